This is an optimization exercise on Yosys and OpenROAD, whose aim is small area, not a production implementation. Where RTL was checked, it was by simulation tests only, not by an equivalence proof against the original. Order is by start time. A run may have started before the one above it ended, and the first run may already hold edits. Some runs may be left out. An edit can pass the tests and still lose a function that they never use. For runs 14, 17, 18 and 21, only the layout was checked, not whether the RTL still works.

File: run.sh
#!/bin/bash
# synth_recipe.tcl (not shown) runs the flow's synth.tcl, then flattens the netlist and writes it again
# the make line also repeats each setting of config.mk as NAME=value (left out here)
make -C /OpenROAD-flow-scripts/flow DESIGN_CONFIG=/design/flow/config.mk WORK_HOME=/design/flow/orfs CLKGATE_MAP_FILE= SYNTH_SCRIPT=/design/flow/synth_recipe.tcl finish
File: config.mk
export PLATFORM = sky130hd
export DESIGN_NAME = SYS_CTRL
export DESIGN_NICKNAME = SYS_CTRL
export VERILOG_FILES = /design/flow/design.v
export SDC_FILE = /design/flow/constraint.sdc
export NUM_CORES = 4
export LEC_CHECK = 0
export CAP_MARGIN = 20
export CORE_MARGIN = 2
export CORE_UTILIZATION = 40
export SLEW_MARGIN = 20
File: constraint.sdc
create_clock -name core_clock -period 40.0 [get_ports {clk}]
set_input_delay 8.0000 -clock core_clock [delete_from_list [all_inputs] [get_ports {clk}]]
set_output_delay 8.0000 -clock core_clock [all_outputs]
set_load 0.01 [all_outputs]
File: design.v
module RST_SYNC
#(
parameter NUM_STAGES = 2
)
(
input wire      RST,
input wire      CLK,
output wire     SYNC_RST
);
reg [NUM_STAGES-1:0] reset_synchronizer;
always @(posedge CLK, negedge RST ) begin
if(!RST)
begin
reset_synchronizer <= 0;
end 
else
begin 
reset_synchronizer <= {reset_synchronizer[NUM_STAGES-2:0],1'b1};
end 
end
assign SYNC_RST = reset_synchronizer[NUM_STAGES-1];
endmodule
module ALU(
input wire   [7:0] A,  
input wire   [7:0] B,  
input wire   [3:0] ALU_FUN,  
input wire CLK,
input wire RST,
input wire Enable,
input wire CLK_EN,  
output reg [15:0]ALU_OUT,  
output reg OUT_VALID
);
reg [15:0]ALU_OUT_COMB;
always @ (*)
begin 
ALU_OUT_COMB =0;
case (ALU_FUN)
4'b0000:    begin 
             ALU_OUT_COMB = A+B;
             end 
4'b0001: 	begin 
			ALU_OUT_COMB = A-B;
			end 
4'b0010: 	begin 
			ALU_OUT_COMB = A*B;
			end 
4'b0011: 	begin 
			ALU_OUT_COMB = (B == 8'd0) ? 16'd0 : A/B;
			end 
4'b0100: 	begin 
			ALU_OUT_COMB = A&B;
			end 
4'b0101: 	begin 
			ALU_OUT_COMB = A|B;
			end 
4'b0110: 	begin 
			ALU_OUT_COMB = ~(A&B);
			end 
4'b0111: 	begin 
			ALU_OUT_COMB = ~(A|B);
			end 
4'b1000: 	begin 
			ALU_OUT_COMB = A^B;
			end 
4'b1001:	begin 
			ALU_OUT_COMB = A~^B;
			end 
4'b1010: 	begin 
		if(A == B)
		begin
			ALU_OUT_COMB = 1;
		end
		else
		begin 
			ALU_OUT_COMB = 0;
		end 
			end 
4'b1011: 	begin 
		if(A > B)
        begin
            ALU_OUT_COMB = 2;
        end
        else
        begin 
			ALU_OUT_COMB = 0;
        end 
			end 
4'b1100: 	begin 
        if(A < B)
        begin
            ALU_OUT_COMB = 3;
        end
        else
        begin 
			ALU_OUT_COMB = 0;
        end 
			end 
4'b1101: 	begin 
			ALU_OUT_COMB = A >> 1;
			end 
4'b1110: 	begin 
			ALU_OUT_COMB = A << 1;
			end 
default : 
			begin
			ALU_OUT_COMB =0;
			end 
endcase 
end 
always @(posedge CLK )
begin
	if(!CLK_EN)
	begin
	ALU_OUT <= ALU_OUT;
	OUT_VALID <= OUT_VALID;
	end
	else if(!RST)
	begin
	ALU_OUT <= 0;
	OUT_VALID <= 0;
	end 
	else if (Enable)
	begin 
    ALU_OUT <= ALU_OUT_COMB;
    OUT_VALID <= 1'b1;
	end 
	else
	begin 
	OUT_VALID <= 0;
	end 
end
endmodule 
module register_file 
#(
parameter  WIDTH = 8,
parameter DEPTH = 16
)
(
input wire WrEn,
input wire CLK,
input wire RST,
input wire RdEn,
input wire [WIDTH-1:0]WrData,
input wire [3:0]Address,
output reg RdData_Valid,
output wire [WIDTH-1:0]REG0,
output wire [WIDTH-1:0]REG1,
output wire [WIDTH-1:0]REG2,
output wire [WIDTH-1:0]REG3,
output reg  [WIDTH-1:0]RdData
);
reg [WIDTH-1:0] rf_mem [DEPTH-1:0];
integer  i;
always @(posedge CLK, negedge RST ) begin
if(!RST)
begin
RdData_Valid <=0;
RdData <= 0;
for(i=0;i<DEPTH;i=i+1)
begin 
if(i == 2)
begin 
rf_mem[2] <= 8'b0010_0001;
end 
else if (i == 3)
begin 
rf_mem[3] <= 8'b0000_1000;
end 
else 
begin 
rf_mem[i] <= 0;
end 
end 
end 
else
begin
RdData_Valid <=0;
RdData <= 0;
if(WrEn)
begin
rf_mem[Address] <= WrData;
end 
else if(RdEn && !WrEn)
begin
RdData <= rf_mem[Address];
RdData_Valid <= 1'b1;
end
end
end 
assign REG0 = rf_mem[0];
assign REG1 = rf_mem[1];
assign REG2 = rf_mem[2];
assign REG3 = rf_mem[3];
endmodule
module CTRL_RX
#(
parameter ADDR_WIDTH = 4,
parameter OPERAND_WIDTH = 16
)
(
input wire RX_D_VLD,
input wire [7:0]RX_P_DATA,
input wire [OPERAND_WIDTH-1:0] ALU_OUT,
input wire ALU_OUT_valid,
input wire clk,
input wire rst, 
input wire [7:0]Rd_D,
input wire Rd_D_Vld,
output reg CLK_Gate_EN,
output reg [3:0]FUN,
output reg EN,
output reg [ADDR_WIDTH-1:0]ADDR,
output reg RdEn,
output reg WrEn,
output reg [7:0]Wr_Data,
output reg CLK_DIV_EN,
output reg [7:0] RF_SEND_TX,
output reg RF_SEND_TX_FLAG,
output reg [15:0] ALU_OUT_LATCHED,
output reg ALU_SEND_FLAG
);
localparam [3:0]IDLE = 4'b0000;
localparam [3:0]WRITE_CMD_RF_S = 4'b0001 ;
localparam [3:0]WRITE_ADDR_RF_S = 4'b0010 ;
localparam [3:0]WRITE_DATA_RF_S = 4'b0011;
localparam [3:0]READ_ADDR_RF_S = 4'b0101;
localparam [3:0]ALU_WNOP_CMD_S = 4'b0110;
localparam [3:0]ALU_WNOP_FUN_S = 4'b0111;
localparam [3:0]ALU_WOP_OPA_S = 4'b1001;
localparam [3:0]ALU_WOP_OPB_S = 4'b1010;
localparam [3:0]ALU_WOP_FUN_S= 4'b1011;
localparam [3:0]RF_WAIT_S =  4'b1110;
localparam [3:0]ALU_EXTRA_STATE = 4'b1111;
localparam [7:0] RF_WRITE_CMD = 8'hAA;
localparam [7:0] RF_READ_CMD = 8'hBB;
localparam [7:0] ALU_W_OP_CMD = 8'hCC;
localparam [7:0] ALU_WN_OP_CMD = 8'hDD;
reg [3:0] present_state, next_state;
always @(posedge clk , negedge rst ) begin
if(!rst)
    begin 
        present_state <= IDLE;
    end 
    else 
    begin 
        present_state <= next_state;
    end 
end
reg store_address_RF;
reg store_data_RF;
reg store_alu_data;
reg [7:0] RF_ADD_STORE;
reg [7:0] RF_DATA_STORE;
always @(posedge clk , negedge rst) begin
if(!rst)
begin 
RF_ADD_STORE <= 0;
end 
else if (store_address_RF)
begin 
RF_ADD_STORE <= RX_P_DATA;
end 
end
always @(posedge clk) begin
if (store_data_RF)
begin 
RF_SEND_TX <= Rd_D ;
end 
end
always @(posedge clk , negedge rst) begin
if(!rst)
begin 
ALU_OUT_LATCHED <=0; 
end 
else if (store_alu_data)
begin 
ALU_OUT_LATCHED <= ALU_OUT;
end 
end
always @(*) begin
case (present_state)
   IDLE : 
                    begin
                                if(!RX_D_VLD)
                                begin 
                                next_state = IDLE;
                                end 
                                else if(RX_P_DATA == RF_WRITE_CMD && RX_D_VLD )
                                begin 
                                next_state = WRITE_ADDR_RF_S;
                                end
                                else if(RX_P_DATA == RF_READ_CMD && RX_D_VLD )
                                begin 
                                next_state = READ_ADDR_RF_S;
                                end 
                                else if(RX_P_DATA == ALU_W_OP_CMD && RX_D_VLD)
                                begin 
                                next_state = ALU_WOP_OPA_S;
                                end
                                else if(RX_P_DATA == ALU_WN_OP_CMD && RX_D_VLD  )
                                begin 
                                next_state = ALU_WOP_FUN_S;
                                end
                                else 
                                begin 
                                next_state = IDLE;
                                end
                    end 
        WRITE_ADDR_RF_S:
                    begin 
                            if(RX_D_VLD)
                            begin 
                            next_state = WRITE_DATA_RF_S;
                            end 
                            else 
                            begin 
                            next_state =  WRITE_ADDR_RF_S;
                            end 
                    end
        WRITE_DATA_RF_S:
                    begin 
                            if(RX_D_VLD)
                                begin 
                                next_state = IDLE;
                                end 
                            else 
                                begin 
                                next_state =  WRITE_DATA_RF_S;  
                                end 
                    end
        READ_ADDR_RF_S:
                    begin
                            if(RX_D_VLD)
                                begin 
                                next_state = RF_WAIT_S;
                                end
                            else
                                begin 
                                next_state = READ_ADDR_RF_S;
                                end  
                    end 
      RF_WAIT_S:
                    begin 
                        if(Rd_D_Vld)
                                begin 
                                next_state = IDLE;
                                end
                        else
                                begin 
                                next_state = RF_WAIT_S;
                                end 
                    end
    ALU_WOP_OPA_S:
                    begin 
                        if(RX_D_VLD)
                                begin
                                next_state = ALU_WOP_OPB_S;
                                end 
                        else 
                                begin 
                                next_state = ALU_WOP_OPA_S;      
                                end 
                    end 
    ALU_WOP_OPB_S:
                    begin 
                        if(RX_D_VLD)
                            begin 
                            next_state = ALU_WOP_FUN_S;
                            end
                        else 
                            begin 
                            next_state = ALU_WOP_OPB_S;
                            end 
                    end 
ALU_WOP_FUN_S:
begin 
                            if(RX_D_VLD)
                                begin 
                                next_state = ALU_EXTRA_STATE;
                                end 
                            else 
                                begin 
                                next_state = ALU_WOP_FUN_S;
                                end
end 
ALU_EXTRA_STATE:
                        begin 
                            if(ALU_OUT_valid)
                                begin
                                next_state = IDLE;
                                end 
                                else 
                                begin 
                                next_state =  ALU_EXTRA_STATE;      
                                end  
                        end 
    default: 
    begin 
    next_state = IDLE; 
    end 
 endcase 
end
always @(*) begin
        CLK_Gate_EN = 0;
        FUN= 4'b0;
        EN= 0 ;
        ADDR=4'b0;
        RdEn= 0 ;
        WrEn= 0;
        Wr_Data= 0;
        CLK_DIV_EN= 1'b1;
        store_address_RF= 1'b0;
        store_data_RF = 1'b0;
        store_alu_data = 1'b0;
        ALU_SEND_FLAG = 1'b0;
        RF_SEND_TX_FLAG = 1'b0;
    case (present_state)
        IDLE:
        begin 
        CLK_Gate_EN = 0;
        FUN= 4'b0;
        EN= 0 ;
        ADDR=4'b0;
        RdEn= 0 ;
        WrEn= 0;
        Wr_Data= 0;
        CLK_DIV_EN= 1'b1;
        end 
        WRITE_ADDR_RF_S:
        begin
        if(RX_D_VLD) 
        begin 
        store_address_RF = 1'b1;
        end 
        else 
        begin 
        store_address_RF = 1'b0;
        end 
        end 
        READ_ADDR_RF_S:
        begin 
        if(RX_D_VLD) 
        begin 
        store_address_RF = 1'b1;
        end 
        else 
        begin 
        store_address_RF = 1'b0;
        end 
        end 
        WRITE_DATA_RF_S:
        begin 
        if(RX_D_VLD) 
        begin 
        Wr_Data = RX_P_DATA;
        ADDR = RF_ADD_STORE;
        WrEn = 1'b1;
        end 
        else 
        begin 
        Wr_Data = RX_P_DATA;
        ADDR = RF_ADD_STORE;
        WrEn = 1'b0;
        end 
        end 
        RF_WAIT_S:
        begin 
        RdEn = 1'b1;
        ADDR = RF_ADD_STORE;
        if(Rd_D_Vld) 
        begin 
        store_data_RF = 1'b1;
        RF_SEND_TX_FLAG = 1'b1;
        end 
        else 
        begin 
        store_data_RF = 1'b0;
        RF_SEND_TX_FLAG = 1'b0;
        end 
        end 
        ALU_WOP_OPA_S:
        begin 
        if(RX_D_VLD) 
        begin 
         WrEn = 1'b1;
         Wr_Data = RX_P_DATA;
         ADDR = 0000_0000;
        end 
        else 
        begin 
        WrEn = 1'b0;
        Wr_Data = RX_P_DATA;
        ADDR = 0000_0000;
        end 
        end 
        ALU_WOP_OPB_S:
        begin 
        if(RX_D_VLD) 
        begin 
         WrEn = 1'b1;
         Wr_Data = RX_P_DATA;
         ADDR = 0000_0001;
        end 
        else 
        begin 
        WrEn = 1'b0;
        Wr_Data = RX_P_DATA;
        ADDR = 0000_0001;
        end 
        end 
        ALU_WOP_FUN_S:
        begin 
        CLK_Gate_EN = 1'b1;
        if(RX_D_VLD) 
        begin 
        FUN = RX_P_DATA;
        EN = 1'b1;
        end 
        else 
        begin 
        FUN = RX_P_DATA;
        EN = 1'b0;
        end 
        end 
        ALU_EXTRA_STATE:
        begin 
        CLK_Gate_EN = 1'b1;
        if(ALU_OUT_valid) 
        begin 
        store_alu_data = 1'b1;
        ALU_SEND_FLAG = 1'b1;
        end 
        else 
        begin 
        store_alu_data = 1'b0;
        ALU_SEND_FLAG = 1'b1;
        end 
        end 
        default: begin
        CLK_Gate_EN = 0;
        FUN= 4'b0;
        EN= 0 ;
        ADDR=4'b0;
        RdEn= 0 ;
        WrEn= 0;
        Wr_Data= 0;
        CLK_DIV_EN= 1'b1;
        store_address_RF= 1'b0;
        store_data_RF = 1'b0;
        store_alu_data = 1'b0;
        ALU_SEND_FLAG = 1'b0;
        RF_SEND_TX_FLAG = 1'b0;
        end 
    endcase
end
endmodule
module CTRL_TX(
input wire clk, 
input wire rst,
input wire UART_TX_busy,
input wire RF_SEND_TX_FLAG,
input wire ALU_SEND_FLAG,
input wire [15:0]ALU_OUT_LATCHED,
input wire [7:0] RF_SEND_TX,
output reg [7:0] P_DATA,
output reg       UART_TX_VALID
);
localparam [2:0] IDLE = 3'b00; 
localparam [2:0] SEND_RD_RF = 3'b01; 
localparam [2:0] SEND_FST_BYTE = 3'b10;
localparam [2:0] SEND_2ND_BYTE = 3'b11;
localparam [2:0] half_alu_delay = 3'b111;
reg [2:0] present_state, next_state;
always @(posedge clk , negedge rst) begin
    if(!rst)
    begin 
    present_state <= 2'b00;
    end 
    else
    begin 
    present_state <= next_state;
    end 
end
always @(*) begin
    case (present_state)
        IDLE: begin 
         if(RF_SEND_TX_FLAG)
         begin 
        next_state = SEND_RD_RF;
         end
         else if(ALU_SEND_FLAG)
         begin 
        next_state = SEND_FST_BYTE;
         end 
         else
         begin 
        next_state = IDLE;
         end 
        end 
        SEND_RD_RF: begin 
        if(!UART_TX_busy)
        begin 
        next_state = SEND_RD_RF;
        end
        else
        begin 
        next_state = IDLE;
        end 
        end 
        SEND_FST_BYTE:begin 
        if(UART_TX_busy)
        begin 
        next_state = half_alu_delay;
        end
        else
        begin 
        next_state = SEND_FST_BYTE ;
        end 
        end 
        half_alu_delay:
        begin
         if(UART_TX_busy)
        begin 
        next_state = half_alu_delay;
        end
        else
        begin 
        next_state = SEND_2ND_BYTE ;
        end 
        end 
        SEND_2ND_BYTE:begin 
        if(UART_TX_busy)
        begin 
            next_state = IDLE;
        end
        else
        begin 
           next_state = SEND_2ND_BYTE ;
        end 
        end 
        default: begin
        next_state = IDLE;
        end
    endcase
end
always @(*) begin
    P_DATA = 8'b0000_0000;
    UART_TX_VALID = 1'b0;
    case (present_state)
        IDLE:begin 
    P_DATA = 8'b0;
    UART_TX_VALID = 1'b0;
        end 
        SEND_RD_RF:begin
    P_DATA = RF_SEND_TX;
    UART_TX_VALID = 1'b1;
        end 
        SEND_FST_BYTE:begin 
    P_DATA = ALU_OUT_LATCHED[7:0];
    UART_TX_VALID = 1'b1;
        end 
        half_alu_delay: begin
    P_DATA = 8'b0;
    UART_TX_VALID = 1'b0;
        end 
        SEND_2ND_BYTE:begin 
    P_DATA = ALU_OUT_LATCHED[15:8];
    UART_TX_VALID = 1'b1;
        end 
    endcase
end
endmodule
module CTRL_TOP 
 (
    input wire clk,
    input wire rst,
    input wire [7:0]Rd_D,
    input wire Rd_D_Vld,
    input wire [15:0]ALU_OUT,
    input wire ALU_OUT_valid,
    input wire UART_RX_VLD,
    input wire [7:0]UART_RX_DATA,
    input wire UART_TX_Busy,
    output wire WrEn,
    output wire RdEn,
    output wire [3:0]ADDR,
    output wire CLK_Gate_EN,
    output wire EN,
    output wire [7:0]WR_DATA,
    output wire CLK_DIV_EN,
    output wire [3:0]FUN,
    output wire [7:0]UART_TX_INPUT,
    output wire UART_TX_VALID
);
wire [7:0]RF_SEND_TX;
wire RF_SEND_TX_FLAG;
wire [15:0]ALU_OUT_LATCHED; 
wire ALU_SEND_FLAG;
CTRL_RX CTRL_RX_U0(
.RX_D_VLD(UART_RX_VLD),
.RX_P_DATA(UART_RX_DATA),
.ALU_OUT(ALU_OUT),
.ALU_OUT_valid(ALU_OUT_valid),
.clk(clk),
.rst(rst), 
.Rd_D(Rd_D),
.Rd_D_Vld(Rd_D_Vld),
.CLK_Gate_EN(CLK_Gate_EN),
.FUN(FUN),
.EN(EN),
.ADDR(ADDR),
.RdEn(RdEn),
.WrEn(WrEn),
.Wr_Data(WR_DATA),
.CLK_DIV_EN(CLK_DIV_EN),
.RF_SEND_TX(RF_SEND_TX),
.RF_SEND_TX_FLAG(RF_SEND_TX_FLAG),
.ALU_OUT_LATCHED(ALU_OUT_LATCHED),
.ALU_SEND_FLAG(ALU_SEND_FLAG)
);
CTRL_TX CTRL_TX_U1 (
.clk(clk), 
.rst(rst),
.UART_TX_busy(UART_TX_Busy),
.RF_SEND_TX_FLAG(RF_SEND_TX_FLAG),
.ALU_SEND_FLAG(ALU_SEND_FLAG),
.ALU_OUT_LATCHED(ALU_OUT_LATCHED),
.RF_SEND_TX(RF_SEND_TX),
.P_DATA(UART_TX_INPUT),
.UART_TX_VALID(UART_TX_VALID)
);
endmodule
module SYS_CTRL(
input wire clk,
input wire rst_n,
input wire [7:0]rx_data,
input wire rx_valid,
input wire tx_busy,
output wire [7:0]tx_data,
output wire tx_valid,
output wire [7:0]uart_config,
output wire [7:0]div_ratio
);
wire [7:0]Rd_D;
wire Rd_D_Vld;
wire [15:0]ALU_OUT;
wire ALU_OUT_valid;
wire WrEn;
wire RdEn;
wire [3:0]ADDR;
wire CLK_Gate_EN;
wire EN;
wire [7:0]wr_data;
wire CLK_DIV_EN;
wire [3:0]FUN;
wire SYNC_RST_CTRL_DOMAIN;
wire [7:0]OPA,OPB;
CTRL_TOP CTRL_TOP_U2(
.clk(clk),
.rst(SYNC_RST_CTRL_DOMAIN),
.Rd_D(Rd_D),
.Rd_D_Vld(Rd_D_Vld),
.ALU_OUT(ALU_OUT),
.ALU_OUT_valid(ALU_OUT_valid),
.UART_RX_VLD(rx_valid),
.UART_RX_DATA(rx_data),
.UART_TX_Busy(tx_busy),
.WrEn(WrEn),
.RdEn(RdEn),
.ADDR(ADDR),
.CLK_Gate_EN(CLK_Gate_EN),
.EN(EN),
.WR_DATA(wr_data),
.CLK_DIV_EN(CLK_DIV_EN),
.FUN(FUN),
.UART_TX_INPUT(tx_data),
.UART_TX_VALID(tx_valid)
);
register_file REGISTER_FILE_U1(
.WrEn(WrEn),
.CLK(clk),
.RST(SYNC_RST_CTRL_DOMAIN),
.RdEn(RdEn),
.WrData(wr_data),
.RdData(Rd_D),
.Address(ADDR),
.RdData_Valid(Rd_D_Vld),
.REG0(OPA),
.REG1(OPB),
.REG2(uart_config),
.REG3(div_ratio)
);
ALU ALU_MODULE_U2(
.A(OPA), 
.B(OPB), 
.ALU_FUN(FUN),
.CLK(clk),
.RST(SYNC_RST_CTRL_DOMAIN),
.Enable(EN),
.CLK_EN(CLK_Gate_EN),
.ALU_OUT(ALU_OUT),
.OUT_VALID(ALU_OUT_valid)
);
RST_SYNC RST_SYNC_REG_FILE(
 .RST(rst_n),
 .CLK(clk),
 .SYNC_RST(SYNC_RST_CTRL_DOMAIN)
);
endmodule
==> flow_metrics.tcl, run 1 <==
set metrics [dict create \
    slowest_stage "nor4_4" \
    cts_tree "yes" \
    yosys-top-cells-area "dfrtp_1 24%, ha_1 12%, mux2_2 9.7%" \
    cts_setup_buffers 0 \
    dpl.hpwl_um 36300 \
    synth_flop_cell "dfrtp_1" \
    drv_slew 0 \
    endpoint_kind "flop" \
    numCtsBuffers 17 \
    crit_top_cell "o21a_1" \
    final.setup_skew_ps 11.8 \
    synthSimpleGateAreaFrac_pct 16.0 \
    timing.final.crit_share_pct 78.4 \
    die_w_um 210 \
    worstMarginPinSlew_ps 965 \
    fin_crit_ps 31380 \
    gp_congestion 0.908 \
    multi_input_area_um2 11300 \
    fmax_mhz 31.9 \
    cp_max_fo 19 \
    clk_pin_slew_ps 70 \
    path_class "flop to flop" \
    synthXorXnorAreaFrac_pct 3.06 \
    synth_commonest_cells "167 x nand2_1, 163 x dfrtp_1, 162 x ha_1, 161 x nor2_1, 145 x mux2_2" \
    placed_area_um2 17800 \
    cts_resized 0 \
    cap_violations 0 \
    synth_top_family_by_area "compound AO/OA/AOI/OAI gates" \
    antenna_found_initial 0 \
    globalRouteOverflowTotal 0 \
    drive_gt1_share_pct 13.0 \
    syn-cell-area_um2 16900 \
    worstSetupStartpointType "flop" \
    syn-instance-count 1862 \
    finalSetupViolCount 0 \
    io_buffer_count 36 \
    postRouteWirelength_um 50200 \
    cp_slowest_stage_delay_ps 870 \
    grt_max_degree 145 \
    hold_viol_final 0 \
    grt_pass1_vias 14100 \
    rsz0062_at_grt "false" \
    outcome "complete, no violations" \
    avgViaCountPerCell 5.96 \
    nNetsFinal 2082 \
    initial_core_util_pct 40.4 \
    die_h_um 210 \
    synth_area_leader_cell "dfrtp_1" \
    dr.first_iter.drc_count 1218 \
    avgRoutedWirePerCell_um 20.7 \
    fillCellCount 4103 \
    h-tree-depth 4 \
    critical_path_arrival_ps 31570 \
    synth_warnings 6 \
    grt_pass1_wl_um 79300 \
    yosysMostFrequentCell "nand2_1" \
    die-area_um2 43900 \
    first_pass_iters 6 \
    syn_area_per_cell_um2 9.07 \
    via_count 14400 \
    drt.antenna.violating_nets 0 \
    area_delta_synth_final_pct 8.92 \
    coreArea_um2 41900 \
    worstPathRequired_ps 40190 \
    drcViolationCount 0 \
    synth_edf_count 25 \
    synth_compound_area_share_pct 19.4 \
    synth.area.mux_share_pct 11.7 \
    postCtsHoldBufs 0 \
    slew_headroom_pct 35.2 \
    yosysUniqueCellTypes 95 \
    synth_seq_area_share_pct 29.1 \
    tns_ps 0 \
    min_path_type "flop to asynchronous set/reset pin" \
    regArea_um2 4910 \
    fin_area_um2 18400 \
    clk_latency_ps 450 \
    antenna_cells 0 \
    async_flop_share_pct 86.9 \
    synth_top_cell_area_share_pct 24.1 \
    grtUsageTotal_pct 22.8 \
    cts_root_buffer "clkbuf_16" \
    rows 75 \
    cts.sinks 191 \
    critical-path-top-delay-family "compound AO/OA/AOI/OAI gates" \
    cts_max_path_buffers 2 \
    ys_ff_latch 191 \
    crit_buf_inv 2 \
    ios 37 \
    synth-adder-area-share_pct 16.5 \
]
==> metal layers <==
layer	part of all wire (%)	GRT usage [%]	routed length (µm)
met1	46	31.8	23000
met2	47	38.1	23700
met3	4.8	2.27	2420
met4	2.2	6.09	1090
met5	0	0	0
==> per-stage QoR <==
stage | util (%) | cells | hold slack (ps) | worst slack, ps
after floorplan | - | 1869 | 331 | 11970
after global placement | 42.6 | 2390 | 262 | 9800
after detailed placement | 42.6 | 2390 | 263 | 9060
after CTS | 44.0 | 2422 | 273 | 8930
after global routing | 44.0 | 2422 | 288 | 5970
final | 44.0 | 2422 | 259 | 8620
==> cell type report <==
| class | instances | area share [%] |
|---|---|---|
| clock buffer | 17 | 2.31 |
| timing repair buffer | 62 | 3.09 |
| inverter | 103 | 2.10 |
| tap | 539 | 3.67 |
| sequential | 191 | 26.7 |
| clock inverter | 15 | 0.687 |
| multi-input combinational | 1495 | 61.5 |
==> worst paths after layout <==
| path | slack [ps] | to | from | depth (start not counted) |
|---|---|---|---|---|
| max in group asynchronous | 32160 | RST_SYNC_REG_FILE.reset_synchronizer[1] | rst_n | 1 |
| min reg2reg | 260 | REGISTER_FILE_U1.rf_mem[5][7] | RST_SYNC_REG_FILE.reset_synchronizer[1] | 0 |
| max reg2reg | 8620 | ALU_MODULE_U2.ALU_OUT[0] | REGISTER_FILE_U1.rf_mem[1][2] | 123 |
| min in group core_clock | 350 | RST_SYNC_REG_FILE.reset_synchronizer[1] | RST_SYNC_REG_FILE.reset_synchronizer[0] | 0 |
| min | 260 | REGISTER_FILE_U1.rf_mem[5][7] | RST_SYNC_REG_FILE.reset_synchronizer[1] | 0 |
| max | 8620 | ALU_MODULE_U2.ALU_OUT[0] | REGISTER_FILE_U1.rf_mem[1][2] | 123 |
==> flip-flops by register name, summed over array words and instances (netlist names), 2 cells and up <==
signal                                  flops
CTRL_TOP_U2.CTRL_RX_U0.RF_SEND_TX           8
RST_SYNC_REG_FILE.reset_synchronizer        2
CTRL_TOP_U2.CTRL_RX_U0.ALU_OUT_LATCHED     16
CTRL_TOP_U2.CTRL_TX_U1.present_state        3
REGISTER_FILE_U1.rf_mem                   128
REGISTER_FILE_U1.RdData                     8
ALU_MODULE_U2.ALU_OUT                      16
CTRL_TOP_U2.CTRL_RX_U0.present_state        4
CTRL_TOP_U2.CTRL_RX_U0.RF_ADD_STORE         4
==> cells by family after synthesis <==
| kind of cell | count (synthesis) |
|---|---|
| and+or+nand+nor | 567 |
| AOI/OAI and AO/OA | 483 |
| adders and majority gates | 200 |
| DFF | 191 |
| buffers and inverters | 183 |
| muxes | 177 |
| xor gates and xnor gates | 59 |
| other | 2 |
==> layout by cell type (no fill, tap or decap), drive strengths merged, types with 15 or more instances in the layout <==
| master | netlist | routed |
|---|---|---|
| dfrtp | 163 | 163 |
| or2 | 15 | 15 |
| clkdlybuf4s50 | 0 | 36 |
| buf | 9 | 26 |
| ha | 162 | 162 |
| a21oi | 116 | 116 |
| a22oi | 33 | 33 |
| o21a | 41 | 41 |
| o31ai | 16 | 16 |
| edfxtp | 25 | 25 |
| mux2i | 25 | 25 |
| mux2 | 152 | 152 |
| nand2b | 17 | 17 |
| nor3 | 58 | 58 |
| a221oi | 26 | 26 |
| xnor2 | 34 | 34 |
| and2 | 16 | 16 |
| nor4 | 18 | 18 |
| fa | 38 | 38 |
| inv | 101 | 107 |
| o211ai | 19 | 19 |
| nand2 | 167 | 167 |
| xor2 | 25 | 25 |
| nor2 | 162 | 162 |
| a21o | 24 | 24 |
| nand3 | 36 | 36 |
| a31oi | 22 | 22 |
| and3 | 15 | 15 |
| a211oi | 16 | 16 |
| o21ai | 90 | 90 |
| clkbuf | 71 | 17 |
Power of run 1 is not shown: the default activity estimate is doubtful for this run.
==> inputs of run 2 (changes only) <==
==> design.v (replaced) <==
module SYS_CTRL(
input wire clk,
input wire rst_n,
input wire [7:0] rx_data,
input wire rx_valid,
input wire tx_busy,
output wire [7:0] tx_data,
output wire tx_valid,
output wire [7:0] uart_config,
output wire [7:0] div_ratio
);
localparam [3:0] S_CLR0 = 4'd0, S_CLR1 = 4'd1, S_CLR2 = 4'd2, S_IDLE = 4'd3,
                 S_WA = 4'd4, S_WD = 4'd5, S_RA = 4'd6, S_RD = 4'd7,
                 S_CA = 4'd8, S_CB = 4'd9, S_FN = 4'd10, S_EX = 4'd11,
                 S_SHA = 4'd12, S_SHB = 4'd13, S_OF1 = 4'd14, S_OF2 = 4'd15;
reg [3:0] state;
reg [3:0] areg;         
reg       rd;           
reg [6:0] cnt;          
reg       c;            
reg       fl;           
reg       dly;          
reg       pend;         
reg [1:0] ph3;          
reg [1:0] ph4;          
reg [15:0] s;
reg [7:0] r0, r1, r2, r3;
reg [95:0] ring;
wire clr = (state == S_CLR0) | (state == S_CLR1) | (state == S_CLR2);
wire rxv = rx_valid;
reg [1:0] m3;
always @(*) begin
  case (areg)
    4'd0, 4'd3, 4'd6, 4'd9, 4'd12, 4'd15: m3 = 2'd1;   
    4'd1, 4'd4, 4'd7, 4'd10, 4'd13:       m3 = 2'd0;
    default:                              m3 = 2'd2;
  endcase
end
wire [2:0] p3s = {1'b0, m3} + {1'b0, ph3};
wire [1:0] pos3 = (p3s >= 3'd3) ? p3s - 3'd3 : p3s[1:0];
wire [1:0] pos4 = areg[1:0] + ph4;
wire ring_addr = (areg[3:2] != 2'b00);
wire ip_hit = (pos3 == 2'd2);                   
wire tap_hit = (pos3 == 2'd0) & (pos4 == 2'd0);  
wire wd_now = (state == S_WD) & rxv;
wire wr_ring = ((wd_now & ring_addr) | pend) & ip_hit;
wire [7:0] wbyte = clr ? 8'd0 : (pend ? s[7:0] : rx_data);
wire ins0 = clr | (wr_ring & (pos4 == 2'd3));
wire ins3 = clr | (wr_ring & (pos4 == 2'd2));
wire ins6 = clr | (wr_ring & (pos4 == 2'd1));
wire ins9 = clr | (wr_ring & (pos4 == 2'd0));
always @(posedge clk) begin
  ring[7:0]   <= ins0 ? wbyte : ring[95:88];
  ring[15:8]  <= ring[7:0];
  ring[23:16] <= ring[15:8];
  ring[31:24] <= ins3 ? wbyte : ring[23:16];
  ring[39:32] <= ring[31:24];
  ring[47:40] <= ring[39:32];
  ring[55:48] <= ins6 ? wbyte : ring[47:40];
  ring[63:56] <= ring[55:48];
  ring[71:64] <= ring[63:56];
  ring[79:72] <= ins9 ? wbyte : ring[71:64];
  ring[87:80] <= ring[79:72];
  ring[95:88] <= ring[87:80];
end
always @(posedge clk or negedge rst_n) begin
  if (!rst_n) begin
    ph3 <= 2'd0;
    ph4 <= 2'd0;
    pend <= 1'b0;
  end else begin
    ph3 <= (ph3 == 2'd2) ? 2'd0 : ph3 + 2'd1;
    ph4 <= ph4 + 2'd1;
    if (wd_now & ring_addr & ~ip_hit)
      pend <= 1'b1;
    else if (pend & ip_hit)
      pend <= 1'b0;
  end
end
wire [7:0] rxd = rx_data & {8{~clr}};
always @(posedge clk) begin
  if (clr | (wd_now & (areg == 4'd0)) | ((state == S_CA) & rxv))
    r0 <= rxd;
  if (clr | (wd_now & (areg == 4'd1)) | ((state == S_CB) & rxv))
    r1 <= rxd;
end
always @(posedge clk or negedge rst_n) begin
  if (!rst_n) begin
    r2 <= 8'h21;
    r3 <= 8'h08;
  end else begin
    if (wd_now & (areg == 4'd2)) r2 <= rx_data;
    if (wd_now & (areg == 4'd3)) r3 <= rx_data;
  end
end
assign uart_config = r2;
assign div_ratio = r3;
wire [3:0] k = cnt[3:0];
wire [2:0] j = cnt[6:4];
wire lo = ~k[3];
wire f_add = ~rd & (areg == 4'd0);
wire f_sub = ~rd & (areg == 4'd1);
wire f_mul = ~rd & (areg == 4'd2);
wire f_div = ~rd & (areg == 4'd3);
wire f_cmp = ~rd & ((areg == 4'd10) | (areg == 4'd11) | (areg == 4'd12));
wire f_shr = ~rd & (areg == 4'd13);
wire f_shl = ~rd & (areg == 4'd14);
reg [4:0] off;
always @(*) begin
  if (f_mul)      off = {2'b00, j};
  else if (f_shl) off = 5'd1;
  else if (f_shr) off = 5'h1f;
  else            off = 5'd0;
end
wire [4:0] d = {1'b0, k} - off;
wire vd = (d[4:3] == 2'b00);
wire [2:0] ia = f_div ? ~j : d[2:0];
wire [2:0] ib = f_mul ? j : k[2:0];
wire [7:0] opa = (rd & areg[1]) ? r2 : r0;
wire [7:0] opb = (rd & areg[1]) ? r3 : r1;
wire a_bit = opa[ia];
wire b_bit = opb[ib];
wire av = a_bit & vd;
wire bv = b_bit & lo;
wire bz = (r1 == 8'd0);
wire first = (k == 4'd0);
reg x, y, cinit;
always @(*) begin
  x = av;
  y = bv;
  cinit = 1'b0;
  if (f_sub | f_cmp) begin
    y = ~bv;
    cinit = 1'b1;
  end
  if (f_mul) begin
    x = s[0] & (j != 3'd0);
    y = av & b_bit;
  end
  if (f_div) begin
    x = first ? a_bit : (dly & (j != 3'd0));
    y = bv ^ fl;
    cinit = fl;
  end
end
wire ce = first ? cinit : c;
wire sum = x ^ y ^ ce;
wire cout = (x & y) | (x & ce) | (y & ce);
wire q = (k == 4'd8) ? ~sum : fl;
reg sin;
always @(*) begin
  if (rd)
    sin = lo & (areg[0] ? b_bit : a_bit);
  else begin
    case (areg)
      4'd0, 4'd1, 4'd2: sin = sum;
      4'd3:  sin = lo ? sum : ((k == (4'd15 - {1'b0, j})) ? (q & ~bz) : s[0]);
      4'd4:  sin = lo & (av & bv);
      4'd5:  sin = lo & (av | bv);
      4'd6:  sin = ~(lo & av & bv);
      4'd7:  sin = ~(lo & (av | bv));
      4'd8:  sin = lo & (av ^ bv);
      4'd9:  sin = ~(lo & (av ^ bv));
      4'd10: sin = (j == 3'd1) & (k == 4'd0) & fl;
      4'd11: sin = (j == 3'd1) & (k == 4'd1) & c & ~fl;
      4'd12: sin = (j == 3'd1) & (k[3:1] == 3'd0) & ~c;
      4'd13, 4'd14: sin = av;
      default: sin = 1'b0;
    endcase
  end
end
wire ex = (state == S_EX);
wire last = (f_mul | f_div) ? (cnt == 7'd127) :
            f_cmp ? (cnt == 7'd31) : (cnt == 7'd15);
always @(posedge clk) begin
  if (ex) begin
    dly <= s[0];
    if (~(f_cmp & (j == 3'd1)))
      c <= cout;
    if (f_div & (k == 4'd8))
      fl <= ~sum;
    if (f_cmp & (j == 3'd0) & lo)
      fl <= fl & ~(av ^ bv);
  end else if (state == S_FN)
    fl <= 1'b1;
end
wire shift = ex | (state == S_SHA) | (state == S_SHB);
wire sbit = ex & sin;
wire ld = wd_now | ((state == S_RD) & tap_hit);
wire [7:0] pbus = (state == S_WD) ? rx_data : ring[7:0];
always @(posedge clk) begin
  if (shift)
    s <= {sbit, s[15:1]};
  else if (ld)
    s[7:0] <= pbus;
end
assign tx_data = s[7:0];
assign tx_valid = (state == S_OF1) | (state == S_OF2);
always @(posedge clk) begin
  if (state == S_FN | state == S_RA | state == S_OF1)
    cnt <= 7'd0;
  else
    cnt <= cnt + 7'd1;
  if ((state == S_WA | state == S_RA | state == S_FN) & rxv)
    areg <= rx_data[3:0];
  if (state == S_RA)
    rd <= 1'b1;
  else if (state == S_FN)
    rd <= 1'b0;
end
always @(posedge clk or negedge rst_n) begin
  if (!rst_n)
    state <= S_CLR0;
  else begin
    case (state)
      S_CLR0: state <= S_CLR1;
      S_CLR1: state <= S_CLR2;
      S_CLR2: state <= S_IDLE;
      S_IDLE: if (rxv) begin
                if (rx_data == 8'hAA) state <= S_WA;
                else if (rx_data == 8'hBB) state <= S_RA;
                else if (rx_data == 8'hCC) state <= S_CA;
                else if (rx_data == 8'hDD) state <= S_FN;
              end
      S_WA:   if (rxv) state <= S_WD;
      S_WD:   if (rxv) state <= S_IDLE;
      S_RA:   if (rxv) state <= (rx_data[3:2] == 2'b00) ? S_EX : S_RD;
      S_RD:   if (tap_hit) state <= S_OF1;
      S_CA:   if (rxv) state <= S_CB;
      S_CB:   if (rxv) state <= S_FN;
      S_FN:   if (rxv) state <= S_EX;
      S_EX:   if (last) state <= f_div ? S_SHA : S_OF1;
      S_SHA:  if (cnt[2:0] == 3'd7) state <= S_OF1;
      S_OF1:  if (~tx_busy) state <= rd ? S_IDLE : S_SHB;
      S_SHB:  if (cnt[2:0] == 3'd7) state <= S_OF2;
      S_OF2:  if (~tx_busy) state <= S_IDLE;
    endcase
  end
end
endmodule
==> flow_metrics.tcl, run 2 <==
set metrics [dict create \
    outcome "complete, no violations" \
    synth_edf_count 39 \
    coreArea_um2 17900 \
    synth_seq_area_share_pct 53.9 \
    cts_root_buffer "clkbuf_16" \
    final_cell_mix "106 x dfxtp_1, 74 x nor2_1, 49 x nand2_1" \
    hold_end "ring[89]" \
    syn-instance-count 692 \
    nNetsFinal 737 \
    cp_max_fo 9 \
    synth_top_cell_area_share_pct 29.2 \
    yosysMostFrequentCell "dfxtp_1" \
    antenna_found_initial 0 \
    r2r_start "areg[1]" \
    cap_violations 0 \
    cts_max_path_buffers 2 \
    initial_core_util_pct 40.6 \
    rows 49 \
    min_from "ring[81]" \
    fillCellCount 1634 \
    area_delta_synth_final_pct 14.8 \
    grtUsageTotal_pct 18.6 \
    postCtsHoldBufs 0 \
    path_class "primary input to flop" \
    drcViolationCount 0 \
    avgViaCountPerCell 5.63 \
    endpoint_kind "flop" \
    cts_setup_buffers 0 \
    synth_flop_cell "dfxtp_1" \
    antenna_cells 0 \
    numCtsBuffers 17 \
    clk_latency_ps 420 \
    rsz0062_at_grt "false" \
    postRouteWirelength_um 17700 \
    synth_area_leader_cell "dfxtp_1" \
    worstSetupStartpointType "primary input" \
    gp_congestion 0.950 \
    grt_pass1_wl_um 28400 \
    synth_commonest_cells "106 x dfxtp_1, 74 x nor2_1, 49 x nand2_1, 39 x edfxtp_1, 35 x a211oi_1" \
    drt.antenna.violating_nets 0 \
    ios 37 \
    yosys-top-cells-area "dfxtp_1 29%, edfxtp_1 16%, dfrtp_1 7.6%" \
    critical_path_arrival_ps 10490 \
    min_path_type "flop to flop" \
    die_h_um 139 \
    clk_pin_slew_ps 70 \
    reg_top3 "ring (96), s (16)" \
    r2r_cells 20 \
    final.setup_skew_ps 8.70 \
    grt_max_degree 41 \
    h-tree-depth 4 \
    grt_pass1_vias 5292 \
    fin_crit_ps 10190 \
    die-area_um2 19300 \
    worstPathRequired_ps 40300 \
    syn-cell-area_um2 7270 \
    top_register "ring" \
    via_count 5340 \
    synth_warnings 1 \
    drive_gt1_share_pct 11.0 \
    finalSetupViolCount 0 \
    cts_tree "yes" \
    largest_reg_flops 96 \
    yosysUniqueCellTypes 76 \
    async_flop_share_pct 14.7 \
    dr.first_iter.drc_count 439 \
    slew_headroom_pct 27.4 \
    globalRouteOverflowTotal 0 \
    hold_viol_final 0 \
    drv_slew 0 \
    first_pass_iters 5 \
    r2r_slack_ps 33630 \
    cts_resized 0 \
    avgRoutedWirePerCell_um 18.7 \
    syn_area_per_cell_um2 10.5 \
    r2r_end "s[15]" \
    cts.sinks 170 \
    tns_ps 0 \
    timing.final.crit_share_pct 25.5 \
    final_common_cell "dfxtp_1" \
    fmax_mhz 98.1 \
    min_path_cells 0 \
    io_buffer_count 36 \
    die_w_um 139 \
    dpl.hpwl_um 12600 \
    ys_ff_latch 170 \
    worstMarginPinSlew_ps 1080 \
]
[run 2: cell types whose count changed after synthesis, moves of 35 or more]
cell and change:
a21oi_1 -87, clkbuf_1 -41, dfrtp_1 -141, dfxtp_1 +106, fa_1 -35, ha_1 -147, inv_1 -73, mux2_2 -123
nand2_1 -118, nor2_1 -87, nor3_1 -42, o21a_1 -38, o21ai_0 -65
[run 2: how the worst max path moves through the flow]
stage,startpoint,depth (start not counted),to,slack [ps]
3_3_place_gp,rx_valid,7,ring[53],29650
3_5_place_dp,rx_data[1],7,state[2],29470
2_1_floorplan,rx_valid,7,m3[1],30290
6_report,rx_data[1],7,state[2],29810
5_1_grt,rx_valid,7,ring[55],29600
4_1_cts,rx_data[1],7,state[2],29870
[run 2: stage by stage]
stage	setup slack [ps]	hold WS, ps	util (%)	instances	cell area [µm²]
final	29810	325	46.6	949	8350
after global routing	29600	331	46.6	949	8350
after CTS	29870	322	46.6	949	8340
after detailed placement	29470	312	43.4	917	7770
after global placement	29650	310	43.4	917	7770
after floorplan	30290	310	-	692	7270
[run 2: cell families after synthesis]
family | synth area share, %
multiplexers | 7.19
XOR/XNOR | 1.45
AO/OA/AOI/OAI | 14.9
adder cells (fa/ha/maj) | 3.41
flip-flops | 53.9
AND/OR/NAND/NOR | 14.6
buffers and inverters | 4.44
[run 2: worst max-delay path, stage by stage]
cell	delay, ps
clkdlybuf4s50_1	700
nor4bb_1	430
o211a_1	250
a311oi_1	130
o31ai_1	440
o21ai_2	180
o41ai_1	360
[run 2: layout make-up]
class / count / area [µm²] / share of cell area, %
Sequential cell: 170 / 3920 / 47.0
Multi-Input combinational cell: 446 / 3040 / 36.5
Clock buffer: 19 / 443 / 5.31
Timing Repair Buffer: 43 / 413 / 4.95
Tap cell: 229 / 287 / 3.43
Clock inverter: 13 / 130 / 1.56
Inverter: 29 / 109 / 1.30
[run 2: metal layers]
layer | GRT usage, % | part of all wire, %
met4 | 8.24 | 3.5
met1 | 23.3 | 43
met2 | 31.3 | 49
met5 | 0 | 0
met3 | 3.83 | 4.4
Power of run 2 is not shown: the default activity estimate is doubtful for this run.
==> inputs of run 3 (changes only) <==
--- a/config.mk
+++ b/config.mk
@@ -7,2 +7,3 @@
 export LEC_CHECK = 0
+export ABC_AREA = 1
 export CAP_MARGIN = 20
@@ -10,2 +11,3 @@
 export CORE_UTILIZATION = 40
+export CTS_BUF_LIST = sky130_fd_sc_hd__clkbuf_8
 export SLEW_MARGIN = 20
==> flow_metrics.tcl, run 3 <==
set metrics [dict create \
    outcome "complete, no violations" \
    worstMarginPinSlew_ps 973 \
    fin_crit_ps 9880 \
    endpoint_kind "primary output" \
    drive_gt1_share_pct 8.16 \
    min_path_type "flop to flop" \
    cp_max_fo 6 \
    grt_pass1_vias 5277 \
    clk_latency_ps 460 \
    met3_usage_pct 3.50 \
    ys_ff_latch 170 \
    gp_congestion 0.935 \
    syn_area_per_cell_um2 8.82 \
    drt.antenna.violating_nets 0 \
    rows 49 \
    dp_slack_ps 29950 \
    numCtsBuffers 17 \
    critical_path_arrival_ps 1880 \
    via_count 5603 \
    grt_pass1_wl_um 28000 \
    synth_commonest_cells "151 x nand2_1, 106 x dfxtp_1, 90 x inv_1, 87 x o21ai_0, 73 x nor2_1" \
    cts_max_path_buffers 2 \
    slew_headroom_pct 35.2 \
    avgViaCountPerCell 5.15 \
    syn-instance-count 817 \
    final_cell_mix "151 x nand2_1, 106 x dfxtp_1, 90 x inv_1" \
    largest_reg_flops 96 \
    antenna_found_initial 0 \
    drv_slew 0 \
    worstPathRequired_ps 32000 \
    yosysMostFrequentCell "nand2_1" \
    synth_flop_cell "dfxtp_1" \
    postRouteWirelength_um 17400 \
    min_path_cells 0 \
    io_buffer_count 36 \
    antenna_cells 0 \
    gr-max-usage-layer "met2" \
    finalWorstSetupSlack_ps 30120 \
    nNetsFinal 875 \
    cts_setup_buffers 0 \
    final.setup_skew_ps 11.3 \
    worstSetupStartpointType "flop" \
    first_pass_iters 5 \
    dpl.hpwl_um 12600 \
    initial_core_util_pct 40.4 \
    die_w_um 138 \
    h-tree-depth 4 \
    ios 37 \
    syn-cell-area_um2 7200 \
    area_delta_synth_final_pct 12.2 \
    hold_viol_final 0 \
    grt_util_met2_pct 28.4 \
    clk_pin_slew_ps 100 \
    yosys-top-cells-area "dfxtp_1 29%, edfxtp_1 16%, nand2_1 7.9%" \
    cts_root_buffer "clkbuf_8" \
    cts_tree "yes" \
    r2r_cells 23 \
    rsz0062_at_grt "false" \
    synth_area_leader_cell "dfxtp_1" \
    postCtsHoldBufs 0 \
    coreArea_um2 17800 \
    timing.final.crit_share_pct 24.7 \
    avgRoutedWirePerCell_um 16.0 \
    final_common_cell "nand2_1" \
    dr.first_iter.drc_count 481 \
    yosysUniqueCellTypes 52 \
    fmax_mhz 101 \
    cts.sinks 170 \
    cap_violations 0 \
    globalRouteOverflowTotal 0 \
    grtUsageTotal_pct 18.6 \
    synth_top_cell_area_share_pct 29.5 \
    drcViolationCount 0 \
    top_register "ring" \
    synth_warnings 1 \
    synth_seq_area_share_pct 54.5 \
    die-area_um2 19100 \
    reg_top3 "ring (96), s (16)" \
    path_class "flop to primary output" \
    grt_max_degree 34 \
    synth_edf_count 39 \
    finalSetupViolCount 0 \
    cts_resized 0 \
    fin_util_pct 45.3 \
    tns_ps 0 \
    async_flop_share_pct 14.7 \
    die_h_um 138 \
    grtUsageMet1_pct 26.1 \
]
[run 3: cell types whose count changed after synthesis, moves of 22 or more]
cell	before	now
a211oi_1	35	2
clkbuf_1	30	8
inv_1	28	90
mux2_2	22	0
mux2i_1	23	1
nand2_1	49	151
nand3_1	12	62
o21ai_0	20	87
[run 3: area by class of cell]
type / count / area (µm²)
Sequential cell: 170 / 3920
Inverter: 99 / 372
Fill cell: 1747 / 9760
Clock inverter: 15 / 156
Timing Repair Buffer: 39 / 383
Multi-Input combinational cell: 518 / 2730
Clock buffer: 17 / 234
Tap cell: 229 / 287
[run 3: layer usage]
| metal | wire, µm | up-vias |
|---|---|---|
| met2 | 7700 | 169 |
| li1 | - | 2769 |
| met1 | 8340 | 2630 |
| met5 | 0 | - |
| met4 | 516 | 0 |
| met3 | 804 | 35 |
[run 3: worst paths after layout]
kind | from | to | slack [ps]
max | state[2] | tx_valid | 30120
min | ring[63] | ring[71] | 330
max reg2reg | areg[1] | s[15] | 35150
min reg2reg | ring[63] | ring[71] | 330
max in group asynchronous | rst_n | r3[3] | 31770
min in group asynchronous | rst_n | r2[1] | 7920
[run 3: stage by stage]
stage / instance area [µm²] / hold slack [ps] / cells
finish: 8080 / 326 / 1087
global route: 8080 / 330 / 1087
CTS: 8080 / 326 / 1087
detailed placement: 7690 / 312 / 1055
global placement: 7690 / 310 / 1055
floorplan: 7200 / 310 / 817
[run 3: kinds of logic after synthesis]
| logic type | after synthesis | share of synthesized area, % |
|---|---|---|
| AND/OR/NAND/NOR | 341 | 21.3 |
| flip-flops | 170 | 54.5 |
| AO/OA/AOI/OAI | 149 | 11.7 |
| buffers and inverters | 129 | 7.69 |
| adder cells (fa/ha/maj) | 18 | 3.44 |
| XOR/XNOR | 9 | 1.30 |
| multiplexers | 1 | 0.139 |
[run 3: critical path, stage by stage, from the launching register on]
cell             delay (ps)
dfrtp_1                 460
nand2_1                 190
nor2_1                  210
clkdlybuf4s50_1         570
Power of run 3 is not shown: the default activity estimate is doubtful for this run.
==> inputs of run 4 (changes only) <==
--- a/design.v
+++ b/design.v
@@ -11,6 +11,6 @@
 );
-localparam [3:0] S_CLR0 = 4'd0, S_CLR1 = 4'd1, S_CLR2 = 4'd2, S_IDLE = 4'd3,
-                 S_WA = 4'd4, S_WD = 4'd5, S_RA = 4'd6, S_RD = 4'd7,
-                 S_CA = 4'd8, S_CB = 4'd9, S_FN = 4'd10, S_EX = 4'd11,
-                 S_SHA = 4'd12, S_SHB = 4'd13, S_OF1 = 4'd14, S_OF2 = 4'd15;
+localparam [3:0] S_CLR = 4'd0, S_IDLE = 4'd1, S_WA = 4'd2, S_WD = 4'd3,
+                 S_RA = 4'd4, S_RD = 4'd5, S_CA = 4'd6, S_CB = 4'd7,
+                 S_EX = 4'd8, S_SHA = 4'd9, S_SHB = 4'd10, S_FN = 4'd11,
+                 S_OF1 = 4'd12, S_OF2 = 4'd13;
 reg [3:0] state;
@@ -28,3 +28,3 @@
 reg [95:0] ring;
-wire clr = (state == S_CLR0) | (state == S_CLR1) | (state == S_CLR2);
+wire clr = (state == S_CLR);
 wire rxv = rx_valid;
@@ -163,5 +163,5 @@
       4'd9:  sin = ~(lo & (av ^ bv));
-      4'd10: sin = (j == 3'd1) & (k == 4'd0) & fl;
-      4'd11: sin = (j == 3'd1) & (k == 4'd1) & c & ~fl;
-      4'd12: sin = (j == 3'd1) & (k[3:1] == 3'd0) & ~c;
+      4'd10: sin = (j != 3'd0) & (k == 4'd0) & fl;
+      4'd11: sin = (j != 3'd0) & (k == 4'd1) & c & ~fl;
+      4'd12: sin = (j != 3'd0) & (k[3:1] == 3'd0) & ~c;
       4'd13, 4'd14: sin = av;
@@ -172,4 +172,3 @@
 wire ex = (state == S_EX);
-wire last = (f_mul | f_div) ? (cnt == 7'd127) :
-            f_cmp ? (cnt == 7'd31) : (cnt == 7'd15);
+wire last = (cnt == 7'd127);
 always @(posedge clk) begin
@@ -177,3 +176,3 @@
     dly <= s[0];
-    if (~(f_cmp & (j == 3'd1)))
+    if (~(f_cmp & (j != 3'd0)))
       c <= cout;
@@ -188,3 +187,3 @@
 wire sbit = ex & sin;
-wire ld = wd_now | ((state == S_RD) & tap_hit);
+wire ld = (state == S_WD) | (state == S_RD);
 wire [7:0] pbus = (state == S_WD) ? rx_data : ring[7:0];
@@ -199,6 +198,3 @@
 always @(posedge clk) begin
-  if (state == S_FN | state == S_RA | state == S_OF1)
-    cnt <= 7'd0;
-  else
-    cnt <= cnt + 7'd1;
+  cnt <= shift ? cnt + 7'd1 : 7'd0;
   if ((state == S_WA | state == S_RA | state == S_FN) & rxv)
@@ -212,8 +208,6 @@
   if (!rst_n)
-    state <= S_CLR0;
+    state <= S_CLR;
   else begin
     case (state)
-      S_CLR0: state <= S_CLR1;
-      S_CLR1: state <= S_CLR2;
-      S_CLR2: state <= S_IDLE;
+      S_CLR:  if (ph3 == 2'd2) state <= S_IDLE;
       S_IDLE: if (rxv) begin
@@ -236,2 +230,3 @@
       S_OF2:  if (~tx_busy) state <= S_IDLE;
+      default: state <= S_IDLE;
     endcase
==> flow_metrics.tcl, run 4 <==
set metrics [dict create \
    postCtsHoldBufs 0 \
    die_h_um 138 \
    finalSetupViolCount 0 \
    async_flop_share_pct 14.7 \
    cts.sinks 170 \
    slew_headroom_pct 32.8 \
    cap_violations 0 \
    drive_gt1_share_pct 7.18 \
    cts_setup_buffers 0 \
    outcome "complete, no violations" \
    final.setup_skew_ps 11.8 \
    fin_crit_ps 9880 \
    rows 49 \
    finalWorstSetupSlack_ps 30120 \
    cts_root_buffer "clkbuf_8" \
    grtUsageTotal_pct 18.2 \
    synth_warnings 1 \
    dpl.hpwl_um 12900 \
    reg_top3 "ring (96), s (16)" \
    final_cell_mix "166 x nand2_1, 119 x inv_1, 106 x dfxtp_1" \
    syn-cell-area_um2 7180 \
    hold_viol_final 0 \
    clk_latency_ps 460 \
    synth_commonest_cells "166 x nand2_1, 119 x inv_1, 106 x dfxtp_1, 91 x o21ai_0, 76 x nor2_1" \
    top_register "ring" \
    yosysMostFrequentCell "nand2_1" \
    drt.antenna.violating_nets 0 \
    grt_pass1_vias 4946 \
    yosys-top-cells-area "dfxtp_1 30%, edfxtp_1 16%, nand2_1 8.7%" \
    drcViolationCount 0 \
    h-tree-depth 4 \
    largest_reg_flops 96 \
    worstSetupStartpointType "flop" \
    syn_area_per_cell_um2 8.76 \
    min_path_type "flop to flop" \
    worstMarginPinSlew_ps 1000 \
    avgRoutedWirePerCell_um 15.7 \
    area_delta_synth_final_pct 12.6 \
    hold_slack_ps 333 \
    antenna_cells 0 \
    coreArea_um2 17800 \
    postRouteWirelength_um 17100 \
    initial_core_util_pct 40.4 \
    synth_top_cell_area_share_pct 29.5 \
    worstPathRequired_ps 32000 \
    drv_slew 0 \
    min_from "ring[60]" \
    dp_slack_ps 29970 \
    cts_resized 0 \
    tns_ps 0 \
    timing.final.crit_share_pct 24.7 \
    startpoint "state[2]" \
    cp_max_fo 5 \
    crit_chain "nand2_1 > nor2_1 > clkdlybuf4s50_1" \
    grt_pass1_wl_um 27300 \
    fmax_mhz 101 \
    critical_path_arrival_ps 1880 \
    gp_congestion 0.898 \
    via_count 5514 \
    cts_max_path_buffers 2 \
    die_w_um 138 \
    io_buffer_count 36 \
    globalRouteOverflowTotal 0 \
    die-area_um2 19000 \
    dr.first_iter.drc_count 598 \
    crit_buf_inv 1 \
    syn-instance-count 820 \
    slowest_stage "clkdlybuf4s50_1" \
    r2r_start "areg[3]" \
    synth_flop_cell "dfxtp_1" \
    ios 37 \
    numCtsBuffers 17 \
    critical-path-top-delay-family "buffers and inverters" \
    cp_slowest_stage_delay_ps 600 \
    nNetsFinal 881 \
    fin_util_pct 45.5 \
    ys_ff_latch 170 \
    endpoint_kind "primary output" \
    path_class "flop to primary output" \
    grt_max_degree 32 \
    antenna_found_initial 0 \
    final_common_cell "nand2_1" \
    rsz0062_at_grt "false" \
    first_pass_iters 5 \
    clk_pin_slew_ps 90 \
    avgViaCountPerCell 5.04 \
    synth_area_leader_cell "dfxtp_1" \
    r2r_slack_ps 35190 \
    cts_tree "yes" \
    yosysUniqueCellTypes 42 \
    synth_edf_count 39 \
    synth_seq_area_share_pct 54.6 \
]
[run 4: worst paths after layout]
path                       depth (start not counted)  endpoint
min reg2reg                                        0  ring[68]
min                                                0  ring[68]
min in group asynchronous                          2      pend
max                                                3  tx_valid
max reg2reg                                       25     s[15]
max in group asynchronous                          2     r3[3]
[run 4: layer usage]
layer / share of wire [%] / track usage, % / routed length [µm] / vias up
met5: 0 / 0 / 0 / -
met2: 44 / 27.4 / 7630 / 187
met1: 48 / 26.2 / 8240 / 2571
met3: 5.6 / 3.81 / 968 / 28
met4: 1.8 / 6.39 / 309 / 0
li1: - / - / - / 2728
[run 4: through the flow]
| stage | std cells | instance area [µm²] |
|---|---|---|
| floorplan | 820 | 7180 |
| global placement | 1061 | 7680 |
| detailed placement | 1061 | 7680 |
| CTS | 1093 | 8090 |
| global route | 1093 | 8090 |
| finish | 1093 | 8090 |
[run 4: final cells by class]
cell class / instances / area, µm²
well taps: 229 / 287
flip-flops and latches: 170 / 3920
repair buffers: 37 / 368
clock inverters: 13 / 145
inverters: 123 / 462
clock buffers: 19 / 262
multi-input cells: 502 / 2650
fillers: 1756 / 9690
[run 4: kinds of logic after synthesis]
| family | count (synthesis) | synth area share, % |
|---|---|---|
| compound gates | 148 | 12.0 |
| xor+xnor | 8 | 0.975 |
| fa+ha+maj | 18 | 3.45 |
| buf+inv | 148 | 8.66 |
| flops | 170 | 54.6 |
| mux | 8 | 1.25 |
| simple gates | 320 | 19.1 |
Power of run 4 is not shown: the default activity estimate is doubtful for this run.
==> inputs of run 5 (changes only) <==
==> flow/run.sh (new file) <==
#!/bin/bash
# Layout flow: the standard flow, with an area-oriented ABC mapping script
# for synthesis (no buffering or upsizing in ABC), buf_1 port buffers and a
# clock tree built from clkbuf_8.
set -euo pipefail
W=$(pwd)
rm -rf "$W/scripts_area"
cp -r "$FLOW_HOME/scripts" "$W/scripts_area"
cp "$W/flow/abc_area.script" "$W/scripts_area/abc_area.script"
bash standard.sh SCRIPTS_DIR="$W/scripts_area" ABC_AREA=1 synth > "$W/synth.log" 2>&1
bash standard.sh "BUFFER_PORTS_ARGS=-buffer_cell sky130_fd_sc_hd__buf_1" finish > "$W/layout.log" 2>&1
==> flow/abc_area.script (new file) <==
strash
&get -n
&st
&dch
&nf -R 1000 -p -F 8 -A 4
&put
topo
==> standard.sh (new file) <==
#!/bin/bash
# synth_recipe.tcl (not shown) runs the flow's synth.tcl, then flattens the netlist and writes it again
# the make line also repeats each setting of config.mk as NAME=value (left out here)
make -C /OpenROAD-flow-scripts/flow DESIGN_CONFIG=/design/flow/config.mk WORK_HOME=/design/flow/orfs CLKGATE_MAP_FILE= SYNTH_SCRIPT=/design/flow/synth_recipe.tcl "${@:-finish}"
removed: run.sh
==> flow_metrics.tcl, run 5 <==
set metrics [dict create \
    dp.cells 873 \
    worstPathRequired_ps 40340 \
    outcome "complete, no violations" \
    fin_cells 906 \
    drt.antenna.violating_nets 0 \
    fin_util_pct 45.7 \
    worstSetupStartpointType "primary input" \
    rsz0062_at_grt "false" \
    final.setup_skew_ps 12.4 \
    cts.sinks 170 \
    r2r_cells 23 \
    nNetsFinal 703 \
    crit_top_cell "nor3_1" \
    fmax_mhz 102 \
    grtUsageTotal_pct 19.1 \
    min_from "ring[24]" \
    clk_latency_ps 450 \
    die-area_um2 17700 \
    r2r_end "s[15]" \
    cts_tree "yes" \
    hold_viol_final 0 \
    slew_headroom_pct 36.1 \
    drcViolationCount 0 \
    drive_gt1_share_pct 6.85 \
    syn-instance-count 616 \
    clk_pin_slew_ps 90 \
    critical_path_arrival_ps 10150 \
    h-tree-depth 4 \
    r2r_slack_ps 33120 \
    critical-path-top-delay-family "simple AND/OR/NAND/NOR gates" \
    cp_slowest_stage_delay_ps 450 \
    synth_area_leader_cell "dfxtp_1" \
    rows 47 \
    hold_end "ring[32]" \
    avgViaCountPerCell 5.41 \
    io_buffer_count 36 \
    globalRouteOverflowTotal 0 \
    endpoint_kind "flop" \
    cts_resized 0 \
    grt_max_degree 26 \
    yosysMostFrequentCell "dfxtp_1" \
    antenna_found_initial 0 \
    min_path_cells 0 \
    via_count 4901 \
    worstMarginPinSlew_ps 949 \
    cap_violations 0 \
    die_h_um 133 \
    initial_core_util_pct 40.5 \
    min_path_type "flop to flop" \
    dpl.hpwl_um 11600 \
    timing.final.crit_share_pct 24.5 \
    coreArea_um2 16400 \
    synth_edf_count 39 \
    final_cell_mix "106 x dfxtp_1, 93 x nand2_1, 50 x o21ai_0" \
    fin_crit_ps 9810 \
    synth_top_cell_area_share_pct 31.9 \
    r2r_start "areg[3]" \
    numCtsBuffers 17 \
    finalSetupViolCount 0 \
    synth_seq_area_share_pct 59.0 \
    postCtsHoldBufs 0 \
    synth_warnings 1 \
    first_pass_iters 5 \
    gp_congestion 0.900 \
    cts_max_path_buffers 2 \
    path_class "primary input to flop" \
    final_common_cell "dfxtp_1" \
    yosysUniqueCellTypes 44 \
    cts_setup_buffers 0 \
    yosys-top-cells-area "dfxtp_1 32%, edfxtp_1 18%, dfrtp_1 8.3%" \
    postRouteWirelength_um 16300 \
    reg_top3 "ring (96), s (16)" \
    top_register "ring" \
    drv_slew 0 \
    hold_slack_ps 332 \
    dr.first_iter.drc_count 336 \
    area_delta_synth_final_pct 12.8 \
    tns_ps 0 \
    slowest_stage "buf_1" \
    cp_max_fo 11 \
    grt_pass1_vias 4777 \
    antenna_cells 0 \
    ys_ff_latch 170 \
    crit_buf_inv 1 \
    synth_commonest_cells "106 x dfxtp_1, 93 x nand2_1, 50 x o21ai_0, 39 x edfxtp_1, 37 x nor2_1" \
    cts_root_buffer "clkbuf_8" \
    syn-cell-area_um2 6640 \
    grt_pass1_wl_um 25900 \
    avgRoutedWirePerCell_um 18.0 \
    largest_reg_flops 96 \
    synth_flop_cell "dfxtp_1" \
    die_w_um 133 \
    syn_area_per_cell_um2 10.8 \
    async_flop_share_pct 14.7 \
    ios 37 \
    crit_chain "buf_1 > nand2_1 > nor3_1 > nand3_1 > nor3_1 > nor3_1 > nand2_1 > a21oi_1 > nor3_1 > nand4_1 > mux2_1" \
]
run 5: per-layer routing:
metal | global-route usage (%) | wire length (µm) | up-vias
met5 | 0 | 0 | -
met4 | 7.95 | 420 | 0
met3 | 3.75 | 884 | 35
met2 | 31.5 | 7900 | 155
met1 | 24.5 | 7130 | 2391
li1 | - | - | 2320
run 5: logic make-up after synthesis:
logic type	share of synthesized area (%)
buffers and inverters	2.26
flip-flops	59.0
multiplexers	7.42
XOR/XNOR	1.45
adder cells (fa/ha/maj)	3.73
AND/OR/NAND/NOR	15.2
AO/OA/AOI/OAI	10.9
run 5: area by class of cell:
class | count | area (µm²)
Clock buffer | 18 | 248
Clock inverter | 14 | 166
Fill cell | 1590 | 8910
Inverter | 24 | 90.1
Multi-Input combinational cell | 414 | 2580
Sequential cell | 170 | 3920
Tap cell | 220 | 275
Timing Repair Buffer | 46 | 218
run 5: how the worst max path moves through the flow:
stage               cells past startpoint       end  startpoint
detailed placement                     11  state[1]  rx_data[3]
global placement                       11  state[1]  rx_data[3]
finish                                 11  state[1]  rx_data[3]
CTS                                    11  state[1]  rx_data[3]
floorplan                               9  state[1]  rx_data[6]
global route                           11  state[1]  rx_data[3]
run 5: stage by stage:
step | cell area [µm²] | setup WS [ps]
after floorplan | 6640 | 30530
after global placement | 7070 | 29850
after detailed placement | 7070 | 29750
after CTS | 7480 | 30230
after global routing | 7500 | 30050
final | 7500 | 30200
Power of run 5 is not shown: the default activity estimate is doubtful for this run.
==> inputs of run 6 (changes only) <==
==> flow/run.sh (replaced) <==
#!/bin/bash
# Layout flow: the standard flow (standard.sh) with these changes:
#  - synthesis maps with an area-oriented ABC script (flow/abc_area.script:
#    no buffering or upsizing inside ABC) and buffers pass-through wires
#    with buf_1 instead of buf_4; registers are mapped exactly as in the
#    standard synthesis;
#  - port buffers are buf_1;
#  - the clock tree is built from clkbuf_8 without dummy loads.
# Each tool's output goes to its own log file in this folder.
set -euo pipefail
W=$(pwd)
rm -rf "$W/scripts_area"
cp -r "$FLOW_HOME/scripts" "$W/scripts_area"
cp "$W/flow/abc_area.script" "$W/scripts_area/abc_area.script"
bash standard.sh SCRIPTS_DIR="$W/scripts_area" ABC_AREA=1 \
  "MIN_BUF_CELL_AND_PORTS=sky130_fd_sc_hd__buf_1 A X" synth > "$W/synth.log" 2>&1
bash standard.sh "BUFFER_PORTS_ARGS=-buffer_cell sky130_fd_sc_hd__buf_1" \
  "CTS_ARGS=-sink_clustering_enable -repair_clock_nets -buf_list sky130_fd_sc_hd__clkbuf_8 -dont_use_dummy_load" \
  finish > "$W/layout.log" 2>&1
==> flow_metrics.tcl, run 6 <==
set metrics [dict create \
    crit_buf_inv 1 \
    yosysMostFrequentCell "dfxtp_1" \
    timing.final.crit_share_pct 24.4 \
    avgViaCountPerCell 5.38 \
    synth_area_leader_cell "dfxtp_1" \
    drv_slew 0 \
    die-area_um2 17600 \
    tns_ps 0 \
    die_h_um 133 \
    cts.sinks 170 \
    reg_top3 "ring (96), s (16)" \
    numCtsBuffers 17 \
    cp_slowest_stage_delay_ps 420 \
    fmax_mhz 102 \
    synth_top_cell_area_share_pct 32.1 \
    cts_root_buffer "clkbuf_8" \
    rsz0062_at_grt "false" \
    worstPathRequired_ps 40310 \
    synth_flop_cell "dfxtp_1" \
    clk_latency_ps 450 \
    antenna_found_initial 0 \
    critical-path-top-delay-family "simple AND/OR/NAND/NOR gates" \
    final_common_cell "dfxtp_1" \
    via_count 4791 \
    dpl.hpwl_um 11500 \
    syn-instance-count 616 \
    endpoint_kind "flop" \
    crit_chain "buf_1 > nand2_1 > nor3_1 > nand3_1 > nor3_1 > nor3_1 > nand2_1 > a21oi_1 > nor3_1 > nand4_1 > mux2_1" \
    drive_gt1_share_pct 4.93 \
    outcome "complete, no violations" \
    synth_warnings 1 \
    top_register "ring" \
    slowest_stage "buf_1" \
    io_buffer_count 36 \
    antenna_cells 0 \
    final.setup_skew_ps 33.0 \
    cts_setup_buffers 0 \
    yosys-top-cells-area "dfxtp_1 32%, edfxtp_1 18%, dfrtp_1 8.3%" \
    postRouteWirelength_um 15800 \
    synth_seq_area_share_pct 59.3 \
    path_class "primary input to flop" \
    initial_core_util_pct 40.5 \
    clk_pin_slew_ps 90 \
    placed_area_um2 7070 \
    grtUsageTotal_pct 18.8 \
    fin_crit_ps 9770 \
    rows 47 \
    slew_headroom_pct 34.1 \
    final_cell_mix "106 x dfxtp_1, 93 x nand2_1, 50 x o21ai_0" \
    synth_edf_count 39 \
    worstMarginPinSlew_ps 979 \
    dr.first_iter.drc_count 403 \
    cap_violations 0 \
    crit_top_cell "nor3_1" \
    worstSetupStartpointType "primary input" \
    die_w_um 133 \
    finalSetupViolCount 0 \
    avgRoutedWirePerCell_um 17.8 \
    critical_path_arrival_ps 10080 \
    grt_max_degree 26 \
    async_flop_share_pct 14.7 \
    drt.antenna.violating_nets 0 \
    hold_viol_final 0 \
    postCtsHoldBufs 0 \
    grt_pass1_vias 4863 \
    ios 37 \
    cts_max_path_buffers 2 \
    largest_reg_flops 96 \
    cts_tree "yes" \
    fin_area_um2 7300 \
    coreArea_um2 16300 \
    min_path_type "flop to flop" \
    area_delta_synth_final_pct 10.4 \
    syn-cell-area_um2 6610 \
    h-tree-depth 4 \
    cp_max_fo 11 \
    first_pass_iters 6 \
    syn_area_per_cell_um2 10.7 \
    grt_pass1_wl_um 25800 \
    drcViolationCount 0 \
    globalRouteOverflowTotal 0 \
    nNetsFinal 702 \
    yosysUniqueCellTypes 44 \
    cts_resized 0 \
    ys_ff_latch 170 \
    gp_congestion 0.891 \
    synth_commonest_cells "106 x dfxtp_1, 93 x nand2_1, 50 x o21ai_0, 39 x edfxtp_1, 37 x nor2_1" \
]
[run 6: stage by stage]
stage | util, % | cells | setup slack [ps] | hold WS, ps
after floorplan | - | 616 | 30530 | 310
after global placement | 43.2 | 873 | 29840 | 310
after detailed placement | 43.2 | 873 | 29760 | 312
after CTS | 44.7 | 890 | 30220 | 318
after global routing | 44.7 | 890 | 30030 | 326
final | 44.7 | 890 | 30230 | 319
[run 6: path summary, 6_finish.rpt]
| kind | startpoint | to | slack (ps) | cells past startpoint |
|---|---|---|---|---|
| max | rx_data[3] | state[1] | 30230 | 11 |
| min | ring[8] | ring[16] | 320 | 0 |
| max reg2reg | areg[0] | s[15] | 33570 | 20 |
| min reg2reg | ring[8] | ring[16] | 320 | 0 |
| max in group asynchronous | rst_n | r3[3] | 32150 | 2 |
| min in group asynchronous | rst_n | ph3[1] | 7540 | 2 |
[run 6: final cells by class]
type | instances | area (µm²)
fillers | 1587 | 9050
flip-flops and latches | 170 | 3920
multi-input cells | 414 | 2580
well taps | 220 | 275
clock buffers | 17 | 234
repair buffers | 45 | 203
inverters | 24 | 90.1
[run 6: cells by family after synthesis]
group,synth area share [%]
flip-flops,59.3
XOR/XNOR,1.46
multiplexers,7.45
buffers and inverters,1.82
AND/OR/NAND/NOR,15.3
AO/OA/AOI/OAI,11.0
adder cells (fa/ha/maj),3.75
[run 6: layer usage]
layer | global-route usage (%) | wire, µm
met1 | 24.9 | 7320
met2 | 28.8 | 7210
met4 | 8.30 | 452
met3 | 5.21 | 840
met5 | 0 | 0
Power of run 6 is not shown: the default activity estimate is doubtful for this run.
==> inputs of run 7 (changes only) <==
--- a/design.v
+++ b/design.v
@@ -110,3 +110,2 @@
   if (f_mul)      off = {2'b00, j};
-  else if (f_shl) off = 5'd1;
   else if (f_shr) off = 5'h1f;
@@ -129,3 +128,3 @@
   x = av;
-  y = bv;
+  y = f_shl ? av : bv;
   cinit = 1'b0;
@@ -148,3 +147,2 @@
 wire cout = (x & y) | (x & ce) | (y & ce);
-wire q = (k == 4'd8) ? ~sum : fl;
 reg sin;
@@ -155,4 +153,4 @@
     case (areg)
-      4'd0, 4'd1, 4'd2: sin = sum;
-      4'd3:  sin = lo ? sum : ((k == (4'd15 - {1'b0, j})) ? (q & ~bz) : s[0]);
+      4'd0, 4'd1, 4'd2, 4'd14: sin = sum;
+      4'd3:  sin = lo ? sum : ((k == 4'd8) ? (~sum & ~bz) : dly);
       4'd4:  sin = lo & (av & bv);
@@ -166,3 +164,3 @@
       4'd12: sin = (j != 3'd0) & (k[3:1] == 3'd0) & ~c;
-      4'd13, 4'd14: sin = av;
+      4'd13: sin = av;
       default: sin = 1'b0;
--- a/flow/run.sh
+++ b/flow/run.sh
@@ -17,3 +17,3 @@
 bash standard.sh "BUFFER_PORTS_ARGS=-buffer_cell sky130_fd_sc_hd__buf_1" \
-  "CTS_ARGS=-sink_clustering_enable -repair_clock_nets -buf_list sky130_fd_sc_hd__clkbuf_8 -dont_use_dummy_load" \
+  "CTS_ARGS=-sink_clustering_enable -repair_clock_nets -buf_list sky130_fd_sc_hd__clkbuf_8 -dont_use_dummy_load -sink_clustering_size 30 -sink_clustering_max_diameter 100" \
   finish > "$W/layout.log" 2>&1
--- a/config.mk
+++ b/config.mk
@@ -10,4 +10,4 @@
 export CORE_MARGIN = 2
-export CORE_UTILIZATION = 40
-export CTS_BUF_LIST = sky130_fd_sc_hd__clkbuf_8
+export CORE_UTILIZATION = 60
+export PLACE_DENSITY = 0.75
 export SLEW_MARGIN = 20
==> flow_metrics.tcl, run 7 <==
set metrics [dict create \
    ys_ff_latch 170 \
    tns_ps 0 \
    cp_slowest_stage_delay_ps 740 \
    cap_violations 0 \
    avgViaCountPerCell 6.03 \
    final_common_cell "dfxtp_1" \
    clk_pin_slew_ps 80 \
    numCtsBuffers 17 \
    r2r_cells 23 \
    gp_congestion 0.961 \
    outcome "complete, no violations" \
    postCtsHoldBufs 0 \
    drcViolationCount 0 \
    synth_edf_count 39 \
    io_buffer_count 36 \
    first_pass_iters 5 \
    path_class "primary input to flop" \
    syn-cell-area_um2 6630 \
    syn-instance-count 611 \
    cts_setup_buffers 0 \
    grt_pass1_wl_um 23200 \
    die_h_um 109 \
    initial_core_util_pct 61.4 \
    finalSetupViolCount 0 \
    cts_tree "yes" \
    synth_area_leader_cell "dfxtp_1" \
    synth_flop_cell "dfxtp_1" \
    coreArea_um2 10800 \
    globalRouteOverflowTotal 0 \
    grtUsageTotal_pct 26.1 \
    largest_reg_flops 96 \
    hold_viol_final 0 \
    rsz0062_at_grt "false" \
    worstMarginPinSlew_ps 967 \
    rows 38 \
    area_delta_synth_final_pct 8.49 \
    dpl.hpwl_um 10300 \
    fin_crit_ps 9720 \
    worstPathRequired_ps 40280 \
    yosysUniqueCellTypes 52 \
    fmax_mhz 103 \
    antenna_found_initial 0 \
    min_path_cells 0 \
    nNetsFinal 692 \
    drv_slew 0 \
    yosysMostFrequentCell "dfxtp_1" \
    worstSetupStartpointType "primary input" \
    drive_gt1_share_pct 4.85 \
    slowest_stage "nor2_1" \
    crit_chain "buf_1 > and2_0 > a21oi_1 > nand2b_1 > nand2b_1 > nor2_1 > nor2_1 > o21ai_0" \
    cts.sinks 170 \
    dp_slack_ps 29850 \
    antenna_cells 0 \
    timing.final.crit_share_pct 24.3 \
    postRouteWirelength_um 14700 \
    async_flop_share_pct 14.7 \
    wl_met2_um 7110 \
    maxUsedRoutingLayer "met4" \
    reg_top3 "ring (96), s (16)" \
    syn_area_per_cell_um2 10.9 \
    die_w_um 109 \
    dr.first_iter.drc_count 346 \
    final.setup_skew_ps 26.1 \
    cts_root_buffer "clkbuf_8" \
    slew_headroom_pct 35.3 \
    synth_seq_area_share_pct 59.2 \
    finalWorstSetupSlack_ps 30280 \
    yosys-top-cells-area "dfxtp_1 32%, edfxtp_1 18%, dfrtp_1 8.3%" \
    top_register "ring" \
    h-tree-depth 4 \
    routed-wl-met3_um 902 \
    ios 37 \
    fillCellCount 831 \
    cts_resized 0 \
    critical_path_arrival_ps 9990 \
    endpoint_kind "flop" \
    grt_max_degree 26 \
    avgRoutedWirePerCell_um 18.3 \
    hold_slack_ps 316 \
    synth_top_cell_area_share_pct 32.0 \
    die-area_um2 11900 \
    wirelength_met1_um 6270 \
    final_cell_mix "106 x dfxtp_1, 93 x nand2_1, 55 x o21ai_0" \
    via_count 4825 \
    cp_max_fo 16 \
    clk_latency_ps 450 \
    min_path_type "flop to flop" \
    drt.antenna.violating_nets 0 \
    synth_commonest_cells "106 x dfxtp_1, 93 x nand2_1, 55 x o21ai_0, 43 x nor2_1, 39 x edfxtp_1" \
    grt_pass1_vias 4620 \
    cts_max_path_buffers 2 \
    synth_warnings 1 \
]
==> run 7: worst paths after layout <==
check | start | end | slack, ps
min in group asynchronous | rst_n | ph3[1] | 7520
min | ring[56] | ring[64] | 320
max in group asynchronous | rst_n | r2[5] | 32140
max | rx_valid | ring[49] | 30280
min reg2reg | ring[56] | ring[64] | 320
max reg2reg | areg[1] | s[15] | 33980
==> run 7: cell type report <==
cell class | instances | area (µm²) | area share [%]
inverters | 20 | 75.1 | 1.04
repair buffers | 40 | 165 | 2.30
well taps | 140 | 175 | 2.43
flip-flops and latches | 170 | 3920 | 54.5
clock buffers | 17 | 234 | 3.25
multi-input cells | 413 | 2620 | 36.5
==> run 7: per-layer routing <==
metal	up-vias	global-route usage, %
met5	-	0
li1	2264	-
met2	190	43.5
met1	2330	33.1
met4	0	10.1
met3	41	5.80
==> run 7: worst max-delay path: cells and delay by family <==
family | cells | cell delay, ps
simple gates | 5 | 1370
compound gates | 2 | 480
buf+inv | 1 | 130
==> run 7: cell families (layout without fill, tap and decap cells) <==
group,after synthesis,after routing,share of synthesized area [%]
buffers and inverters,28,77,1.58
xor gates and xnor gates,9,9,1.19
muxes,47,47,8.40
AOI/OAI and AO/OA,123,123,11.0
DFF,170,170,59.2
and+or+nand+nor,216,216,15.0
adders and majority gates,18,18,3.74
==> run 7: per-stage QoR <==
step	instances	util [%]	instance area [µm²]
2_1_floorplan	611	-	6630
3_3_place_gp	783	64.4	6950
3_5_place_dp	783	64.4	6950
4_1_cts	800	66.5	7180
5_1_grt	800	66.7	7190
6_report	800	66.7	7190
Power of run 7 is not shown: the default activity estimate is doubtful for this run.
==> inputs of run 8 (changes only) <==
--- a/flow/run.sh
+++ b/flow/run.sh
@@ -17,3 +17,3 @@
 bash standard.sh "BUFFER_PORTS_ARGS=-buffer_cell sky130_fd_sc_hd__buf_1" \
-  "CTS_ARGS=-sink_clustering_enable -repair_clock_nets -buf_list sky130_fd_sc_hd__clkbuf_8 -dont_use_dummy_load -sink_clustering_size 30 -sink_clustering_max_diameter 100" \
+  "CTS_ARGS=-sink_clustering_enable -repair_clock_nets -buf_list sky130_fd_sc_hd__clkbuf_8 -dont_use_dummy_load -sink_buffer_max_cap_derate 0.05" \
   finish > "$W/layout.log" 2>&1
==> flow_metrics.tcl, run 8 <==
set metrics [dict create \
    avgRoutedWirePerCell_um 18.3 \
    clk_pin_slew_ps 80 \
    finalSetupViolCount 0 \
    ys_ff_latch 170 \
    min_path_type "flop to flop" \
    async_flop_share_pct 14.7 \
    synth_commonest_cells "106 x dfxtp_1, 93 x nand2_1, 55 x o21ai_0, 43 x nor2_1, 39 x edfxtp_1" \
    initial_core_util_pct 61.4 \
    numCtsBuffers 17 \
    via_count 4825 \
    die-area_um2 11900 \
    rows 38 \
    min_path_cells 0 \
    die_h_um 109 \
    met3_usage_pct 5.80 \
    clk_latency_ps 450 \
    cts.sinks 170 \
    antenna_cells 0 \
    drv_slew 0 \
    drt.antenna.violating_nets 0 \
    hold_viol_final 0 \
    reg_top3 "ring (96), s (16)" \
    slew_headroom_pct 35.3 \
    antenna_found_initial 0 \
    ios 37 \
    critical_path_arrival_ps 9990 \
    drive_gt1_share_pct 4.85 \
    top_register "ring" \
    r2r_cells 23 \
    synth_area_leader_cell "dfxtp_1" \
    coreArea_um2 10800 \
    final_cell_mix "106 x dfxtp_1, 93 x nand2_1, 55 x o21ai_0" \
    synth_edf_count 39 \
    grt_util_met2_pct 43.5 \
    postCtsHoldBufs 0 \
    hold_end "ring[64]" \
    fin_crit_ps 9720 \
    die_w_um 109 \
    synth_seq_area_share_pct 59.2 \
    synth_flop_cell "dfxtp_1" \
    hold_slack_ps 316 \
    cts_setup_buffers 0 \
    endpoint_kind "flop" \
    worstSetupStartpointType "primary input" \
    final.setup_skew_ps 26.1 \
    min_from "ring[56]" \
    nNetsFinal 692 \
    dpl.hpwl_um 10300 \
    grt_max_degree 26 \
    gp_congestion 0.961 \
    grtUsageTotal_pct 26.1 \
    first_pass_iters 5 \
    yosys-top-cells-area "dfxtp_1 32%, edfxtp_1 18%, dfrtp_1 8.3%" \
    grt_pass1_wl_um 23200 \
    syn-instance-count 611 \
    worstPathRequired_ps 40280 \
    cts_root_buffer "clkbuf_8" \
    cts_max_path_buffers 2 \
    yosysMostFrequentCell "dfxtp_1" \
    cp_max_fo 16 \
    r2r_end "s[15]" \
    cap_violations 0 \
    area_delta_synth_final_pct 8.49 \
    fillCellCount 831 \
    r2r_start "areg[1]" \
    drcViolationCount 0 \
    synth_top_cell_area_share_pct 32.0 \
    rsz0062_at_grt "false" \
    syn-cell-area_um2 6630 \
    synth_warnings 1 \
    tns_ps 0 \
    largest_reg_flops 96 \
    r2r_slack_ps 33980 \
    grt_pass1_vias 4620 \
    grtUsageMet1_pct 33.1 \
    syn_area_per_cell_um2 10.9 \
    yosysUniqueCellTypes 52 \
    postRouteWirelength_um 14700 \
    timing.final.crit_share_pct 24.3 \
    avgViaCountPerCell 6.03 \
    io_buffer_count 36 \
    h-tree-depth 4 \
    cts_tree "yes" \
    outcome "complete, no violations" \
    dr.first_iter.drc_count 346 \
    globalRouteOverflowTotal 0 \
    fmax_mhz 103 \
    cts_resized 0 \
    gr-max-usage-layer "met2" \
    path_class "primary input to flop" \
    worstMarginPinSlew_ps 967 \
    final_common_cell "dfxtp_1" \
]
==> run 8: cell counts after synthesis <==
Identical to the previous run, type by type.
==> run 8: cells by family after synthesis <==
group	share of synthesized area, %
AO/OA/AOI/OAI	11.0
buffers and inverters	1.58
adder cells (fa/ha/maj)	3.74
XOR/XNOR	1.19
AND/OR/NAND/NOR	15.0
flip-flops	59.2
multiplexers	8.40
==> run 8: cell type report <==
class	instances	area [µm²]	share of cell area [%]
Timing Repair Buffer	40	165	2.30
Tap cell	140	175	2.43
Multi-Input combinational cell	413	2620	36.5
Inverter	20	75.1	1.04
Clock buffer	17	234	3.25
Sequential cell	170	3920	54.5
==> run 8: through the flow <==
step / utilization, % / instance area [µm²] / cells / worst slack (ps)
finish: 66.7 / 7190 / 800 / 30280
global placement: 64.4 / 6950 / 783 / 29920
CTS: 66.5 / 7180 / 800 / 30320
floorplan: - / 6630 / 611 / 30470
global route: 66.7 / 7190 / 800 / 30090
detailed placement: 64.4 / 6950 / 783 / 29850
==> run 8: worst max-delay path by stage <==
stage                from  endpoint  cells after the start
2_1_floorplan    rx_valid   ring[7]                      7
3_3_place_gp     rx_valid   ring[7]                      8
3_5_place_dp     rx_valid   ring[7]                      8
4_1_cts          rx_valid   ring[0]                      8
5_1_grt        rx_data[3]  state[0]                     11
6_report         rx_valid  ring[49]                      8
==> run 8: critical path: stages <==
cell and delay (ps):
buf_1 130, and2_0 220, a21oi_1 250, nand2b_1 200
nand2b_1 160, nor2_1 50, nor2_1 740, o21ai_0 230
==> run 8: per-layer routing <==
layer	part of all wire (%)	vias to the layer above
met1	43	2330
li1	-	2264
met4	2.6	0
met5	0	-
met2	49	190
met3	6.2	41
Power of run 8 is not shown: the default activity estimate is doubtful for this run.
==> inputs of run 9 (changes only) <==
--- a/flow/run.sh
+++ b/flow/run.sh
@@ -17,3 +17,3 @@
 bash standard.sh "BUFFER_PORTS_ARGS=-buffer_cell sky130_fd_sc_hd__buf_1" \
-  "CTS_ARGS=-sink_clustering_enable -repair_clock_nets -buf_list sky130_fd_sc_hd__clkbuf_8 -dont_use_dummy_load -sink_buffer_max_cap_derate 0.05" \
+  "CTS_ARGS=-sink_clustering_enable -repair_clock_nets -buf_list sky130_fd_sc_hd__clkbuf_8 -dont_use_dummy_load" \
   finish > "$W/layout.log" 2>&1
--- a/config.mk
+++ b/config.mk
@@ -10,4 +10,3 @@
 export CORE_MARGIN = 2
-export CORE_UTILIZATION = 60
-export PLACE_DENSITY = 0.75
+export CORE_UTILIZATION = 40
 export SLEW_MARGIN = 20
==> flow_metrics.tcl, run 9 <==
set metrics [dict create \
    cts_root_buffer "clkbuf_8" \
    final_cell_mix "106 x dfxtp_1, 93 x nand2_1, 55 x o21ai_0" \
    drcViolationCount 0 \
    antenna_cells 0 \
    cts_tree "yes" \
    syn-cell-area_um2 6630 \
    die-area_um2 17600 \
    yosysMostFrequentCell "dfxtp_1" \
    globalRouteOverflowTotal 0 \
    io_buffer_count 36 \
    yosys-top-cells-area "dfxtp_1 32%, edfxtp_1 18%, dfrtp_1 8.3%" \
    rows 47 \
    final.setup_skew_ps 23.6 \
    met3_usage_pct 3.68 \
    finalSetupViolCount 0 \
    synth_edf_count 39 \
    outcome "complete, no violations" \
    gr-max-usage-layer "met2" \
    synth_area_leader_cell "dfxtp_1" \
    die_w_um 133 \
    avgRoutedWirePerCell_um 17.0 \
    min_path_cells 0 \
    cap_violations 0 \
    tns_ps 0 \
    cts_resized 0 \
    r2r_slack_ps 33830 \
    worstSetupStartpointType "primary input" \
    synth_commonest_cells "106 x dfxtp_1, 93 x nand2_1, 55 x o21ai_0, 43 x nor2_1, 39 x edfxtp_1" \
    path_class "primary input to flop" \
    fmax_mhz 103 \
    slew_headroom_pct 31.6 \
    top_register "ring" \
    via_count 4635 \
    ys_ff_latch 170 \
    min_from "ring[85]" \
    fillCellCount 1522 \
    cts_setup_buffers 0 \
    h-tree-depth 4 \
    die_h_um 133 \
    worstPathRequired_ps 40270 \
    dp.cells 863 \
    yosysUniqueCellTypes 52 \
    cts.sinks 170 \
    grt_max_degree 26 \
    final_common_cell "dfxtp_1" \
    initial_core_util_pct 40.4 \
    synth_flop_cell "dfxtp_1" \
    synth_seq_area_share_pct 59.2 \
    numCtsBuffers 17 \
    drive_gt1_share_pct 4.70 \
    ios 37 \
    gp_congestion 0.916 \
    fin_cells 880 \
    grt_pass1_wl_um 24400 \
    crit_chain "buf_1 > and2_0 > a21oi_1 > nand2b_1 > nand2b_1 > clkinv_1 > a21oi_1 > o21ai_0" \
    reg_top3 "ring (96), s (16)" \
    first_pass_iters 4 \
    async_flop_share_pct 14.7 \
    cts_max_path_buffers 2 \
    grt_pass1_vias 4549 \
    avgViaCountPerCell 5.27 \
    hold_end "ring[93]" \
    antenna_found_initial 0 \
    endpoint_kind "flop" \
    timing.final.crit_share_pct 24.2 \
    grtUsageMet1_pct 24.0 \
    fin_crit_ps 9690 \
    postCtsHoldBufs 0 \
    grtUsageTotal_pct 17.8 \
    clk_latency_ps 440 \
    synth_warnings 1 \
    r2r_cells 23 \
    drt.antenna.violating_nets 0 \
    cp_max_fo 16 \
    syn-instance-count 611 \
    drv_slew 0 \
    postRouteWirelength_um 15000 \
    critical_path_arrival_ps 9960 \
    r2r_start "areg[1]" \
    rsz0062_at_grt "false" \
    syn_area_per_cell_um2 10.9 \
    synth_top_cell_area_share_pct 32.0 \
    nNetsFinal 692 \
    slowest_stage "a21oi_1" \
    grt_util_met2_pct 28.0 \
    cp_slowest_stage_delay_ps 800 \
    min_path_type "flop to flop" \
    hold_viol_final 0 \
    coreArea_um2 16400 \
    dpl.hpwl_um 10800 \
    worstMarginPinSlew_ps 1030 \
    clk_pin_slew_ps 80 \
    r2r_end "s[15]" \
    dr.first_iter.drc_count 314 \
    area_delta_synth_final_pct 9.94 \
    largest_reg_flops 96 \
]
run 9: cell counts after synthesis:
Identical to the previous run, type by type.
run 9: how the worst max path moves through the flow:
stage          startpoint       end  cells after the start
3_5_place_dp   rx_data[3]  state[3]                     11
4_1_cts          state[3]  tx_valid                      3
3_3_place_gp     rx_valid   ring[7]                      8
5_1_grt          rx_valid   ring[7]                      8
6_report         rx_valid   ring[1]                      8
2_1_floorplan    rx_valid   ring[7]                      7
run 9: cells by family after synthesis:
group	synth area share [%]
adders and majority gates	3.74
AOI/OAI and AO/OA	11.0
muxes	8.40
DFF	59.2
and+or+nand+nor	15.0
xor gates and xnor gates	1.19
buffers and inverters	1.58
run 9: layout make-up:
type | count | area (µm²) | area share [%]
clock buffer | 17 | 234 | 3.21
inverter | 20 | 75.1 | 1.03
multi-input combinational | 413 | 2620 | 35.9
sequential | 170 | 3920 | 53.8
tap | 220 | 275 | 3.78
timing repair buffer | 40 | 165 | 2.27
run 9: through the flow:
step	util, %	hold WS (ps)	area (µm²)	setup slack (ps)
final	44.4	321	7290	30310
after global routing	44.4	322	7290	30110
after CTS	44.4	324	7280	30370
after detailed placement	43.0	312	7050	29910
after global placement	43.0	310	7050	29980
after floorplan	-	310	6630	30470
run 9: critical path, delay by kind of cell:
| family | cells | cell delay, ps |
|---|---|---|
| compound gates | 3 | 1260 |
| buf+inv | 2 | 170 |
| simple gates | 3 | 530 |
run 9: routing by layer:
metal,vias to the layer above,part of all wire [%]
met4,0,2.2
met1,2244,47
met2,109,46
met3,20,5.0
li1,2262,-
met5,-,0
Power of run 9 is not shown: the default activity estimate is doubtful for this run.
==> inputs of run 10 (changes only) <==
--- a/design.v
+++ b/design.v
@@ -30,2 +30,3 @@
 wire rxv = rx_valid;
+wire [7:0] rxd = rx_data & {8{~clr}};
 reg [1:0] m3;
@@ -46,3 +47,3 @@
 wire wr_ring = ((wd_now & ring_addr) | pend) & ip_hit;
-wire [7:0] wbyte = clr ? 8'd0 : (pend ? s[7:0] : rx_data);
+wire [7:0] wbyte = pend ? s[7:0] : rxd;    
 wire ins0 = clr | (wr_ring & (pos4 == 2'd3));
@@ -79,3 +80,2 @@
 end
-wire [7:0] rxd = rx_data & {8{~clr}};
 always @(posedge clk) begin
@@ -100,9 +100,11 @@
 wire lo = ~k[3];
-wire f_add = ~rd & (areg == 4'd0);
-wire f_sub = ~rd & (areg == 4'd1);
-wire f_mul = ~rd & (areg == 4'd2);
-wire f_div = ~rd & (areg == 4'd3);
-wire f_cmp = ~rd & ((areg == 4'd10) | (areg == 4'd11) | (areg == 4'd12));
-wire f_shr = ~rd & (areg == 4'd13);
-wire f_shl = ~rd & (areg == 4'd14);
+wire [3:0] f = areg;
+wire f_sub = ~rd & (f == 4'd1);
+wire f_mul = ~rd & (f == 4'd2);
+wire f_div = ~rd & (f == 4'd3);
+wire f_log = ~rd & (f >= 4'd4) & (f <= 4'd9);
+wire f_cmp = ~rd & ((f == 4'd10) | (f == 4'd11) | (f == 4'd12));
+wire f_shr = ~rd & (f == 4'd13);
+wire f_shl = ~rd & (f == 4'd14);
+wire f_zero = ~rd & (f == 4'd15);
 reg [4:0] off;
@@ -125,22 +127,22 @@
 wire first = (k == 4'd0);
-reg x, y, cinit;
-always @(*) begin
-  x = av;
-  y = f_shl ? av : bv;
-  cinit = 1'b0;
-  if (f_sub | f_cmp) begin
-    y = ~bv;
-    cinit = 1'b1;
-  end
-  if (f_mul) begin
-    x = s[0] & (j != 3'd0);
-    y = av & b_bit;
-  end
-  if (f_div) begin
-    x = first ? a_bit : (dly & (j != 3'd0));
-    y = bv ^ fl;
-    cinit = fl;
-  end
-end
-wire ce = first ? cinit : c;
+reg x, y, cinit, cforce, cval, selc, inv;
+always @(*) begin
+  x = av; y = bv; cinit = 1'b0; cforce = 1'b0; cval = 1'b0; selc = 1'b0; inv = 1'b0;
+  if (rd) begin
+    x = areg[0] ? bv : av; y = 1'b0; cforce = 1'b1;
+  end
+  if (f_sub | f_cmp) begin y = ~bv; cinit = 1'b1; end
+  if (f_shl) y = av;
+  if (f_shr | f_zero) begin y = 1'b0; cforce = 1'b1; end
+  if (f_zero) x = 1'b0;
+  if (f_log) begin
+    cforce = 1'b1;
+    cval = f[0];                  
+    selc = ~f[3];                 
+    inv = f[2] & f[1];            
+  end
+  if (f_mul) begin x = s[0] & (j != 3'd0); y = av & b_bit; end
+  if (f_div) begin x = first ? a_bit : (dly & (j != 3'd0)); y = bv ^ fl; cinit = fl; end
+end
+wire ce = cforce ? cval : (first ? cinit : c);
 wire sum = x ^ y ^ ce;
@@ -149,21 +151,9 @@
 always @(*) begin
-  if (rd)
-    sin = lo & (areg[0] ? b_bit : a_bit);
-  else begin
-    case (areg)
-      4'd0, 4'd1, 4'd2, 4'd14: sin = sum;
-      4'd3:  sin = lo ? sum : ((k == 4'd8) ? (~sum & ~bz) : dly);
-      4'd4:  sin = lo & (av & bv);
-      4'd5:  sin = lo & (av | bv);
-      4'd6:  sin = ~(lo & av & bv);
-      4'd7:  sin = ~(lo & (av | bv));
-      4'd8:  sin = lo & (av ^ bv);
-      4'd9:  sin = ~(lo & (av ^ bv));
-      4'd10: sin = (j != 3'd0) & (k == 4'd0) & fl;
-      4'd11: sin = (j != 3'd0) & (k == 4'd1) & c & ~fl;
-      4'd12: sin = (j != 3'd0) & (k[3:1] == 3'd0) & ~c;
-      4'd13: sin = av;
-      default: sin = 1'b0;
-    endcase
-  end
+  if (f_div)
+    sin = lo ? sum : ((k == 4'd8) ? (~sum & ~bz) : dly);
+  else if (f_cmp & (j != 3'd0))
+    sin = (k == 4'd0) ? ((f[1:0] == 2'd2) & fl | f[2] & ~c) :
+          (k == 4'd1) ? ((f[1:0] == 2'd3) & c & ~fl | f[2] & ~c) : 1'b0;
+  else
+    sin = (selc ? cout : sum) ^ inv;
 end
==> flow_metrics.tcl, run 10 <==
set metrics [dict create \
    outcome "complete, no violations" \
    synth_area_leader_cell "dfxtp_1" \
    dpl.hpwl_um 11100 \
    synth_top_cell_area_share_pct 32.7 \
    initial_core_util_pct 40.9 \
    largest_reg_flops 96 \
    critical_path_arrival_ps 9860 \
    grt_pass1_wl_um 24900 \
    ys_ff_latch 170 \
    clk_latency_ps 440 \
    h-tree-depth 4 \
    path_class "primary input to flop" \
    reg_top3 "ring (96), s (16)" \
    endpoint_kind "flop" \
    drcViolationCount 0 \
    worstSetupStartpointType "primary input" \
    final.setup_skew_ps 32.7 \
    io_buffer_count 36 \
    die_w_um 131 \
    antenna_found_initial 0 \
    rows 46 \
    final_common_cell "dfxtp_1" \
    synth_warnings 1 \
    die_h_um 131 \
    synth_edf_count 39 \
    yosysUniqueCellTypes 47 \
    fmax_mhz 105 \
    nNetsFinal 670 \
    area_delta_synth_final_pct 10.7 \
    avgRoutedWirePerCell_um 17.8 \
    fillCellCount 1532 \
    syn_area_per_cell_um2 11.1 \
    cts_setup_buffers 0 \
    coreArea_um2 15900 \
    r2r_start "areg[1]" \
    cts_max_path_buffers 2 \
    postCtsHoldBufs 0 \
    ios 37 \
    yosysMostFrequentCell "dfxtp_1" \
    startpoint "rx_data[2]" \
    cp_max_fo 9 \
    worstPathRequired_ps 40310 \
    min_from "ring[30]" \
    synth_flop_cell "dfxtp_1" \
    clk_pin_slew_ps 80 \
    via_count 4559 \
    die-area_um2 17300 \
    finalSetupViolCount 0 \
    gp_congestion 0.893 \
    rsz0062_at_grt "false" \
    numCtsBuffers 17 \
    cts.sinks 170 \
    top_register "ring" \
    grt_max_degree 26 \
    drive_gt1_share_pct 5.16 \
    synth_seq_area_share_pct 60.4 \
    worstMarginPinSlew_ps 841 \
    tns_ps 0 \
    fin_crit_ps 9550 \
    dr.first_iter.drc_count 302 \
    grtUsageTotal_pct 18.5 \
    hold_viol_final 0 \
    yosys-top-cells-area "dfxtp_1 33%, edfxtp_1 18%, dfrtp_1 8.5%" \
    timing.final.crit_share_pct 23.9 \
    cap_violations 0 \
    cts_resized 0 \
    min_path_type "flop to flop" \
    final_cell_mix "106 x dfxtp_1, 67 x nand2_1, 63 x o21ai_0" \
    cts_tree "yes" \
    drt.antenna.violating_nets 0 \
    antenna_cells 0 \
    globalRouteOverflowTotal 0 \
    first_pass_iters 5 \
    avgViaCountPerCell 5.33 \
    syn-instance-count 585 \
    slew_headroom_pct 43.3 \
    synth_commonest_cells "106 x dfxtp_1, 67 x nand2_1, 63 x o21ai_0, 39 x edfxtp_1, 35 x nor2_1" \
    drv_slew 0 \
    postRouteWirelength_um 15200 \
    syn-cell-area_um2 6500 \
    cts_root_buffer "clkbuf_8" \
    grt_pass1_vias 4592 \
    async_flop_share_pct 14.7 \
]
==> run 10: changes by cell type after synthesis, moves of 5 or more <==
cell      delta
xor2_1       +5
a31oi_1      -5
nor2_1       -8
nand2_1     -26
mux2i_1     +10
a22oi_1      +6
mux2_1       -7
o21ai_0      +8
nand2b_1     -7
==> run 10: path summary, 6_finish.rpt <==
path	endpoint	slack [ps]	cells past startpoint
setup / recovery	state[2]	30450	8
hold / removal	ring[38]	310	0
setup reg to reg	s[15]	33980	20
hold reg to reg	ring[38]	310	0
max in group asynchronous	r2[5]	32120	2
min in group asynchronous	ph4[0]	7540	2
==> run 10: per-stage QoR <==
stage | utilization, % | cells | hold slack (ps) | setup slack [ps] | cell area [µm²]
final | 45.3 | 856 | 314 | 30450 | 7190
after detailed placement | 43.8 | 839 | 312 | 30000 | 6960
after global routing | 45.3 | 856 | 325 | 30230 | 7190
after floorplan | - | 585 | 310 | 30580 | 6500
after global placement | 43.8 | 839 | 310 | 30090 | 6960
after CTS | 45.3 | 856 | 315 | 30460 | 7190
==> run 10: metal layers <==
layer  global-route usage (%)  vias to the layer above  part of all wire [%]
li1                         -                     2209                     -
met3                     4.17                       24                   4.4
met1                     24.5                     2211                    46
met2                     29.6                      115                    47
met4                     7.07                        0                   2.3
met5                        0                        -                     0
==> run 10: worst max-delay path, stage by stage <==
cell	delay (ps)
buf_1	320
nor3_1	120
nand3_1	130
nor2_1	70
nor2_1	130
nand2_1	120
o21ai_0	580
mux2_1	380
==> run 10: layout make-up <==
type	count	area, µm²	area share, %
sequential	170	3920	54.5
multi-input combinational	389	2490	34.6
tap	216	270	3.76
clock buffer	17	234	3.25
timing repair buffer	46	210	2.92
inverter	18	67.6	0.939
==> run 10: logic make-up (layout without fill, tap and decap cells) <==
family,Yosys count,in the layout,share of synthesized area [%]
multiplexers,47,47,7.86
adder cells (fa/ha/maj),16,16,3.43
XOR/XNOR,12,12,1.62
flip-flops,170,170,60.4
AND/OR/NAND/NOR,178,178,12.9
buffers and inverters,26,81,1.50
AO/OA/AOI/OAI,136,136,12.3
Power of run 10 is not shown: the default activity estimate is doubtful for this run.
==> inputs of run 11 (changes only) <==
--- a/flow/run.sh
+++ b/flow/run.sh
@@ -17,3 +17,3 @@
 bash standard.sh "BUFFER_PORTS_ARGS=-buffer_cell sky130_fd_sc_hd__buf_1" \
-  "CTS_ARGS=-sink_clustering_enable -repair_clock_nets -buf_list sky130_fd_sc_hd__clkbuf_8 -dont_use_dummy_load" \
+  "CTS_ARGS=-repair_clock_nets -buf_list sky130_fd_sc_hd__clkbuf_16 -dont_use_dummy_load" \
   finish > "$W/layout.log" 2>&1
==> flow_metrics.tcl, run 11 <==
set metrics [dict create \
    outcome "complete, no violations" \
    top_register "ring" \
    ys_ff_latch 170 \
    cts_setup_buffers 0 \
    r2r_cells 20 \
    synth_flop_cell "dfxtp_1" \
    nNetsFinal 670 \
    dpl.hpwl_um 11100 \
    r2r_start "areg[1]" \
    via_count 4530 \
    syn-instance-count 585 \
    cts_max_path_buffers 2 \
    cts_root_buffer "clkbuf_16" \
    drive_gt1_share_pct 5.16 \
    final_common_cell "dfxtp_1" \
    fmax_mhz 105 \
    coreArea_um2 15900 \
    die-area_um2 17300 \
    io_buffer_count 36 \
    dr.first_iter.drc_count 324 \
    syn-cell-area_um2 6500 \
    cts_resized 0 \
    r2r_end "s[15]" \
    rsz0062_at_grt "false" \
    synth_area_leader_cell "dfxtp_1" \
    final.setup_skew_ps 20.4 \
    synth_top_cell_area_share_pct 32.7 \
    finalSetupViolCount 0 \
    r2r_slack_ps 34020 \
    synth_seq_area_share_pct 60.4 \
    drt.antenna.violating_nets 0 \
    critical_path_arrival_ps 9850 \
    placed_area_um2 6960 \
    avgViaCountPerCell 5.29 \
    hold_end "ring[38]" \
    async_flop_share_pct 14.7 \
    postRouteWirelength_um 15400 \
    syn_area_per_cell_um2 11.1 \
    endpoint_kind "flop" \
    yosysMostFrequentCell "dfxtp_1" \
    cp_max_fo 9 \
    hold_viol_final 0 \
    tns_ps 0 \
    synth_edf_count 39 \
    grt_pass1_vias 4580 \
    grtUsageTotal_pct 18.5 \
    rows 46 \
    slew_headroom_pct 43.4 \
    worstPathRequired_ps 40290 \
    reg_top3 "ring (96), s (16)" \
    area_delta_synth_final_pct 13.7 \
    yosysUniqueCellTypes 47 \
    yosys-top-cells-area "dfxtp_1 33%, edfxtp_1 18%, dfrtp_1 8.5%" \
    cts.sinks 170 \
    h-tree-depth 4 \
    fillCellCount 1513 \
    grt_pass1_wl_um 24900 \
    avgRoutedWirePerCell_um 18.0 \
    gp_congestion 0.893 \
    cts_tree "yes" \
    synth_commonest_cells "106 x dfxtp_1, 67 x nand2_1, 63 x o21ai_0, 39 x edfxtp_1, 35 x nor2_1" \
    die_h_um 131 \
    globalRouteOverflowTotal 0 \
    timing.final.crit_share_pct 23.9 \
    clk_latency_ps 410 \
    clk_pin_slew_ps 60 \
    grt_max_degree 26 \
    final_cell_mix "106 x dfxtp_1, 67 x nand2_1, 63 x o21ai_0" \
    min_path_type "flop to flop" \
    hold_slack_ps 317 \
    worstSetupStartpointType "primary input" \
    drv_slew 0 \
    path_class "primary input to flop" \
    first_pass_iters 6 \
    die_w_um 131 \
    largest_reg_flops 96 \
    ios 37 \
    postCtsHoldBufs 0 \
    min_from "ring[30]" \
    synth_warnings 1 \
    antenna_cells 0 \
    drcViolationCount 0 \
    worstMarginPinSlew_ps 841 \
    numCtsBuffers 17 \
    fin_crit_ps 9560 \
    min_path_cells 0 \
    cap_violations 0 \
    antenna_found_initial 0 \
    fin_area_um2 7380 \
    initial_core_util_pct 40.9 \
]
run 11: cell counts after synthesis:
No cell type changed its count.
run 11: how the worst max path moves through the flow:
| stage | from | endpoint | slack (ps) |
|---|---|---|---|
| 3_3_place_gp | rx_data[2] | state[2] | 30090 |
| 2_1_floorplan | rx_valid | m3[0] | 30580 |
| 4_1_cts | rx_data[2] | state[2] | 30420 |
| 3_5_place_dp | rx_data[2] | state[2] | 30000 |
| 6_report | rx_data[2] | state[2] | 30440 |
| 5_1_grt | rx_data[2] | state[2] | 30190 |
run 11: routing by layer:
metal	share of wire, %	wire length, µm	GRT usage (%)
met1	47	7220	24.4
met2	48	7360	30.1
met3	3.2	491	4.28
met4	1.9	293	5.92
met5	0	0	0
run 11: layout make-up:
type	count	area (µm²)	area share, %
Sequential cell	170	3920	53.1
Multi-Input combinational cell	389	2490	33.7
Clock buffer	17	425	5.76
Tap cell	216	270	3.66
Timing Repair Buffer	46	210	2.85
Inverter	18	67.6	0.915
run 11: kinds of logic after synthesis:
| kind of cell | after synthesis | synth area share, % |
|---|---|---|
| buffers and inverters | 26 | 1.50 |
| AO/OA/AOI/OAI | 136 | 12.3 |
| adder cells (fa/ha/maj) | 16 | 3.43 |
| AND/OR/NAND/NOR | 178 | 12.9 |
| XOR/XNOR | 12 | 1.62 |
| multiplexers | 47 | 7.86 |
| flip-flops | 170 | 60.4 |
run 11: stage by stage:
| step | cells | worst slack [ps] | util, % |
|---|---|---|---|
| floorplan | 585 | 30580 | - |
| finish | 856 | 30440 | 46.5 |
| global placement | 839 | 30090 | 43.8 |
| detailed placement | 839 | 30000 | 43.8 |
| CTS | 856 | 30420 | 46.5 |
| global route | 856 | 30190 | 46.5 |
run 11: worst max-delay path, cell delays in order:
cell	delay (ps)
buf_1	320
nor3_1	120
nand3_1	130
nor2_1	70
nor2_1	130
nand2_1	120
o21ai_0	570
mux2_1	380
Power of run 11 is not shown: the default activity estimate is doubtful for this run.
==> inputs of run 12 (changes only) <==
--- a/design.v
+++ b/design.v
@@ -170,6 +170,7 @@
       fl <= fl & ~(av ^ bv);
-  end else if (state == S_FN)
+  end else
     fl <= 1'b1;
 end
-wire shift = ex | (state == S_SHA) | (state == S_SHB);
+wire of1_go = (state == S_OF1) & ~tx_busy & ~rd;
+wire shift = ex | (state == S_SHA) | (state == S_SHB) | of1_go;
 wire sbit = ex & sin;
@@ -178,4 +179,5 @@
 always @(posedge clk) begin
+  s[15:8] <= {sbit, s[15:9]};
   if (shift)
-    s <= {sbit, s[15:1]};
+    s[7:0] <= s[8:1];
   else if (ld)
@@ -216,2 +218,3 @@
       S_OF1:  if (~tx_busy) state <= rd ? S_IDLE : S_SHB;
+              else if (~rd) state <= S_EX;
       S_SHB:  if (cnt[2:0] == 3'd7) state <= S_OF2;
--- a/flow/run.sh
+++ b/flow/run.sh
@@ -17,3 +17,3 @@
 bash standard.sh "BUFFER_PORTS_ARGS=-buffer_cell sky130_fd_sc_hd__buf_1" \
-  "CTS_ARGS=-repair_clock_nets -buf_list sky130_fd_sc_hd__clkbuf_16 -dont_use_dummy_load" \
+  "CTS_ARGS=-sink_clustering_enable -repair_clock_nets -buf_list sky130_fd_sc_hd__clkbuf_8 -dont_use_dummy_load" \
   finish > "$W/layout.log" 2>&1
==> flow_metrics.tcl, run 12 <==
set metrics [dict create \
    outcome "complete, no violations" \
    worstMarginPinSlew_ps 1100 \
    synth_seq_area_share_pct 59.4 \
    cts_root_buffer "clkbuf_8" \
    reg_top3 "ring (96), s (16)" \
    yosysUniqueCellTypes 47 \
    timing.final.crit_share_pct 24.0 \
    r2r_end "s[15]" \
    coreArea_um2 15800 \
    startpoint "tx_busy" \
    cp_max_fo 24 \
    final_common_cell "dfxtp_1" \
    grt_max_degree 26 \
    area_delta_synth_final_pct 10.7 \
    path_class "primary input to flop" \
    async_flop_share_pct 14.7 \
    largest_reg_flops 96 \
    worstPathRequired_ps 40040 \
    drive_gt1_share_pct 5.09 \
    postCtsHoldBufs 0 \
    grt_pass1_wl_um 24500 \
    synth_edf_count 30 \
    cts.sinks 170 \
    slew_headroom_pct 26.3 \
    numCtsBuffers 17 \
    syn-instance-count 594 \
    synth_commonest_cells "115 x dfxtp_1, 64 x nand2_1, 56 x o21ai_0, 48 x nor2_1, 34 x a21oi_1" \
    via_count 4598 \
    gp_congestion 0.880 \
    yosys-top-cells-area "dfxtp_1 36%, edfxtp_1 14%, dfrtp_1 8.5%" \
    fillCellCount 1537 \
    syn-cell-area_um2 6450 \
    globalRouteOverflowTotal 0 \
    initial_core_util_pct 40.8 \
    r2r_start "areg[0]" \
    hold_viol_final 0 \
    fmax_mhz 104 \
    drv_slew 0 \
    fin_area_um2 7140 \
    drcViolationCount 0 \
    regArea_um2 3830 \
    avgViaCountPerCell 5.32 \
    cts_resized 0 \
    syn_area_per_cell_um2 10.9 \
    grt_pass1_vias 4480 \
    r2r_slack_ps 33640 \
    nNetsFinal 678 \
    clk_pin_slew_ps 90 \
    yosysMostFrequentCell "dfxtp_1" \
    worstSetupStartpointType "primary input" \
    antenna_cells 0 \
    cap_violations 0 \
    ys_ff_latch 170 \
    rsz0062_at_grt "false" \
    cts_max_path_buffers 2 \
    clk_latency_ps 450 \
    finalSetupViolCount 0 \
    ios 37 \
    drt.antenna.violating_nets 0 \
    dr.first_iter.drc_count 328 \
    multi_input_area_um2 2530 \
    min_path_type "flop to flop" \
    io_buffer_count 36 \
    rows 46 \
    avgRoutedWirePerCell_um 18.1 \
    synth_area_leader_cell "dfxtp_1" \
    r2r_cells 25 \
    die_w_um 131 \
    die_h_um 131 \
    fin_crit_ps 9590 \
    dpl.hpwl_um 11500 \
    first_pass_iters 4 \
    synth_top_cell_area_share_pct 35.7 \
    cts_setup_buffers 0 \
    die-area_um2 17200 \
    postRouteWirelength_um 15600 \
    endpoint_kind "flop" \
    antenna_found_initial 0 \
    h-tree-depth 4 \
    placed_area_um2 6910 \
    tns_ps 0 \
    grtUsageTotal_pct 19.3 \
    min_from "ring[79]" \
    final.setup_skew_ps 34.1 \
    critical_path_arrival_ps 9630 \
    min_path_cells 0 \
    cts_tree "yes" \
    synth_flop_cell "dfxtp_1" \
    final_cell_mix "115 x dfxtp_1, 64 x nand2_1, 56 x o21ai_0" \
    top_register "ring" \
    hold_end "ring[87]" \
    synth_warnings 1 \
]
[run 12: cell types whose count changed after synthesis, sizes merged, moves of 4 or more]
cell and change:
a21oi +7, a22oi -6, dfxtp +9, edfxtp -9
mux2i +9, nand3 +4, nor2 +13, nor3 -4
o21ai -7
[run 12: cell type report]
class / instances / share of cell area (%)
flip-flops and latches: 170 / 53.7
inverters: 19 / 0.999
multi-input cells: 397 / 35.4
repair buffers: 45 / 2.84
well taps: 216 / 3.78
clock buffers: 17 / 3.28
[run 12: logic make-up after synthesis]
logic type / share of synthesized area (%)
buffers and inverters: 1.57
flip-flops: 59.4
AO/OA/AOI/OAI: 11.4
adder cells (fa/ha/maj): 3.45
AND/OR/NAND/NOR: 13.2
multiplexers: 8.96
XOR/XNOR: 1.90
[run 12: how the worst max path moves through the flow]
stage | to | slack [ps]
after floorplan | s[0] | 30240
after global placement | s[0] | 30120
after detailed placement | s[7] | 30020
after CTS | s[1] | 30460
after global routing | s[1] | 30340
final | s[1] | 30410
[run 12: worst max-delay path: stages]
cell and delay [ps]:
buf_1 160, nor3_1 110, a21oi_2 840, nand3b_1 500
[run 12: metal layers]
metal	global-route usage, %	share of wire, %	wire, µm	vias up
met5	0	0	0	-
met4	5.94	1.3	210	0
met3	4.76	4.3	670	17
met2	31.9	48	7530	107
met1	25.2	46	7210	2261
li1	-	-	-	2213
[run 12: metrics by stage]
step | setup slack [ps] | std cells | hold WS (ps) | util [%]
finish | 30410 | 864 | 317 | 45.1
global route | 30340 | 864 | 324 | 45.1
CTS | 30460 | 864 | 319 | 45.1
detailed placement | 30020 | 847 | 312 | 43.6
global placement | 30120 | 847 | 311 | 43.6
floorplan | 30240 | 594 | 310 | -
Power of run 12 is not shown: the default activity estimate is doubtful for this run.
==> inputs of run 13 (changes only) <==
--- a/flow/run.sh
+++ b/flow/run.sh
@@ -15,3 +15,3 @@
 bash standard.sh SCRIPTS_DIR="$W/scripts_area" ABC_AREA=1 \
-  "MIN_BUF_CELL_AND_PORTS=sky130_fd_sc_hd__buf_1 A X" synth > "$W/synth.log" 2>&1
+  SYNTH_INSBUF=0 synth > "$W/synth.log" 2>&1
 bash standard.sh "BUFFER_PORTS_ARGS=-buffer_cell sky130_fd_sc_hd__buf_1" \
==> flow_metrics.tcl, run 13 <==
set metrics [dict create \
    coreArea_um2 15800 \
    clk_latency_ps 440 \
    cts_setup_buffers 0 \
    numCtsBuffers 17 \
    via_count 4586 \
    fin_crit_ps 9510 \
    min_path_type "flop to flop" \
    postRouteWirelength_um 15200 \
    nNetsFinal 676 \
    drive_gt1_share_pct 5.26 \
    synth_area_leader_cell "dfxtp_1" \
    area_delta_synth_final_pct 11.2 \
    regArea_um2 3830 \
    grtUsageTotal_pct 19.0 \
    antenna_found_initial 0 \
    drcViolationCount 0 \
    synth_flop_cell "dfxtp_1" \
    syn-cell-area_um2 6420 \
    drt.antenna.violating_nets 0 \
    avgRoutedWirePerCell_um 17.6 \
    multi_input_area_um2 2540 \
    synth_top_cell_area_share_pct 35.9 \
    async_flop_share_pct 14.7 \
    yosys-top-cells-area "dfxtp_1 36%, edfxtp_1 14%, dfrtp_1 8.6%" \
    cts_root_buffer "clkbuf_8" \
    dp_slack_ps 30090 \
    cts_tree "yes" \
    top_register "ring" \
    dpl.hpwl_um 11200 \
    rsz0062_at_grt "false" \
    cts_resized 0 \
    worstPathRequired_ps 40050 \
    critical_path_arrival_ps 9560 \
    finalWorstSetupSlack_ps 30490 \
    ys_ff_latch 170 \
    final.setup_skew_ps 23.9 \
    worstSetupStartpointType "primary input" \
    io_buffer_count 36 \
    grt_pass1_vias 4495 \
    hold_viol_final 0 \
    h-tree-depth 4 \
    final_common_cell "dfxtp_1" \
    globalRouteOverflowTotal 0 \
    grt_max_degree 26 \
    dr.first_iter.drc_count 272 \
    cts.sinks 170 \
    grt_pass1_wl_um 23900 \
    cts_max_path_buffers 2 \
    reg_top3 "ring (96), s (16)" \
    antenna_cells 0 \
    outcome "complete, no violations" \
    initial_core_util_pct 40.7 \
    die_h_um 131 \
    path_class "primary input to flop" \
    synth_seq_area_share_pct 59.7 \
    yosysUniqueCellTypes 46 \
    avgViaCountPerCell 5.32 \
    hold_slack_ps 322 \
    syn_area_per_cell_um2 11.0 \
    first_pass_iters 5 \
    worstMarginPinSlew_ps 1070 \
    rows 46 \
    cap_violations 0 \
    synth_commonest_cells "115 x dfxtp_1, 64 x nand2_1, 56 x o21ai_0, 48 x nor2_1, 34 x a21oi_1" \
    synth_edf_count 30 \
    fmax_mhz 105 \
    finalSetupViolCount 0 \
    fillCellCount 1527 \
    timing.final.crit_share_pct 23.8 \
    cp_max_fo 24 \
    yosysMostFrequentCell "dfxtp_1" \
    syn-instance-count 586 \
    die-area_um2 17100 \
    slew_headroom_pct 28.7 \
    postCtsHoldBufs 0 \
    gp_congestion 0.860 \
    final_cell_mix "115 x dfxtp_1, 64 x nand2_1, 56 x o21ai_0" \
    clk_pin_slew_ps 70 \
    die_w_um 131 \
    tns_ps 0 \
    synth_warnings 1 \
    drv_slew 0 \
    largest_reg_flops 96 \
    ios 37 \
    endpoint_kind "flop" \
]
-- run 13: changes by cell type in the layout (fill, tap and decap cells not counted) --
cell | previous run | this run
a21oi_2 | 1 | 3
a31oi_1 | 8 | 7
a31oi_2 | 0 | 1
a21oi_1 | 33 | 31
buf_4 | 9 | 7
-- run 13: area by class of cell --
class / instances / area share (%)
flip-flops and latches: 170 / 53.7
well taps: 216 / 3.78
inverters: 19 / 0.999
clock buffers: 17 / 3.28
repair buffers: 43 / 2.63
multi-input cells: 397 / 35.6
-- run 13: critical path, stage by stage --
cell and delay, ps:
buf_1 150, nor3_1 100, a21oi_2 810, nand3b_1 480
-- run 13: per-stage QoR --
stage                     cell area [µm²]  utilization (%)  std cells
after floorplan                      6420                -        586
after global placement               6890             43.7        845
after detailed placement             6900             43.7        845
after CTS                            7130             45.2        862
after global routing                 7140             45.3        862
final                                7140             45.3        862
-- run 13: path summary, 6_finish.rpt --
| kind | to | start | cells after the start | slack [ps] |
|---|---|---|---|---|
| max in group asynchronous | r2[0] | rst_n | 2 | 32090 |
| worst min-delay path | s[10] | s[11] | 0 | 320 |
| worst max register to register | s[15] | areg[0] | 25 | 33610 |
| worst min register to register | s[10] | s[11] | 0 | 320 |
| worst max-delay path | s[7] | tx_busy | 4 | 30490 |
| min in group asynchronous | ph3[0] | rst_n | 2 | 7560 |
-- run 13: logic make-up (layout without fill, tap and decap cells) --
group / Yosys count / in the layout / synth area share [%]
DFF: 170 / 170 / 59.7
buffers and inverters: 19 / 79 / 1.11
and+or+nand+nor: 186 / 186 / 13.3
AOI/OAI and AO/OA: 127 / 127 / 11.5
xor gates and xnor gates: 14 / 14 / 1.91
muxes: 54 / 54 / 9.00
adders and majority gates: 16 / 16 / 3.47
-- run 13: routing by layer --
layer	GRT usage [%]	share of wire [%]	vias to the layer above
met5	0	0	-
met1	24.5	46	2225
met3	3.62	3.7	21
met4	7.13	2.0	0
li1	-	-	2217
met2	31.8	48	123
Power of run 13 is not shown: the default activity estimate is doubtful for this run.
==> inputs of run 14 (changes only) <==
--- a/design.v
+++ b/design.v
@@ -119,4 +119,4 @@
 wire [2:0] ib = f_mul ? j : k[2:0];
-wire [7:0] opa = (rd & areg[1]) ? r2 : r0;
-wire [7:0] opb = (rd & areg[1]) ? r3 : r1;
+wire [7:0] opa = r0;
+wire [7:0] opb = r1;
 wire a_bit = opa[ia];
@@ -177,3 +177,3 @@
 wire ld = (state == S_WD) | (state == S_RD);
-wire [7:0] pbus = (state == S_WD) ? rx_data : ring[7:0];
+wire [7:0] pbus = (state == S_WD) ? rx_data : ring_addr ? ring[7:0] : areg[0] ? r3 : r2;
 always @(posedge clk) begin
@@ -210,4 +210,4 @@
       S_WD:   if (rxv) state <= S_IDLE;
-      S_RA:   if (rxv) state <= (rx_data[3:2] == 2'b00) ? S_EX : S_RD;
-      S_RD:   if (tap_hit) state <= S_OF1;
+      S_RA:   if (rxv) state <= (rx_data[3:1] == 3'b000) ? S_EX : S_RD;
+      S_RD:   if (tap_hit | ~ring_addr) state <= S_OF1;
       S_CA:   if (rxv) state <= S_CB;
--- a/flow/run.sh
+++ b/flow/run.sh
@@ -15,3 +15,3 @@
 bash standard.sh SCRIPTS_DIR="$W/scripts_area" ABC_AREA=1 \
-  SYNTH_INSBUF=0 synth > "$W/synth.log" 2>&1
+  "MIN_BUF_CELL_AND_PORTS=sky130_fd_sc_hd__buf_1 A X" synth > "$W/synth.log" 2>&1
 bash standard.sh "BUFFER_PORTS_ARGS=-buffer_cell sky130_fd_sc_hd__buf_1" \
==> flow_metrics.tcl, run 14 <==
set metrics [dict create \
    min_path_type "flop to flop" \
    cts_root_buffer "clkbuf_8" \
    grt_pass1_vias 4761 \
    gr-max-usage-layer "met2" \
    coreArea_um2 15800 \
    worstPathRequired_ps 40310 \
    fillCellCount 1530 \
    syn_area_per_cell_um2 10.5 \
    cts.sinks 170 \
    antenna_found_initial 0 \
    grt_pass1_wl_um 24800 \
    fin_crit_ps 9760 \
    die-area_um2 17200 \
    yosys-top-cells-area "dfxtp_1 36%, edfxtp_1 14%, dfrtp_1 8.5%" \
    dr.first_iter.drc_count 422 \
    drv_slew 0 \
    final_cell_mix "115 x dfxtp_1, 85 x nand2_1, 64 x o21ai_0" \
    worstSetupStartpointType "primary input" \
    met3_usage_pct 4.40 \
    synth_edf_count 30 \
    yosysUniqueCellTypes 47 \
    outcome "complete, no violations" \
    cap_violations 0 \
    postCtsHoldBufs 0 \
    slew_headroom_pct 35.5 \
    critical_path_arrival_ps 10070 \
    initial_core_util_pct 40.8 \
    h-tree-depth 4 \
    final.setup_skew_ps 22.8 \
    grtUsageTotal_pct 18.4 \
    synth_flop_cell "dfxtp_1" \
    grtUsageMet1_pct 24.5 \
    yosysMostFrequentCell "dfxtp_1" \
    gp_congestion 0.888 \
    reg_top3 "ring (96), s (16)" \
    nNetsFinal 700 \
    globalRouteOverflowTotal 0 \
    grt_max_degree 28 \
    die_h_um 131 \
    fmax_mhz 102 \
    ios 37 \
    drive_gt1_share_pct 5.07 \
    path_class "primary input to flop" \
    final_common_cell "dfxtp_1" \
    top_register "ring" \
    synth_top_cell_area_share_pct 35.6 \
    startpoint "rx_data[3]" \
    numCtsBuffers 17 \
    synth_seq_area_share_pct 59.3 \
    cts_tree "yes" \
    min_from "ring[51]" \
    async_flop_share_pct 14.7 \
    die_w_um 131 \
    worstMarginPinSlew_ps 958 \
    finalSetupViolCount 0 \
    hold_viol_final 0 \
    cts_max_path_buffers 2 \
    largest_reg_flops 96 \
    syn-cell-area_um2 6460 \
    area_delta_synth_final_pct 11.0 \
    tns_ps 0 \
    endpoint_kind "flop" \
    antenna_cells 0 \
    clk_pin_slew_ps 90 \
    avgRoutedWirePerCell_um 17.4 \
    synth_commonest_cells "115 x dfxtp_1, 85 x nand2_1, 64 x o21ai_0, 37 x nor2_1, 30 x edfxtp_1" \
    first_pass_iters 5 \
    cts_resized 0 \
    drcViolationCount 0 \
    drt.antenna.violating_nets 0 \
    rsz0062_at_grt "false" \
    syn-instance-count 614 \
    timing.final.crit_share_pct 24.4 \
    ys_ff_latch 170 \
    cts_setup_buffers 0 \
    cp_max_fo 9 \
    via_count 4753 \
    clk_latency_ps 440 \
    synth_area_leader_cell "dfxtp_1" \
    postRouteWirelength_um 15400 \
    grt_util_met2_pct 30.3 \
    synth_warnings 1 \
    fin_util_pct 45.3 \
    io_buffer_count 36 \
    dpl.hpwl_um 11100 \
    r2r_start "areg[1]" \
    avgViaCountPerCell 5.36 \
    rows 46 \
]
run 14: changes by cell type in the layout (fill, tap and decap cells not counted), moves of 3 or more:
cell	before	now
nand2_1	64	85
mux2i_1	33	20
nor2_1	48	37
a21oi_1	31	22
a31oi_1	7	16
nand2b_1	7	15
o21ai_0	56	64
o211ai_1	5	10
buf_4	7	11
clkinv_1	19	23
nor2b_1	16	19
run 14: cells by family after synthesis:
| family | count (synthesis) | share of synthesized area, % |
|---|---|---|
| xor gates and xnor gates | 12 | 1.63 |
| DFF | 170 | 59.3 |
| muxes | 38 | 6.23 |
| and+or+nand+nor | 210 | 15.2 |
| buffers and inverters | 31 | 1.80 |
| adders and majority gates | 16 | 3.45 |
| AOI/OAI and AO/OA | 137 | 12.4 |
run 14: critical path, stage by stage:
cell and delay, ps:
buf_1 300, nand3_1 140, or4_1 500, nand3_1 110
nand2b_1 150, o21ai_0 80, a31oi_1 410, mux2_1 370
run 14: final cells by class:
| class | count | area, µm² | area share (%) |
|---|---|---|---|
| Sequential cell | 170 | 3830 | 53.4 |
| Timing Repair Buffer | 47 | 218 | 3.04 |
| Multi-Input combinational cell | 413 | 2530 | 35.3 |
| Inverter | 23 | 86.3 | 1.20 |
| Tap cell | 216 | 270 | 3.77 |
| Clock buffer | 17 | 234 | 3.26 |
run 14: path summary, 6_finish.rpt:
path,cells past startpoint,slack [ps],endpoint
setup / recovery,8,30240,state[2]
max in group asynchronous,2,32150,r2[5]
min in group asynchronous,2,7530,ph4[1]
hold / removal,0,320,ring[59]
setup reg to reg,19,34190,s[15]
hold reg to reg,0,320,ring[59]
run 14: per-stage QoR:
step | worst slack, ps | cell area (µm²) | hold slack [ps] | std cells
floorplan | 30260 | 6460 | 310 | 614
global placement | 29900 | 6940 | 310 | 869
detailed placement | 29830 | 6940 | 312 | 869
CTS | 30270 | 7170 | 316 | 886
global route | 30120 | 7170 | 316 | 886
finish | 30240 | 7170 | 318 | 886
run 14: routing by layer:
layer	wire, µm	up-vias
li1	-	2285
met1	7190	2291
met2	7170	157
met3	829	20
met4	193	0
met5	0	-
Power of run 14 is not shown: the default activity estimate is doubtful for this run.
==> inputs of run 15 (changes only) <==
--- a/design.v
+++ b/design.v
@@ -11,6 +11,3 @@
 );
-localparam [3:0] S_CLR = 4'd0, S_IDLE = 4'd1, S_WA = 4'd2, S_WD = 4'd3,
-                 S_RA = 4'd4, S_RD = 4'd5, S_CA = 4'd6, S_CB = 4'd7,
-                 S_EX = 4'd8, S_SHA = 4'd9, S_SHB = 4'd10, S_FN = 4'd11,
-                 S_OF1 = 4'd12, S_OF2 = 4'd13;
+localparam [3:0] S_CLR = 4'd9, S_IDLE = 4'd14, S_WA = 4'd13, S_WD = 4'd1, S_RA = 4'd0, S_RD = 4'd15, S_CA = 4'd4, S_CB = 4'd6, S_EX = 4'd8, S_SHA = 4'd10, S_SHB = 4'd2, S_FN = 4'd12, S_OF1 = 4'd7, S_OF2 = 4'd3;
 reg [3:0] state;
@@ -119,4 +116,4 @@
 wire [2:0] ib = f_mul ? j : k[2:0];
-wire [7:0] opa = r0;
-wire [7:0] opb = r1;
+wire [7:0] opa = (rd & areg[1]) ? r2 : r0;
+wire [7:0] opb = (rd & areg[1]) ? r3 : r1;
 wire a_bit = opa[ia];
@@ -177,3 +174,3 @@
 wire ld = (state == S_WD) | (state == S_RD);
-wire [7:0] pbus = (state == S_WD) ? rx_data : ring_addr ? ring[7:0] : areg[0] ? r3 : r2;
+wire [7:0] pbus = (state == S_WD) ? rx_data : ring[7:0];
 always @(posedge clk) begin
@@ -210,4 +207,4 @@
       S_WD:   if (rxv) state <= S_IDLE;
-      S_RA:   if (rxv) state <= (rx_data[3:1] == 3'b000) ? S_EX : S_RD;
-      S_RD:   if (tap_hit | ~ring_addr) state <= S_OF1;
+      S_RA:   if (rxv) state <= (rx_data[3:2] == 2'b00) ? S_EX : S_RD;
+      S_RD:   if (tap_hit) state <= S_OF1;
       S_CA:   if (rxv) state <= S_CB;
==> flow_metrics.tcl, run 15 <==
set metrics [dict create \
    globalRouteOverflowTotal 0 \
    yosysMostFrequentCell "dfxtp_1" \
    outcome "complete, no violations" \
    slew_headroom_pct 36.9 \
    gp_congestion 0.897 \
    fin_crit_ps 10080 \
    io_buffer_count 36 \
    synth_seq_area_share_pct 59.7 \
    grt_pass1_vias 4403 \
    critical_path_arrival_ps 10390 \
    synth_commonest_cells "115 x dfxtp_1, 58 x nand2_1, 56 x o21ai_0, 47 x nor2_1, 32 x a21oi_1" \
    hold_viol_final 0 \
    fillCellCount 1515 \
    r2r_slack_ps 34180 \
    synth_top_cell_area_share_pct 35.8 \
    hold_slack_ps 309 \
    worstPathRequired_ps 40310 \
    min_path_type "flop to flop" \
    reg_top3 "ring (96), s (16)" \
    antenna_found_initial 0 \
    cts_resized 0 \
    top_register "ring" \
    cts_setup_buffers 0 \
    worstSetupStartpointType "primary input" \
    clk_pin_slew_ps 70 \
    final_common_cell "dfxtp_1" \
    timing.final.crit_share_pct 25.2 \
    syn-cell-area_um2 6430 \
    die_h_um 131 \
    dr.first_iter.drc_count 276 \
    numCtsBuffers 17 \
    cts_root_buffer "clkbuf_8" \
    drive_gt1_share_pct 5.70 \
    final_cell_mix "115 x dfxtp_1, 58 x nand2_1, 56 x o21ai_0" \
    die-area_um2 17100 \
    dp_slack_ps 29480 \
    syn-instance-count 579 \
    yosysUniqueCellTypes 46 \
    cts_max_path_buffers 2 \
    grtUsageTotal_pct 18.7 \
    fin_util_pct 45.1 \
    dpl.hpwl_um 10600 \
    endpoint_kind "flop" \
    worstMarginPinSlew_ps 938 \
    antenna_cells 0 \
    r2r_cells 22 \
    synth_edf_count 30 \
    largest_reg_flops 96 \
    regArea_um2 3830 \
    area_delta_synth_final_pct 10.6 \
    initial_core_util_pct 40.8 \
    yosys-top-cells-area "dfxtp_1 36%, edfxtp_1 14%, dfrtp_1 7.8%" \
    rows 46 \
    ios 37 \
    ys_ff_latch 170 \
    finalSetupViolCount 0 \
    postRouteWirelength_um 14800 \
    finalWorstSetupSlack_ps 29920 \
    async_flop_share_pct 14.7 \
    min_path_cells 0 \
    synth_warnings 1 \
    nNetsFinal 662 \
    cp_max_fo 9 \
    drcViolationCount 0 \
    syn_area_per_cell_um2 11.1 \
    avgViaCountPerCell 5.21 \
    final.setup_skew_ps 34.8 \
    path_class "primary input to flop" \
    first_pass_iters 4 \
    grt_max_degree 26 \
    cts_tree "yes" \
    postCtsHoldBufs 0 \
    synth_area_leader_cell "dfxtp_1" \
    drv_slew 0 \
    grt_pass1_wl_um 23900 \
    coreArea_um2 15800 \
    rsz0062_at_grt "false" \
    clk_latency_ps 460 \
    avgRoutedWirePerCell_um 17.5 \
    drt.antenna.violating_nets 0 \
    cts.sinks 170 \
    via_count 4419 \
    synth_flop_cell "dfxtp_1" \
    tns_ps 0 \
    cap_violations 0 \
    die_w_um 131 \
    fmax_mhz 99.3 \
    multi_input_area_um2 2520 \
    h-tree-depth 4 \
]
## run 15: logic make-up after synthesis
family	count (synthesis)	share of synthesized area, %
flops	170	59.7
simple gates	180	13.2
mux	54	9.58
compound gates	120	10.6
xor+xnor	15	2.04
buf+inv	24	1.40
fa+ha+maj	16	3.47
## run 15: worst paths after layout
path	from	endpoint
setup reg to reg	areg[2]	s[15]
hold / removal	ring[58]	ring[66]
hold reg to reg	ring[58]	ring[66]
min in group asynchronous	rst_n	r2[7]
setup / recovery	rx_data[1]	state[2]
max in group asynchronous	rst_n	r3[3]
## run 15: layout make-up
cell class / instances / area share (%)
timing repair buffer: 44 / 2.75
clock buffer: 17 / 3.29
sequential: 170 / 53.9
inverter: 16 / 0.845
tap: 216 / 3.80
multi-input combinational: 385 / 35.4
## run 15: stage by stage
stage / std cells / area [µm²]
after floorplan: 579 / 6430
after global placement: 831 / 6870
after detailed placement: 831 / 6870
after CTS: 848 / 7100
after global routing: 848 / 7110
final: 848 / 7110
## run 15: worst max-delay path: stages
cell and delay, ps:
buf_1 350, nor4bb_1 280, nand3_1 140, o21a_1 230, o21ai_0 110, nor3_1 90
nor4_1 810, mux2_1 390
## run 15: layer usage
metal  global-route usage [%]  wire [µm]  up-vias
met2                     29.9       6830       89
met3                     4.68        499       12
met4                     4.69        129        0
met5                        0          0        -
met1                     25.6       7360     2162
li1                         -          -     2156
Power of run 15 is not shown: the default activity estimate is doubtful for this run.
==> inputs of run 16 (changes only) <==
--- a/flow/run.sh
+++ b/flow/run.sh
@@ -17,3 +17,3 @@
 bash standard.sh "BUFFER_PORTS_ARGS=-buffer_cell sky130_fd_sc_hd__buf_1" \
-  "CTS_ARGS=-sink_clustering_enable -repair_clock_nets -buf_list sky130_fd_sc_hd__clkbuf_8 -dont_use_dummy_load" \
+  "CTS_ARGS=-sink_clustering_enable -repair_clock_nets -buf_list sky130_fd_sc_hd__clkbuf_16 -dont_use_dummy_load -sink_clustering_size 40 -sink_clustering_max_diameter 150 -sink_clustering_levels 1" \
   finish > "$W/layout.log" 2>&1
==> flow_metrics.tcl, run 16 <==
set metrics [dict create \
    die_w_um 131 \
    finalWorstSetupSlack_ps 29940 \
    endpoint_kind "flop" \
    slew_headroom_pct 37.7 \
    cts_root_buffer "clkbuf_16" \
    initial_core_util_pct 40.8 \
    fillCellCount 1500 \
    via_count 4447 \
    synth_top_cell_area_share_pct 35.8 \
    dr.first_iter.drc_count 259 \
    final_common_cell "dfxtp_1" \
    rows 46 \
    hold_viol_final 0 \
    slowest_stage "nor4_1" \
    cap_violations 0 \
    io_buffer_count 36 \
    synth_area_leader_cell "dfxtp_1" \
    nNetsFinal 662 \
    met3_usage_pct 4.28 \
    rsz0062_at_grt "false" \
    min_path_type "flop to flop" \
    syn-instance-count 579 \
    postCtsHoldBufs 0 \
    globalRouteOverflowTotal 0 \
    drt.antenna.violating_nets 0 \
    final_cell_mix "115 x dfxtp_1, 58 x nand2_1, 56 x o21ai_0" \
    fin_crit_ps 10060 \
    syn-cell-area_um2 6430 \
    synth_flop_cell "dfxtp_1" \
    fmax_mhz 99.4 \
    r2r_end "s[15]" \
    timing.final.crit_share_pct 25.2 \
    final.setup_skew_ps 25.6 \
    path_class "primary input to flop" \
    dp_slack_ps 29480 \
    cp_max_fo 7 \
    outcome "complete, no violations" \
    regArea_um2 3830 \
    r2r_cells 22 \
    reg_top3 "ring (96), s (16)" \
    tns_ps 0 \
    cp_slowest_stage_delay_ps 800 \
    grt_pass1_vias 4372 \
    drv_slew 0 \
    drcViolationCount 0 \
    synth_commonest_cells "115 x dfxtp_1, 58 x nand2_1, 56 x o21ai_0, 47 x nor2_1, 32 x a21oi_1" \
    multi_input_area_um2 2520 \
    grtUsageMet1_pct 25.5 \
    synth_warnings 1 \
    syn_area_per_cell_um2 11.1 \
    cts.sinks 170 \
    min_from "ring[58]" \
    gr-max-usage-layer "met2" \
    cts_resized 0 \
    cts_tree "yes" \
    coreArea_um2 15800 \
    avgViaCountPerCell 5.24 \
    clk_latency_ps 430 \
    finalSetupViolCount 0 \
    yosys-top-cells-area "dfxtp_1 36%, edfxtp_1 14%, dfrtp_1 7.8%" \
    dp.cells 831 \
    crit_buf_inv 1 \
    crit_chain "buf_1 > nor4bb_1 > nand3_1 > o21a_1 > o21ai_0 > nor3_1 > nor4_1 > mux2_1" \
    critical-path-top-delay-family "simple AND/OR/NAND/NOR gates" \
    h-tree-depth 4 \
    critical_path_arrival_ps 10350 \
    min_path_cells 0 \
    antenna_cells 0 \
    grt_pass1_wl_um 23800 \
    postRouteWirelength_um 14800 \
    cts_setup_buffers 0 \
    drive_gt1_share_pct 5.70 \
    yosysUniqueCellTypes 46 \
    async_flop_share_pct 14.7 \
    grt_max_degree 26 \
    die_h_um 131 \
    r2r_start "areg[2]" \
    synth_edf_count 30 \
    numCtsBuffers 17 \
    largest_reg_flops 96 \
    hold_end "ring[66]" \
    r2r_slack_ps 34100 \
    area_delta_synth_final_pct 13.6 \
    ios 37 \
    ys_ff_latch 170 \
    worstMarginPinSlew_ps 926 \
    synth_seq_area_share_pct 59.7 \
    yosysMostFrequentCell "dfxtp_1" \
    clk_pin_slew_ps 60 \
    antenna_found_initial 0 \
    worstPathRequired_ps 40290 \
    first_pass_iters 4 \
    dpl.hpwl_um 10600 \
    grtUsageTotal_pct 18.7 \
    die-area_um2 17100 \
    fin_cells 848 \
    cts_max_path_buffers 2 \
    grt_util_met2_pct 29.7 \
    top_register "ring" \
    gp_congestion 0.897 \
    avgRoutedWirePerCell_um 17.5 \
    worstSetupStartpointType "primary input" \
]
run 16: cell counts after synthesis:
No cell type changed its count.
run 16: metrics by stage:
step	util [%]	area, µm²	hold slack [ps]
2_1_floorplan	-	6430	310
3_3_place_gp	43.5	6870	310
3_5_place_dp	43.5	6870	313
4_1_cts	46.2	7290	315
5_1_grt	46.3	7300	325
6_report	46.3	7300	311
run 16: logic make-up (layout without fill, tap and decap cells):
group	after synthesis	after routing	share of synthesized area, %
adder cells (fa/ha/maj)	16	16	3.47
flip-flops	170	170	59.7
AND/OR/NAND/NOR	180	180	13.2
buffers and inverters	24	77	1.40
AO/OA/AOI/OAI	120	120	10.6
XOR/XNOR	15	15	2.04
multiplexers	54	54	9.58
run 16: how the worst max path moves through the flow:
stage	from	to	slack, ps	cells past startpoint
floorplan	rx_data[0]	state[2]	30090	5
global placement	rx_data[5]	state[2]	29660	8
detailed placement	rx_data[1]	state[2]	29480	8
CTS	rx_data[1]	state[2]	29940	8
global route	rx_data[1]	state[2]	29690	8
finish	rx_data[5]	state[2]	29940	8
run 16: final cells by class:
cell class	count	share of cell area, %
Tap cell	216	3.70
Clock buffer	17	5.83
Sequential cell	170	52.5
Multi-Input combinational cell	385	34.5
Inverter	16	0.822
Timing Repair Buffer	44	2.67
run 16: routing by layer:
metal | wire [µm] | vias up
li1 | - | 2158
met3 | 642 | 18
met5 | 0 | -
met4 | 208 | 0
met1 | 7210 | 2167
met2 | 6790 | 104
Power of run 16 is not shown: the default activity estimate is doubtful for this run.
==> inputs of run 17 (changes only) <==
--- a/design.v
+++ b/design.v
@@ -11,3 +11,3 @@
 );
-localparam [3:0] S_CLR = 4'd9, S_IDLE = 4'd14, S_WA = 4'd13, S_WD = 4'd1, S_RA = 4'd0, S_RD = 4'd15, S_CA = 4'd4, S_CB = 4'd6, S_EX = 4'd8, S_SHA = 4'd10, S_SHB = 4'd2, S_FN = 4'd12, S_OF1 = 4'd7, S_OF2 = 4'd3;
+localparam [3:0] S_CLR = 4'd5, S_IDLE = 4'd8, S_WA = 4'd11, S_WD = 4'd15, S_RA = 4'd6, S_RD = 4'd7, S_CA = 4'd2, S_CB = 4'd9, S_EX = 4'd0, S_SHA = 4'd3, S_SHB = 4'd1, S_FN = 4'd10, S_OF1 = 4'd12, S_OF2 = 4'd4;
 reg [3:0] state;
--- a/flow/run.sh
+++ b/flow/run.sh
@@ -17,3 +17,3 @@
 bash standard.sh "BUFFER_PORTS_ARGS=-buffer_cell sky130_fd_sc_hd__buf_1" \
-  "CTS_ARGS=-sink_clustering_enable -repair_clock_nets -buf_list sky130_fd_sc_hd__clkbuf_16 -dont_use_dummy_load -sink_clustering_size 40 -sink_clustering_max_diameter 150 -sink_clustering_levels 1" \
+  "CTS_ARGS=-sink_clustering_enable -repair_clock_nets -buf_list sky130_fd_sc_hd__clkbuf_8 -dont_use_dummy_load" \
   finish > "$W/layout.log" 2>&1
==> flow_metrics.tcl, run 17 <==
set metrics [dict create \
    antenna_found_initial 0 \
    min_path_cells 0 \
    grt_pass1_wl_um 23800 \
    min_path_type "flop to flop" \
    rows 46 \
    r2r_cells 22 \
    postRouteWirelength_um 15300 \
    synth_warnings 1 \
    worstPathRequired_ps 32000 \
    numCtsBuffers 17 \
    drt.antenna.violating_nets 0 \
    ios 37 \
    cts_max_path_buffers 2 \
    slew_headroom_pct 37.6 \
    outcome "complete, no violations" \
    routed-wl-met3_um 768 \
    syn-cell-area_um2 6440 \
    via_count 4500 \
    r2r_end "s[15]" \
    grt_max_degree 26 \
    dr.first_iter.drc_count 360 \
    fin_crit_ps 9640 \
    fillCellCount 1458 \
    path_class "flop to primary output" \
    fmax_mhz 104 \
    hold_end "ring[86]" \
    final.setup_skew_ps 27.1 \
    globalRouteOverflowTotal 0 \
    avgViaCountPerCell 5.26 \
    largest_reg_flops 96 \
    synth_edf_count 30 \
    gp_congestion 0.875 \
    r2r_slack_ps 34210 \
    wl_met2_um 7400 \
    worstMarginPinSlew_ps 926 \
    cp_slowest_stage_delay_ps 530 \
    dpl.hpwl_um 11200 \
    coreArea_um2 15800 \
    cts_setup_buffers 0 \
    maxUsedRoutingLayer "met4" \
    cts_tree "yes" \
    crit_buf_inv 1 \
    antenna_cells 0 \
    final_common_cell "dfxtp_1" \
    die_w_um 131 \
    top_register "ring" \
    finalSetupViolCount 0 \
    cts_resized 0 \
    ys_ff_latch 170 \
    wirelength_met1_um 6980 \
    initial_core_util_pct 40.7 \
    synth_area_leader_cell "dfxtp_1" \
    rsz0062_at_grt "false" \
    clk_latency_ps 450 \
    yosysUniqueCellTypes 46 \
    first_pass_iters 5 \
    critical_path_arrival_ps 1640 \
    crit_chain "nor2_1 > and2_0 > buf_1" \
    postCtsHoldBufs 0 \
    tns_ps 0 \
    hold_viol_final 0 \
    r2r_start "areg[2]" \
    reg_top3 "ring (96), s (16)" \
    cts_root_buffer "clkbuf_8" \
    synth_seq_area_share_pct 59.5 \
    avgRoutedWirePerCell_um 17.9 \
    cts.sinks 170 \
    min_from "ring[78]" \
    syn-instance-count 585 \
    clk_pin_slew_ps 80 \
    worstSetupStartpointType "flop" \
    die-area_um2 17100 \
    cap_violations 0 \
    synth_top_cell_area_share_pct 35.7 \
    drv_slew 0 \
    yosysMostFrequentCell "dfxtp_1" \
    die_h_um 131 \
    timing.final.crit_share_pct 24.1 \
    synth_flop_cell "dfxtp_1" \
    endpoint_kind "primary output" \
    cp_max_fo 12 \
    h-tree-depth 4 \
    drcViolationCount 0 \
    io_buffer_count 36 \
    grtUsageTotal_pct 18.8 \
    async_flop_share_pct 14.7 \
    syn_area_per_cell_um2 11.0 \
    critical-path-top-delay-family "flip-flops" \
    final_cell_mix "115 x dfxtp_1, 64 x nand2_1, 54 x o21ai_0" \
    slowest_stage "dfrtp_1" \
    nNetsFinal 669 \
    grt_pass1_vias 4313 \
    area_delta_synth_final_pct 10.9 \
    drive_gt1_share_pct 5.63 \
    synth_commonest_cells "115 x dfxtp_1, 64 x nand2_1, 55 x o21ai_0, 41 x nor2_1, 34 x a21oi_1" \
    yosys-top-cells-area "dfxtp_1 36%, edfxtp_1 14%, dfrtp_1 7.8%" \
]
## run 17: cells by family (layout without fill, tap and decap cells)
| group | after synthesis | count (layout) | synth area share [%] |
|---|---|---|---|
| buffers and inverters | 29 | 83 | 1.69 |
| DFF | 170 | 170 | 59.5 |
| xor gates and xnor gates | 16 | 16 | 2.18 |
| and+or+nand+nor | 175 | 175 | 12.6 |
| muxes | 54 | 54 | 9.36 |
| adders and majority gates | 16 | 16 | 3.46 |
| AOI/OAI and AO/OA | 125 | 125 | 11.2 |
## run 17: through the flow
stage | utilization [%] | setup WS (ps) | std cells | instance area [µm²] | hold slack (ps)
after floorplan | - | 30140 | 585 | 6440 | 310
after global placement | 43.6 | 30020 | 838 | 6890 | 309
after detailed placement | 43.6 | 29980 | 838 | 6890 | 312
after CTS | 45.0 | 30370 | 855 | 7130 | 311
after global routing | 45.1 | 30240 | 855 | 7140 | 322
final | 45.1 | 30360 | 855 | 7140 | 314
## run 17: area by class of cell
cell class / instances / area [µm²] / area share, %
sequential: 170 / 3830 / 53.7
multi-input combinational: 386 / 2520 / 35.3
tap: 216 / 270 / 3.78
clock buffer: 17 / 234 / 3.28
timing repair buffer: 45 / 203 / 2.84
inverter: 21 / 78.8 / 1.10
## run 17: per-layer routing
metal / vias up / track usage (%)
met4: 0 / 5.57
met3: 17 / 4.85
met2: 130 / 30.8
met1: 2175 / 24.8
li1: 2178 / -
met5: - / 0
## run 17: worst max path at each step
| stage | startpoint | end | cells after the start |
|---|---|---|---|
| 6_report | state[1] | tx_valid | 3 |
| 5_1_grt | state[1] | tx_valid | 3 |
| 4_1_cts | state[1] | tx_valid | 3 |
| 3_5_place_dp | tx_busy | s[6] | 4 |
| 3_3_place_gp | tx_busy | s[4] | 4 |
| 2_1_floorplan | tx_busy | s[0] | 3 |
Power of run 17 is not shown: the default activity estimate is doubtful for this run.
==> inputs of run 18 (changes only) <==
--- a/design.v
+++ b/design.v
@@ -11,3 +11,3 @@
 );
-localparam [3:0] S_CLR = 4'd5, S_IDLE = 4'd8, S_WA = 4'd11, S_WD = 4'd15, S_RA = 4'd6, S_RD = 4'd7, S_CA = 4'd2, S_CB = 4'd9, S_EX = 4'd0, S_SHA = 4'd3, S_SHB = 4'd1, S_FN = 4'd10, S_OF1 = 4'd12, S_OF2 = 4'd4;
+localparam [3:0] S_CLR = 4'd6, S_IDLE = 4'd9, S_WA = 4'd1, S_WD = 4'd13, S_RA = 4'd12, S_RD = 4'd15, S_CA = 4'd0, S_CB = 4'd4, S_EX = 4'd8, S_SHA = 4'd10, S_SHB = 4'd7, S_FN = 4'd2, S_OF1 = 4'd14, S_OF2 = 4'd11;
 reg [3:0] state;
==> flow_metrics.tcl, run 18 <==
set metrics [dict create \
    outcome "complete, no violations" \
    critical_path_arrival_ps 2020 \
    clk_pin_slew_ps 90 \
    synth_area_leader_cell "dfxtp_1" \
    synth_edf_count 30 \
    worstMarginPinSlew_ps 904 \
    cp_max_fo 10 \
    grt_pass1_wl_um 23500 \
    grt_pass1_vias 4388 \
    avgViaCountPerCell 5.24 \
    nNetsFinal 665 \
    dr.first_iter.drc_count 289 \
    synth_warnings 1 \
    fillCellCount 1500 \
    ys_ff_latch 170 \
    fin_area_um2 7110 \
    globalRouteOverflowTotal 0 \
    cts_tree "yes" \
    syn-cell-area_um2 6450 \
    regArea_um2 3830 \
    top_register "ring" \
    finalSetupViolCount 0 \
    drcViolationCount 0 \
    syn-instance-count 584 \
    drv_slew 0 \
    fin_crit_ps 10020 \
    cap_violations 0 \
    timing.final.crit_share_pct 25.0 \
    largest_reg_flops 96 \
    cts_root_buffer "clkbuf_8" \
    rows 46 \
    placed_area_um2 6880 \
    initial_core_util_pct 40.8 \
    fmax_mhz 99.8 \
    slew_headroom_pct 39.5 \
    clk_latency_ps 450 \
    final.setup_skew_ps 35.4 \
    antenna_found_initial 0 \
    yosysUniqueCellTypes 44 \
    via_count 4456 \
    synth_commonest_cells "115 x dfxtp_1, 60 x nand2_1, 57 x o21ai_0, 42 x nor2_1, 35 x a21oi_1" \
    avgRoutedWirePerCell_um 17.7 \
    grt_max_degree 26 \
    die_w_um 131 \
    io_buffer_count 36 \
    tns_ps 0 \
    postRouteWirelength_um 15100 \
    ios 37 \
    antenna_cells 0 \
    synth_top_cell_area_share_pct 35.7 \
    h-tree-depth 4 \
    coreArea_um2 15800 \
    first_pass_iters 4 \
    final_common_cell "dfxtp_1" \
    die_h_um 131 \
    synth_seq_area_share_pct 59.4 \
    grtUsageTotal_pct 18.4 \
    drive_gt1_share_pct 5.20 \
    multi_input_area_um2 2530 \
    cts_setup_buffers 0 \
    finalWorstSetupSlack_ps 29980 \
    endpoint_kind "primary output" \
    numCtsBuffers 17 \
    dp_slack_ps 29570 \
    reg_top3 "ring (96), s (16)" \
    final_cell_mix "115 x dfxtp_1, 60 x nand2_1, 57 x o21ai_0" \
    die-area_um2 17200 \
    hold_viol_final 0 \
    synth_flop_cell "dfxtp_1" \
    yosysMostFrequentCell "dfxtp_1" \
    worstPathRequired_ps 32000 \
    syn_area_per_cell_um2 11.0 \
    yosys-top-cells-area "dfxtp_1 36%, edfxtp_1 14%, dfrtp_1 7.8%" \
    postCtsHoldBufs 0 \
    drt.antenna.violating_nets 0 \
    min_path_type "flop to flop" \
    dpl.hpwl_um 10900 \
    path_class "flop to primary output" \
    cts.sinks 170 \
    cts_max_path_buffers 2 \
    gp_congestion 0.948 \
    rsz0062_at_grt "false" \
    area_delta_synth_final_pct 10.3 \
    async_flop_share_pct 14.7 \
    worstSetupStartpointType "flop" \
    cts_resized 0 \
]
[run 18: cell count changes in the layout (fill, tap and decap cells not counted), moves of 4 or more]
cell and change:
nand2_1 -4, nor3_1 +6, a31oi_1 +4, a211oi_1 -5
clkinv_1 -5
[run 18: worst paths after layout]
check                          from        to  slack (ps)  cells past startpoint
max                        state[1]  tx_valid       29980                      4
min                        ring[78]  ring[86]         310                      0
max reg2reg                 areg[2]     s[15]       34400                     20
min reg2reg                ring[78]  ring[86]         310                      0
max in group asynchronous     rst_n  state[1]       32120                      2
min in group asynchronous     rst_n    ph3[1]        7540                      2
[run 18: cells by family (layout without fill, tap and decap cells)]
logic type | Yosys count | in the layout | synth area share, %
buffers and inverters | 24 | 75 | 1.40
AND/OR/NAND/NOR | 179 | 179 | 13.1
multiplexers | 59 | 59 | 10.2
XOR/XNOR | 14 | 14 | 1.90
adder cells (fa/ha/maj) | 16 | 16 | 3.45
AO/OA/AOI/OAI | 122 | 122 | 10.6
flip-flops | 170 | 170 | 59.4
[run 18: metal layers]
layer	track usage, %	share of wire, %	vias up	wire length, µm
met4	6.32	1.7	0	263
li1	-	-	2178	-
met3	4.48	3.9	21	589
met2	30.4	48	96	7200
met5	0	0	-	0
met1	23.7	47	2161	7010
[run 18: worst max-delay path, stage by stage, from the launching register on]
cell and delay (ps):
dfstp_2 630, nor2b_1 350, nand3_1 230, o21ai_0 190, buf_1 190
[run 18: cell type report]
| type | count | area share [%] |
|---|---|---|
| Clock buffer | 17 | 3.29 |
| Inverter | 16 | 0.844 |
| Multi-Input combinational cell | 390 | 35.6 |
| Sequential cell | 170 | 53.9 |
| Tap cell | 216 | 3.80 |
| Timing Repair Buffer | 42 | 2.53 |
[run 18: per-stage QoR]
step	utilization, %	cells	hold WS (ps)
4_1_cts	44.9	851	316
3_3_place_gp	43.4	834	310
5_1_grt	44.9	851	324
2_1_floorplan	-	584	310
3_5_place_dp	43.4	834	312
6_report	44.9	851	315
Power of run 18 is not shown: the default activity estimate is doubtful for this run.
==> inputs of run 19 (changes only) <==
--- a/design.v
+++ b/design.v
@@ -11,3 +11,3 @@
 );
-localparam [3:0] S_CLR = 4'd6, S_IDLE = 4'd9, S_WA = 4'd1, S_WD = 4'd13, S_RA = 4'd12, S_RD = 4'd15, S_CA = 4'd0, S_CB = 4'd4, S_EX = 4'd8, S_SHA = 4'd10, S_SHB = 4'd7, S_FN = 4'd2, S_OF1 = 4'd14, S_OF2 = 4'd11;
+localparam [3:0] S_CLR = 4'd9, S_IDLE = 4'd14, S_WA = 4'd13, S_WD = 4'd1, S_RA = 4'd0, S_RD = 4'd15, S_CA = 4'd4, S_CB = 4'd6, S_EX = 4'd8, S_SHA = 4'd10, S_SHB = 4'd2, S_FN = 4'd12, S_OF1 = 4'd7, S_OF2 = 4'd3;
 reg [3:0] state;
--- a/config.mk
+++ b/config.mk
@@ -11,2 +11,3 @@
 export CORE_UTILIZATION = 40
+export GPL_TIMING_DRIVEN = 0
 export SLEW_MARGIN = 20
==> flow_metrics.tcl, run 19 <==
set metrics [dict create \
    outcome "complete, no violations" \
    initial_core_util_pct 40.8 \
    cts_resized 0 \
    min_path_type "flop to flop" \
    cts_root_buffer "clkbuf_8" \
    worstSetupStartpointType "primary input" \
    endpoint_kind "flop" \
    grt_pass1_wl_um 23100 \
    postCtsHoldBufs 0 \
    final.setup_skew_ps 34.4 \
    coreArea_um2 15800 \
    timing.final.crit_share_pct 25.6 \
    gp_congestion 0.873 \
    final_cell_mix "115 x dfxtp_1, 58 x nand2_1, 56 x o21ai_0" \
    worstMarginPinSlew_ps 1060 \
    top_register "ring" \
    nNetsFinal 664 \
    ios 37 \
    postRouteWirelength_um 14700 \
    synth_area_leader_cell "dfxtp_1" \
    largest_reg_flops 96 \
    grt_pass1_vias 4224 \
    drt.antenna.violating_nets 0 \
    syn_area_per_cell_um2 11.1 \
    yosysMostFrequentCell "dfxtp_1" \
    clk_latency_ps 440 \
    cts_setup_buffers 0 \
    grtUsageTotal_pct 18.1 \
    h-tree-depth 4 \
    die_w_um 131 \
    ys_ff_latch 170 \
    fin_crit_ps 10250 \
    slew_headroom_pct 28.5 \
    hold_viol_final 0 \
    avgRoutedWirePerCell_um 17.3 \
    die-area_um2 17100 \
    avgViaCountPerCell 5.22 \
    async_flop_share_pct 14.7 \
    reg_top3 "ring (96), s (16)" \
    cp_max_fo 7 \
    grt_max_degree 26 \
    cap_violations 0 \
    antenna_found_initial 0 \
    globalRouteOverflowTotal 0 \
    die_h_um 131 \
    synth_seq_area_share_pct 59.7 \
    rows 46 \
    via_count 4436 \
    clk_pin_slew_ps 70 \
    drv_slew 0 \
    drive_gt1_share_pct 5.68 \
    rsz0062_at_grt "false" \
    syn-cell-area_um2 6430 \
    cts.sinks 170 \
    worstPathRequired_ps 40300 \
    io_buffer_count 36 \
    path_class "primary input to flop" \
    syn-instance-count 579 \
    first_pass_iters 6 \
    antenna_cells 0 \
    area_delta_synth_final_pct 10.8 \
    tns_ps 0 \
    numCtsBuffers 17 \
    dpl.hpwl_um 10600 \
    cts_max_path_buffers 2 \
    synth_flop_cell "dfxtp_1" \
    synth_edf_count 30 \
    synth_commonest_cells "115 x dfxtp_1, 58 x nand2_1, 56 x o21ai_0, 47 x nor2_1, 32 x a21oi_1" \
    finalSetupViolCount 0 \
    synth_top_cell_area_share_pct 35.8 \
    cts_tree "yes" \
    yosysUniqueCellTypes 46 \
    dr.first_iter.drc_count 364 \
    critical_path_arrival_ps 10540 \
    synth_warnings 1 \
    yosys-top-cells-area "dfxtp_1 36%, edfxtp_1 14%, dfrtp_1 7.8%" \
    drcViolationCount 0 \
    fmax_mhz 97.6 \
    final_common_cell "dfxtp_1" \
]
## run 19: stage by stage
step	util, %	cells	worst slack, ps	area, µm²	hold WS (ps)
after detailed placement	43.7	833	29350	6880	312
after CTS	45.1	850	29820	7120	305
after global routing	45.2	850	29750	7120	321
after global placement	43.3	831	29180	6830	310
final	45.2	850	29750	7120	305
after floorplan	-	579	30090	6430	310
## run 19: area by class of cell
type                    count  area, µm²
fillers                  1517       8650
flip-flops and latches    170       3830
plain buffers               8       30.0
multi-input cells         385       2530
inverters                  16       60.1
repair buffers             38        159
well taps                 216        270
clock buffers              17        234
## run 19: cell families after synthesis
| logic type | share of synthesized area, % |
|---|---|
| xor+xnor | 2.04 |
| fa+ha+maj | 3.47 |
| flops | 59.7 |
| mux | 9.58 |
| simple gates | 13.2 |
| buf+inv | 1.40 |
| compound gates | 10.6 |
## run 19: critical path, stage by stage
cell and delay, ps:
buf_1 330, nor4bb_1 320, nand3_1 140, o21a_1 230, o21ai_0 120, nor3_1 110
nor4_1 900, mux2_1 390
## run 19: per-layer routing
metal | global-route usage (%) | vias up | routed length [µm]
li1 | - | 2162 | -
met1 | 24.9 | 2145 | 6990
met2 | 27.8 | 117 | 6730
met3 | 5.09 | 12 | 770
met4 | 5.69 | 0 | 219
met5 | 0 | - | 0
## run 19: path summary, 6_finish.rpt
kind	start	endpoint	slack (ps)	cells past startpoint
max reg2reg	areg[1]	s[15]	33820	22
min reg2reg	s[13]	s[12]	310	0
min	s[13]	s[12]	310	0
max	rx_data[5]	state[2]	29750	8
max in group asynchronous	rst_n	r3[1]	31990	1
min in group asynchronous	rst_n	ph3[1]	7570	1
Power of run 19 is not shown: the default activity estimate is doubtful for this run.
==> inputs of run 20 (changes only) <==
--- a/config.mk
+++ b/config.mk
@@ -8,3 +8,3 @@
 export ABC_AREA = 1
-export CAP_MARGIN = 20
+export CAP_MARGIN = 0
 export CORE_MARGIN = 2
@@ -12,2 +12,2 @@
 export GPL_TIMING_DRIVEN = 0
-export SLEW_MARGIN = 20
+export SLEW_MARGIN = 0
==> flow_metrics.tcl, run 20 <==
set metrics [dict create \
    outcome "complete, no violations" \
    worstSetupStartpointType "primary input" \
    yosys-top-cells-area "dfxtp_1 36%, edfxtp_1 14%, dfrtp_1 7.8%" \
    globalRouteOverflowTotal 0 \
    critical_path_arrival_ps 10490 \
    gr-max-usage-layer "met2" \
    drv_slew 0 \
    final_cell_mix "115 x dfxtp_1, 58 x nand2_1, 56 x o21ai_0" \
    die-area_um2 17100 \
    synthXorXnorAreaFrac_pct 2.04 \
    avgViaCountPerCell 5.28 \
    critical-path-top-delay-family "simple AND/OR/NAND/NOR gates" \
    r2r_slack_ps 33900 \
    grt_pass1_wl_um 23400 \
    die_h_um 131 \
    antenna_found_initial 0 \
    worstMarginPinSlew_ps 1290 \
    dr.first_iter.drc_count 435 \
    timing.final.crit_share_pct 25.5 \
    synth_flop_cell "dfxtp_1" \
    cts_max_path_buffers 2 \
    met3_usage_pct 4.56 \
    final.setup_skew_ps 29.6 \
    initial_core_util_pct 40.8 \
    cts_root_buffer "clkbuf_8" \
    synth_compound_area_share_pct 10.6 \
    min_path_type "flop to flop" \
    synth_seq_area_share_pct 59.7 \
    cap_violations 0 \
    postCtsHoldBufs 0 \
    dpl.hpwl_um 10600 \
    synth_area_leader_cell "dfxtp_1" \
    top_register "ring" \
    grt_pass1_vias 4293 \
    grt_max_degree 26 \
    synth_commonest_cells "115 x dfxtp_1, 58 x nand2_1, 56 x o21ai_0, 47 x nor2_1, 32 x a21oi_1" \
    grt_util_met2_pct 28.5 \
    r2r_cells 22 \
    synth_top_cell_area_share_pct 35.8 \
    drt.antenna.violating_nets 0 \
    fin_crit_ps 10180 \
    cts_tree "yes" \
    syn-instance-count 579 \
    synth-adder-area-share_pct 3.47 \
    gp_congestion 0.873 \
    grtUsageMet1_pct 25.0 \
    endpoint_kind "flop" \
    postRouteWirelength_um 14700 \
    synth_warnings 1 \
    yosysMostFrequentCell "dfxtp_1" \
    fillCellCount 1498 \
    via_count 4488 \
    reg_top3 "ring (96), s (16)" \
    clk_pin_slew_ps 80 \
    endpoint "state[2]" \
    h-tree-depth 4 \
    fmax_mhz 98.2 \
    yosysUniqueCellTypes 46 \
    rsz0062_at_grt "false" \
    startpoint "rx_data[5]" \
    synth.area.mux_share_pct 9.58 \
    final_common_cell "dfxtp_1" \
    tns_ps 0 \
    cts_resized 0 \
    ios 37 \
    avgRoutedWirePerCell_um 17.3 \
    path_class "primary input to flop" \
    synth_edf_count 30 \
    r2r_start "areg[1]" \
    hold_viol_final 0 \
    numCtsBuffers 17 \
    finalSetupViolCount 0 \
    largest_reg_flops 96 \
    syn-cell-area_um2 6430 \
    drcViolationCount 0 \
    syn_area_per_cell_um2 11.1 \
    cts_setup_buffers 0 \
    grtUsageTotal_pct 18.2 \
    slowest_stage "nor4_1" \
    rows 46 \
    first_pass_iters 5 \
    worstPathRequired_ps 40310 \
    crit_buf_inv 1 \
    coreArea_um2 15800 \
    synthSimpleGateAreaFrac_pct 13.2 \
    slew_headroom_pct 13.9 \
    cp_max_fo 7 \
    cp_slowest_stage_delay_ps 870 \
    cp_num_cells 8 \
    nNetsFinal 664 \
    ys_ff_latch 170 \
    area_delta_synth_final_pct 10.7 \
    cts.sinks 170 \
    drive_gt1_share_pct 5.21 \
    async_flop_share_pct 14.7 \
    synth_top_family_by_area "simple AND/OR/NAND/NOR gates" \
    r2r_end "s[15]" \
    io_buffer_count 36 \
    clk_latency_ps 450 \
    die_w_um 131 \
    antenna_cells 0 \
    crit_chain "buf_1 > nor4bb_1 > nand3_1 > o21a_1 > o21ai_0 > nor3_1 > nor4_1 > mux2_1" \
]
-- run 20: cell counts after synthesis --
Identical to the previous run, type by type.
-- run 20: metrics by stage --
stage / util [%] / cells / hold slack (ps) / instance area (µm²) / setup slack (ps)
after global routing: 45.1 / 850 / 325 / 7110 / 29710
final: 45.1 / 850 / 314 / 7110 / 29820
after CTS: 45.0 / 850 / 316 / 7100 / 29820
after detailed placement: 43.5 / 833 / 312 / 6870 / 29370
after floorplan: - / 579 / 310 / 6430 / 30090
after global placement: 43.3 / 831 / 310 / 6830 / 29180
-- run 20: cell families (layout without fill, tap and decap cells) --
logic type,after synthesis,in the layout
AND/OR/NAND/NOR,180,180
flip-flops,170,170
AO/OA/AOI/OAI,120,120
multiplexers,54,54
buffers and inverters,24,79
adder cells (fa/ha/maj),16,16
XOR/XNOR,15,15
-- run 20: area by class of cell --
cell class | count | area (µm²) | area share [%]
sequential | 170 | 3830 | 53.9
buffer | 8 | 30.0 | 0.422
tap | 216 | 270 | 3.80
inverter | 16 | 60.1 | 0.844
timing repair buffer | 38 | 163 | 2.29
clock buffer | 17 | 234 | 3.29
multi-input combinational | 385 | 2520 | 35.5
-- run 20: worst min-delay path by stage --
| stage | start | end | slack [ps] | cells past startpoint |
|---|---|---|---|---|
| after global placement | ring[56] | ring[64] | 310 | 0 |
| after floorplan | ring[8] | ring[16] | 310 | 0 |
| final | ring[83] | ring[91] | 310 | 0 |
| after CTS | ring[83] | ring[91] | 320 | 0 |
| after detailed placement | ring[56] | ring[64] | 310 | 0 |
| after global routing | ring[83] | ring[91] | 330 | 0 |
-- run 20: metal layers --
layer,share of wire (%),vias up
li1,-,2160
met1,47,2183
met2,46,131
met3,5.5,14
met4,1.4,0
met5,0,-
Power of run 20 is not shown: the default activity estimate is doubtful for this run.
==> inputs of run 21 (changes only) <==
--- a/design.v
+++ b/design.v
@@ -11,3 +11,3 @@
 );
-localparam [3:0] S_CLR = 4'd9, S_IDLE = 4'd14, S_WA = 4'd13, S_WD = 4'd1, S_RA = 4'd0, S_RD = 4'd15, S_CA = 4'd4, S_CB = 4'd6, S_EX = 4'd8, S_SHA = 4'd10, S_SHB = 4'd2, S_FN = 4'd12, S_OF1 = 4'd7, S_OF2 = 4'd3;
+localparam [3:0] S_CLR = 4'd9, S_IDLE = 4'd14, S_WA = 4'd13, S_WD = 4'd1, S_RA = 4'd0, S_RD = 4'd15, S_CA = 4'd4, S_CB = 4'd6, S_EX = 4'd8, S_SHA = 4'd10, S_SHB = 4'd2, S_FN = 4'd12, S_OF1 = 4'd7, S_OF2 = 4'd3, S_PRE = 4'd5;
 reg [3:0] state;
@@ -15,3 +15,5 @@
 reg       rd;           
-reg [6:0] cnt;          
+reg [3:0] kc;           
+reg [2:0] jc;           
+wire [6:0] cnt = {jc, kc};
 reg       c;            
@@ -21,3 +23,2 @@
 reg [1:0] ph3;          
-reg [1:0] ph4;          
 reg [15:0] s;
@@ -38,3 +39,3 @@
 wire [1:0] pos3 = (p3s >= 3'd3) ? p3s - 3'd3 : p3s[1:0];
-wire [1:0] pos4 = areg[1:0] + ph4;
+wire [1:0] pos4 = areg[1:0] + cnt[1:0];    
 wire ring_addr = (areg[3:2] != 2'b00);
@@ -66,3 +67,3 @@
     ph3 <= 2'd0;
-    ph4 <= 2'd0;
+    kc <= 4'd0;
     pend <= 1'b0;
@@ -70,3 +71,3 @@
     ph3 <= (ph3 == 2'd2) ? 2'd0 : ph3 + 2'd1;
-    ph4 <= ph4 + 2'd1;
+    kc <= kc + 4'd1;
     if (wd_now & ring_addr & ~ip_hit)
@@ -158,2 +159,3 @@
 wire last = (cnt == 7'd127);
+wire k15 = (cnt[3:0] == 4'd15);
 always @(posedge clk) begin
@@ -185,3 +187,3 @@
 always @(posedge clk) begin
-  cnt <= shift ? cnt + 7'd1 : 7'd0;
+  jc <= ex ? jc + {2'b00, k15} : 3'd0;
   if ((state == S_WA | state == S_RA | state == S_FN) & rxv)
@@ -207,3 +209,3 @@
       S_WD:   if (rxv) state <= S_IDLE;
-      S_RA:   if (rxv) state <= (rx_data[3:2] == 2'b00) ? S_EX : S_RD;
+      S_RA:   if (rxv) state <= (rx_data[3:2] == 2'b00) ? S_PRE : S_RD;
       S_RD:   if (tap_hit) state <= S_OF1;
@@ -211,3 +213,4 @@
       S_CB:   if (rxv) state <= S_FN;
-      S_FN:   if (rxv) state <= S_EX;
+      S_FN:   if (rxv) state <= S_PRE;
+      S_PRE:  if (k15) state <= S_EX;
       S_EX:   if (last) state <= f_div ? S_SHA : S_OF1;
@@ -215,3 +218,3 @@
       S_OF1:  if (~tx_busy) state <= rd ? S_IDLE : S_SHB;
-              else if (~rd) state <= S_EX;
+              else if (~rd) state <= S_PRE;
       S_SHB:  if (cnt[2:0] == 3'd7) state <= S_OF2;
--- a/config.mk
+++ b/config.mk
@@ -8,6 +8,5 @@
 export ABC_AREA = 1
-export CAP_MARGIN = 0
+export CAP_MARGIN = 20
 export CORE_MARGIN = 2
 export CORE_UTILIZATION = 40
-export GPL_TIMING_DRIVEN = 0
-export SLEW_MARGIN = 0
+export SLEW_MARGIN = 20
==> flow_metrics.tcl, run 21 <==
set metrics [dict create \
    async_flop_share_pct 16.1 \
    grt_pass1_wl_um 24100 \
    grt_max_degree 28 \
    critical_path_arrival_ps 10090 \
    rsz0062_at_grt "false" \
    min_from "ring[24]" \
    yosysMostFrequentCell "dfxtp_1" \
    clk_latency_ps 440 \
    final.setup_skew_ps 27.5 \
    regArea_um2 3800 \
    antenna_found_initial 0 \
    synth_area_leader_cell "dfxtp_1" \
    yosys-top-cells-area "dfxtp_1 35%, edfxtp_1 14%, dfrtp_1 8.6%" \
    drv_slew 0 \
    antenna_cells 0 \
    syn-cell-area_um2 6410 \
    numCtsBuffers 17 \
    ios 37 \
    grtUsageTotal_pct 18.8 \
    timing.final.crit_share_pct 24.3 \
    first_pass_iters 7 \
    avgViaCountPerCell 5.39 \
    io_buffer_count 36 \
    cp_max_fo 8 \
    globalRouteOverflowTotal 0 \
    h-tree-depth 4 \
    worstPathRequired_ps 40360 \
    cts_resized 0 \
    crit_top_cell "nand2_1" \
    largest_reg_flops 96 \
    postCtsHoldBufs 0 \
    multi_input_area_um2 2540 \
    min_path_type "flop to flop" \
    fillCellCount 1510 \
    crit_chain "buf_1 > nand2_1 > nor4_1 > nand3_1 > nand2_1 > a21oi_1 > a31oi_1 > o21ai_0 > a41oi_1 > a21o_1" \
    synth_commonest_cells "111 x dfxtp_1, 62 x nand2_1, 50 x o21ai_0, 41 x nor2_1, 34 x a21oi_1" \
    outcome "complete, no violations" \
    synth_seq_area_share_pct 59.3 \
    r2r_start "areg[1]" \
    worstSetupStartpointType "primary input" \
    gp_congestion 0.923 \
    cts_tree "yes" \
    die_w_um 131 \
    fin_crit_ps 9730 \
    yosysUniqueCellTypes 50 \
    rows 46 \
    endpoint_kind "flop" \
    final_cell_mix "111 x dfxtp_1, 62 x nand2_1, 50 x o21ai_0" \
    drive_gt1_share_pct 5.56 \
    avgRoutedWirePerCell_um 17.8 \
    hold_viol_final 0 \
    finalSetupViolCount 0 \
    die-area_um2 17100 \
    drcViolationCount 0 \
    path_class "primary input to flop" \
    coreArea_um2 15800 \
    area_delta_synth_final_pct 10.6 \
    cts_setup_buffers 0 \
    postRouteWirelength_um 15100 \
    tns_ps 0 \
    dp_slack_ps 29890 \
    cts_root_buffer "clkbuf_8" \
    synth_flop_cell "dfxtp_1" \
    dr.first_iter.drc_count 342 \
    cts_max_path_buffers 2 \
    critical-path-top-delay-family "compound AO/OA/AOI/OAI gates" \
    nNetsFinal 662 \
    drt.antenna.violating_nets 0 \
    startpoint "rx_data[3]" \
    crit_buf_inv 1 \
    ys_ff_latch 168 \
    fmax_mhz 103 \
    cap_violations 0 \
    initial_core_util_pct 40.7 \
    die_h_um 131 \
    via_count 4557 \
    worstMarginPinSlew_ps 827 \
    cp_slowest_stage_delay_ps 490 \
    synth_edf_count 30 \
    reg_top3 "ring (96), s (16)" \
    top_register "ring" \
    dpl.hpwl_um 11000 \
    cts.sinks 168 \
    synth_warnings 1 \
    finalWorstSetupSlack_ps 30270 \
    syn_area_per_cell_um2 11.1 \
    grt_pass1_vias 4411 \
    final_common_cell "dfxtp_1" \
    slowest_stage "nor4_1" \
    slew_headroom_pct 44.8 \
    syn-instance-count 578 \
    synth_top_cell_area_share_pct 34.6 \
    clk_pin_slew_ps 90 \
]
-- run 21: cell types whose count changed after synthesis, moves of 3 or more --
cell | previous run | this run
a31oi_1 | 10 | 6
nand2_1 | 58 | 62
nor2_1 | 47 | 41
or3_1 | 2 | 5
nand2b_1 | 15 | 10
clkinv_1 | 16 | 13
xor2_1 | 10 | 6
dfxtp_1 | 115 | 111
and3_1 | 0 | 4
o21ai_0 | 56 | 50
-- run 21: worst paths after layout --
path | to | slack, ps | cells past startpoint
setup / recovery | state[2] | 30270 | 10
hold / removal | ring[32] | 310 | 0
setup reg to reg | s[15] | 33950 | 23
hold reg to reg | ring[32] | 310 | 0
max in group asynchronous | r3[5] | 31860 | 1
min in group asynchronous | ph3[0] | 7620 | 1
-- run 21: cell type report --
cell class | instances | share of cell area, %
Clock buffer | 17 | 3.30
Tap cell | 216 | 3.81
Inverter | 13 | 0.688
Sequential cell | 168 | 53.7
Multi-Input combinational cell | 389 | 35.9
Timing Repair Buffer | 43 | 2.66
-- run 21: kinds of logic after synthesis --
family                   Yosys count  share of synthesized area, %
AND/OR/NAND/NOR                  180                          13.3
flip-flops                       168                          59.3
AO/OA/AOI/OAI                    126                          11.6
multiplexers                      54                          9.21
buffers and inverters             21                          1.23
adder cells (fa/ha/maj)           18                          3.86
XOR/XNOR                          11                          1.50
-- run 21: routing by layer --
layer | vias to the layer above | part of all wire, % | GRT usage (%)
met3 | 25 | 6.1 | 5.01
met5 | - | 0 | 0
met4 | 0 | 2.0 | 6.82
met2 | 150 | 47 | 29.7
li1 | 2174 | - | -
met1 | 2208 | 45 | 25.2
-- run 21: through the flow --
| stage | hold slack, ps | utilization, % | instances | instance area (µm²) |
|---|---|---|---|---|
| after floorplan | 310 | - | 578 | 6410 |
| after global placement | 310 | 43.4 | 829 | 6850 |
| after detailed placement | 312 | 43.4 | 829 | 6850 |
| after CTS | 309 | 44.9 | 846 | 7090 |
| after global routing | 313 | 45.0 | 846 | 7090 |
| final | 307 | 45.0 | 846 | 7090 |
Power of run 21 is not shown: the default activity estimate is doubtful for this run.
==> inputs of run 22 (changes only) <==
--- a/design.v
+++ b/design.v
@@ -214,3 +214,3 @@
       S_FN:   if (rxv) state <= S_PRE;
-      S_PRE:  if (k15) state <= S_EX;
+      S_PRE:  if (k15) state <= S_EX;       
       S_EX:   if (last) state <= f_div ? S_SHA : S_OF1;
==> flow_metrics.tcl, run 22 <==
set metrics [dict create \
    final_cell_mix "111 x dfxtp_1, 62 x nand2_1, 50 x o21ai_0" \
    synth_warnings 1 \
    gp_congestion 0.923 \
    outcome "complete, no violations" \
    numCtsBuffers 17 \
    via_count 4557 \
    drv_slew 0 \
    nNetsFinal 662 \
    dr.first_iter.drc_count 342 \
    die_h_um 131 \
    worstPathRequired_ps 40360 \
    reg_top3 "ring (96), s (16)" \
    path_class "primary input to flop" \
    finalSetupViolCount 0 \
    synth_top_cell_area_share_pct 34.6 \
    ys_ff_latch 168 \
    yosysUniqueCellTypes 50 \
    die-area_um2 17100 \
    antenna_cells 0 \
    timing.final.crit_share_pct 24.3 \
    final.setup_skew_ps 27.5 \
    io_buffer_count 36 \
    coreArea_um2 15800 \
    slew_headroom_pct 44.8 \
    grtUsageTotal_pct 18.8 \
    synth_edf_count 30 \
    grt_pass1_wl_um 24100 \
    fmax_mhz 103 \
    drcViolationCount 0 \
    top_register "ring" \
    syn-instance-count 578 \
    initial_core_util_pct 40.7 \
    syn_area_per_cell_um2 11.1 \
    cts_setup_buffers 0 \
    first_pass_iters 7 \
    cts_tree "yes" \
    ios 37 \
    tns_ps 0 \
    drt.antenna.violating_nets 0 \
    cp_max_fo 8 \
    grt_pass1_vias 4411 \
    antenna_found_initial 0 \
    postCtsHoldBufs 0 \
    rsz0062_at_grt "false" \
    avgViaCountPerCell 5.39 \
    die_w_um 131 \
    final_common_cell "dfxtp_1" \
    worstMarginPinSlew_ps 827 \
    cts_max_path_buffers 2 \
    synth_flop_cell "dfxtp_1" \
    cts.sinks 168 \
    rows 46 \
    clk_latency_ps 440 \
    hold_viol_final 0 \
    critical_path_arrival_ps 10090 \
    avgRoutedWirePerCell_um 17.8 \
    synth_seq_area_share_pct 59.3 \
    fin_crit_ps 9730 \
    cts_resized 0 \
    cap_violations 0 \
    syn-cell-area_um2 6410 \
    synth_commonest_cells "111 x dfxtp_1, 62 x nand2_1, 50 x o21ai_0, 41 x nor2_1, 34 x a21oi_1" \
    globalRouteOverflowTotal 0 \
    async_flop_share_pct 16.1 \
    clk_pin_slew_ps 90 \
    min_path_type "flop to flop" \
    yosysMostFrequentCell "dfxtp_1" \
    yosys-top-cells-area "dfxtp_1 35%, edfxtp_1 14%, dfrtp_1 8.6%" \
    h-tree-depth 4 \
    worstSetupStartpointType "primary input" \
    endpoint_kind "flop" \
    synth_area_leader_cell "dfxtp_1" \
    area_delta_synth_final_pct 10.6 \
    cts_root_buffer "clkbuf_8" \
    dpl.hpwl_um 11000 \
    drive_gt1_share_pct 5.56 \
    largest_reg_flops 96 \
    postRouteWirelength_um 15100 \
    grt_max_degree 28 \
]
-- run 22: cell counts after synthesis --
Identical to the previous run, type by type.
-- run 22: cell families (layout without fill, tap and decap cells) --
family / after synthesis / count (layout) / share of synthesized area [%]
buf+inv: 21 / 73 / 1.23
fa+ha+maj: 18 / 18 / 3.86
simple gates: 180 / 180 / 13.3
flops: 168 / 168 / 59.3
mux: 54 / 54 / 9.21
xor+xnor: 11 / 11 / 1.50
compound gates: 126 / 126 / 11.6
-- run 22: through the flow --
stage | setup WS [ps] | area [µm²] | std cells | hold WS, ps | util [%]
after detailed placement | 29890 | 6850 | 829 | 312 | 43.4
final | 30270 | 7090 | 846 | 307 | 45.0
after floorplan | 30490 | 6410 | 578 | 310 | -
after global placement | 29990 | 6850 | 829 | 310 | 43.4
after global routing | 30040 | 7090 | 846 | 313 | 45.0
after CTS | 30320 | 7090 | 846 | 309 | 44.9
-- run 22: layout make-up --
type	instances	area [µm²]
fill	1510	8680
inverter	13	48.8
clock buffer	17	234
timing repair buffer	43	189
multi-input combinational	389	2540
tap	216	270
sequential	168	3800
-- run 22: worst paths after layout --
path / slack [ps] / endpoint / startpoint / cells past startpoint
worst min register to register: 310 / ring[32] / ring[24] / 0
max in group asynchronous: 31860 / r3[5] / rst_n / 1
worst max-delay path: 30270 / state[2] / rx_data[3] / 10
worst min-delay path: 310 / ring[32] / ring[24] / 0
min in group asynchronous: 7620 / ph3[0] / rst_n / 1
worst max register to register: 33950 / s[15] / areg[1] / 23
-- run 22: metal layers --
metal | vias up | part of all wire [%] | track usage (%)
li1 | 2174 | - | -
met1 | 2208 | 45 | 25.2
met2 | 150 | 47 | 29.7
met3 | 25 | 6.1 | 5.01
met4 | 0 | 2.0 | 6.82
met5 | - | 0 | 0
-- run 22: worst max-delay path, stage by stage --
cell and delay [ps]:
buf_1 310, nand2_1 120, nor4_1 490, nand3_1 140, nand2_1 130, a21oi_1 60
a31oi_1 150, o21ai_0 290, a41oi_1 280, a21o_1 110
Power of run 22 is not shown: the default activity estimate is doubtful for this run.

[port drivers added, routing unchanged]
The results above use ideal ports. As a check the final layouts listed here were re-extracted and re-timed, cells and wires unchanged. Step 1 (the two cells are an assumption about what drives the block):
set clk [get_ports {clk}]
set_driving_cell -lib_cell sky130_fd_sc_hd__clkbuf_16 $clk
set_driving_cell -lib_cell sky130_fd_sc_hd__buf_2 [delete_from_list [all_inputs] $clk]
Step 2 also shifts input and output timing later by t, the mid clock arrival at the registers, as if the neighbouring blocks saw the same clock. Slacks: no drivers / after step 1 / after step 2; pairs: no drivers / after step 1.
| run | t, ns | setup slack, ns | clock arrival spread, ns | slew at the worst register clock pin (ns) | pins driven straight from the clock port |
|---|---|---|---|---|---|
| run 1 | 0.490 | 8.623 / 8.623 / 8.623 | 0.011 / 0.012 | 0.08 / 0.08 | 1 |
| run 2 | 0.458 | 29.806 / 29.781 / 29.367 | 0.012 / 0.012 | 0.07 / 0.07 | 1 |
| run 3 | 0.494 | 30.125 / 30.085 / 29.914 | 0.012 / 0.012 | 0.10 / 0.10 | 1 |
| run 4 | 0.492 | 30.120 / 30.083 / 29.950 | 0.012 / 0.012 | 0.10 / 0.10 | 1 |
| run 5 | 0.483 | 30.195 / 30.196 / 29.713 | 0.013 / 0.014 | 0.10 / 0.10 | 1 |
| run 6 | 0.474 | 30.230 / 30.239 / 29.766 | 0.036 / 0.035 | 0.09 / 0.09 | 1 |
| run 7 | 0.477 | 30.283 / 30.299 / 29.822 | 0.027 / 0.026 | 0.09 / 0.09 | 1 |
| run 8 | 0.477 | 30.283 / 30.299 / 29.822 | 0.027 / 0.026 | 0.09 / 0.09 | 1 |
| run 9 | 0.464 | 30.307 / 30.298 / 29.835 | 0.026 / 0.025 | 0.08 / 0.08 | 1 |
| run 10 | 0.467 | 30.448 / 30.460 / 29.993 | 0.042 / 0.042 | 0.09 / 0.09 | 1 |
| run 11 | 0.450 | 30.441 / 30.454 / 30.005 | 0.027 / 0.027 | 0.07 / 0.07 | 1 |
| run 12 | 0.467 | 30.410 / 30.423 / 29.957 | 0.035 / 0.035 | 0.09 / 0.09 | 1 |
| run 13 | 0.458 | 30.490 / 30.496 / 30.038 | 0.033 / 0.032 | 0.09 / 0.09 | 1 |
| run 14 | 0.464 | 30.241 / 30.254 / 29.791 | 0.025 / 0.025 | 0.09 / 0.09 | 1 |
| run 15 | 0.475 | 29.924 / 29.933 / 29.458 | 0.036 / 0.035 | 0.10 / 0.10 | 1 |
| run 16 | 0.456 | 29.936 / 29.946 / 29.490 | 0.026 / 0.026 | 0.07 / 0.07 | 1 |
| run 17 | 0.469 | 30.357 / 30.321 / 30.063 | 0.028 / 0.028 | 0.09 / 0.09 | 1 |
| run 18 | 0.472 | 29.981 / 29.946 / 29.522 | 0.036 / 0.035 | 0.10 / 0.10 | 1 |
| run 19 | 0.462 | 29.753 / 29.763 / 29.302 | 0.036 / 0.035 | 0.09 / 0.09 | 1 |
| run 20 | 0.468 | 29.820 / 29.827 / 29.359 | 0.034 / 0.034 | 0.09 / 0.09 | 1 |
| run 21 | 0.465 | 30.274 / 30.280 / 29.815 | 0.028 / 0.028 | 0.09 / 0.09 | 1 |
| run 22 | 0.465 | 30.274 / 30.280 / 29.815 | 0.028 / 0.028 | 0.09 / 0.09 | 1 |
After both steps every run listed still meets setup and hold. For run 5, which loses most, drivers alone change the setup slack by +0.001 ns; drivers and shift together by -0.482 ns.
